From an optimization exercise on the open Yosys and OpenROAD flow, aimed at small area, a short achievable clock period and few clock cycles per item; shortcuts taken in it are not production practice.
RTL that was checked went through simulation tests only; none was proved equivalent to the original.
The runs stand in the order in which they began. Some may have run side by side, so a run need not build on the results above it, and the first need not be the original design.
The series may have gaps, and a smaller design here may also do less where the tests do not look.
Function not checked in runs 3 to 7: the RTL went through the layout flow alone.

<file path="design/flow/design.v">
module mul_invert_2(
input i_clk,i_rst,i_start,
input [31:0] i_operand_a,
input [31:0] i_operand_b,
output reg [31:0] o_operand_o,
output o_exception,o_overflow,o_underflow,
output reg o_done
);
wire overflow,underflow;
reg [8:0] exponent;
wire [8:0] sum_exponent;
reg [22:0] product_mantissa;
wire [23:0] op_a,op_b;
reg [47:0] product;
wire [47:0] product_normalised;
reg [31:0] temp_o;
wire sign,normalised,zero;
wire exception,round;
reg [1:0] cnt;					 
assign o_exception = exception;
assign o_overflow  = overflow;
assign o_underflow = underflow;
assign sign = i_operand_a[31] ^ i_operand_b[31];				 
assign exception = (&i_operand_a[30:23]) | (&i_operand_b[30:23]);  
assign op_a = (|i_operand_a[30:23]) ? {1'b1,i_operand_a[22:0]} : {1'b0,i_operand_a[22:0]};
assign op_b = (|i_operand_b[30:23]) ? {1'b1,i_operand_b[22:0]} : {1'b0,i_operand_b[22:0]};
assign normalised = product[47] ? 1'b1 : 1'b0;
assign product_normalised = normalised ? product : product << 1;
assign round = |product_normalised[22:0];
assign zero = exception ? 1'b0 : (product_mantissa == 23'd0) ? 1'b1 : 1'b0;
assign sum_exponent = i_operand_a[30:23] + i_operand_b[30:23];
assign overflow = ((exponent[8] & !exponent[7]) & !zero); 									 
assign underflow = ((exponent[8] & exponent[7]) & !zero) ? 1'b1 : 1'b0; 							 
always@(posedge i_clk,posedge i_rst) begin
if(i_rst) begin
o_operand_o <= 32'b0;
exponent <= 8'b0;
product_mantissa <= 23'b0;
product <= 48'b0;
end
else begin
 product <= op_a * op_b;
 product_mantissa <= product_normalised[46:24] + (product_normalised[23] & round);
 exponent <= sum_exponent - 8'd127 + normalised;
 o_operand_o <= exception ? 32'd0 : zero ? {sign,31'd0} : overflow ? {sign,8'hFF,23'd0} : underflow ? {sign,31'd0} : {sign,exponent[7:0],product_mantissa};
end
end
always@(posedge i_clk,posedge i_rst) begin
if(i_rst) begin
cnt <= 2'd0;
o_done <= 1'b0;
end
else if(i_start) begin
cnt <= 2'd1;
o_done <= 1'b0;
end
else if(cnt == 2'd2) begin
cnt <= 2'd0;
o_done <= 1'b1;
end
else if(cnt != 2'd0) begin
cnt <= cnt + 2'd1;
end
end
endmodule
</file>
<file path="design/flow/config.mk">
export PLATFORM = sky130hd
export DESIGN_NAME = mul_invert_2
export DESIGN_NICKNAME = mul_invert_2
export VERILOG_FILES = /design/flow/design.v
export SDC_FILE = /design/flow/constraint.sdc
export NUM_CORES = 4
export LEC_CHECK = 0
export CAP_MARGIN = 20
export CORE_MARGIN = 2
export CORE_UTILIZATION = 40
export SLEW_MARGIN = 20
</file>
<file path="design/flow/constraint.sdc">
create_clock -name core_clock -period 8.5 [get_ports {i_clk}]
set_input_delay 1.7000 -clock core_clock [delete_from_list [all_inputs] [get_ports {i_clk}]]
set_output_delay 1.7000 -clock core_clock [all_outputs]
set_load 0.01 [all_outputs]
</file>
<file path="design/flow/run.sh">
#!/bin/bash
# synth_recipe.tcl (not shown) runs the flow's synth.tcl, then flattens the netlist and writes it again
# the make line also repeats each setting of config.mk as NAME=value (left out here)
make -C /OpenROAD-flow-scripts/flow DESIGN_CONFIG=/design/flow/config.mk WORK_HOME=/design/flow/orfs CLKGATE_MAP_FILE= SYNTH_SCRIPT=/design/flow/synth_recipe.tcl finish
</file>
==> results of run 1 <==
[layout make-up]
type	count	area, um2
multi-input cells	1733	17900
fillers	5401	30900
repair buffers	212	2160
well taps	765	957
clock buffers	20	457
clock inverters	12	201
flip-flops and latches	115	2880
inverters	531	2000
[Yosys cell counts, drive strengths merged, types with 13 or more instances]
| cell type | n |
|---|---|
| dfrtp | 115 |
| xor2 | 29 |
| inv | 531 |
| o21ai | 28 |
| a21o | 31 |
| a21oi | 81 |
| nor4 | 16 |
| nand4 | 13 |
| nand3 | 23 |
| fa | 483 |
| nor2 | 33 |
| ha | 192 |
| and2 | 274 |
| clkbuf | 112 |
| nand2 | 390 |
| xnor2 | 52 |
[per-stage QoR]
step	setup WS, ps	TNS (ps)
floorplan	565	0
global placement	-104	-615
detailed placement	-196	-1600
CTS	214	0
global route	-13.1	-27.4
finish	323	0
[routing by layer]
metal	wire (um)	vias to the layer above	GRT usage, %
met5	0	-	0
met4	1020	0	5.18
met3	3250	79	2.79
met2	27600	457	34.3
met1	24500	8497	26.3
li1	-	7641	-
[final timing paths]
kind,start,to,slack (ps),cells past startpoint
max in group asynchronous,i_rst,product_mantissa[0]$_DFF_PP0_,5560,3
min in group asynchronous,i_rst,cnt[0]$_DFFE_PP0P_,1770,2
worst min register to register,cnt[1]$_DFFE_PP0P_,cnt[1]$_DFFE_PP0P_,440,1
worst min-delay path,cnt[1]$_DFFE_PP0P_,cnt[1]$_DFFE_PP0P_,440,1
worst max register to register,product[47]$_DFF_PP0_,exponent[8]$_DFF_PP0_,5100,15
worst max-delay path,i_operand_b[11],product[42]$_DFF_PP0_,320,24
[kinds of logic (layout without fill, tap and decap cells)]
logic type / Yosys count / count (layout)
buffers and inverters: 648 / 775
and+or+nand+nor: 783 / 783
muxes: 7 / 7
adders and majority gates: 675 / 675
AOI/OAI and AO/OA: 187 / 187
xor gates and xnor gates: 81 / 81
DFF: 115 / 115
[what timing repair did]
item                                    4_1_cts  5_1_grt
endpoints found under the setup margin        0       11
hold endpoints to repair                      0        0
gates resized for setup                       0        7
hold buffers                                  0        0
[state kept, by name (all words and copies together), names as in the netlist]
name,cells
product,48
o_operand_o,32
product_mantissa,23
exponent,9
cnt,2
o_done,1
==> summary.txt, run 1 <==
Outcome:
- The flow ran to the end and the layout has no timing, DRC or antenna violations.

Synthesis:
- The number of different library cells in the post-synthesis netlist is 59.
- Counting every net in the synthesized netlist gives 3,238.
- The synthesized design contains 0 enable-type register cells.
- The complex-gate fraction of the synthesized area is 5.09%.
- The xor and xnor fraction of the mapped netlist area is 3.06%.
- After synthesis, the largest area contributor takes up 41.7% of total cell area.
- The number of instances in the synthesized netlist is 2,496.
- The average size of a mapped cell is 9.29 um2.
- By area, the combinational part of the netlist is dominated by adder cells.
- The share of flip-flops with an asynchronous set or reset after synthesis is 100%.
- After Yosys synthesis, and, or, nand and nor cells account for 16.5% of the synthesized area.
- The cell type contributing the most total cell area after synthesis is sky130_fd_sc_hd__fa_1.
- Multiplexer cells account for 0.308% of the synthesized area.
- The most used flip-flop cell after synthesis is sky130_fd_sc_hd__dfrtp_1.
- Sorting the synthesized cells by area gives the leading types as sky130_fd_sc_hd__fa_1, sky130_fd_sc_hd__dfrtp_1, sky130_fd_sc_hd__ha_1.
- The synthesized design contains 115 register bits.
- Sequential elements use 12.4% of the synthesized area.
- The number of synthesis warnings is 1.
- The arithmetic-cell share of the synthesized area counting full adders, half adders and majority gates is 52.1%.
- After synthesis the cells add up to 23,200 um2.

Placement:
- The congestion estimate from routability-driven global placement came to 0.902.
- Counting tap cells, the placed design contains a total of 3,356 instances.
- Input and output buffers added on the ports amount to 102.
- The detailed-placement wirelength estimate is 47.5 mm.
- The placed instance area is between 20,000 and 30,000 um2.

Job:
- The number of violations of the max-capacitance limit is 0.

Global route:
- The first global-routing pass estimated 95.6 mm of wire.
- For this run the aggregate overflow at the end of global routing stands at 0.
- The initial antenna violation count is 0.
- In the global route stage, overall resource usage came out at 19.9%.
- The maximum number of pins on one net before global-route repair is 62.
- The via count of the first global-routing pass came to between 15,000 and 20,000.

Route:
- For this block, the via count after detailed routing is 16,674.
- Dividing the detail-routed via count by the number of cells gives between 4 and 5.
- The detailed router finished its first iteration with between 800 and 900 violations.
- Dividing the detail-routed wire length by the instance count gives 16.6 um.
- The count of nets left with antenna violations once routing finished came out at 0.
- For this run, design rule violations remaining after detail routing come to 0.
- The iteration count of the initial detailed-routing pass is 7.
- The final layout contains routed wiring with a total length of 56.3 mm.

Cells and area:
- The final cell count without fillers is 3,388.
- The most common library cell in the layout ignoring fill and taps is sky130_fd_sc_hd__inv_1.
- The layout overhead on the synthesized area is 14.6%.
- The repair_antennas step left the layout with diodes totalling 0.
- The final cell area excluding filler cells is 26,600 um2.
- The top cell types in the final layout, fill and taps aside, are sky130_fd_sc_hd__inv_1, sky130_fd_sc_hd__fa_1, sky130_fd_sc_hd__nand2_1.
- At the end of the flow the core is filled with cells to 46.2%.
- The number of nets in the finished design is 3,352.
- The fraction of final layout cells with drive strength greater than 1 is 6.63%.

Critical path:
- For the worst setup path, the data required time is roughly 8800 ps.
- The largest single stage delay on the critical path is around 770 ps.
- STA classifies the critical path endpoint as a flop.
- The worst setup path is launched from an input pin.
- The slowest stage of the critical path is the sky130_fd_sc_hd__clkdlybuf4s50_1 cell.
- The most frequent cell on the critical path is sky130_fd_sc_hd__fa_1.
- Traced cell by cell, the critical path runs through clkdlybuf4s50_1, nand2_1, fa_1, inv_1, fa_1, inv_1, fa_1, inv_1, fa_1, inv_1, fa_1, fa_1, inv_1, fa_1, ha_1, nand4_1, nor4_1, a21oi_1, a31oi_2, o221ai_2, a21oi_2, a41oi_2, o21ai_1, xor2_1.
- The kind of cell with the highest combined delay on the critical path is adder cells.
- The buffering stage count on the worst path with inverters included is 6.
- The critical path is of the input pin to flop type.
- Along the worst path, the maximum fanout reaches 8.
- Data on the critical path arrives at its endpoint at roughly 8500 ps.

Die:
- The initial utilization of the core area, before any placement, comes to 40.3%.
- The number of standard-cell rows in the floorplan is 88.
- After floorplanning, the core was sized to cover 57,500 um2.
- From left edge to right edge, the die measures 245 um.
- The die extent in y is 245 um.
- The floorplan step defined a die boundary enclosing between 50,000 and 60,000 um2.
- The total I/O pin count is 103.

Timing:
- For the pin with the worst max-slew slack, the measured transition is 742 ps.
- The highest clock frequency the design can meet is around 120 MHz.
- For the final database, setup skew stands at 9.91 ps.
- The portion of the clock cycle consumed by the worst path in the final layout is 96.2%.
- The worst slew slack as a fraction of its limit is 50.5%.
- The final critical-path required period is just over 8000 ps.
- Setup violations remaining at the end of the flow were counted as 0.
- The final number of max-transition violations is 0.
- The final count of hold timing violations was 0.
- The final-layout worst hold slack is 444 ps.

CTS:
- No sink is reached through more buffers than the 2 on the longest clock path.
- The number of sinks on the clock net is around 120.
- The number of clock buffers added by TritonCTS is 17.
- At the later pin of the worst-skew pair, clock insertion delay measures 410 ps.
- The post-CTS setup-driven buffer insertion count is 0.
- The clock transition at the registers of the reported paths is 60 ps.
- The cell sitting at the root of the clock tree is a sky130_fd_sc_hd__clkbuf_16.
- The H-tree depth is 4.
- TritonCTS built the clock tree.

Hold path:
- The class of the worst hold path is flop to flop.
Testbench counts, summed over its fixed seeds: cycles 96,000, items 32,000.
Power of run 1 is not shown: default switching activity piles up to over one toggle a cycle in this logic, so the estimate is an artifact.
==> run 2, diff against run 1 <==
==> design/flow/design.v (replaced) <==
module mul_invert_2(
input i_clk,i_rst,i_start,
input [31:0] i_operand_a,
input [31:0] i_operand_b,
output [31:0] o_operand_o,
output o_exception,o_overflow,o_underflow,
output reg o_done
);
wire [7:0] ea = i_operand_a[30:23];
wire [7:0] eb = i_operand_b[30:23];
wire [23:0] ma = {|ea, i_operand_a[22:0]};
wire [23:0] mb = {|eb, i_operand_b[22:0]};
wire [47:0] p = ma * mb;
reg [47:22] prod;		 
reg sticky;			 
reg [8:0] exp_sum;		 
reg exc, sgn;
always @(posedge i_clk) begin
  prod <= p[47:22];
  sticky <= |p[21:0];
  exp_sum <= {1'b0,ea} + {1'b0,eb} - 9'd127;
  exc <= (&ea) | (&eb);
  sgn <= i_operand_a[31] ^ i_operand_b[31];
end
always @(posedge i_clk or posedge i_rst) begin
  if (i_rst) o_done <= 1'b0;
  else if (i_start) o_done <= 1'b1;
end
wire n = prod[47];
wire [22:0] mant = n ? prod[46:24] + (prod[23] & (prod[22] | sticky))
                     : prod[45:23] + (prod[22] & sticky);
wire [8:0] e = exp_sum + n;
wire zero = !exc & (mant == 23'd0);
assign o_overflow  = e[8] & !e[7] & !zero;
assign o_underflow = e[8] & e[7] & !zero;
assign o_exception = exc;
assign o_operand_o = exc ? 32'd0 : zero ? {sgn,31'd0} : o_overflow ? {sgn,8'hFF,23'd0} :
                     o_underflow ? {sgn,31'd0} : {sgn,e[7:0],mant};
endmodule
==> summary.txt, run 2 <==
Cells and area:
- Cells fill between 40 and 50% of the core in the end.
- The post-route netlist has between 8 and 9% of its cells at a drive strength greater than 1.
- For this run, the post-layout net count is 3,435.
- The largest registers in the layout are prod (26), exp_sum (9).
- The library cells used most frequently in the layout, excluding fill and tap cells, are sky130_fd_sc_hd__inv_1, sky130_fd_sc_hd__fa_1, sky130_fd_sc_hd__nand2_1.
- The library cell used most frequently in the layout, excluding fill and tap cells, is sky130_fd_sc_hd__inv_1.
- The number of antenna cells inserted is 0.
- Relative to the synthesized area, the layout overhead comes to 15.3%.
- The number of flip-flops in the largest register is 26.
- The register name with the most flops is prod.

Synthesis:
- The number of different library cells in the post-synthesis netlist is 74.
- Sorting the synthesized cells by area gives the leading types as sky130_fd_sc_hd__fa_1, sky130_fd_sc_hd__ha_1, sky130_fd_sc_hd__inv_1.
- By instance count, the leading cell after synthesis is sky130_fd_sc_hd__inv_1.
- The commonest cells after synthesis are sky130_fd_sc_hd__inv_1, sky130_fd_sc_hd__fa_1, sky130_fd_sc_hd__nand2_1.
- The share of flip-flops with an asynchronous set or reset after synthesis is around 2.6%.
- The area share of the largest cell type after synthesis is between 40 and 50%.
- The number of nets in the synthesized netlist is 3,282.
- Sequential elements use between 3 and 4% of the synthesized area.
- The cell type contributing the most total cell area after synthesis is sky130_fd_sc_hd__fa_1.
- Among all flip-flop cells after synthesis, the most frequent one is sky130_fd_sc_hd__dfxtp_1.
- The number of instances in the synthesized netlist is roughly 2,500.
- After synthesis the cells add up to 21,900 um2.
- For this run, the number of Yosys warnings is 1.
- The average size of a mapped cell is 8.64 um2.
- The number of register bits inferred by synthesis is 39.
- Counting flops with a built-in enable in the synthesized netlist gives 0.

Die:
- The die extent in y is 238 um.
- The die area is approximately 57,000 um2.
- The floorplan step set the die width to 238 um.
- The initial utilization of the core area, before any placement, comes to about two fifths.
- In this run the count of I/O pins placed on the die edge is ~100.
- The floorplan step defined a core boundary enclosing between 50,000 and 60,000 um2.
- In this run the core area contains 85 standard-cell rows.

Global route:
- The global-route total usage across every layer is 21.0%.
- Global routing finished with a remaining overflow of 0.
- The initial antenna violation count is 0.
- The via count of the first global-routing pass came to 18,987.
- Entering global routing, the biggest net connects 49 pins.
- The wire length of the first global-routing pass is 96.6 mm.

Critical path:
- The largest driver fanout on the critical path is 23.
- STA classifies the critical path endpoint as a flop.
- Together, buffers and inverters on the worst path number 5.
- The end of the worst register-to-register path is o_done$_DFFE_PP0P_.
- The depth of the critical timing path with buffers and inverters included is 24.
- In this run the critical register-to-register path is launched from o_done$_DFFE_PP0P_.
- The signal on the critical path passes through clkdlybuf4s50_1, nor4_2, nand2_2, buf_4, and2_1, ha_1, fa_1, fa_1, inv_1, fa_1, fa_1, inv_1, fa_1, fa_1, ha_1, inv_1, o21bai_1, a2111oi_2, o21ai_1, nand4b_1, nand2_1, or2_2, a211oi_1, nor2_1.
- The nature of the critical path startpoint is an input pin.
- The most frequent cell on the critical path is sky130_fd_sc_hd__fa_1.
- Following the worst setup path forward leads to its endpoint at prod[40]$_DFF_P_.
- For flop-to-flop paths, the worst setup slack is 7730 ps.
- By startpoint and endpoint, the worst setup path is classified as input pin to flop.
- The number of cells on the worst reg-to-reg path is 1.
- The launch point of the worst path is i_operand_a[29].
- For the worst setup path, the data required time is 8670 ps.
- The critical path arrival is 8410 ps.
- The worst stage delay on the critical path is 560 ps.
- The slowest stage cell on the critical path is sky130_fd_sc_hd__fa_1.
- The kind of cell with the highest combined delay on the critical path is adder cells.

Route:
- The total via count after detailed routing is about 17,000.
- Using the TritonRoute via totals, the vias-per-cell ratio works out to ~5.
- In the routed design, unresolved DRC markers number 0.
- For this run, the detailed router's first-pass iteration total came to 5.
- Once detail routing completed, the nets flagged for antenna violations numbered 0.
- The wire length reported by the detailed router is 57.2 mm.
- The DRC violation total after the first TritonRoute iteration is 973.
- The mean routed wirelength per cell is approximately 17 um.

Job:
- Max-cap violations in this run came to 0.

CTS:
- CTS placed an instance of sky130_fd_sc_hd__clkbuf_16 at the clock tree root.
- TritonCTS built the clock tree.
- The H-tree depth is 2.
- The insertion delay to the later sink of the worst-skew pair is 280 ps.
- The clock transition at the registers of the reported paths is around 60 ps.
- No sink is reached through more buffers than the 2 on the longest clock path.
- The quantity of hold-fixing buffers added after cts is 0.
- The number of sinks on the clock net is 39.
- The number of CTS-inserted buffers is 5.

Timing:
- The final number of max-transition violations is 0.
- Adding up every negative setup slack in the final design gives 0 ps.
- The clock skew is 0 ps.
- The portion of the clock cycle consumed by the worst path in the final layout is 97.0%.
- The final critical-path required period is 8240 ps.
- The transition time at the pin with the least slew margin is 882 ps.
- The final-report setup violation count is 0.
- The worst slew slack as a fraction of its limit is approximately two fifths.
- The final count of hold timing violations is 0.
- Based on the critical path, the design can be clocked at up to 121 MHz.

Outcome:
- The run finished with no timing, DRC or antenna violations.

Placement:
- At the end of routability-driven placement, the weighted congestion stood at 0.936.
- The count of input and output buffers is a little over 100.
- The detailed-placement wirelength estimate is 49.6 mm.

Hold path:
- The min-delay analysis places its worst path in the category flop to flop.
- The startpoint of the lowest-slack hold path is o_done$_DFFE_PP0P_.
-- run 2: changes by cell type after synthesis, sizes merged, moves of 11 or more --
| cell | before | now |
|---|---|---|
| a21oi | 81 | 68 |
| nor3 | 9 | 25 |
| o21bai | 7 | 19 |
| nor2 | 33 | 60 |
| dfxtp | 0 | 38 |
| a211oi | 7 | 18 |
| and2 | 274 | 230 |
| nand4 | 13 | 34 |
| dfrtp | 115 | 1 |
| nand2 | 390 | 409 |
-- run 2: area by class of cell --
class / instances / area [um2]
flip-flops and latches: 39 / 787
repair buffers: 273 / 2780
clock buffers: 5 / 125
well taps: 696 / 871
clock inverters: 3 / 20.0
inverters: 542 / 2030
multi-input cells: 1829 / 18700
fillers: 5182 / 28700
-- run 2: cell families after synthesis --
logic type      count (synthesis)  share of synthesized area [%]
mux                            12                          0.559
flops                          39                           3.58
xor+xnor                       88                           3.51
buf+inv                       669                           11.9
compound gates                212                           6.34
simple gates                  839                           18.9
fa+ha+maj                     678                           55.2
-- run 2: what timing repair did --
action | CTS | global route
pin swaps | 3 | 19
cloned | 0 | 0
buffers inserted | 0 | 4
endpoints found under the setup margin | 6 | 16
resized for setup | 5 | 35
-- run 2: how the worst min path moves through the flow --
| stage | end | cells past startpoint |
|---|---|---|
| after floorplan | o_done$_DFFE_PP0P_ | 1 |
| after global placement | o_done$_DFFE_PP0P_ | 1 |
| after detailed placement | o_done$_DFFE_PP0P_ | 1 |
| after CTS | o_done$_DFFE_PP0P_ | 1 |
| after global routing | o_done$_DFFE_PP0P_ | 1 |
| final | o_done$_DFFE_PP0P_ | 1 |
-- run 2: through the flow --
step,hold WS (ps),area (um2),setup slack (ps),instances
2_1_floorplan,512,21900,389,2537
3_3_place_gp,452,25000,-344,3375
6_report,470,25300,257,3387
4_1_cts,471,25100,4.44,3383
5_1_grt,498,25300,-19.4,3387
3_5_place_dp,457,25000,-478,3375
-- run 2: routing by layer --
metal | global-route usage [%] | wire length, um
met3 | 2.08 | 3160
met1 | 29.5 | 26200
met2 | 35.1 | 26700
met4 | 4.70 | 1130
met5 | 0 | 0
Testbench counts for the RTL of run 2, summed over its fixed seeds: cycles 32,000, items 32,000.
Power of run 2 is left out for the same reason.
==> run 3, diff against run 2 <==
==> design/flow/design.v (replaced) <==
module mul_invert_2(
input i_clk,i_rst,i_start,
input [31:0] i_operand_a,
input [31:0] i_operand_b,
output [31:0] o_operand_o,
output o_exception,o_overflow,o_underflow,
output reg o_done
);
wire [7:0] ea = i_operand_a[30:23];
wire [7:0] eb = i_operand_b[30:23];
wire [22:0] fa = i_operand_a[22:0];
wire [22:0] fb = i_operand_b[22:0];
wire ha = |ea;
wire hb = |eb;
wire [23:0] ma = {ha, fa};
wire [23:0] mb = {hb, fb};
wire s1, c2;
wire s3, c4;
wire s5, c6;
wire s7, c8;
wire s9, c10;
wire s11, c12;
wire s13, c14;
wire s15, c16;
wire s17, c18;
wire s19, c20;
wire s21, c22;
wire s23, c24;
wire s25, c26;
wire s27, c28;
wire s29, c30;
wire s31, c32;
wire s33, c34;
wire s35, c36;
wire s37, c38;
wire s39, c40;
wire s41, c42;
wire s43, c44;
wire s45, c46;
wire s47, c48;
wire s49, c50;
wire s51, c52;
wire s53, c54;
wire s55, c56;
wire s57, c58;
wire s59, c60;
wire s61, c62;
wire s63, c64;
wire s65, c66;
wire s67, c68;
wire s69, c70;
wire s71, c72;
wire s73, c74;
wire s75, c76;
wire s77, c78;
wire s79, c80;
wire s81, c82;
wire s83, c84;
wire s85, c86;
wire s87, c88;
wire s89, c90;
wire s91, c92;
wire s93, c94;
wire s95, c96;
wire s97, c98;
wire s99, c100;
wire s101, c102;
wire s103, c104;
wire s105, c106;
wire s107, c108;
wire s109, c110;
wire s111, c112;
wire s113, c114;
wire s115, c116;
wire s117, c118;
wire s119, c120;
wire s121, c122;
wire s123, c124;
wire s125, c126;
wire s127, c128;
wire s129, c130;
wire s131, c132;
wire s133, c134;
wire s135, c136;
wire s137, c138;
wire s139, c140;
wire s141, c142;
wire s143, c144;
wire s145, c146;
wire s147, c148;
wire s149, c150;
wire s151, c152;
wire s153, c154;
wire s155, c156;
wire s157, c158;
wire s159, c160;
wire s161, c162;
wire s163, c164;
wire s165, c166;
wire s167, c168;
wire s169, c170;
wire s171, c172;
wire s173, c174;
wire s175, c176;
wire s177, c178;
wire s179, c180;
wire s181, c182;
wire s183, c184;
wire s185, c186;
wire s187, c188;
wire s189, c190;
wire s191, c192;
wire s193, c194;
wire s195, c196;
wire s197, c198;
wire s199, c200;
wire s201, c202;
wire s203, c204;
wire s205, c206;
wire s207, c208;
wire s209, c210;
wire s211, c212;
wire s213, c214;
wire s215, c216;
wire s217, c218;
wire s219, c220;
wire s221, c222;
wire s223, c224;
wire s225, c226;
wire s227, c228;
wire s229, c230;
wire s231, c232;
wire s233, c234;
wire s235, c236;
wire s237, c238;
wire s239, c240;
wire s241, c242;
wire s243, c244;
wire s245, c246;
wire s247, c248;
wire s249, c250;
wire s251, c252;
wire s253, c254;
wire s255, c256;
wire s257, c258;
wire s259, c260;
wire s261, c262;
wire s263, c264;
wire s265, c266;
wire s267, c268;
wire s269, c270;
wire s271, c272;
wire s273, c274;
wire s275, c276;
wire s277, c278;
wire s279, c280;
wire s281, c282;
wire s283, c284;
wire s285, c286;
wire s287, c288;
wire s289, c290;
wire s291, c292;
wire s293, c294;
wire s295, c296;
wire s297, c298;
wire s299, c300;
wire s301, c302;
wire s303, c304;
wire s305, c306;
wire s307, c308;
wire s309, c310;
wire s311, c312;
wire s313, c314;
wire s315, c316;
wire s317, c318;
wire s319, c320;
wire s321, c322;
wire s323, c324;
wire s325, c326;
wire s327, c328;
wire s329, c330;
wire s331, c332;
wire s333, c334;
wire s335, c336;
wire s337, c338;
wire s339, c340;
wire s341, c342;
wire s343, c344;
wire s345, c346;
wire s347, c348;
wire s349, c350;
wire s351, c352;
wire s353, c354;
wire s355, c356;
wire s357, c358;
wire s359, c360;
wire s361, c362;
wire s363, c364;
wire s365, c366;
wire s367, c368;
wire s369, c370;
wire s371, c372;
wire s373, c374;
wire s375, c376;
wire s377, c378;
wire s379, c380;
wire s381, c382;
wire s383, c384;
wire s385, c386;
wire s387, c388;
wire s389, c390;
wire s391, c392;
wire s393, c394;
wire s395, c396;
wire s397, c398;
wire s399, c400;
wire s401, c402;
wire s403, c404;
wire s405, c406;
wire s407, c408;
wire s409, c410;
wire s411, c412;
wire s413, c414;
wire s415, c416;
wire s417, c418;
wire s419, c420;
wire s421, c422;
wire s423, c424;
wire s425, c426;
wire s427, c428;
wire s429, c430;
wire s431, c432;
wire s433, c434;
wire s435, c436;
wire s437, c438;
wire s439, c440;
wire s441, c442;
wire s443, c444;
wire s445, c446;
wire s447, c448;
wire s449, c450;
wire s451, c452;
wire s453, c454;
wire s455, c456;
wire s457, c458;
wire s459, c460;
wire s461, c462;
wire s463, c464;
wire s465, c466;
wire s467, c468;
wire s469, c470;
wire s471, c472;
wire s473, c474;
wire s475, c476;
wire s477, c478;
wire s479, c480;
wire s481, c482;
wire s483, c484;
wire s485, c486;
wire s487, c488;
wire s489, c490;
wire s491, c492;
wire s493, c494;
wire s495, c496;
wire s497, c498;
wire s499, c500;
wire s501, c502;
wire s503, c504;
wire s505, c506;
wire s507, c508;
wire s509, c510;
wire s511, c512;
wire s513, c514;
wire s515, c516;
wire s517, c518;
wire s519, c520;
wire s521, c522;
wire s523, c524;
wire s525, c526;
wire s527, c528;
wire s529, c530;
wire s531, c532;
wire s533, c534;
wire s535, c536;
wire s537, c538;
wire s539, c540;
wire s541, c542;
wire s543, c544;
wire s545, c546;
wire s547, c548;
wire s549, c550;
wire s551, c552;
wire s553, c554;
wire s555, c556;
wire s557, c558;
wire s559, c560;
wire s561, c562;
wire s563, c564;
wire s565, c566;
wire s567, c568;
wire s569, c570;
wire s571, c572;
wire s573, c574;
wire s575, c576;
wire s577, c578;
wire s579, c580;
wire s581, c582;
wire s583, c584;
wire s585, c586;
wire s587, c588;
wire s589, c590;
wire s591, c592;
wire s593, c594;
wire s595, c596;
wire s597, c598;
wire s599, c600;
wire s601, c602;
wire s603, c604;
wire s605, c606;
wire s607, c608;
wire s609, c610;
wire s611, c612;
wire s613, c614;
wire s615, c616;
wire s617, c618;
wire s619, c620;
wire s621, c622;
wire s623, c624;
wire s625, c626;
wire s627, c628;
wire s629, c630;
wire s631, c632;
wire s633, c634;
wire s635, c636;
wire s637, c638;
wire s639, c640;
wire s641, c642;
wire s643, c644;
wire s645, c646;
wire s647, c648;
wire b0_h = fb[1];
wire b0_m = fb[0];
wire b0_l = 1'b0;
wire one0 = b0_m ^ b0_l;
wire two0 = (b0_h & ~b0_m & ~b0_l) | (~b0_h & b0_m & b0_l);
wire neg0 = b0_h;
wire [24:0] pp0;
assign pp0[0] = ((one0 & ma[0])) ^ neg0;
assign pp0[1] = ((one0 & ma[1]) | (two0 & ma[0])) ^ neg0;
assign pp0[2] = ((one0 & ma[2]) | (two0 & ma[1])) ^ neg0;
assign pp0[3] = ((one0 & ma[3]) | (two0 & ma[2])) ^ neg0;
assign pp0[4] = ((one0 & ma[4]) | (two0 & ma[3])) ^ neg0;
assign pp0[5] = ((one0 & ma[5]) | (two0 & ma[4])) ^ neg0;
assign pp0[6] = ((one0 & ma[6]) | (two0 & ma[5])) ^ neg0;
assign pp0[7] = ((one0 & ma[7]) | (two0 & ma[6])) ^ neg0;
assign pp0[8] = ((one0 & ma[8]) | (two0 & ma[7])) ^ neg0;
assign pp0[9] = ((one0 & ma[9]) | (two0 & ma[8])) ^ neg0;
assign pp0[10] = ((one0 & ma[10]) | (two0 & ma[9])) ^ neg0;
assign pp0[11] = ((one0 & ma[11]) | (two0 & ma[10])) ^ neg0;
assign pp0[12] = ((one0 & ma[12]) | (two0 & ma[11])) ^ neg0;
assign pp0[13] = ((one0 & ma[13]) | (two0 & ma[12])) ^ neg0;
assign pp0[14] = ((one0 & ma[14]) | (two0 & ma[13])) ^ neg0;
assign pp0[15] = ((one0 & ma[15]) | (two0 & ma[14])) ^ neg0;
assign pp0[16] = ((one0 & ma[16]) | (two0 & ma[15])) ^ neg0;
assign pp0[17] = ((one0 & ma[17]) | (two0 & ma[16])) ^ neg0;
assign pp0[18] = ((one0 & ma[18]) | (two0 & ma[17])) ^ neg0;
assign pp0[19] = ((one0 & ma[19]) | (two0 & ma[18])) ^ neg0;
assign pp0[20] = ((one0 & ma[20]) | (two0 & ma[19])) ^ neg0;
assign pp0[21] = ((one0 & ma[21]) | (two0 & ma[20])) ^ neg0;
assign pp0[22] = ((one0 & ma[22]) | (two0 & ma[21])) ^ neg0;
assign pp0[23] = ((one0 & ma[23]) | (two0 & ma[22])) ^ neg0;
assign pp0[24] = ((two0 & ma[23])) ^ neg0;
wire b1_h = fb[3];
wire b1_m = fb[2];
wire b1_l = fb[1];
wire one1 = b1_m ^ b1_l;
wire two1 = (b1_h & ~b1_m & ~b1_l) | (~b1_h & b1_m & b1_l);
wire neg1 = b1_h;
wire [24:0] pp1;
assign pp1[0] = ((one1 & ma[0])) ^ neg1;
assign pp1[1] = ((one1 & ma[1]) | (two1 & ma[0])) ^ neg1;
assign pp1[2] = ((one1 & ma[2]) | (two1 & ma[1])) ^ neg1;
assign pp1[3] = ((one1 & ma[3]) | (two1 & ma[2])) ^ neg1;
assign pp1[4] = ((one1 & ma[4]) | (two1 & ma[3])) ^ neg1;
assign pp1[5] = ((one1 & ma[5]) | (two1 & ma[4])) ^ neg1;
assign pp1[6] = ((one1 & ma[6]) | (two1 & ma[5])) ^ neg1;
assign pp1[7] = ((one1 & ma[7]) | (two1 & ma[6])) ^ neg1;
assign pp1[8] = ((one1 & ma[8]) | (two1 & ma[7])) ^ neg1;
assign pp1[9] = ((one1 & ma[9]) | (two1 & ma[8])) ^ neg1;
assign pp1[10] = ((one1 & ma[10]) | (two1 & ma[9])) ^ neg1;
assign pp1[11] = ((one1 & ma[11]) | (two1 & ma[10])) ^ neg1;
assign pp1[12] = ((one1 & ma[12]) | (two1 & ma[11])) ^ neg1;
assign pp1[13] = ((one1 & ma[13]) | (two1 & ma[12])) ^ neg1;
assign pp1[14] = ((one1 & ma[14]) | (two1 & ma[13])) ^ neg1;
assign pp1[15] = ((one1 & ma[15]) | (two1 & ma[14])) ^ neg1;
assign pp1[16] = ((one1 & ma[16]) | (two1 & ma[15])) ^ neg1;
assign pp1[17] = ((one1 & ma[17]) | (two1 & ma[16])) ^ neg1;
assign pp1[18] = ((one1 & ma[18]) | (two1 & ma[17])) ^ neg1;
assign pp1[19] = ((one1 & ma[19]) | (two1 & ma[18])) ^ neg1;
assign pp1[20] = ((one1 & ma[20]) | (two1 & ma[19])) ^ neg1;
assign pp1[21] = ((one1 & ma[21]) | (two1 & ma[20])) ^ neg1;
assign pp1[22] = ((one1 & ma[22]) | (two1 & ma[21])) ^ neg1;
assign pp1[23] = ((one1 & ma[23]) | (two1 & ma[22])) ^ neg1;
assign pp1[24] = ((two1 & ma[23])) ^ neg1;
wire b2_h = fb[5];
wire b2_m = fb[4];
wire b2_l = fb[3];
wire one2 = b2_m ^ b2_l;
wire two2 = (b2_h & ~b2_m & ~b2_l) | (~b2_h & b2_m & b2_l);
wire neg2 = b2_h;
wire [24:0] pp2;
assign pp2[0] = ((one2 & ma[0])) ^ neg2;
assign pp2[1] = ((one2 & ma[1]) | (two2 & ma[0])) ^ neg2;
assign pp2[2] = ((one2 & ma[2]) | (two2 & ma[1])) ^ neg2;
assign pp2[3] = ((one2 & ma[3]) | (two2 & ma[2])) ^ neg2;
assign pp2[4] = ((one2 & ma[4]) | (two2 & ma[3])) ^ neg2;
assign pp2[5] = ((one2 & ma[5]) | (two2 & ma[4])) ^ neg2;
assign pp2[6] = ((one2 & ma[6]) | (two2 & ma[5])) ^ neg2;
assign pp2[7] = ((one2 & ma[7]) | (two2 & ma[6])) ^ neg2;
assign pp2[8] = ((one2 & ma[8]) | (two2 & ma[7])) ^ neg2;
assign pp2[9] = ((one2 & ma[9]) | (two2 & ma[8])) ^ neg2;
assign pp2[10] = ((one2 & ma[10]) | (two2 & ma[9])) ^ neg2;
assign pp2[11] = ((one2 & ma[11]) | (two2 & ma[10])) ^ neg2;
assign pp2[12] = ((one2 & ma[12]) | (two2 & ma[11])) ^ neg2;
assign pp2[13] = ((one2 & ma[13]) | (two2 & ma[12])) ^ neg2;
assign pp2[14] = ((one2 & ma[14]) | (two2 & ma[13])) ^ neg2;
assign pp2[15] = ((one2 & ma[15]) | (two2 & ma[14])) ^ neg2;
assign pp2[16] = ((one2 & ma[16]) | (two2 & ma[15])) ^ neg2;
assign pp2[17] = ((one2 & ma[17]) | (two2 & ma[16])) ^ neg2;
assign pp2[18] = ((one2 & ma[18]) | (two2 & ma[17])) ^ neg2;
assign pp2[19] = ((one2 & ma[19]) | (two2 & ma[18])) ^ neg2;
assign pp2[20] = ((one2 & ma[20]) | (two2 & ma[19])) ^ neg2;
assign pp2[21] = ((one2 & ma[21]) | (two2 & ma[20])) ^ neg2;
assign pp2[22] = ((one2 & ma[22]) | (two2 & ma[21])) ^ neg2;
assign pp2[23] = ((one2 & ma[23]) | (two2 & ma[22])) ^ neg2;
assign pp2[24] = ((two2 & ma[23])) ^ neg2;
wire b3_h = fb[7];
wire b3_m = fb[6];
wire b3_l = fb[5];
wire one3 = b3_m ^ b3_l;
wire two3 = (b3_h & ~b3_m & ~b3_l) | (~b3_h & b3_m & b3_l);
wire neg3 = b3_h;
wire [24:0] pp3;
assign pp3[0] = ((one3 & ma[0])) ^ neg3;
assign pp3[1] = ((one3 & ma[1]) | (two3 & ma[0])) ^ neg3;
assign pp3[2] = ((one3 & ma[2]) | (two3 & ma[1])) ^ neg3;
assign pp3[3] = ((one3 & ma[3]) | (two3 & ma[2])) ^ neg3;
assign pp3[4] = ((one3 & ma[4]) | (two3 & ma[3])) ^ neg3;
assign pp3[5] = ((one3 & ma[5]) | (two3 & ma[4])) ^ neg3;
assign pp3[6] = ((one3 & ma[6]) | (two3 & ma[5])) ^ neg3;
assign pp3[7] = ((one3 & ma[7]) | (two3 & ma[6])) ^ neg3;
assign pp3[8] = ((one3 & ma[8]) | (two3 & ma[7])) ^ neg3;
assign pp3[9] = ((one3 & ma[9]) | (two3 & ma[8])) ^ neg3;
assign pp3[10] = ((one3 & ma[10]) | (two3 & ma[9])) ^ neg3;
assign pp3[11] = ((one3 & ma[11]) | (two3 & ma[10])) ^ neg3;
assign pp3[12] = ((one3 & ma[12]) | (two3 & ma[11])) ^ neg3;
assign pp3[13] = ((one3 & ma[13]) | (two3 & ma[12])) ^ neg3;
assign pp3[14] = ((one3 & ma[14]) | (two3 & ma[13])) ^ neg3;
assign pp3[15] = ((one3 & ma[15]) | (two3 & ma[14])) ^ neg3;
assign pp3[16] = ((one3 & ma[16]) | (two3 & ma[15])) ^ neg3;
assign pp3[17] = ((one3 & ma[17]) | (two3 & ma[16])) ^ neg3;
assign pp3[18] = ((one3 & ma[18]) | (two3 & ma[17])) ^ neg3;
assign pp3[19] = ((one3 & ma[19]) | (two3 & ma[18])) ^ neg3;
assign pp3[20] = ((one3 & ma[20]) | (two3 & ma[19])) ^ neg3;
assign pp3[21] = ((one3 & ma[21]) | (two3 & ma[20])) ^ neg3;
assign pp3[22] = ((one3 & ma[22]) | (two3 & ma[21])) ^ neg3;
assign pp3[23] = ((one3 & ma[23]) | (two3 & ma[22])) ^ neg3;
assign pp3[24] = ((two3 & ma[23])) ^ neg3;
wire b4_h = fb[9];
wire b4_m = fb[8];
wire b4_l = fb[7];
wire one4 = b4_m ^ b4_l;
wire two4 = (b4_h & ~b4_m & ~b4_l) | (~b4_h & b4_m & b4_l);
wire neg4 = b4_h;
wire [24:0] pp4;
assign pp4[0] = ((one4 & ma[0])) ^ neg4;
assign pp4[1] = ((one4 & ma[1]) | (two4 & ma[0])) ^ neg4;
assign pp4[2] = ((one4 & ma[2]) | (two4 & ma[1])) ^ neg4;
assign pp4[3] = ((one4 & ma[3]) | (two4 & ma[2])) ^ neg4;
assign pp4[4] = ((one4 & ma[4]) | (two4 & ma[3])) ^ neg4;
assign pp4[5] = ((one4 & ma[5]) | (two4 & ma[4])) ^ neg4;
assign pp4[6] = ((one4 & ma[6]) | (two4 & ma[5])) ^ neg4;
assign pp4[7] = ((one4 & ma[7]) | (two4 & ma[6])) ^ neg4;
assign pp4[8] = ((one4 & ma[8]) | (two4 & ma[7])) ^ neg4;
assign pp4[9] = ((one4 & ma[9]) | (two4 & ma[8])) ^ neg4;
assign pp4[10] = ((one4 & ma[10]) | (two4 & ma[9])) ^ neg4;
assign pp4[11] = ((one4 & ma[11]) | (two4 & ma[10])) ^ neg4;
assign pp4[12] = ((one4 & ma[12]) | (two4 & ma[11])) ^ neg4;
assign pp4[13] = ((one4 & ma[13]) | (two4 & ma[12])) ^ neg4;
assign pp4[14] = ((one4 & ma[14]) | (two4 & ma[13])) ^ neg4;
assign pp4[15] = ((one4 & ma[15]) | (two4 & ma[14])) ^ neg4;
assign pp4[16] = ((one4 & ma[16]) | (two4 & ma[15])) ^ neg4;
assign pp4[17] = ((one4 & ma[17]) | (two4 & ma[16])) ^ neg4;
assign pp4[18] = ((one4 & ma[18]) | (two4 & ma[17])) ^ neg4;
assign pp4[19] = ((one4 & ma[19]) | (two4 & ma[18])) ^ neg4;
assign pp4[20] = ((one4 & ma[20]) | (two4 & ma[19])) ^ neg4;
assign pp4[21] = ((one4 & ma[21]) | (two4 & ma[20])) ^ neg4;
assign pp4[22] = ((one4 & ma[22]) | (two4 & ma[21])) ^ neg4;
assign pp4[23] = ((one4 & ma[23]) | (two4 & ma[22])) ^ neg4;
assign pp4[24] = ((two4 & ma[23])) ^ neg4;
wire b5_h = fb[11];
wire b5_m = fb[10];
wire b5_l = fb[9];
wire one5 = b5_m ^ b5_l;
wire two5 = (b5_h & ~b5_m & ~b5_l) | (~b5_h & b5_m & b5_l);
wire neg5 = b5_h;
wire [24:0] pp5;
assign pp5[0] = ((one5 & ma[0])) ^ neg5;
assign pp5[1] = ((one5 & ma[1]) | (two5 & ma[0])) ^ neg5;
assign pp5[2] = ((one5 & ma[2]) | (two5 & ma[1])) ^ neg5;
assign pp5[3] = ((one5 & ma[3]) | (two5 & ma[2])) ^ neg5;
assign pp5[4] = ((one5 & ma[4]) | (two5 & ma[3])) ^ neg5;
assign pp5[5] = ((one5 & ma[5]) | (two5 & ma[4])) ^ neg5;
assign pp5[6] = ((one5 & ma[6]) | (two5 & ma[5])) ^ neg5;
assign pp5[7] = ((one5 & ma[7]) | (two5 & ma[6])) ^ neg5;
assign pp5[8] = ((one5 & ma[8]) | (two5 & ma[7])) ^ neg5;
assign pp5[9] = ((one5 & ma[9]) | (two5 & ma[8])) ^ neg5;
assign pp5[10] = ((one5 & ma[10]) | (two5 & ma[9])) ^ neg5;
assign pp5[11] = ((one5 & ma[11]) | (two5 & ma[10])) ^ neg5;
assign pp5[12] = ((one5 & ma[12]) | (two5 & ma[11])) ^ neg5;
assign pp5[13] = ((one5 & ma[13]) | (two5 & ma[12])) ^ neg5;
assign pp5[14] = ((one5 & ma[14]) | (two5 & ma[13])) ^ neg5;
assign pp5[15] = ((one5 & ma[15]) | (two5 & ma[14])) ^ neg5;
assign pp5[16] = ((one5 & ma[16]) | (two5 & ma[15])) ^ neg5;
assign pp5[17] = ((one5 & ma[17]) | (two5 & ma[16])) ^ neg5;
assign pp5[18] = ((one5 & ma[18]) | (two5 & ma[17])) ^ neg5;
assign pp5[19] = ((one5 & ma[19]) | (two5 & ma[18])) ^ neg5;
assign pp5[20] = ((one5 & ma[20]) | (two5 & ma[19])) ^ neg5;
assign pp5[21] = ((one5 & ma[21]) | (two5 & ma[20])) ^ neg5;
assign pp5[22] = ((one5 & ma[22]) | (two5 & ma[21])) ^ neg5;
assign pp5[23] = ((one5 & ma[23]) | (two5 & ma[22])) ^ neg5;
assign pp5[24] = ((two5 & ma[23])) ^ neg5;
wire b6_h = fb[13];
wire b6_m = fb[12];
wire b6_l = fb[11];
wire one6 = b6_m ^ b6_l;
wire two6 = (b6_h & ~b6_m & ~b6_l) | (~b6_h & b6_m & b6_l);
wire neg6 = b6_h;
wire [24:0] pp6;
assign pp6[0] = ((one6 & ma[0])) ^ neg6;
assign pp6[1] = ((one6 & ma[1]) | (two6 & ma[0])) ^ neg6;
assign pp6[2] = ((one6 & ma[2]) | (two6 & ma[1])) ^ neg6;
assign pp6[3] = ((one6 & ma[3]) | (two6 & ma[2])) ^ neg6;
assign pp6[4] = ((one6 & ma[4]) | (two6 & ma[3])) ^ neg6;
assign pp6[5] = ((one6 & ma[5]) | (two6 & ma[4])) ^ neg6;
assign pp6[6] = ((one6 & ma[6]) | (two6 & ma[5])) ^ neg6;
assign pp6[7] = ((one6 & ma[7]) | (two6 & ma[6])) ^ neg6;
assign pp6[8] = ((one6 & ma[8]) | (two6 & ma[7])) ^ neg6;
assign pp6[9] = ((one6 & ma[9]) | (two6 & ma[8])) ^ neg6;
assign pp6[10] = ((one6 & ma[10]) | (two6 & ma[9])) ^ neg6;
assign pp6[11] = ((one6 & ma[11]) | (two6 & ma[10])) ^ neg6;
assign pp6[12] = ((one6 & ma[12]) | (two6 & ma[11])) ^ neg6;
assign pp6[13] = ((one6 & ma[13]) | (two6 & ma[12])) ^ neg6;
assign pp6[14] = ((one6 & ma[14]) | (two6 & ma[13])) ^ neg6;
assign pp6[15] = ((one6 & ma[15]) | (two6 & ma[14])) ^ neg6;
assign pp6[16] = ((one6 & ma[16]) | (two6 & ma[15])) ^ neg6;
assign pp6[17] = ((one6 & ma[17]) | (two6 & ma[16])) ^ neg6;
assign pp6[18] = ((one6 & ma[18]) | (two6 & ma[17])) ^ neg6;
assign pp6[19] = ((one6 & ma[19]) | (two6 & ma[18])) ^ neg6;
assign pp6[20] = ((one6 & ma[20]) | (two6 & ma[19])) ^ neg6;
assign pp6[21] = ((one6 & ma[21]) | (two6 & ma[20])) ^ neg6;
assign pp6[22] = ((one6 & ma[22]) | (two6 & ma[21])) ^ neg6;
assign pp6[23] = ((one6 & ma[23]) | (two6 & ma[22])) ^ neg6;
assign pp6[24] = ((two6 & ma[23])) ^ neg6;
wire b7_h = fb[15];
wire b7_m = fb[14];
wire b7_l = fb[13];
wire one7 = b7_m ^ b7_l;
wire two7 = (b7_h & ~b7_m & ~b7_l) | (~b7_h & b7_m & b7_l);
wire neg7 = b7_h;
wire [24:0] pp7;
assign pp7[0] = ((one7 & ma[0])) ^ neg7;
assign pp7[1] = ((one7 & ma[1]) | (two7 & ma[0])) ^ neg7;
assign pp7[2] = ((one7 & ma[2]) | (two7 & ma[1])) ^ neg7;
assign pp7[3] = ((one7 & ma[3]) | (two7 & ma[2])) ^ neg7;
assign pp7[4] = ((one7 & ma[4]) | (two7 & ma[3])) ^ neg7;
assign pp7[5] = ((one7 & ma[5]) | (two7 & ma[4])) ^ neg7;
assign pp7[6] = ((one7 & ma[6]) | (two7 & ma[5])) ^ neg7;
assign pp7[7] = ((one7 & ma[7]) | (two7 & ma[6])) ^ neg7;
assign pp7[8] = ((one7 & ma[8]) | (two7 & ma[7])) ^ neg7;
assign pp7[9] = ((one7 & ma[9]) | (two7 & ma[8])) ^ neg7;
assign pp7[10] = ((one7 & ma[10]) | (two7 & ma[9])) ^ neg7;
assign pp7[11] = ((one7 & ma[11]) | (two7 & ma[10])) ^ neg7;
assign pp7[12] = ((one7 & ma[12]) | (two7 & ma[11])) ^ neg7;
assign pp7[13] = ((one7 & ma[13]) | (two7 & ma[12])) ^ neg7;
assign pp7[14] = ((one7 & ma[14]) | (two7 & ma[13])) ^ neg7;
assign pp7[15] = ((one7 & ma[15]) | (two7 & ma[14])) ^ neg7;
assign pp7[16] = ((one7 & ma[16]) | (two7 & ma[15])) ^ neg7;
assign pp7[17] = ((one7 & ma[17]) | (two7 & ma[16])) ^ neg7;
assign pp7[18] = ((one7 & ma[18]) | (two7 & ma[17])) ^ neg7;
assign pp7[19] = ((one7 & ma[19]) | (two7 & ma[18])) ^ neg7;
assign pp7[20] = ((one7 & ma[20]) | (two7 & ma[19])) ^ neg7;
assign pp7[21] = ((one7 & ma[21]) | (two7 & ma[20])) ^ neg7;
assign pp7[22] = ((one7 & ma[22]) | (two7 & ma[21])) ^ neg7;
assign pp7[23] = ((one7 & ma[23]) | (two7 & ma[22])) ^ neg7;
assign pp7[24] = ((two7 & ma[23])) ^ neg7;
wire b8_h = fb[17];
wire b8_m = fb[16];
wire b8_l = fb[15];
wire one8 = b8_m ^ b8_l;
wire two8 = (b8_h & ~b8_m & ~b8_l) | (~b8_h & b8_m & b8_l);
wire neg8 = b8_h;
wire [24:0] pp8;
assign pp8[0] = ((one8 & ma[0])) ^ neg8;
assign pp8[1] = ((one8 & ma[1]) | (two8 & ma[0])) ^ neg8;
assign pp8[2] = ((one8 & ma[2]) | (two8 & ma[1])) ^ neg8;
assign pp8[3] = ((one8 & ma[3]) | (two8 & ma[2])) ^ neg8;
assign pp8[4] = ((one8 & ma[4]) | (two8 & ma[3])) ^ neg8;
assign pp8[5] = ((one8 & ma[5]) | (two8 & ma[4])) ^ neg8;
assign pp8[6] = ((one8 & ma[6]) | (two8 & ma[5])) ^ neg8;
assign pp8[7] = ((one8 & ma[7]) | (two8 & ma[6])) ^ neg8;
assign pp8[8] = ((one8 & ma[8]) | (two8 & ma[7])) ^ neg8;
assign pp8[9] = ((one8 & ma[9]) | (two8 & ma[8])) ^ neg8;
assign pp8[10] = ((one8 & ma[10]) | (two8 & ma[9])) ^ neg8;
assign pp8[11] = ((one8 & ma[11]) | (two8 & ma[10])) ^ neg8;
assign pp8[12] = ((one8 & ma[12]) | (two8 & ma[11])) ^ neg8;
assign pp8[13] = ((one8 & ma[13]) | (two8 & ma[12])) ^ neg8;
assign pp8[14] = ((one8 & ma[14]) | (two8 & ma[13])) ^ neg8;
assign pp8[15] = ((one8 & ma[15]) | (two8 & ma[14])) ^ neg8;
assign pp8[16] = ((one8 & ma[16]) | (two8 & ma[15])) ^ neg8;
assign pp8[17] = ((one8 & ma[17]) | (two8 & ma[16])) ^ neg8;
assign pp8[18] = ((one8 & ma[18]) | (two8 & ma[17])) ^ neg8;
assign pp8[19] = ((one8 & ma[19]) | (two8 & ma[18])) ^ neg8;
assign pp8[20] = ((one8 & ma[20]) | (two8 & ma[19])) ^ neg8;
assign pp8[21] = ((one8 & ma[21]) | (two8 & ma[20])) ^ neg8;
assign pp8[22] = ((one8 & ma[22]) | (two8 & ma[21])) ^ neg8;
assign pp8[23] = ((one8 & ma[23]) | (two8 & ma[22])) ^ neg8;
assign pp8[24] = ((two8 & ma[23])) ^ neg8;
wire b9_h = fb[19];
wire b9_m = fb[18];
wire b9_l = fb[17];
wire one9 = b9_m ^ b9_l;
wire two9 = (b9_h & ~b9_m & ~b9_l) | (~b9_h & b9_m & b9_l);
wire neg9 = b9_h;
wire [24:0] pp9;
assign pp9[0] = ((one9 & ma[0])) ^ neg9;
assign pp9[1] = ((one9 & ma[1]) | (two9 & ma[0])) ^ neg9;
assign pp9[2] = ((one9 & ma[2]) | (two9 & ma[1])) ^ neg9;
assign pp9[3] = ((one9 & ma[3]) | (two9 & ma[2])) ^ neg9;
assign pp9[4] = ((one9 & ma[4]) | (two9 & ma[3])) ^ neg9;
assign pp9[5] = ((one9 & ma[5]) | (two9 & ma[4])) ^ neg9;
assign pp9[6] = ((one9 & ma[6]) | (two9 & ma[5])) ^ neg9;
assign pp9[7] = ((one9 & ma[7]) | (two9 & ma[6])) ^ neg9;
assign pp9[8] = ((one9 & ma[8]) | (two9 & ma[7])) ^ neg9;
assign pp9[9] = ((one9 & ma[9]) | (two9 & ma[8])) ^ neg9;
assign pp9[10] = ((one9 & ma[10]) | (two9 & ma[9])) ^ neg9;
assign pp9[11] = ((one9 & ma[11]) | (two9 & ma[10])) ^ neg9;
assign pp9[12] = ((one9 & ma[12]) | (two9 & ma[11])) ^ neg9;
assign pp9[13] = ((one9 & ma[13]) | (two9 & ma[12])) ^ neg9;
assign pp9[14] = ((one9 & ma[14]) | (two9 & ma[13])) ^ neg9;
assign pp9[15] = ((one9 & ma[15]) | (two9 & ma[14])) ^ neg9;
assign pp9[16] = ((one9 & ma[16]) | (two9 & ma[15])) ^ neg9;
assign pp9[17] = ((one9 & ma[17]) | (two9 & ma[16])) ^ neg9;
assign pp9[18] = ((one9 & ma[18]) | (two9 & ma[17])) ^ neg9;
assign pp9[19] = ((one9 & ma[19]) | (two9 & ma[18])) ^ neg9;
assign pp9[20] = ((one9 & ma[20]) | (two9 & ma[19])) ^ neg9;
assign pp9[21] = ((one9 & ma[21]) | (two9 & ma[20])) ^ neg9;
assign pp9[22] = ((one9 & ma[22]) | (two9 & ma[21])) ^ neg9;
assign pp9[23] = ((one9 & ma[23]) | (two9 & ma[22])) ^ neg9;
assign pp9[24] = ((two9 & ma[23])) ^ neg9;
wire b10_h = fb[21];
wire b10_m = fb[20];
wire b10_l = fb[19];
wire one10 = b10_m ^ b10_l;
wire two10 = (b10_h & ~b10_m & ~b10_l) | (~b10_h & b10_m & b10_l);
wire neg10 = b10_h;
wire [24:0] pp10;
assign pp10[0] = ((one10 & ma[0])) ^ neg10;
assign pp10[1] = ((one10 & ma[1]) | (two10 & ma[0])) ^ neg10;
assign pp10[2] = ((one10 & ma[2]) | (two10 & ma[1])) ^ neg10;
assign pp10[3] = ((one10 & ma[3]) | (two10 & ma[2])) ^ neg10;
assign pp10[4] = ((one10 & ma[4]) | (two10 & ma[3])) ^ neg10;
assign pp10[5] = ((one10 & ma[5]) | (two10 & ma[4])) ^ neg10;
assign pp10[6] = ((one10 & ma[6]) | (two10 & ma[5])) ^ neg10;
assign pp10[7] = ((one10 & ma[7]) | (two10 & ma[6])) ^ neg10;
assign pp10[8] = ((one10 & ma[8]) | (two10 & ma[7])) ^ neg10;
assign pp10[9] = ((one10 & ma[9]) | (two10 & ma[8])) ^ neg10;
assign pp10[10] = ((one10 & ma[10]) | (two10 & ma[9])) ^ neg10;
assign pp10[11] = ((one10 & ma[11]) | (two10 & ma[10])) ^ neg10;
assign pp10[12] = ((one10 & ma[12]) | (two10 & ma[11])) ^ neg10;
assign pp10[13] = ((one10 & ma[13]) | (two10 & ma[12])) ^ neg10;
assign pp10[14] = ((one10 & ma[14]) | (two10 & ma[13])) ^ neg10;
assign pp10[15] = ((one10 & ma[15]) | (two10 & ma[14])) ^ neg10;
assign pp10[16] = ((one10 & ma[16]) | (two10 & ma[15])) ^ neg10;
assign pp10[17] = ((one10 & ma[17]) | (two10 & ma[16])) ^ neg10;
assign pp10[18] = ((one10 & ma[18]) | (two10 & ma[17])) ^ neg10;
assign pp10[19] = ((one10 & ma[19]) | (two10 & ma[18])) ^ neg10;
assign pp10[20] = ((one10 & ma[20]) | (two10 & ma[19])) ^ neg10;
assign pp10[21] = ((one10 & ma[21]) | (two10 & ma[20])) ^ neg10;
assign pp10[22] = ((one10 & ma[22]) | (two10 & ma[21])) ^ neg10;
assign pp10[23] = ((one10 & ma[23]) | (two10 & ma[22])) ^ neg10;
assign pp10[24] = ((two10 & ma[23])) ^ neg10;
wire b11_h = 1'b0;
wire b11_m = fb[22];
wire b11_l = fb[21];
wire one11 = b11_m ^ b11_l;
wire two11 = (b11_h & ~b11_m & ~b11_l) | (~b11_h & b11_m & b11_l);
wire neg11 = b11_h;
wire [24:0] pp11;
assign pp11[0] = ((one11 & ma[0])) ^ neg11;
assign pp11[1] = ((one11 & ma[1]) | (two11 & ma[0])) ^ neg11;
assign pp11[2] = ((one11 & ma[2]) | (two11 & ma[1])) ^ neg11;
assign pp11[3] = ((one11 & ma[3]) | (two11 & ma[2])) ^ neg11;
assign pp11[4] = ((one11 & ma[4]) | (two11 & ma[3])) ^ neg11;
assign pp11[5] = ((one11 & ma[5]) | (two11 & ma[4])) ^ neg11;
assign pp11[6] = ((one11 & ma[6]) | (two11 & ma[5])) ^ neg11;
assign pp11[7] = ((one11 & ma[7]) | (two11 & ma[6])) ^ neg11;
assign pp11[8] = ((one11 & ma[8]) | (two11 & ma[7])) ^ neg11;
assign pp11[9] = ((one11 & ma[9]) | (two11 & ma[8])) ^ neg11;
assign pp11[10] = ((one11 & ma[10]) | (two11 & ma[9])) ^ neg11;
assign pp11[11] = ((one11 & ma[11]) | (two11 & ma[10])) ^ neg11;
assign pp11[12] = ((one11 & ma[12]) | (two11 & ma[11])) ^ neg11;
assign pp11[13] = ((one11 & ma[13]) | (two11 & ma[12])) ^ neg11;
assign pp11[14] = ((one11 & ma[14]) | (two11 & ma[13])) ^ neg11;
assign pp11[15] = ((one11 & ma[15]) | (two11 & ma[14])) ^ neg11;
assign pp11[16] = ((one11 & ma[16]) | (two11 & ma[15])) ^ neg11;
assign pp11[17] = ((one11 & ma[17]) | (two11 & ma[16])) ^ neg11;
assign pp11[18] = ((one11 & ma[18]) | (two11 & ma[17])) ^ neg11;
assign pp11[19] = ((one11 & ma[19]) | (two11 & ma[18])) ^ neg11;
assign pp11[20] = ((one11 & ma[20]) | (two11 & ma[19])) ^ neg11;
assign pp11[21] = ((one11 & ma[21]) | (two11 & ma[20])) ^ neg11;
assign pp11[22] = ((one11 & ma[22]) | (two11 & ma[21])) ^ neg11;
assign pp11[23] = ((one11 & ma[23]) | (two11 & ma[22])) ^ neg11;
assign pp11[24] = ((two11 & ma[23])) ^ neg11;
assign s1 = 1'b1 ^ neg7;
assign c2 = 1'b1 & neg7;
assign s3 = 1'b1 ^ pp0[15];
assign c4 = 1'b1 & pp0[15];
assign s5 = 1'b1 ^ neg8 ^ pp0[16];
assign c6 = (1'b1 & neg8) | (1'b1 & pp0[16]) | (neg8 & pp0[16]);
assign s7 = pp1[14] ^ pp2[12];
assign c8 = pp1[14] & pp2[12];
assign s9 = 1'b1 ^ pp0[17] ^ pp1[15];
assign c10 = (1'b1 & pp0[17]) | (1'b1 & pp1[15]) | (pp0[17] & pp1[15]);
assign s11 = pp2[13] ^ pp3[11];
assign c12 = pp2[13] & pp3[11];
assign s13 = 1'b1 ^ neg9 ^ pp0[18];
assign c14 = (1'b1 & neg9) | (1'b1 & pp0[18]) | (neg9 & pp0[18]);
assign s15 = pp1[16] ^ pp2[14] ^ pp3[12];
assign c16 = (pp1[16] & pp2[14]) | (pp1[16] & pp3[12]) | (pp2[14] & pp3[12]);
assign s17 = pp4[10] ^ pp5[8];
assign c18 = pp4[10] & pp5[8];
assign s19 = 1'b1 ^ pp0[19] ^ pp1[17];
assign c20 = (1'b1 & pp0[19]) | (1'b1 & pp1[17]) | (pp0[19] & pp1[17]);
assign s21 = pp2[15] ^ pp3[13] ^ pp4[11];
assign c22 = (pp2[15] & pp3[13]) | (pp2[15] & pp4[11]) | (pp3[13] & pp4[11]);
assign s23 = pp5[9] ^ pp6[7];
assign c24 = pp5[9] & pp6[7];
assign s25 = 1'b1 ^ neg10 ^ pp0[20];
assign c26 = (1'b1 & neg10) | (1'b1 & pp0[20]) | (neg10 & pp0[20]);
assign s27 = pp1[18] ^ pp2[16] ^ pp3[14];
assign c28 = (pp1[18] & pp2[16]) | (pp1[18] & pp3[14]) | (pp2[16] & pp3[14]);
assign s29 = pp4[12] ^ pp5[10] ^ pp6[8];
assign c30 = (pp4[12] & pp5[10]) | (pp4[12] & pp6[8]) | (pp5[10] & pp6[8]);
assign s31 = pp7[6] ^ pp8[4];
assign c32 = pp7[6] & pp8[4];
assign s33 = 1'b1 ^ pp0[21] ^ pp1[19];
assign c34 = (1'b1 & pp0[21]) | (1'b1 & pp1[19]) | (pp0[21] & pp1[19]);
assign s35 = pp2[17] ^ pp3[15] ^ pp4[13];
assign c36 = (pp2[17] & pp3[15]) | (pp2[17] & pp4[13]) | (pp3[15] & pp4[13]);
assign s37 = pp5[11] ^ pp6[9] ^ pp7[7];
assign c38 = (pp5[11] & pp6[9]) | (pp5[11] & pp7[7]) | (pp6[9] & pp7[7]);
assign s39 = pp8[5] ^ pp9[3];
assign c40 = pp8[5] & pp9[3];
assign s41 = neg11 ^ pp0[22] ^ pp1[20];
assign c42 = (neg11 & pp0[22]) | (neg11 & pp1[20]) | (pp0[22] & pp1[20]);
assign s43 = pp2[18] ^ pp3[16] ^ pp4[14];
assign c44 = (pp2[18] & pp3[16]) | (pp2[18] & pp4[14]) | (pp3[16] & pp4[14]);
assign s45 = (hb & ma[0]) ^ pp1[21] ^ pp2[19];
assign c46 = ((hb & ma[0]) & pp1[21]) | ((hb & ma[0]) & pp2[19]) | (pp1[21] & pp2[19]);
assign s47 = (hb & ma[1]) ^ pp1[22];
assign c48 = (hb & ma[1]) & pp1[22];
assign s49 = 1'b1 ^ ~neg0 ^ (hb & ma[2]);
assign c50 = (1'b1 & ~neg0) | (1'b1 & (hb & ma[2])) | (~neg0 & (hb & ma[2]));
assign s51 = 1'b1 ^ (hb & ma[3]);
assign c52 = 1'b1 & (hb & ma[3]);
assign s53 = 1'b1 ^ neg4;
assign c54 = 1'b1 & neg4;
assign s55 = 1'b1 ^ pp0[9];
assign c56 = 1'b1 & pp0[9];
assign s57 = 1'b1 ^ neg5 ^ pp0[10];
assign c58 = (1'b1 & neg5) | (1'b1 & pp0[10]) | (neg5 & pp0[10]);
assign s59 = pp1[8] ^ pp2[6];
assign c60 = pp1[8] & pp2[6];
assign s61 = 1'b1 ^ pp0[11] ^ pp1[9];
assign c62 = (1'b1 & pp0[11]) | (1'b1 & pp1[9]) | (pp0[11] & pp1[9]);
assign s63 = pp2[7] ^ pp3[5];
assign c64 = pp2[7] & pp3[5];
assign s65 = 1'b1 ^ neg6 ^ pp0[12];
assign c66 = (1'b1 & neg6) | (1'b1 & pp0[12]) | (neg6 & pp0[12]);
assign s67 = pp1[10] ^ pp2[8] ^ pp3[6];
assign c68 = (pp1[10] & pp2[8]) | (pp1[10] & pp3[6]) | (pp2[8] & pp3[6]);
assign s69 = pp4[4] ^ pp5[2];
assign c70 = pp4[4] & pp5[2];
assign s71 = 1'b1 ^ pp0[13] ^ pp1[11];
assign c72 = (1'b1 & pp0[13]) | (1'b1 & pp1[11]) | (pp0[13] & pp1[11]);
assign s73 = pp2[9] ^ pp3[7] ^ pp4[5];
assign c74 = (pp2[9] & pp3[7]) | (pp2[9] & pp4[5]) | (pp3[7] & pp4[5]);
assign s75 = pp5[3] ^ pp6[1];
assign c76 = pp5[3] & pp6[1];
assign s77 = s1 ^ pp0[14] ^ pp1[12];
assign c78 = (s1 & pp0[14]) | (s1 & pp1[12]) | (pp0[14] & pp1[12]);
assign s79 = pp2[10] ^ pp3[8] ^ pp4[6];
assign c80 = (pp2[10] & pp3[8]) | (pp2[10] & pp4[6]) | (pp3[8] & pp4[6]);
assign s81 = pp5[4] ^ pp6[2] ^ pp7[0];
assign c82 = (pp5[4] & pp6[2]) | (pp5[4] & pp7[0]) | (pp6[2] & pp7[0]);
assign s83 = c2 ^ pp1[13] ^ pp2[11];
assign c84 = (c2 & pp1[13]) | (c2 & pp2[11]) | (pp1[13] & pp2[11]);
assign s85 = pp3[9] ^ pp4[7] ^ pp5[5];
assign c86 = (pp3[9] & pp4[7]) | (pp3[9] & pp5[5]) | (pp4[7] & pp5[5]);
assign s87 = pp6[3] ^ pp7[1] ^ s3;
assign c88 = (pp6[3] & pp7[1]) | (pp6[3] & s3) | (pp7[1] & s3);
assign s89 = pp3[10] ^ pp4[8] ^ pp5[6];
assign c90 = (pp3[10] & pp4[8]) | (pp3[10] & pp5[6]) | (pp4[8] & pp5[6]);
assign s91 = pp6[4] ^ pp7[2] ^ pp8[0];
assign c92 = (pp6[4] & pp7[2]) | (pp6[4] & pp8[0]) | (pp7[2] & pp8[0]);
assign s93 = c4 ^ s7 ^ s5;
assign c94 = (c4 & s7) | (c4 & s5) | (s7 & s5);
assign s95 = pp4[9] ^ pp5[7] ^ pp6[5];
assign c96 = (pp4[9] & pp5[7]) | (pp4[9] & pp6[5]) | (pp5[7] & pp6[5]);
assign s97 = pp7[3] ^ pp8[1] ^ c8;
assign c98 = (pp7[3] & pp8[1]) | (pp7[3] & c8) | (pp8[1] & c8);
assign s99 = s11 ^ c6 ^ s9;
assign c100 = (s11 & c6) | (s11 & s9) | (c6 & s9);
assign s101 = pp6[6] ^ pp7[4] ^ pp8[2];
assign c102 = (pp6[6] & pp7[4]) | (pp6[6] & pp8[2]) | (pp7[4] & pp8[2]);
assign s103 = pp9[0] ^ c12 ^ s17;
assign c104 = (pp9[0] & c12) | (pp9[0] & s17) | (c12 & s17);
assign s105 = c10 ^ s13 ^ s15;
assign c106 = (c10 & s13) | (c10 & s15) | (s13 & s15);
assign s107 = pp7[5] ^ pp8[3] ^ pp9[1];
assign c108 = (pp7[5] & pp8[3]) | (pp7[5] & pp9[1]) | (pp8[3] & pp9[1]);
assign s109 = c18 ^ s23 ^ c14;
assign c110 = (c18 & s23) | (c18 & c14) | (s23 & c14);
assign s111 = c16 ^ s19 ^ s21;
assign c112 = (c16 & s19) | (c16 & s21) | (s19 & s21);
assign s113 = pp9[2] ^ pp10[0] ^ c24;
assign c114 = (pp9[2] & pp10[0]) | (pp9[2] & c24) | (pp10[0] & c24);
assign s115 = s31 ^ c20 ^ c22;
assign c116 = (s31 & c20) | (s31 & c22) | (c20 & c22);
assign s117 = s25 ^ s27 ^ s29;
assign c118 = (s25 & s27) | (s25 & s29) | (s27 & s29);
assign s119 = pp10[1] ^ c32 ^ s39;
assign c120 = (pp10[1] & c32) | (pp10[1] & s39) | (c32 & s39);
assign s121 = c26 ^ c28 ^ c30;
assign c122 = (c26 & c28) | (c26 & c30) | (c28 & c30);
assign s123 = s33 ^ s35 ^ s37;
assign c124 = (s33 & s35) | (s33 & s37) | (s35 & s37);
assign s125 = pp5[12] ^ pp6[10] ^ pp7[8];
assign c126 = (pp5[12] & pp6[10]) | (pp5[12] & pp7[8]) | (pp6[10] & pp7[8]);
assign s127 = pp8[6] ^ pp9[4] ^ pp10[2];
assign c128 = (pp8[6] & pp9[4]) | (pp8[6] & pp10[2]) | (pp9[4] & pp10[2]);
assign s129 = pp11[0] ^ c40 ^ c34;
assign c130 = (pp11[0] & c40) | (pp11[0] & c34) | (c40 & c34);
assign s131 = c36 ^ c38;
assign c132 = c36 & c38;
assign s133 = pp3[17] ^ pp4[15] ^ pp5[13];
assign c134 = (pp3[17] & pp4[15]) | (pp3[17] & pp5[13]) | (pp4[15] & pp5[13]);
assign s135 = pp6[11] ^ pp7[9] ^ pp8[7];
assign c136 = (pp6[11] & pp7[9]) | (pp6[11] & pp8[7]) | (pp7[9] & pp8[7]);
assign s137 = pp9[5] ^ pp10[3] ^ pp11[1];
assign c138 = (pp9[5] & pp10[3]) | (pp9[5] & pp11[1]) | (pp10[3] & pp11[1]);
assign s139 = pp0[23] ^ c42 ^ c44;
assign c140 = (pp0[23] & c42) | (pp0[23] & c44) | (c42 & c44);
assign s141 = pp2[20] ^ pp3[18] ^ pp4[16];
assign c142 = (pp2[20] & pp3[18]) | (pp2[20] & pp4[16]) | (pp3[18] & pp4[16]);
assign s143 = pp5[14] ^ pp6[12] ^ pp7[10];
assign c144 = (pp5[14] & pp6[12]) | (pp5[14] & pp7[10]) | (pp6[12] & pp7[10]);
assign s145 = pp8[8] ^ pp9[6] ^ pp10[4];
assign c146 = (pp8[8] & pp9[6]) | (pp8[8] & pp10[4]) | (pp9[6] & pp10[4]);
assign s147 = pp11[2] ^ s47 ^ pp0[24];
assign c148 = (pp11[2] & s47) | (pp11[2] & pp0[24]) | (s47 & pp0[24]);
assign s149 = pp2[21] ^ pp3[19] ^ pp4[17];
assign c150 = (pp2[21] & pp3[19]) | (pp2[21] & pp4[17]) | (pp3[19] & pp4[17]);
assign s151 = pp5[15] ^ pp6[13] ^ pp7[11];
assign c152 = (pp5[15] & pp6[13]) | (pp5[15] & pp7[11]) | (pp6[13] & pp7[11]);
assign s153 = pp8[9] ^ pp9[7] ^ pp10[5];
assign c154 = (pp8[9] & pp9[7]) | (pp8[9] & pp10[5]) | (pp9[7] & pp10[5]);
assign s155 = pp11[3] ^ c48 ^ pp1[23];
assign c156 = (pp11[3] & c48) | (pp11[3] & pp1[23]) | (c48 & pp1[23]);
assign s157 = pp2[22] ^ pp3[20] ^ pp4[18];
assign c158 = (pp2[22] & pp3[20]) | (pp2[22] & pp4[18]) | (pp3[20] & pp4[18]);
assign s159 = pp5[16] ^ pp6[14] ^ pp7[12];
assign c160 = (pp5[16] & pp6[14]) | (pp5[16] & pp7[12]) | (pp6[14] & pp7[12]);
assign s161 = pp8[10] ^ pp9[8] ^ pp10[6];
assign c162 = (pp8[10] & pp9[8]) | (pp8[10] & pp10[6]) | (pp9[8] & pp10[6]);
assign s163 = pp11[4] ^ s51 ^ c50;
assign c164 = (pp11[4] & s51) | (pp11[4] & c50) | (s51 & c50);
assign s165 = ~neg1 ^ (hb & ma[4]) ^ pp3[21];
assign c166 = (~neg1 & (hb & ma[4])) | (~neg1 & pp3[21]) | ((hb & ma[4]) & pp3[21]);
assign s167 = pp4[19] ^ pp5[17] ^ pp6[15];
assign c168 = (pp4[19] & pp5[17]) | (pp4[19] & pp6[15]) | (pp5[17] & pp6[15]);
assign s169 = pp7[13] ^ pp8[11] ^ pp9[9];
assign c170 = (pp7[13] & pp8[11]) | (pp7[13] & pp9[9]) | (pp8[11] & pp9[9]);
assign s171 = pp10[7] ^ pp11[5] ^ c52;
assign c172 = (pp10[7] & pp11[5]) | (pp10[7] & c52) | (pp11[5] & c52);
assign s173 = 1'b1 ^ (hb & ma[5]) ^ pp3[22];
assign c174 = (1'b1 & (hb & ma[5])) | (1'b1 & pp3[22]) | ((hb & ma[5]) & pp3[22]);
assign s175 = pp4[20] ^ pp5[18] ^ pp6[16];
assign c176 = (pp4[20] & pp5[18]) | (pp4[20] & pp6[16]) | (pp5[18] & pp6[16]);
assign s177 = pp7[14] ^ pp8[12] ^ pp9[10];
assign c178 = (pp7[14] & pp8[12]) | (pp7[14] & pp9[10]) | (pp8[12] & pp9[10]);
assign s179 = pp10[8] ^ pp11[6];
assign c180 = pp10[8] & pp11[6];
assign s181 = ~neg2 ^ (hb & ma[6]) ^ pp4[21];
assign c182 = (~neg2 & (hb & ma[6])) | (~neg2 & pp4[21]) | ((hb & ma[6]) & pp4[21]);
assign s183 = pp5[19] ^ pp6[17] ^ pp7[15];
assign c184 = (pp5[19] & pp6[17]) | (pp5[19] & pp7[15]) | (pp6[17] & pp7[15]);
assign s185 = pp8[13] ^ pp9[11] ^ pp10[9];
assign c186 = (pp8[13] & pp9[11]) | (pp8[13] & pp10[9]) | (pp9[11] & pp10[9]);
assign s187 = 1'b1 ^ (hb & ma[7]) ^ pp4[22];
assign c188 = (1'b1 & (hb & ma[7])) | (1'b1 & pp4[22]) | ((hb & ma[7]) & pp4[22]);
assign s189 = pp5[20] ^ pp6[18] ^ pp7[16];
assign c190 = (pp5[20] & pp6[18]) | (pp5[20] & pp7[16]) | (pp6[18] & pp7[16]);
assign s191 = pp8[14] ^ pp9[12];
assign c192 = pp8[14] & pp9[12];
assign s193 = ~neg3 ^ (hb & ma[8]) ^ pp5[21];
assign c194 = (~neg3 & (hb & ma[8])) | (~neg3 & pp5[21]) | ((hb & ma[8]) & pp5[21]);
assign s195 = pp6[19] ^ pp7[17] ^ pp8[15];
assign c196 = (pp6[19] & pp7[17]) | (pp6[19] & pp8[15]) | (pp7[17] & pp8[15]);
assign s197 = 1'b1 ^ (hb & ma[9]) ^ pp5[22];
assign c198 = (1'b1 & (hb & ma[9])) | (1'b1 & pp5[22]) | ((hb & ma[9]) & pp5[22]);
assign s199 = pp6[20] ^ pp7[18];
assign c200 = pp6[20] & pp7[18];
assign s201 = ~neg4 ^ (hb & ma[10]) ^ pp6[21];
assign c202 = (~neg4 & (hb & ma[10])) | (~neg4 & pp6[21]) | ((hb & ma[10]) & pp6[21]);
assign s203 = 1'b1 ^ (hb & ma[11]);
assign c204 = 1'b1 & (hb & ma[11]);
assign s205 = 1'b1 ^ neg2;
assign c206 = 1'b1 & neg2;
assign s207 = 1'b1 ^ pp0[5];
assign c208 = 1'b1 & pp0[5];
assign s209 = 1'b1 ^ neg3 ^ pp0[6];
assign c210 = (1'b1 & neg3) | (1'b1 & pp0[6]) | (neg3 & pp0[6]);
assign s211 = pp1[4] ^ pp2[2];
assign c212 = pp1[4] & pp2[2];
assign s213 = 1'b1 ^ pp0[7] ^ pp1[5];
assign c214 = (1'b1 & pp0[7]) | (1'b1 & pp1[5]) | (pp0[7] & pp1[5]);
assign s215 = pp2[3] ^ pp3[1];
assign c216 = pp2[3] & pp3[1];
assign s217 = s53 ^ pp0[8] ^ pp1[6];
assign c218 = (s53 & pp0[8]) | (s53 & pp1[6]) | (pp0[8] & pp1[6]);
assign s219 = pp2[4] ^ pp3[2] ^ pp4[0];
assign c220 = (pp2[4] & pp3[2]) | (pp2[4] & pp4[0]) | (pp3[2] & pp4[0]);
assign s221 = c54 ^ pp1[7] ^ pp2[5];
assign c222 = (c54 & pp1[7]) | (c54 & pp2[5]) | (pp1[7] & pp2[5]);
assign s223 = pp3[3] ^ pp4[1] ^ s55;
assign c224 = (pp3[3] & pp4[1]) | (pp3[3] & s55) | (pp4[1] & s55);
assign s225 = pp3[4] ^ pp4[2] ^ pp5[0];
assign c226 = (pp3[4] & pp4[2]) | (pp3[4] & pp5[0]) | (pp4[2] & pp5[0]);
assign s227 = c56 ^ s59 ^ s57;
assign c228 = (c56 & s59) | (c56 & s57) | (s59 & s57);
assign s229 = pp4[3] ^ pp5[1] ^ c60;
assign c230 = (pp4[3] & pp5[1]) | (pp4[3] & c60) | (pp5[1] & c60);
assign s231 = s63 ^ c58 ^ s61;
assign c232 = (s63 & c58) | (s63 & s61) | (c58 & s61);
assign s233 = pp6[0] ^ c64 ^ s69;
assign c234 = (pp6[0] & c64) | (pp6[0] & s69) | (c64 & s69);
assign s235 = c62 ^ s65 ^ s67;
assign c236 = (c62 & s65) | (c62 & s67) | (s65 & s67);
assign s237 = c70 ^ s75 ^ c66;
assign c238 = (c70 & s75) | (c70 & c66) | (s75 & c66);
assign s239 = c68 ^ s71 ^ s73;
assign c240 = (c68 & s71) | (c68 & s73) | (s71 & s73);
assign s241 = c76 ^ c72 ^ c74;
assign c242 = (c76 & c72) | (c76 & c74) | (c72 & c74);
assign s243 = s77 ^ s79 ^ s81;
assign c244 = (s77 & s79) | (s77 & s81) | (s79 & s81);
assign s245 = c78 ^ c80 ^ c82;
assign c246 = (c78 & c80) | (c78 & c82) | (c80 & c82);
assign s247 = s83 ^ s85 ^ s87;
assign c248 = (s83 & s85) | (s83 & s87) | (s85 & s87);
assign s249 = c84 ^ c86 ^ s89;
assign c250 = (c84 & c86) | (c84 & s89) | (c86 & s89);
assign s251 = s91 ^ c88 ^ s93;
assign c252 = (s91 & c88) | (s91 & s93) | (c88 & s93);
assign s253 = c90 ^ c92 ^ s95;
assign c254 = (c90 & c92) | (c90 & s95) | (c92 & s95);
assign s255 = s97 ^ c94 ^ s99;
assign c256 = (s97 & c94) | (s97 & s99) | (c94 & s99);
assign s257 = c96 ^ s101 ^ c98;
assign c258 = (c96 & s101) | (c96 & c98) | (s101 & c98);
assign s259 = s103 ^ c100 ^ s105;
assign c260 = (s103 & c100) | (s103 & s105) | (c100 & s105);
assign s261 = c102 ^ s107 ^ c104;
assign c262 = (c102 & s107) | (c102 & c104) | (s107 & c104);
assign s263 = c106 ^ s109 ^ s111;
assign c264 = (c106 & s109) | (c106 & s111) | (s109 & s111);
assign s265 = c108 ^ s113 ^ c110;
assign c266 = (c108 & s113) | (c108 & c110) | (s113 & c110);
assign s267 = c112 ^ s115 ^ s117;
assign c268 = (c112 & s115) | (c112 & s117) | (s115 & s117);
assign s269 = c114 ^ s119 ^ c116;
assign c270 = (c114 & s119) | (c114 & c116) | (s119 & c116);
assign s271 = c118 ^ s121 ^ s123;
assign c272 = (c118 & s121) | (c118 & s123) | (s121 & s123);
assign s273 = s125 ^ s127 ^ s41;
assign c274 = (s125 & s127) | (s125 & s41) | (s127 & s41);
assign s275 = s43 ^ c120 ^ s131;
assign c276 = (s43 & c120) | (s43 & s131) | (c120 & s131);
assign s277 = c122 ^ c124;
assign c278 = c122 & c124;
assign s279 = c126 ^ c128 ^ s133;
assign c280 = (c126 & c128) | (c126 & s133) | (c128 & s133);
assign s281 = s135 ^ s137 ^ s45;
assign c282 = (s135 & s137) | (s135 & s45) | (s137 & s45);
assign s283 = c132 ^ c130 ^ s139;
assign c284 = (c132 & c130) | (c132 & s139) | (c130 & s139);
assign s285 = c134 ^ c136 ^ c138;
assign c286 = (c134 & c136) | (c134 & c138) | (c136 & c138);
assign s287 = c46 ^ s141 ^ s143;
assign c288 = (c46 & s141) | (c46 & s143) | (s141 & s143);
assign s289 = s145 ^ c140 ^ s147;
assign c290 = (s145 & c140) | (s145 & s147) | (c140 & s147);
assign s291 = s49 ^ c142 ^ c144;
assign c292 = (s49 & c142) | (s49 & c144) | (c142 & c144);
assign s293 = c146 ^ s149 ^ s151;
assign c294 = (c146 & s149) | (c146 & s151) | (s149 & s151);
assign s295 = s153 ^ c148 ^ s155;
assign c296 = (s153 & c148) | (s153 & s155) | (c148 & s155);
assign s297 = pp1[24] ^ c150 ^ c152;
assign c298 = (pp1[24] & c150) | (pp1[24] & c152) | (c150 & c152);
assign s299 = c154 ^ s157 ^ s159;
assign c300 = (c154 & s157) | (c154 & s159) | (s157 & s159);
assign s301 = s161 ^ c156 ^ s163;
assign c302 = (s161 & c156) | (s161 & s163) | (c156 & s163);
assign s303 = pp2[23] ^ c158 ^ c160;
assign c304 = (pp2[23] & c158) | (pp2[23] & c160) | (c158 & c160);
assign s305 = c162 ^ s165 ^ s167;
assign c306 = (c162 & s165) | (c162 & s167) | (s165 & s167);
assign s307 = s169 ^ s171 ^ c164;
assign c308 = (s169 & s171) | (s169 & c164) | (s171 & c164);
assign s309 = s179 ^ pp2[24] ^ c166;
assign c310 = (s179 & pp2[24]) | (s179 & c166) | (pp2[24] & c166);
assign s311 = c168 ^ c170 ^ s173;
assign c312 = (c168 & c170) | (c168 & s173) | (c170 & s173);
assign s313 = s175 ^ s177 ^ c172;
assign c314 = (s175 & s177) | (s175 & c172) | (s177 & c172);
assign s315 = pp11[7] ^ c180 ^ pp3[23];
assign c316 = (pp11[7] & c180) | (pp11[7] & pp3[23]) | (c180 & pp3[23]);
assign s317 = c174 ^ c176 ^ c178;
assign c318 = (c174 & c176) | (c174 & c178) | (c176 & c178);
assign s319 = s181 ^ s183 ^ s185;
assign c320 = (s181 & s183) | (s181 & s185) | (s183 & s185);
assign s321 = pp10[10] ^ pp11[8] ^ s191;
assign c322 = (pp10[10] & pp11[8]) | (pp10[10] & s191) | (pp11[8] & s191);
assign s323 = pp3[24] ^ c182 ^ c184;
assign c324 = (pp3[24] & c182) | (pp3[24] & c184) | (c182 & c184);
assign s325 = c186 ^ s187 ^ s189;
assign c326 = (c186 & s187) | (c186 & s189) | (s187 & s189);
assign s327 = pp9[13] ^ pp10[11] ^ pp11[9];
assign c328 = (pp9[13] & pp10[11]) | (pp9[13] & pp11[9]) | (pp10[11] & pp11[9]);
assign s329 = c192 ^ pp4[23] ^ c188;
assign c330 = (c192 & pp4[23]) | (c192 & c188) | (pp4[23] & c188);
assign s331 = c190 ^ s193 ^ s195;
assign c332 = (c190 & s193) | (c190 & s195) | (s193 & s195);
assign s333 = pp8[16] ^ pp9[14] ^ pp10[12];
assign c334 = (pp8[16] & pp9[14]) | (pp8[16] & pp10[12]) | (pp9[14] & pp10[12]);
assign s335 = pp11[10] ^ s199 ^ pp4[24];
assign c336 = (pp11[10] & s199) | (pp11[10] & pp4[24]) | (s199 & pp4[24]);
assign s337 = c194 ^ c196 ^ s197;
assign c338 = (c194 & c196) | (c194 & s197) | (c196 & s197);
assign s339 = pp7[19] ^ pp8[17] ^ pp9[15];
assign c340 = (pp7[19] & pp8[17]) | (pp7[19] & pp9[15]) | (pp8[17] & pp9[15]);
assign s341 = pp10[13] ^ pp11[11] ^ c200;
assign c342 = (pp10[13] & pp11[11]) | (pp10[13] & c200) | (pp11[11] & c200);
assign s343 = pp5[23] ^ c198 ^ s201;
assign c344 = (pp5[23] & c198) | (pp5[23] & s201) | (c198 & s201);
assign s345 = pp6[22] ^ pp7[20] ^ pp8[18];
assign c346 = (pp6[22] & pp7[20]) | (pp6[22] & pp8[18]) | (pp7[20] & pp8[18]);
assign s347 = pp9[16] ^ pp10[14] ^ pp11[12];
assign c348 = (pp9[16] & pp10[14]) | (pp9[16] & pp11[12]) | (pp10[14] & pp11[12]);
assign s349 = s203 ^ pp5[24] ^ c202;
assign c350 = (s203 & pp5[24]) | (s203 & c202) | (pp5[24] & c202);
assign s351 = ~neg5 ^ (hb & ma[12]) ^ pp7[21];
assign c352 = (~neg5 & (hb & ma[12])) | (~neg5 & pp7[21]) | ((hb & ma[12]) & pp7[21]);
assign s353 = pp8[19] ^ pp9[17] ^ pp10[15];
assign c354 = (pp8[19] & pp9[17]) | (pp8[19] & pp10[15]) | (pp9[17] & pp10[15]);
assign s355 = pp11[13] ^ c204 ^ pp6[23];
assign c356 = (pp11[13] & c204) | (pp11[13] & pp6[23]) | (c204 & pp6[23]);
assign s357 = 1'b1 ^ (hb & ma[13]) ^ pp7[22];
assign c358 = (1'b1 & (hb & ma[13])) | (1'b1 & pp7[22]) | ((hb & ma[13]) & pp7[22]);
assign s359 = pp8[20] ^ pp9[18] ^ pp10[16];
assign c360 = (pp8[20] & pp9[18]) | (pp8[20] & pp10[16]) | (pp9[18] & pp10[16]);
assign s361 = pp11[14] ^ pp6[24];
assign c362 = pp11[14] & pp6[24];
assign s363 = ~neg6 ^ (hb & ma[14]) ^ pp8[21];
assign c364 = (~neg6 & (hb & ma[14])) | (~neg6 & pp8[21]) | ((hb & ma[14]) & pp8[21]);
assign s365 = pp9[19] ^ pp10[17] ^ pp11[15];
assign c366 = (pp9[19] & pp10[17]) | (pp9[19] & pp11[15]) | (pp10[17] & pp11[15]);
assign s367 = 1'b1 ^ (hb & ma[15]) ^ pp8[22];
assign c368 = (1'b1 & (hb & ma[15])) | (1'b1 & pp8[22]) | ((hb & ma[15]) & pp8[22]);
assign s369 = pp9[20] ^ pp10[18];
assign c370 = pp9[20] & pp10[18];
assign s371 = ~neg7 ^ (hb & ma[16]) ^ pp9[21];
assign c372 = (~neg7 & (hb & ma[16])) | (~neg7 & pp9[21]) | ((hb & ma[16]) & pp9[21]);
assign s373 = 1'b1 ^ (hb & ma[17]);
assign c374 = 1'b1 & (hb & ma[17]);
assign s375 = 1'b1 ^ neg1;
assign c376 = 1'b1 & neg1;
assign s377 = 1'b1 ^ pp0[3];
assign c378 = 1'b1 & pp0[3];
assign s379 = s205 ^ pp0[4] ^ pp1[2];
assign c380 = (s205 & pp0[4]) | (s205 & pp1[2]) | (pp0[4] & pp1[2]);
assign s381 = c206 ^ pp1[3] ^ pp2[1];
assign c382 = (c206 & pp1[3]) | (c206 & pp2[1]) | (pp1[3] & pp2[1]);
assign s383 = pp3[0] ^ c208 ^ s211;
assign c384 = (pp3[0] & c208) | (pp3[0] & s211) | (c208 & s211);
assign s385 = c212 ^ s215 ^ c210;
assign c386 = (c212 & s215) | (c212 & c210) | (s215 & c210);
assign s387 = c216 ^ c214 ^ s217;
assign c388 = (c216 & c214) | (c216 & s217) | (c214 & s217);
assign s389 = c218 ^ c220 ^ s221;
assign c390 = (c218 & c220) | (c218 & s221) | (c220 & s221);
assign s391 = c222 ^ s225 ^ c224;
assign c392 = (c222 & s225) | (c222 & c224) | (s225 & c224);
assign s393 = c226 ^ s229 ^ c228;
assign c394 = (c226 & s229) | (c226 & c228) | (s229 & c228);
assign s395 = c230 ^ s233 ^ c232;
assign c396 = (c230 & s233) | (c230 & c232) | (s233 & c232);
assign s397 = c234 ^ c236 ^ s237;
assign c398 = (c234 & c236) | (c234 & s237) | (c236 & s237);
assign s399 = c238 ^ c240 ^ s241;
assign c400 = (c238 & c240) | (c238 & s241) | (c240 & s241);
assign s401 = c242 ^ c244 ^ s245;
assign c402 = (c242 & c244) | (c242 & s245) | (c244 & s245);
assign s403 = c246 ^ s249 ^ c248;
assign c404 = (c246 & s249) | (c246 & c248) | (s249 & c248);
assign s405 = c250 ^ s253 ^ c252;
assign c406 = (c250 & s253) | (c250 & c252) | (s253 & c252);
assign s407 = c254 ^ s257 ^ c256;
assign c408 = (c254 & s257) | (c254 & c256) | (s257 & c256);
assign s409 = c258 ^ s261 ^ c260;
assign c410 = (c258 & s261) | (c258 & c260) | (s261 & c260);
assign s411 = c262 ^ s265 ^ c264;
assign c412 = (c262 & s265) | (c262 & c264) | (s265 & c264);
assign s413 = c266 ^ s269 ^ c268;
assign c414 = (c266 & s269) | (c266 & c268) | (s269 & c268);
assign s415 = s129 ^ s273 ^ s275;
assign c416 = (s129 & s273) | (s129 & s275) | (s273 & s275);
assign s417 = s277 ^ c270;
assign c418 = s277 & c270;
assign s419 = c274 ^ s279 ^ s281;
assign c420 = (c274 & s279) | (c274 & s281) | (s279 & s281);
assign s421 = c276 ^ c278 ^ s283;
assign c422 = (c276 & c278) | (c276 & s283) | (c278 & s283);
assign s423 = c280 ^ c282 ^ s285;
assign c424 = (c280 & c282) | (c280 & s285) | (c282 & s285);
assign s425 = s287 ^ s289 ^ c284;
assign c426 = (s287 & s289) | (s287 & c284) | (s289 & c284);
assign s427 = c286 ^ c288 ^ s291;
assign c428 = (c286 & c288) | (c286 & s291) | (c288 & s291);
assign s429 = s293 ^ c290 ^ s295;
assign c430 = (s293 & c290) | (s293 & s295) | (c290 & s295);
assign s431 = c292 ^ c294 ^ s297;
assign c432 = (c292 & c294) | (c292 & s297) | (c294 & s297);
assign s433 = s299 ^ c296 ^ s301;
assign c434 = (s299 & c296) | (s299 & s301) | (c296 & s301);
assign s435 = c298 ^ c300 ^ s303;
assign c436 = (c298 & c300) | (c298 & s303) | (c300 & s303);
assign s437 = s305 ^ c302 ^ s307;
assign c438 = (s305 & c302) | (s305 & s307) | (c302 & s307);
assign s439 = c304 ^ c306 ^ s309;
assign c440 = (c304 & c306) | (c304 & s309) | (c306 & s309);
assign s441 = s311 ^ s313 ^ c308;
assign c442 = (s311 & s313) | (s311 & c308) | (s313 & c308);
assign s443 = c310 ^ s315 ^ c312;
assign c444 = (c310 & s315) | (c310 & c312) | (s315 & c312);
assign s445 = s317 ^ s319 ^ c314;
assign c446 = (s317 & s319) | (s317 & c314) | (s319 & c314);
assign s447 = c316 ^ s321 ^ c318;
assign c448 = (c316 & s321) | (c316 & c318) | (s321 & c318);
assign s449 = c320 ^ s323 ^ s325;
assign c450 = (c320 & s323) | (c320 & s325) | (s323 & s325);
assign s451 = s327 ^ c322 ^ c324;
assign c452 = (s327 & c322) | (s327 & c324) | (c322 & c324);
assign s453 = c326 ^ s329 ^ s331;
assign c454 = (c326 & s329) | (c326 & s331) | (s329 & s331);
assign s455 = c328 ^ s333 ^ c330;
assign c456 = (c328 & s333) | (c328 & c330) | (s333 & c330);
assign s457 = s335 ^ c332 ^ s337;
assign c458 = (s335 & c332) | (s335 & s337) | (c332 & s337);
assign s459 = c334 ^ s339 ^ s341;
assign c460 = (c334 & s339) | (c334 & s341) | (s339 & s341);
assign s461 = c336 ^ c338 ^ s343;
assign c462 = (c336 & c338) | (c336 & s343) | (c338 & s343);
assign s463 = c340 ^ s345 ^ s347;
assign c464 = (c340 & s345) | (c340 & s347) | (s345 & s347);
assign s465 = c342 ^ c344 ^ s349;
assign c466 = (c342 & c344) | (c342 & s349) | (c344 & s349);
assign s467 = c346 ^ c348 ^ s351;
assign c468 = (c346 & c348) | (c346 & s351) | (c348 & s351);
assign s469 = s353 ^ c350 ^ s355;
assign c470 = (s353 & c350) | (s353 & s355) | (c350 & s355);
assign s471 = c352 ^ c354 ^ s357;
assign c472 = (c352 & c354) | (c352 & s357) | (c354 & s357);
assign s473 = s359 ^ s361 ^ c356;
assign c474 = (s359 & s361) | (s359 & c356) | (s361 & c356);
assign s475 = pp7[23] ^ c358 ^ c360;
assign c476 = (pp7[23] & c358) | (pp7[23] & c360) | (c358 & c360);
assign s477 = s363 ^ s365 ^ c362;
assign c478 = (s363 & s365) | (s363 & c362) | (s365 & c362);
assign s479 = pp11[16] ^ s369 ^ pp7[24];
assign c480 = (pp11[16] & s369) | (pp11[16] & pp7[24]) | (s369 & pp7[24]);
assign s481 = c364 ^ c366 ^ s367;
assign c482 = (c364 & c366) | (c364 & s367) | (c366 & s367);
assign s483 = pp10[19] ^ pp11[17] ^ c370;
assign c484 = (pp10[19] & pp11[17]) | (pp10[19] & c370) | (pp11[17] & c370);
assign s485 = pp8[23] ^ c368 ^ s371;
assign c486 = (pp8[23] & c368) | (pp8[23] & s371) | (c368 & s371);
assign s487 = pp9[22] ^ pp10[20] ^ pp11[18];
assign c488 = (pp9[22] & pp10[20]) | (pp9[22] & pp11[18]) | (pp10[20] & pp11[18]);
assign s489 = s373 ^ pp8[24] ^ c372;
assign c490 = (s373 & pp8[24]) | (s373 & c372) | (pp8[24] & c372);
assign s491 = ~neg8 ^ (hb & ma[18]) ^ pp10[21];
assign c492 = (~neg8 & (hb & ma[18])) | (~neg8 & pp10[21]) | ((hb & ma[18]) & pp10[21]);
assign s493 = pp11[19] ^ c374 ^ pp9[23];
assign c494 = (pp11[19] & c374) | (pp11[19] & pp9[23]) | (c374 & pp9[23]);
assign s495 = 1'b1 ^ (hb & ma[19]) ^ pp10[22];
assign c496 = (1'b1 & (hb & ma[19])) | (1'b1 & pp10[22]) | ((hb & ma[19]) & pp10[22]);
assign s497 = pp11[20] ^ pp9[24];
assign c498 = pp11[20] & pp9[24];
assign s499 = ~neg9 ^ (hb & ma[20]) ^ pp11[21];
assign c500 = (~neg9 & (hb & ma[20])) | (~neg9 & pp11[21]) | ((hb & ma[20]) & pp11[21]);
assign s501 = 1'b1 ^ (hb & ma[21]);
assign c502 = 1'b1 & (hb & ma[21]);
assign s503 = 1'b1 ^ neg0;
assign c504 = 1'b1 & neg0;
assign s505 = 1'b1 ^ pp0[1];
assign c506 = 1'b1 & pp0[1];
assign s507 = s375 ^ pp0[2] ^ pp1[0];
assign c508 = (s375 & pp0[2]) | (s375 & pp1[0]) | (pp0[2] & pp1[0]);
assign s509 = c376 ^ pp1[1] ^ s377;
assign c510 = (c376 & pp1[1]) | (c376 & s377) | (pp1[1] & s377);
assign s511 = pp2[0] ^ c378 ^ s379;
assign c512 = (pp2[0] & c378) | (pp2[0] & s379) | (c378 & s379);
assign s513 = s207 ^ c380 ^ s381;
assign c514 = (s207 & c380) | (s207 & s381) | (c380 & s381);
assign s515 = c382 ^ s209 ^ s383;
assign c516 = (c382 & s209) | (c382 & s383) | (s209 & s383);
assign s517 = s213 ^ c384 ^ s385;
assign c518 = (s213 & c384) | (s213 & s385) | (c384 & s385);
assign s519 = s219 ^ c386 ^ s387;
assign c520 = (s219 & c386) | (s219 & s387) | (c386 & s387);
assign s521 = s223 ^ c388 ^ s389;
assign c522 = (s223 & c388) | (s223 & s389) | (c388 & s389);
assign s523 = c390 ^ s227 ^ s391;
assign c524 = (c390 & s227) | (c390 & s391) | (s227 & s391);
assign s525 = s231 ^ c392 ^ s393;
assign c526 = (s231 & c392) | (s231 & s393) | (c392 & s393);
assign s527 = s235 ^ c394 ^ s395;
assign c528 = (s235 & c394) | (s235 & s395) | (c394 & s395);
assign s529 = s239 ^ c396 ^ s397;
assign c530 = (s239 & c396) | (s239 & s397) | (c396 & s397);
assign s531 = s243 ^ c398 ^ s399;
assign c532 = (s243 & c398) | (s243 & s399) | (c398 & s399);
assign s533 = s247 ^ c400 ^ s401;
assign c534 = (s247 & c400) | (s247 & s401) | (c400 & s401);
assign s535 = c402 ^ s251 ^ s403;
assign c536 = (c402 & s251) | (c402 & s403) | (s251 & s403);
assign s537 = s255 ^ c404 ^ s405;
assign c538 = (s255 & c404) | (s255 & s405) | (c404 & s405);
assign s539 = s259 ^ c406 ^ s407;
assign c540 = (s259 & c406) | (s259 & s407) | (c406 & s407);
assign s541 = s263 ^ c408 ^ s409;
assign c542 = (s263 & c408) | (s263 & s409) | (c408 & s409);
assign s543 = s267 ^ c410 ^ s411;
assign c544 = (s267 & c410) | (s267 & s411) | (c410 & s411);
assign s545 = s271 ^ c412 ^ s413;
assign c546 = (s271 & c412) | (s271 & s413) | (c412 & s413);
assign s547 = c272 ^ s417 ^ s415;
assign c548 = (c272 & s417) | (c272 & s415) | (s417 & s415);
assign s549 = s419 ^ c418 ^ c416;
assign c550 = (s419 & c418) | (s419 & c416) | (c418 & c416);
assign s551 = c420 ^ s423 ^ c422;
assign c552 = (c420 & s423) | (c420 & c422) | (s423 & c422);
assign s553 = c424 ^ s427 ^ c426;
assign c554 = (c424 & s427) | (c424 & c426) | (s427 & c426);
assign s555 = c428 ^ s431 ^ c430;
assign c556 = (c428 & s431) | (c428 & c430) | (s431 & c430);
assign s557 = c432 ^ s435 ^ c434;
assign c558 = (c432 & s435) | (c432 & c434) | (s435 & c434);
assign s559 = c436 ^ s439 ^ c438;
assign c560 = (c436 & s439) | (c436 & c438) | (s439 & c438);
assign s561 = c440 ^ s443 ^ s445;
assign c562 = (c440 & s443) | (c440 & s445) | (s443 & s445);
assign s563 = c444 ^ s447 ^ s449;
assign c564 = (c444 & s447) | (c444 & s449) | (s447 & s449);
assign s565 = c448 ^ s451 ^ c450;
assign c566 = (c448 & s451) | (c448 & c450) | (s451 & c450);
assign s567 = c452 ^ s455 ^ c454;
assign c568 = (c452 & s455) | (c452 & c454) | (s455 & c454);
assign s569 = s459 ^ c456 ^ c458;
assign c570 = (s459 & c456) | (s459 & c458) | (c456 & c458);
assign s571 = s463 ^ c460 ^ c462;
assign c572 = (s463 & c460) | (s463 & c462) | (c460 & c462);
assign s573 = c464 ^ s467 ^ s469;
assign c574 = (c464 & s467) | (c464 & s469) | (s467 & s469);
assign s575 = c468 ^ s471 ^ c470;
assign c576 = (c468 & s471) | (c468 & c470) | (s471 & c470);
assign s577 = c472 ^ s475 ^ s477;
assign c578 = (c472 & s475) | (c472 & s477) | (s475 & s477);
assign s579 = c476 ^ s479 ^ s481;
assign c580 = (c476 & s479) | (c476 & s481) | (s479 & s481);
assign s581 = s483 ^ c480 ^ c482;
assign c582 = (s483 & c480) | (s483 & c482) | (c480 & c482);
assign s583 = s487 ^ c484 ^ c486;
assign c584 = (s487 & c484) | (s487 & c486) | (c484 & c486);
assign s585 = c488 ^ s491 ^ c490;
assign c586 = (c488 & s491) | (c488 & c490) | (s491 & c490);
assign s587 = c492 ^ s495 ^ s497;
assign c588 = (c492 & s495) | (c492 & s497) | (s495 & s497);
assign s589 = pp10[23] ^ c496 ^ s499;
assign c590 = (pp10[23] & c496) | (pp10[23] & s499) | (c496 & s499);
assign s591 = pp11[22] ^ s501 ^ pp10[24];
assign c592 = (pp11[22] & s501) | (pp11[22] & pp10[24]) | (s501 & pp10[24]);
assign s593 = ~neg10 ^ (hb & ma[22]) ^ c502;
assign c594 = (~neg10 & (hb & ma[22])) | (~neg10 & c502) | ((hb & ma[22]) & c502);
assign s595 = 1'b1 ^ (hb & ma[23]);
assign c596 = 1'b1 & (hb & ma[23]);
assign s597 = c414 ^ s547 ^ c546;
assign c598 = (c414 & s547) | (c414 & c546) | (s547 & c546);
assign s599 = s421 ^ c548 ^ s549;
assign c600 = (s421 & c548) | (s421 & s549) | (c548 & s549);
assign s601 = s425 ^ c550 ^ s551;
assign c602 = (s425 & c550) | (s425 & s551) | (c550 & s551);
assign s603 = s429 ^ c552 ^ s553;
assign c604 = (s429 & c552) | (s429 & s553) | (c552 & s553);
assign s605 = s433 ^ c554 ^ s555;
assign c606 = (s433 & c554) | (s433 & s555) | (c554 & s555);
assign s607 = s437 ^ c556 ^ s557;
assign c608 = (s437 & c556) | (s437 & s557) | (c556 & s557);
assign s609 = s441 ^ c558 ^ s559;
assign c610 = (s441 & c558) | (s441 & s559) | (c558 & s559);
assign s611 = c442 ^ s561 ^ c560;
assign c612 = (c442 & s561) | (c442 & c560) | (s561 & c560);
assign s613 = c446 ^ s563 ^ c562;
assign c614 = (c446 & s563) | (c446 & c562) | (s563 & c562);
assign s615 = s453 ^ c564 ^ s565;
assign c616 = (s453 & c564) | (s453 & s565) | (c564 & s565);
assign s617 = s457 ^ c566 ^ s567;
assign c618 = (s457 & c566) | (s457 & s567) | (c566 & s567);
assign s619 = s461 ^ c568 ^ s569;
assign c620 = (s461 & c568) | (s461 & s569) | (c568 & s569);
assign s621 = s465 ^ c570 ^ s571;
assign c622 = (s465 & c570) | (s465 & s571) | (c570 & s571);
assign s623 = c466 ^ c572 ^ s573;
assign c624 = (c466 & c572) | (c466 & s573) | (c572 & s573);
assign s625 = s473 ^ c574 ^ s575;
assign c626 = (s473 & c574) | (s473 & s575) | (c574 & s575);
assign s627 = c474 ^ s577 ^ c576;
assign c628 = (c474 & s577) | (c474 & c576) | (s577 & c576);
assign s629 = c478 ^ s579 ^ c578;
assign c630 = (c478 & s579) | (c478 & c578) | (s579 & c578);
assign s631 = s485 ^ s581 ^ c580;
assign c632 = (s485 & s581) | (s485 & c580) | (s581 & c580);
assign s633 = s489 ^ c582 ^ s583;
assign c634 = (s489 & c582) | (s489 & s583) | (c582 & s583);
assign s635 = s493 ^ c584 ^ s585;
assign c636 = (s493 & c584) | (s493 & s585) | (c584 & s585);
assign s637 = c494 ^ s587 ^ c586;
assign c638 = (c494 & s587) | (c494 & c586) | (s587 & c586);
assign s639 = c498 ^ s589 ^ c588;
assign c640 = (c498 & s589) | (c498 & c588) | (s589 & c588);
assign s641 = c500 ^ s591 ^ c590;
assign c642 = (c500 & s591) | (c500 & c590) | (s591 & c590);
assign s643 = pp11[23] ^ s593 ^ c592;
assign c644 = (pp11[23] & s593) | (pp11[23] & c592) | (s593 & c592);
assign s645 = s595 ^ pp11[24] ^ c594;
assign c646 = (s595 & pp11[24]) | (s595 & c594) | (pp11[24] & c594);
assign s647 = ~neg11 ^ c596;
assign c648 = ~neg11 & c596;
wire [21:0] lx, ly;
assign lx[0] = s503;
assign ly[0] = pp0[0];
assign lx[1] = c504;
assign ly[1] = s505;
assign lx[2] = c506;
assign ly[2] = s507;
assign lx[3] = c508;
assign ly[3] = s509;
assign lx[4] = c510;
assign ly[4] = s511;
assign lx[5] = c512;
assign ly[5] = s513;
assign lx[6] = c514;
assign ly[6] = s515;
assign lx[7] = c516;
assign ly[7] = s517;
assign lx[8] = c518;
assign ly[8] = s519;
assign lx[9] = c520;
assign ly[9] = s521;
assign lx[10] = c522;
assign ly[10] = s523;
assign lx[11] = c524;
assign ly[11] = s525;
assign lx[12] = c526;
assign ly[12] = s527;
assign lx[13] = c528;
assign ly[13] = s529;
assign lx[14] = c530;
assign ly[14] = s531;
assign lx[15] = c532;
assign ly[15] = s533;
assign lx[16] = c534;
assign ly[16] = s535;
assign lx[17] = c536;
assign ly[17] = s537;
assign lx[18] = c538;
assign ly[18] = s539;
assign lx[19] = c540;
assign ly[19] = s541;
assign lx[20] = c542;
assign ly[20] = s543;
assign lx[21] = c544;
assign ly[21] = s545;
wire [22:0] lsum = {1'b0, lx} + {1'b0, ly};
reg [24:0] rx, ry;
reg r22, rlc;
reg [8:0] rexp;
reg rexc, rsgn;
always @(posedge i_clk) begin
  rx[0] <= c598;
  ry[0] <= s599;
  rx[1] <= c600;
  ry[1] <= s601;
  rx[2] <= c602;
  ry[2] <= s603;
  rx[3] <= c604;
  ry[3] <= s605;
  rx[4] <= c606;
  ry[4] <= s607;
  rx[5] <= c608;
  ry[5] <= s609;
  rx[6] <= c610;
  ry[6] <= s611;
  rx[7] <= c612;
  ry[7] <= s613;
  rx[8] <= c614;
  ry[8] <= s615;
  rx[9] <= c616;
  ry[9] <= s617;
  rx[10] <= c618;
  ry[10] <= s619;
  rx[11] <= c620;
  ry[11] <= s621;
  rx[12] <= c622;
  ry[12] <= s623;
  rx[13] <= c624;
  ry[13] <= s625;
  rx[14] <= c626;
  ry[14] <= s627;
  rx[15] <= c628;
  ry[15] <= s629;
  rx[16] <= c630;
  ry[16] <= s631;
  rx[17] <= c632;
  ry[17] <= s633;
  rx[18] <= c634;
  ry[18] <= s635;
  rx[19] <= c636;
  ry[19] <= s637;
  rx[20] <= c638;
  ry[20] <= s639;
  rx[21] <= c640;
  ry[21] <= s641;
  rx[22] <= c642;
  ry[22] <= s643;
  rx[23] <= c644;
  ry[23] <= s645;
  rx[24] <= c646;
  ry[24] <= s647;
  r22 <= s597;
  rlc <= lsum[22];
  rexp <= {1'b0, ea} + {1'b0, eb} - 9'd127;
  rexc <= (&ea) | (&eb);
  rsgn <= i_operand_a[31] ^ i_operand_b[31];
end
always @(posedge i_clk or posedge i_rst) begin
  if (i_rst) o_done <= 1'b0;
  else if (i_start) o_done <= 1'b1;
end
wire k0 = r22 & rlc;		 
wire k1 = r22 | rlc;		 
wire [24:0] u0 = rx + ry;
wire [24:0] u1 = rx + ry + 25'd1;
wire n = k0 ? u1[24] : u0[24];
wire [22:0] m1 = k1 ? u1[23:1] : u0[23:1];
wire [22:0] m0 = k0 ? u1[22:0] : u0[22:0];
wire [22:0] mant = n ? m1 : m0;
wire z1 = k1 ? (u1[23:1] == 23'd0) : (u0[23:1] == 23'd0);
wire z0 = k0 ? (u1[22:0] == 23'd0) : (u0[22:0] == 23'd0);
wire zero = !rexc & (n ? z1 : z0);
wire [8:0] e = n ? rexp + 9'd1 : rexp;
assign o_overflow  = e[8] & !e[7] & !zero;
assign o_underflow = e[8] & e[7] & !zero;
assign o_exception = rexc;
assign o_operand_o[31] = rsgn & !rexc;
assign o_operand_o[30:23] = (rexc | zero) ? 8'd0 : e[8] ? {8{!e[7]}} : e[7:0];
assign o_operand_o[22:0] = (rexc | e[8]) ? 23'd0 : mant;
endmodule
--- a/design/flow/config.mk
+++ b/design/flow/config.mk
@@ -5,6 +5,7 @@
 export SDC_FILE = /design/flow/constraint.sdc
 export NUM_CORES = 4
 export LEC_CHECK = 0
+export ABC_AREA = 1
 export CAP_MARGIN = 20
 export CORE_MARGIN = 2
 export CORE_UTILIZATION = 40
==> summary.txt, run 3 <==
Die:
- For this configuration, the core starts out at a cell density of 40.6%.
- In this run the core area contains 78 standard-cell rows.
- The die extent in x is 219 um.
- In this run the vertical extent of the chip is 219 um.
- In this run the standard cell core region covers 45,500 um2.
- The total I/O pin count is roughly 100.
- The floorplan step defined a die boundary enclosing 47,900 um2.

Synthesis:
- In this run the biggest area consumer among cell types represents between 20% and 30% of the synthesized area.
- The average size of a mapped cell is 7.52 um2.
- The net count after synthesis is 2,892.
- Counting distinct cell types in the post-synthesis netlist gives 44.
- The share of flip-flops with an asynchronous set or reset after synthesis is 1.56%.
- The synthesized design spends more area on one cell type than any other, namely sky130_fd_sc_hd__fa_1.
- For this run, the number of Yosys warnings is 1.
- The summed instance area of the synthesized netlist is 18,500 um2.
- The count of flip-flops with a built-in enable after synthesis is 0.
- For this run, the leading register cell type out of synthesis is sky130_fd_sc_hd__dfxtp_1.
- Of the synthesized area, sequential elements account for 6.97%.
- After synthesis, the cell types taking the most area are sky130_fd_sc_hd__fa_1, sky130_fd_sc_hd__xor2_1, sky130_fd_sc_hd__inv_1.
- By count the netlist is led by sky130_fd_sc_hd__inv_1, sky130_fd_sc_hd__nand2_1, sky130_fd_sc_hd__xor2_1.
- The number of instances in the synthesized netlist is ~2,500.
- After synthesis the netlist holds a flip-flop and latch count of 64.
- Among all cell types in the netlist, the one instantiated most often is sky130_fd_sc_hd__inv_1.

Route:
- After detailed routing, the number of remaining DRC violations is 0.
- After detailed routing, the average wire length per cell comes to just under 20 um.
- The number of nets with antenna violations after routing is 0.
- The DRC violation total after the first TritonRoute iteration is ~1,600.
- Summed over all layers, the routed wires come to 59.9 mm.
- The total via count after detailed routing is 16,716.
- Using the TritonRoute via totals, the vias-per-cell ratio works out to 5.42.
- The iteration count of the initial detailed-routing pass is 7.

Critical path:
- The type of the worst setup path is input pin to flop.
- In this run the worst path has a maximum fanout of 18.
- The signal on the critical path passes through clkdlybuf4s50_1, nor2_1, a21oi_1, buf_4, o22ai_1, xor2_1, fa_1, fa_1, fa_1, inv_1, fa_1, inv_1, ha_1, nand4_1, o221ai_1, a41oi_1, o41ai_1.
- The data required time at the worst endpoint is 8750 ps.
- The capturing element type of the critical path is a flop.
- The slowest stage cell on the critical path is sky130_fd_sc_hd__clkdlybuf4s50_1.
- The nature of the critical path startpoint is an input pin.
- The most frequent cell on the critical path is sky130_fd_sc_hd__fa_1.
- The reg-to-reg setup timing slack is 7720 ps.
- The critical path arrival is 7190 ps.
- For this run, the slowest stage of the critical path takes roughly 840 ps.

Cells and area:
- In the final layout, the registers with the most flip-flops are rx (25), ry (25), rexp (9).
- The number of nets in the finished design is 2,916.
- The final-layout fill cell count is 4,673.
- The most common library cell in the layout ignoring fill and taps is sky130_fd_sc_hd__inv_1.
- The final core area utilization is 44.7%.
- The number of antenna cells inserted is 0.
- The library cells used most frequently in the layout, excluding fill and tap cells, are sky130_fd_sc_hd__inv_1, sky130_fd_sc_hd__nand2_1, sky130_fd_sc_hd__xor2_1.
- Of the cells placed in the final design, the portion with a size suffix greater than 1 is 6.24%.
- The layout overhead on the synthesized area is 10.2%.

Timing:
- Hold timing on the final database bottoms out at a slack of 474 ps.
- The final count of hold timing violations is 0.
- The portion of the clock cycle consumed by the worst path in the final layout is roughly four fifths.
- The total negative slack for setup checks is 0 ps.
- The final number of max-transition violations is 0.
- The final-report setup violation count is 0.
- The worst slew slack as a fraction of its limit is 36.6%.
- For the pin with the worst max-slew slack, the measured transition is 950 ps.
- After layout, the minimum clock period comes to 6940 ps.
- Based on the critical path, the design can be clocked at up to 144 MHz.
- Between clock sinks in the finished design, the worst skew comes to 0 ps.
- Setup repair after global routing left no endpoint under its margin.

Global route:
- Entering global routing, the biggest net connects 42 pins.
- The via count of the first global-routing pass was 17,022.
- The leftover overflow at the end of global routing is 0.
- The initial antenna violation count came to 1.
- The first global-routing pass estimated 94.2 mm of wire.
- Global routing used 25.4% of the available tracks.

CTS:
- The number of sinks on the clock net is 64.
- The number of CTS-inserted buffers is 9.
- The TritonCTS clock tree is built.
- In this run the deepest clock path goes through 2 buffers.
- In this run, post-CTS repair resized a total of 0 instances.
- The insertion delay to the later sink of the worst-skew pair is around 340 ps.
- The clock root buffer is sky130_fd_sc_hd__clkbuf_16.
- The clock tree synthesis step divided the H-tree into 3 levels.
- The quantity of hold-fixing buffers added after cts is 0.
- In this run the post-CTS setup repair buffer count came out at 0.
- Clock-pin slew was measured on the worst setup and hold paths at 70 ps.

Job:
- Across the run, the number of max-cap violations was 0.

Placement:
- The count of input and output buffers is slightly above 100.
- The HPWL after detailed placement is 46.9 mm.
- The global placement routability congestion is 1.01.

Outcome:
- The flow ran to the end and the layout has no timing, DRC or antenna violations.

Hold path:
- The tightest min-delay check is of the flop to flop type.
-- run 3: cell types whose count changed after synthesis, sizes merged, moves of 34 or more --
cell   before  now
o22ai       2  277
xor2       34  291
and2      230    0
fa        483  265
ha        195  107
nor2       60  138
xnor2      54    6
nand3      24   68
inv       540  506
-- run 3: area by class of cell --
cell class                      instances  area (um2)  area share [%]
Tap cell                              600         751            3.69
Inverter                              509        1910            9.41
Multi-Input combinational cell       1738       14700            72.2
Timing Repair Buffer                  155        1420            6.98
Clock buffer                           12         246            1.21
Sequential cell                        64        1290            6.32
Clock inverter                          4        30.0           0.148
-- run 3: path summary, 6_finish.rpt --
path                               startpoint  cells after the start                 end
setup / recovery               i_operand_b[1]                     17         rlc$_DFF_P_
min in group asynchronous               i_rst                      2  o_done$_DFFE_PP0P_
setup reg to reg           o_done$_DFFE_PP0P_                      1  o_done$_DFFE_PP0P_
max in group asynchronous               i_rst                      2  o_done$_DFFE_PP0P_
hold reg to reg            o_done$_DFFE_PP0P_                      1  o_done$_DFFE_PP0P_
hold / removal             o_done$_DFFE_PP0P_                      1  o_done$_DFFE_PP0P_
-- run 3: through the flow --
stage / std cells / worst slack (ps) / area [um2]
6_report: 3082 / 1560 / 20300
5_1_grt: 3082 / 1270 / 20300
4_1_cts: 3082 / 1700 / 20300
3_5_place_dp: 3066 / 1360 / 20100
3_3_place_gp: 3066 / 1420 / 20100
2_1_floorplan: 2453 / 2160 / 18500
-- run 3: worst max-delay path: cells and delay by family --
kind	cells	cell delay, ps
AOI/OAI and AO/OA	5	1360
xor gates and xnor gates	1	220
adders and majority gates	5	2300
and+or+nand+nor	2	270
buffers and inverters	4	1330
-- run 3: kinds of logic (layout without fill, tap and decap cells) --
kind of cell,after synthesis,in the layout,synth area share [%]
AOI/OAI and AO/OA,417,417,13.8
buffers and inverters,651,680,13.5
DFF,64,64,6.97
muxes,1,1,0.0543
adders and majority gates,372,372,36.0
xor gates and xnor gates,297,297,14.1
and+or+nand+nor,651,651,15.5
-- run 3: per-layer routing --
metal | track usage [%] | wire length, um | up-vias
met5 | 0 | 12 | -
met4 | 11.2 | 2910 | 2
met1 | 33.9 | 25700 | 7978
li1 | - | - | 7808
met3 | 4.42 | 4900 | 159
met2 | 40.3 | 26300 | 769
Power of run 3 is not shown: the default activity estimate is doubtful for this run.
==> run 4, diff against run 3 <==
--- a/design/flow/config.mk
+++ b/design/flow/config.mk
@@ -9,4 +9,5 @@
 export CAP_MARGIN = 20
 export CORE_MARGIN = 2
 export CORE_UTILIZATION = 40
+export SETUP_SLACK_MARGIN = 2.0
 export SLEW_MARGIN = 20
==> summary.txt, run 4 <==
Synthesis:
- Counting flops with an async set or reset pin after synthesis yields a share of 1.56%.
- Yosys mapped the design onto 44 distinct sky130hd cell types.
- The complex-gate fraction of the synthesized area is roughly 14%.
- By count the netlist is led by sky130_fd_sc_hd__inv_1, sky130_fd_sc_hd__nand2_1, sky130_fd_sc_hd__xor2_1.
- The count of flip-flops with a built-in enable after synthesis is 0.
- The number of synthesis warnings is 1.
- Summed over its instances, the top area cell type makes up 28.8% of the synthesized netlist area.
- By area the synthesized netlist is led by sky130_fd_sc_hd__fa_1, sky130_fd_sc_hd__xor2_1, sky130_fd_sc_hd__inv_1.
- The dominant synthesized flop cell is sky130_fd_sc_hd__dfxtp_1.
- The fraction of the mapped netlist area in simple logic gates is 15.5%.
- After synthesis, the largest family of logic cells by area is adder cells.
- Sequential cells were found to cover under 10% of the synthesized design area.
- The average size of a mapped cell is 7.52 um2.
- The mux contribution to synthesized area is 0.0543%.
- The cell type contributing the most total cell area after synthesis is sky130_fd_sc_hd__fa_1.
- Counting flops and latches in the post-synthesis netlist gives 64.
- Synthesis handed over a netlist of 2,453 instances.
- The summed instance area of the synthesized netlist is 18,500 um2.
- After Yosys synthesis, full adders, half adders and majority gates account for between 30% and 40% of the synthesized area.
- The synthesized netlist devotes ~14% of its cell area to XOR and XNOR gates.
- The net count after synthesis is 2,892.
- The most frequent cell after synthesis is sky130_fd_sc_hd__inv_1.

Timing:
- The worst slew slack as a fraction of its limit is 43.2%.
- The worst path uses approximately three quarters of the clock period.
- Static timing analysis puts the maximum clock frequency at 157 MHz.
- Setup repair after global routing could not meet its margin everywhere.
- The final-layout worst hold slack is between 400 and 500 ps.
- The final count of hold timing violations was 0.
- The transition time at the pin with the least slew margin is 851 ps.
- The final number of max-transition violations came to 0.
- The final-report setup violation count is 0.
- Summed over all failing endpoints, the final setup total negative slack is 0 ps.
- The clock period could shrink to 6370 ps.
- On the final layout, the worst clock skew is 0 ps.

CTS:
- The longest clock path from root to sink contains 2 buffers.
- For this design, the CTS-stage hold fixing added 0 buffers.
- The clock root buffer is sky130_fd_sc_hd__clkbuf_16.
- After clock tree synthesis, the clock-pin slew on the worst setup and hold paths is ~70 ps.
- Counting every sink on the clock net gives 64.
- The insertion delay to the later sink of the worst-skew pair is 340 ps.
- The TritonCTS clock tree is built.
- The H-tree depth is 3.
- The number of clock buffers added by TritonCTS is 9.

Placement:
- Routability-driven placement finished with a final weighted congestion of 1.01.
- Including well taps, the total number of placed cells is 3,066.
- The placed instance area is 20,100 um2.
- The detailed-placement wirelength estimate is 46.9 mm.
- In this run the tool buffered the top-level ports with 102 buffer cells.

Cells and area:
- The final-layout fill cell count is 4,658.
- The library cell used most frequently in the layout, excluding fill and tap cells, is sky130_fd_sc_hd__inv_1.
- In the layout the commonest cells are sky130_fd_sc_hd__inv_1, sky130_fd_sc_hd__nand2_1, sky130_fd_sc_hd__xor2_1.
- In the final layout, the registers with the most flip-flops are rx (25), ry (25), rexp (9).
- Summing all flip-flop and latch instances after layout gives 1290 um2.
- The fraction of final layout cells with drive strength greater than 1 is roughly 8.1%.
- The layout overhead on the synthesized area is 12.4%.
- The final cell count without fillers is 3,108.
- The final cell area excluding filler cells is 20,700 um2.
- The number of nets in the finished design is 2,942.
- In the final layout, the multi-input gates occupy 14,800 um2.
- The number of antenna cells inserted is 0.

Critical path:
- The data required time at the worst endpoint is 8750 ps.
- In this design, the critical path's most frequently occurring cell is sky130_fd_sc_hd__inv_1.
- The nature of the critical path startpoint is an input pin.
- The critical path goes through clkdlybuf4s50_1, inv_1, buf_4, o22ai_1, xor2_1, fa_1, inv_1, fa_1, inv_1, fa_1, inv_1, fa_1, inv_1, fa_1, inv_1, ha_1, nand4_1, o41ai_1.
- In this run the worst path has a maximum fanout of 14.
- The slowest stage cell on the critical path is sky130_fd_sc_hd__fa_1.
- The critical path arrival is between 6000 and 7000 ps.
- For flop-to-flop paths, the worst setup slack is 7720 ps.
- The worst setup path is of the input pin to flop kind.
- For this run, the slowest stage of the critical path takes 550 ps.
- The capturing element type of the critical path is a flop.

Route:
- The wire length reported by the detailed router is 61.5 mm.
- The total via count after detailed routing is 16,965.
- The first TritonRoute pass finished after 6 iterations.
- The DRC violation total after the first TritonRoute iteration is around 1,700.
- Dividing the detail-routed via count by the number of cells gives about 5.5.
- The mean routed wirelength per cell is between 15 and 20 um.
- The number of nets with antenna violations after routing is 0.
- In the routed design, unresolved DRC markers number 0.

Global route:
- Entering global routing, the biggest net connects 42 pins.
- The initial antenna violation count was 2.
- In the global route stage, overall resource usage came out at 25.6%.
- The via count of the first global-routing pass came to 17,085.
- Summed over all layers, the global routing overflow is 0.
- The wire length of the first global-routing pass is 94.6 mm.

Die:
- The die covers 47,900 um2.
- From bottom edge to top edge, the die measures ~220 um.
- The initial cell density of the core is 40.6%.
- The initialized floorplan defines 78 standard-cell rows.
- The total I/O pin count is 103.
- The die is between 200 and 250 um wide.
- The region available for standard cell placement spans 45,500 um2.

Job:
- The number of violations of the max-capacitance limit is 0.

Hold path:
- The class of the worst hold path is flop to flop.

Outcome:
- The run finished with no timing, DRC or antenna violations.
[run 4: cell count changes in the layout (fill, tap and decap cells not counted), sizes merged]
cell           delta
clkinvlp          +7
nand2             +2
dlymetal6s2s      +8
buf              +20
inv               -4
clkbuf            +3
clkdlybuf4s50    -10
[run 4: routing by layer]
layer | share of wire, % | GRT usage (%) | vias to the layer above
li1 | - | - | 7861
met1 | 42 | 33.8 | 8107
met2 | 44 | 40.4 | 847
met3 | 9.0 | 5.17 | 146
met4 | 4.5 | 11.6 | 4
met5 | 0.037 | 0 | -
[run 4: final cells by class]
type / instances / share of cell area (%)
Timing Repair inverter: 3 / 0.0724
Clock inverter: 4 / 0.145
Clock buffer: 12 / 1.19
Tap cell: 600 / 3.62
Inverter: 509 / 9.31
Timing Repair Buffer: 176 / 7.94
Multi-Input combinational cell: 1740 / 71.5
Sequential cell: 64 / 6.20
[run 4: kinds of logic after synthesis]
| logic type | Yosys count |
|---|---|
| flip-flops | 64 |
| multiplexers | 1 |
| buffers and inverters | 651 |
| XOR/XNOR | 297 |
| AO/OA/AOI/OAI | 417 |
| AND/OR/NAND/NOR | 651 |
| adder cells (fa/ha/maj) | 372 |
[run 4: path summary, 6_finish.rpt]
check                                    from                  to  cells after the start
max                            i_operand_a[9]         rlc$_DFF_P_                     18
min                        o_done$_DFFE_PP0P_  o_done$_DFFE_PP0P_                      1
max reg2reg                o_done$_DFFE_PP0P_  o_done$_DFFE_PP0P_                      1
min reg2reg                o_done$_DFFE_PP0P_  o_done$_DFFE_PP0P_                      1
max in group asynchronous               i_rst  o_done$_DFFE_PP0P_                      2
min in group asynchronous               i_rst  o_done$_DFFE_PP0P_                      2
[run 4: critical path, delay by kind of cell]
family / cells / cell delay, ps
adder cells (fa/ha/maj): 6 / 2590
buffers and inverters: 8 / 1530
AO/OA/AOI/OAI: 2 / 480
XOR/XNOR: 1 / 190
AND/OR/NAND/NOR: 1 / 120
[run 4: through the flow]
stage          setup WS [ps]  util [%]
4_1_cts                 1930      44.9
6_report                2130      45.6
3_5_place_dp            1360      44.1
5_1_grt                 1950      45.6
3_3_place_gp            1420      44.1
2_1_floorplan           2160         -
[run 4: timing repair]
action,4_1_cts,5_1_grt
cloned,3,5
gates resized for setup,10,49
endpoints found under the setup margin,10,46
setup buffers,5,13
pin swaps,0,3
Power of run 4 is not shown: the default activity estimate is doubtful for this run.
==> run 5, diff against run 4 <==
--- a/design/flow/config.mk
+++ b/design/flow/config.mk
@@ -8,6 +8,7 @@
 export ABC_AREA = 1
 export CAP_MARGIN = 20
 export CORE_MARGIN = 2
-export CORE_UTILIZATION = 40
-export SETUP_SLACK_MARGIN = 2.0
+export CORE_UTILIZATION = 60
+export PLACE_DENSITY = 0.75
+export SETUP_SLACK_MARGIN = 3.0
 export SLEW_MARGIN = 20
==> summary.txt, run 5 <==
Global route:
- The fraction of met2 tracks used by global routing is 65.9%.
- The met3 usage in global routing is 12.4%.
- The via count of the first global-routing pass is 18,713.
- Entering global routing, the biggest net connects 29 pins.
- The most used routing layer in global routing is met2.
- The initial antenna violation count was 4.
- Across every metal layer, demand over resource in global routing totals 42.6%.
- The first global-routing pass estimated ~100 mm of wire.
- For this run the aggregate overflow at the end of global routing stands at 0.
- In the global route stage, met1 resource usage came out at 52.9%.

Die:
- The die covers roughly 32,000 um2.
- The floorplan has 64 rows.
- In this run the vertical extent of the chip is approximately 180 um.
- The die extent in x is 179 um.
- The total I/O pin count is 103.
- Once the floorplan was initialized, standard cells occupied 60.6% of the core.
- The region available for standard cell placement spans a little over 30,000 um2.

Critical path:
- In this run the worst setup path begins at i_operand_a[7].
- The critical path arrival is 6240 ps.
- The type of the worst setup path is input pin to flop.
- STA classifies the critical path endpoint as a flop.
- The largest driver fanout on the critical path is 7.
- The data required time at the worst endpoint is 8750 ps.
- The worst setup path is launched from an input pin.
- The launching point of the worst reg2reg path is o_done$_DFFE_PP0P_.

Placement:
- The global placement routability congestion is 1.05.
- The detailed-placement wirelength estimate is 44.6 mm.
- The placed instances occupy a cell area of approximately 20,000 um2.
- During placement, the flow inserted port buffers numbering 102.

Timing:
- Hold timing on the final database bottoms out at a slack of 479 ps.
- Setup violations remaining at the end of the flow were counted as 0.
- The final number of max-transition violations is 0.
- The final count of hold timing violations was 0.
- The portion of the clock cycle consumed by the worst path in the final layout is 70.4%.
- The final critical-path required period is 5990 ps.
- Setup repair after global routing could not meet its margin everywhere.
- Between clock sinks in the finished design, the worst skew comes to 0 ps.
- In this run the tightest slew margin relative to its limit is 37.5%.
- At the pin with the least slew margin, the transition time is 937 ps.
- Derived from the worst setup path, the maximum achievable clock frequency is 167 MHz.
- Adding up every negative setup slack in the final design gives 0 ps.

Synthesis:
- Synthesis produced a netlist with a net count of 2,892.
- By area the synthesized netlist is led by sky130_fd_sc_hd__fa_1, sky130_fd_sc_hd__xor2_1, sky130_fd_sc_hd__inv_1.
- Summed over all instances, the cell type with the most area after synthesis is sky130_fd_sc_hd__fa_1.
- The share of the yosys chip area belonging to registers is 6.97%.
- After synthesis, the netlist uses 44 different library cells.
- The number of synthesis warnings is 1.
- The number of instances in the synthesized netlist is 2,453.
- The dominant synthesized flop cell is sky130_fd_sc_hd__dfxtp_1.
- The count of flip-flops with a built-in enable after synthesis is 0.
- By count the netlist is led by sky130_fd_sc_hd__inv_1, sky130_fd_sc_hd__nand2_1, sky130_fd_sc_hd__xor2_1.
- Synthesis inferred 64 register bits.
- The most frequent cell after synthesis is sky130_fd_sc_hd__inv_1.
- The share of synthesized area in the top cell type comes to between 20 and 30%.
- The summed instance area of the synthesized netlist is between 15,000 and 20,000 um2.
- The share of flip-flops with an asynchronous set or reset after synthesis is about 1.6%.
- Averaged over all synthesized cells, the footprint is about 7.5 um2.

Hold path:
- The worst hold path belongs to the class flop to flop.
- The startpoint of the lowest-slack hold path is o_done$_DFFE_PP0P_.

Cells and area:
- In the final design database the tool counted between 3,000 and 4,000 nets.
- In the final layout, flip-flops and latches occupy 1290 um2.
- The top cell types in the final layout, fill and taps aside, are sky130_fd_sc_hd__inv_1, sky130_fd_sc_hd__nand2_1, sky130_fd_sc_hd__xor2_1.
- From synthesis to final layout, the design area changed by 28.8%.
- The final cell area excluding filler cells is 23,800 um2.
- The most common library cell in the layout ignoring fill and taps is sky130_fd_sc_hd__inv_1.
- The largest registers in the layout are rx (25), ry (25), rexp (9).
- In the final layout, the multi-input gates occupy 16,300 um2.
- Fill cells in the final layout number 1,998.
- The post-route netlist has a little over a quarter of its cells at a drive strength greater than 1.

Job:
- The number of violations of the max-capacitance limit is 0.

Route:
- The DRC violation total after the first TritonRoute iteration is between 2,000 and 3,000.
- In the routed layout, each cell is associated on average with a via count of 6.42.
- The number of nets with antenna violations after routing is 0.
- In the final routed layout, each cell accounts on average for approximately 24 um.
- The iteration count of the initial detailed-routing pass is 11.
- The total via count after detailed routing is between 15,000 and 20,000.
- For this run, design rule violations remaining after detail routing come to 0.
- The wire length reported by the detailed router is 74.9 mm.

CTS:
- The number of CTS-inserted buffers is 9.
- For this design, the CTS-stage hold fixing added 0 buffers.
- The clock tree synthesis step divided the H-tree into 3 levels.
- The tree built by TritonCTS fans out to 64 sinks.
- Clock-pin slew was measured on the worst setup and hold paths at 70 ps.
- The clock reaches the later pin of the worst-skew pair after between 300 and 400 ps.
- The clock root buffer is sky130_fd_sc_hd__clkbuf_16.
- The TritonCTS clock tree is built.
- The maximum buffer depth of the clock tree is 2.

Outcome:
- The flow ran to the end and the layout has no timing, DRC or antenna violations.
-- run 5: cell counts after synthesis --
Identical to the previous run, type by type.
-- run 5: layer usage --
layer  up-vias  wire length [um]
met4         4              7100
met5         -                28
met2      1739             31700
met3       601             11200
li1       8189                 -
met1      9099             25000
-- run 5: cells by family after synthesis --
family / share of synthesized area (%)
XOR/XNOR: 14.1
flip-flops: 6.97
adder cells (fa/ha/maj): 36.0
AND/OR/NAND/NOR: 15.5
buffers and inverters: 13.5
AO/OA/AOI/OAI: 13.8
multiplexers: 0.0543
-- run 5: repair_timing --
| action | in CTS | in global routing |
|---|---|---|
| pin swaps | 94 | 112 |
| gates resized for setup | 509 | 264 |
| cloned | 22 | 4 |
| hold endpoints to repair | 0 | 0 |
| setup endpoints to repair | 71 | 62 |
| setup buffers | 124 | 36 |
-- run 5: path summary, 6_finish.rpt --
check	slack (ps)	end	depth (start not counted)
max	2510	rlc$_DFF_P_	19
min	480	o_done$_DFFE_PP0P_	1
max reg2reg	7710	o_done$_DFFE_PP0P_	1
min reg2reg	480	o_done$_DFFE_PP0P_	1
max in group asynchronous	6930	o_done$_DFFE_PP0P_	2
min in group asynchronous	1480	o_done$_DFFE_PP0P_	2
-- run 5: critical path: stages --
cell                              delay, ps
sky130_fd_sc_hd__clkdlybuf4s15_1        430
sky130_fd_sc_hd__clkinvlp_4             300
sky130_fd_sc_hd__buf_12                 200
sky130_fd_sc_hd__buf_4                  150
sky130_fd_sc_hd__o22ai_1                150
sky130_fd_sc_hd__xor2_1                 180
sky130_fd_sc_hd__ha_1                   170
sky130_fd_sc_hd__inv_1                   60
sky130_fd_sc_hd__fa_1                   530
sky130_fd_sc_hd__inv_1                   50
sky130_fd_sc_hd__fa_1                   500
sky130_fd_sc_hd__inv_1                   50
sky130_fd_sc_hd__fa_1                   530
sky130_fd_sc_hd__inv_1                   40
sky130_fd_sc_hd__ha_1                   300
sky130_fd_sc_hd__nand4_1                160
sky130_fd_sc_hd__nor2_2                 140
sky130_fd_sc_hd__a41oi_2                180
sky130_fd_sc_hd__o41ai_2                400
-- run 5: cell type report --
type / count / share of cell area [%]
multi-input combinational: 1746 / 68.7
timing repair buffer: 315 / 12.6
inverter: 509 / 9.34
sequential: 64 / 5.42
tap: 396 / 2.08
clock buffer: 9 / 0.948
clock inverter: 7 / 0.432
timing repair inverter: 13 / 0.432
antenna: 1 / 0.0105
-- run 5: stage by stage --
step / worst slack [ps] / instances / util, %
after detailed placement: 1180 / 2857 / 65.2
after CTS: 2820 / 3019 / 73.8
after floorplan: 2740 / 2453 / -
after global routing: 2400 / 3059 / 78.1
final: 2510 / 3060 / 78.1
after global placement: 1350 / 2857 / 65.2
Power of run 5 is not shown: the default activity estimate is doubtful for this run.
==> run 6, diff against run 5 <==
--- a/design/flow/config.mk
+++ b/design/flow/config.mk
@@ -8,7 +8,6 @@
 export ABC_AREA = 1
 export CAP_MARGIN = 20
 export CORE_MARGIN = 2
-export CORE_UTILIZATION = 60
-export PLACE_DENSITY = 0.75
+export CORE_UTILIZATION = 40
 export SETUP_SLACK_MARGIN = 3.0
 export SLEW_MARGIN = 20
==> summary.txt, run 6 <==
Cells and area:
- In the layout the commonest cells are sky130_fd_sc_hd__inv_1, sky130_fd_sc_hd__nand2_1, sky130_fd_sc_hd__xor2_1.
- The final-layout fill cell count is 4,205.
- The layout overhead on the synthesized area is 30.8%.
- The most common library cell in the layout ignoring fill and taps is sky130_fd_sc_hd__inv_1.
- The fraction of final layout cells with drive strength greater than 1 is 25.5%.
- After the last flow step, the layout net total stands at around 3,100.
- In the final layout, the registers with the most flip-flops are rx (25), ry (25), rexp (9).

Synthesis:
- When the netlist entered floorplanning its net count stood at 2,892.
- The cell type contributing the most total cell area after synthesis is sky130_fd_sc_hd__fa_1.
- The number of synthesis warnings is 1.
- The share of the yosys chip area belonging to registers is 6.97%.
- The summed instance area of the synthesized netlist is 18,500 um2.
- Yosys mapped the design onto 44 distinct sky130hd cell types.
- A synthesized cell averages 7.52 um2.
- The share of flip-flops with an asynchronous set or reset after synthesis is 1.56%.
- In this run, synthesis produced a sequential element count of 64.
- The most common cell in the synthesized netlist is sky130_fd_sc_hd__inv_1.
- The commonest cells after synthesis are sky130_fd_sc_hd__inv_1, sky130_fd_sc_hd__nand2_1, sky130_fd_sc_hd__xor2_1.
- In the synthesized netlist the dominant register cell turns out to be sky130_fd_sc_hd__dfxtp_1.
- In this run the biggest area consumer among cell types represents approximately 29% of the synthesized area.
- Yosys attributes the largest share of cell area to sky130_fd_sc_hd__fa_1, sky130_fd_sc_hd__xor2_1, sky130_fd_sc_hd__inv_1.
- The number of instances in the synthesized netlist is 2,453.
- Yosys mapped a number of flops with a built-in enable equal to 0.

Global route:
- The wire length of the first global-routing pass is approximately 100 mm.
- The leftover overflow at the end of global routing is 0.
- The most used routing layer in global routing is met2.
- Global routing used 5.50% of the available met3 tracks.
- The initial antenna violation count is 3.
- For this run, global-route usage on met1 was measured as 36.6%.
- The fraction of met2 tracks used by global routing is 44.6%.
- The via count of the first global-routing pass is around 18,000.
- Entering global routing, the biggest net connects 29 pins.
- Global routing used between 20% and 30% of the available tracks.

CTS:
- After clock tree synthesis, the flow added hold-fix buffers numbering 0.
- Counting every sink on the clock net gives 64.
- The maximum buffer depth of the clock tree is 2.
- The clock root buffer is sky130_fd_sc_hd__clkbuf_16.
- The insertion delay to the later sink of the worst-skew pair is 330 ps.
- The H-tree depth is 3.
- The TritonCTS clock tree is built.
- Counting the buffers created by CTS gives 9.
- Clock-pin slew was measured on the worst setup and hold paths at 70 ps.

Hold path:
- The startpoint of the lowest-slack hold path is o_done$_DFFE_PP0P_.
- In this run the worst hold path is classified as flop to flop.
- The instance count along the most critical hold path is 1.
- The endpoint of the worst hold path is o_done$_DFFE_PP0P_.

Placement:
- The detailed-placement wirelength estimate is 47.0 mm.
- The count of input and output buffers is 102.
- The congestion estimate from routability-driven global placement came to 0.929.

Timing:
- The final critical-path required period is 5740 ps.
- The worst slew slack as a fraction of its limit is 41.0%.
- Setup violations remaining at the end of the flow were counted as 0.
- The final count of hold timing violations is 0.
- The portion of the clock cycle consumed by the worst path in the final layout is 67.6%.
- The final number of max-transition violations is 0.
- The transition time at the pin with the least slew margin is 885 ps.
- Clock skew on the completed layout was measured at 0 ps.
- In the final timing run, aggregate negative setup slack is 0 ps.
- The highest clock frequency the design can meet is 174 MHz.
- Setup repair after global routing could not meet its margin everywhere.

Route:
- The detailed router placed 18,499 vias in this run.
- Once detail routing completed, the nets flagged for antenna violations numbered 0.
- Wires add up to approximately 70 mm.
- The DRC violation total after the first TritonRoute iteration is approximately 1,900.
- The vias per cell is between 5 and 6.
- After detailed routing, the average wire length per cell comes to around 21 um.
- After detailed routing, the number of remaining DRC violations is 0.
- The iteration count of the initial detailed-routing pass is 6.

Outcome:
- The run finished with no timing, DRC or antenna violations.

Critical path:
- The critical path arrival is 5980 ps.
- The launching point of the worst reg2reg path is o_done$_DFFE_PP0P_.
- The end of the worst register-to-register path is o_done$_DFFE_PP0P_.
- On the critical path, the stage with the largest delay is an instance of sky130_fd_sc_hd__fa_1.
- For flop-to-flop paths, the worst setup slack is around 7700 ps.
- The nature of the critical path startpoint is an input pin.
- The data required time at the worst endpoint is 8730 ps.
- The critical path runs through a total of 19 cells.
- The kind of cell with the highest combined delay on the critical path is adder cells.
- By instance count, the cell type seen most on the critical path is sky130_fd_sc_hd__fa_1.
- The number of cells on the worst reg-to-reg path is 1.
- The type of the worst setup path is input pin to flop.
- The buffering stage count on the worst path with inverters included is 5.
- The capturing element type of the critical path is a flop.
- The signal on the critical path passes through buf_4, nand2_2, inv_2, nor2_4, clkinvlp_4, buf_8, buf_4, o22ai_1, xor2_1, fa_1, fa_2, fa_1, fa_1, ha_1, nand2_2, nor2_1, a211oi_2, o221a_2, o41ai_2.
- For this run, the slowest stage of the critical path takes 610 ps.
- The largest driver fanout on the critical path is 7.

Die:
- For this design the top-level I/O count stands at 103.
- For this configuration, the core starts out at a cell density of around two fifths.
- The die area is 47,900 um2.
- The floorplan step defined a core boundary enclosing 45,500 um2.
- The die extent in y is 219 um.
- Row generation in the floorplan step produced 78 rows.
- The die is between 200 and 250 um wide.

Job:
- The number of violations of the max-capacitance limit is 0.
==> run 6: final cells by class <==
class                           instances  area, um2  area share [%]
Clock inverter                          7        103           0.425
Sequential cell                        64       1290            5.34
Timing Repair inverter                 11       87.6           0.363
Multi-Input combinational cell       1745      16200            67.2
Antenna cell                            1       2.50          0.0104
Tap cell                              600        751            3.11
Clock buffer                            9        225           0.933
Timing Repair Buffer                  326       3230            13.4
Inverter                              509       2220            9.21
==> run 6: cells by family after synthesis <==
logic type | Yosys count | synth area share, %
AOI/OAI and AO/OA | 417 | 13.8
xor gates and xnor gates | 297 | 14.1
DFF | 64 | 6.97
buffers and inverters | 651 | 13.5
muxes | 1 | 0.0543
and+or+nand+nor | 651 | 15.5
adders and majority gates | 372 | 36.0
==> run 6: repair_timing <==
action / 4_1_cts / 5_1_grt
setup buffers: 122 / 43
gates resized for setup: 522 / 233
gates cloned: 22 / 5
pin swaps: 111 / 114
setup endpoints to repair: 67 / 57
==> run 6: worst max-delay path by stage <==
stage | startpoint | to | slack [ps]
after floorplan | i_operand_b[1] | rlc$_DFF_P_ | 2740
after global placement | i_operand_b[1] | rlc$_DFF_P_ | 1260
after detailed placement | i_operand_b[1] | rlc$_DFF_P_ | 1140
after CTS | i_operand_b[3] | rlc$_DFF_P_ | 2800
after global routing | i_operand_b[7] | rlc$_DFF_P_ | 2590
final | i_operand_b[5] | rlc$_DFF_P_ | 2760
==> run 6: stage by stage <==
stage | hold WS [ps] | instance area [um2] | util [%] | instances | setup slack [ps]
4_1_cts | 473 | 22900 | 50.3 | 3223 | 2800
3_3_place_gp | 450 | 20100 | 44.3 | 3063 | 1260
3_5_place_dp | 459 | 20100 | 44.3 | 3063 | 1140
6_report | 465 | 24100 | 53.1 | 3272 | 2760
5_1_grt | 492 | 24100 | 53.1 | 3271 | 2590
2_1_floorplan | 512 | 18800 | - | 2453 | 2740
==> run 6: metal layers <==
metal / share of wire (%) / vias to the layer above
li1: - / 8192
met5: 0.034 / -
met2: 44 / 1165
met3: 10 / 306
met1: 39 / 8832
met4: 6.1 / 4
Power of run 6 is not shown: the default activity estimate is doubtful for this run.
==> run 7, diff against run 6 <==
==> design/flow/design.v (replaced) <==
module mul_invert_2(
input i_clk,i_rst,i_start,
input [31:0] i_operand_a,
input [31:0] i_operand_b,
output [31:0] o_operand_o,
output o_exception,o_overflow,o_underflow,
output reg o_done
);
wire [7:0] ea = i_operand_a[30:23];
wire [7:0] eb = i_operand_b[30:23];
wire [22:0] fb = i_operand_b[22:0];
wire ha = |ea;
wire hb = |eb;
wire [23:0] ma = {ha, i_operand_a[22:0]};
wire s1, c2;
wire s3, c4;
wire s5, c6;
wire s7, c8;
wire s9, c10;
wire s11, c12;
wire s13, c14;
wire s15, c16;
wire s17, c18;
wire s19, c20;
wire s21, c22;
wire s23, c24;
wire s25, c26;
wire s27, c28;
wire s29, c30;
wire s31, c32;
wire s33, c34;
wire s35, c36;
wire s37, c38;
wire s39, c40;
wire s41, c42;
wire s43, c44;
wire s45, c46;
wire s47, c48;
wire s49, c50;
wire s51, c52;
wire s53, c54;
wire s55, c56;
wire s57, c58;
wire s59, c60;
wire s61, c62;
wire s63, c64;
wire s65, c66;
wire s67, c68;
wire s69, c70;
wire s71, c72;
wire s73, c74;
wire s75, c76;
wire s77, c78;
wire s79, c80;
wire s81, c82;
wire s83, c84;
wire s85, c86;
wire s87, c88;
wire s89, c90;
wire s91, c92;
wire s93, c94;
wire s95, c96;
wire s97, c98;
wire s99, c100;
wire s101, c102;
wire s103, c104;
wire s105, c106;
wire s107, c108;
wire s109, c110;
wire s111, c112;
wire s113, c114;
wire s115, c116;
wire s117, c118;
wire s119, c120;
wire s121, c122;
wire s123, c124;
wire s125, c126;
wire s127, c128;
wire s129, c130;
wire s131, c132;
wire s133, c134;
wire s135, c136;
wire s137, c138;
wire s139, c140;
wire s141, c142;
wire s143, c144;
wire s145, c146;
wire s147, c148;
wire s149, c150;
wire s151, c152;
wire s153, c154;
wire s155, c156;
wire s157, c158;
wire s159, c160;
wire s161, c162;
wire s163, c164;
wire s165, c166;
wire s167, c168;
wire s169, c170;
wire s171, c172;
wire s173, c174;
wire s175, c176;
wire s177, c178;
wire s179, c180;
wire s181, c182;
wire s183, c184;
wire s185, c186;
wire s187, c188;
wire s189, c190;
wire s191, c192;
wire s193, c194;
wire s195, c196;
wire s197, c198;
wire s199, c200;
wire s201, c202;
wire s203, c204;
wire s205, c206;
wire s207, c208;
wire s209, c210;
wire s211, c212;
wire s213, c214;
wire s215, c216;
wire s217, c218;
wire s219, c220;
wire s221, c222;
wire s223, c224;
wire s225, c226;
wire s227, c228;
wire s229, c230;
wire s231, c232;
wire s233, c234;
wire s235, c236;
wire s237, c238;
wire s239, c240;
wire s241, c242;
wire s243, c244;
wire s245, c246;
wire s247, c248;
wire s249, c250;
wire s251, c252;
wire s253, c254;
wire s255, c256;
wire s257, c258;
wire s259, c260;
wire s261, c262;
wire s263, c264;
wire s265, c266;
wire s267, c268;
wire s269, c270;
wire s271, c272;
wire s273, c274;
wire s275, c276;
wire s277, c278;
wire s279, c280;
wire s281, c282;
wire s283, c284;
wire s285, c286;
wire s287, c288;
wire s289, c290;
wire s291, c292;
wire s293, c294;
wire s295, c296;
wire s297, c298;
wire s299, c300;
wire s301, c302;
wire s303, c304;
wire s305, c306;
wire s307, c308;
wire s309, c310;
wire s311, c312;
wire s313, c314;
wire s315, c316;
wire s317, c318;
wire s319, c320;
wire s321, c322;
wire s323, c324;
wire s325, c326;
wire s327, c328;
wire s329, c330;
wire s331, c332;
wire s333, c334;
wire s335, c336;
wire s337, c338;
wire s339, c340;
wire s341, c342;
wire s343, c344;
wire s345, c346;
wire s347, c348;
wire s349, c350;
wire s351, c352;
wire s353, c354;
wire s355, c356;
wire s357, c358;
wire s359, c360;
wire s361, c362;
wire s363, c364;
wire s365, c366;
wire s367, c368;
wire s369, c370;
wire s371, c372;
wire s373, c374;
wire s375, c376;
wire s377, c378;
wire s379, c380;
wire s381, c382;
wire s383, c384;
wire s385, c386;
wire s387, c388;
wire s389, c390;
wire s391, c392;
wire s393, c394;
wire s395, c396;
wire s397, c398;
wire s399, c400;
wire s401, c402;
wire s403, c404;
wire s405, c406;
wire s407, c408;
wire s409, c410;
wire s411, c412;
wire s413, c414;
wire s415, c416;
wire s417, c418;
wire s419, c420;
wire s421, c422;
wire s423, c424;
wire s425, c426;
wire s427, c428;
wire s429, c430;
wire s431, c432;
wire s433, c434;
wire s435, c436;
wire s437, c438;
wire s439, c440;
wire s441, c442;
wire s443, c444;
wire s445, c446;
wire s447, c448;
wire s449, c450;
wire s451, c452;
wire s453, c454;
wire s455, c456;
wire s457, c458;
wire s459, c460;
wire s461, c462;
wire s463, c464;
wire s465, c466;
wire s467, c468;
wire s469, c470;
wire s471, c472;
wire s473, c474;
wire s475, c476;
wire s477, c478;
wire s479, c480;
wire s481, c482;
wire s483, c484;
wire s485, c486;
wire s487, c488;
wire s489, c490;
wire s491, c492;
wire s493, c494;
wire s495, c496;
wire s497, c498;
wire s499, c500;
wire s501, c502;
wire s503, c504;
wire s505, c506;
wire s507, c508;
wire s509, c510;
wire s511, c512;
wire s513, c514;
wire s515, c516;
wire s517, c518;
wire s519, c520;
wire s521, c522;
wire s523, c524;
wire s525, c526;
wire s527, c528;
wire s529, c530;
wire s531, c532;
wire s533, c534;
wire s535, c536;
wire s537, c538;
wire s539, c540;
wire s541, c542;
wire s543, c544;
wire s545, c546;
wire s547, c548;
wire s549, c550;
wire s551, c552;
wire s553, c554;
wire s555, c556;
wire s557, c558;
wire s559, c560;
wire s561, c562;
wire s563, c564;
wire s565, c566;
wire s567, c568;
wire s569, c570;
wire s571, c572;
wire s573, c574;
wire s575, c576;
wire s577, c578;
wire s579, c580;
wire s581, c582;
wire s583, c584;
wire s585, c586;
wire s587, c588;
wire s589, c590;
wire s591, c592;
wire s593, c594;
wire s595, c596;
wire s597, c598;
wire s599, c600;
wire s601, c602;
wire s603, c604;
wire s605, c606;
wire s607, c608;
wire s609, c610;
wire s611, c612;
wire s613, c614;
wire s615, c616;
wire s617, c618;
wire s619, c620;
wire s621, c622;
wire s623, c624;
wire s625, c626;
wire s627, c628;
wire s629, c630;
wire s631, c632;
wire s633, c634;
wire s635, c636;
wire s637, c638;
wire s639, c640;
wire s641, c642;
wire s643, c644;
wire s645, c646;
wire s647, c648;
wire s649, c650;
wire s651, c652;
wire s653, c654;
wire s655, c656;
wire s657, c658;
wire s659, c660;
wire s661, c662;
wire s663, c664;
wire s665, c666;
wire s667, c668;
wire s669, c670;
wire s671, c672;
wire s673, c674;
wire s675, c676;
wire s677, c678;
wire s679, c680;
wire s681, c682;
wire s683, c684;
wire s685, c686;
wire s687, c688;
wire s689, c690;
wire s691, c692;
wire s693, c694;
wire s695, c696;
wire s697, c698;
wire s699, c700;
wire s701, c702;
wire s703, c704;
wire s705, c706;
wire s707, c708;
wire one0 = fb[0] ^ 1'b0;
wire two0 = (fb[1] & ~fb[0] & ~1'b0) | (~fb[1] & fb[0] & 1'b0);
wire neg0 = fb[1];
wire [24:0] pp0;
assign pp0[0] = ((one0 & ma[0])) ^ neg0;
assign pp0[1] = ((one0 & ma[1]) | (two0 & ma[0])) ^ neg0;
assign pp0[2] = ((one0 & ma[2]) | (two0 & ma[1])) ^ neg0;
assign pp0[3] = ((one0 & ma[3]) | (two0 & ma[2])) ^ neg0;
assign pp0[4] = ((one0 & ma[4]) | (two0 & ma[3])) ^ neg0;
assign pp0[5] = ((one0 & ma[5]) | (two0 & ma[4])) ^ neg0;
assign pp0[6] = ((one0 & ma[6]) | (two0 & ma[5])) ^ neg0;
assign pp0[7] = ((one0 & ma[7]) | (two0 & ma[6])) ^ neg0;
assign pp0[8] = ((one0 & ma[8]) | (two0 & ma[7])) ^ neg0;
assign pp0[9] = ((one0 & ma[9]) | (two0 & ma[8])) ^ neg0;
assign pp0[10] = ((one0 & ma[10]) | (two0 & ma[9])) ^ neg0;
assign pp0[11] = ((one0 & ma[11]) | (two0 & ma[10])) ^ neg0;
assign pp0[12] = ((one0 & ma[12]) | (two0 & ma[11])) ^ neg0;
assign pp0[13] = ((one0 & ma[13]) | (two0 & ma[12])) ^ neg0;
assign pp0[14] = ((one0 & ma[14]) | (two0 & ma[13])) ^ neg0;
assign pp0[15] = ((one0 & ma[15]) | (two0 & ma[14])) ^ neg0;
assign pp0[16] = ((one0 & ma[16]) | (two0 & ma[15])) ^ neg0;
assign pp0[17] = ((one0 & ma[17]) | (two0 & ma[16])) ^ neg0;
assign pp0[18] = ((one0 & ma[18]) | (two0 & ma[17])) ^ neg0;
assign pp0[19] = ((one0 & ma[19]) | (two0 & ma[18])) ^ neg0;
assign pp0[20] = ((one0 & ma[20]) | (two0 & ma[19])) ^ neg0;
assign pp0[21] = ((one0 & ma[21]) | (two0 & ma[20])) ^ neg0;
assign pp0[22] = ((one0 & ma[22]) | (two0 & ma[21])) ^ neg0;
assign pp0[23] = ((one0 & ma[23]) | (two0 & ma[22])) ^ neg0;
assign pp0[24] = ((two0 & ma[23])) ^ neg0;
wire one1 = fb[2] ^ fb[1];
wire two1 = (fb[3] & ~fb[2] & ~fb[1]) | (~fb[3] & fb[2] & fb[1]);
wire neg1 = fb[3];
wire [24:0] pp1;
assign pp1[0] = ((one1 & ma[0])) ^ neg1;
assign pp1[1] = ((one1 & ma[1]) | (two1 & ma[0])) ^ neg1;
assign pp1[2] = ((one1 & ma[2]) | (two1 & ma[1])) ^ neg1;
assign pp1[3] = ((one1 & ma[3]) | (two1 & ma[2])) ^ neg1;
assign pp1[4] = ((one1 & ma[4]) | (two1 & ma[3])) ^ neg1;
assign pp1[5] = ((one1 & ma[5]) | (two1 & ma[4])) ^ neg1;
assign pp1[6] = ((one1 & ma[6]) | (two1 & ma[5])) ^ neg1;
assign pp1[7] = ((one1 & ma[7]) | (two1 & ma[6])) ^ neg1;
assign pp1[8] = ((one1 & ma[8]) | (two1 & ma[7])) ^ neg1;
assign pp1[9] = ((one1 & ma[9]) | (two1 & ma[8])) ^ neg1;
assign pp1[10] = ((one1 & ma[10]) | (two1 & ma[9])) ^ neg1;
assign pp1[11] = ((one1 & ma[11]) | (two1 & ma[10])) ^ neg1;
assign pp1[12] = ((one1 & ma[12]) | (two1 & ma[11])) ^ neg1;
assign pp1[13] = ((one1 & ma[13]) | (two1 & ma[12])) ^ neg1;
assign pp1[14] = ((one1 & ma[14]) | (two1 & ma[13])) ^ neg1;
assign pp1[15] = ((one1 & ma[15]) | (two1 & ma[14])) ^ neg1;
assign pp1[16] = ((one1 & ma[16]) | (two1 & ma[15])) ^ neg1;
assign pp1[17] = ((one1 & ma[17]) | (two1 & ma[16])) ^ neg1;
assign pp1[18] = ((one1 & ma[18]) | (two1 & ma[17])) ^ neg1;
assign pp1[19] = ((one1 & ma[19]) | (two1 & ma[18])) ^ neg1;
assign pp1[20] = ((one1 & ma[20]) | (two1 & ma[19])) ^ neg1;
assign pp1[21] = ((one1 & ma[21]) | (two1 & ma[20])) ^ neg1;
assign pp1[22] = ((one1 & ma[22]) | (two1 & ma[21])) ^ neg1;
assign pp1[23] = ((one1 & ma[23]) | (two1 & ma[22])) ^ neg1;
assign pp1[24] = ((two1 & ma[23])) ^ neg1;
wire one2 = fb[4] ^ fb[3];
wire two2 = (fb[5] & ~fb[4] & ~fb[3]) | (~fb[5] & fb[4] & fb[3]);
wire neg2 = fb[5];
wire [24:0] pp2;
assign pp2[0] = ((one2 & ma[0])) ^ neg2;
assign pp2[1] = ((one2 & ma[1]) | (two2 & ma[0])) ^ neg2;
assign pp2[2] = ((one2 & ma[2]) | (two2 & ma[1])) ^ neg2;
assign pp2[3] = ((one2 & ma[3]) | (two2 & ma[2])) ^ neg2;
assign pp2[4] = ((one2 & ma[4]) | (two2 & ma[3])) ^ neg2;
assign pp2[5] = ((one2 & ma[5]) | (two2 & ma[4])) ^ neg2;
assign pp2[6] = ((one2 & ma[6]) | (two2 & ma[5])) ^ neg2;
assign pp2[7] = ((one2 & ma[7]) | (two2 & ma[6])) ^ neg2;
assign pp2[8] = ((one2 & ma[8]) | (two2 & ma[7])) ^ neg2;
assign pp2[9] = ((one2 & ma[9]) | (two2 & ma[8])) ^ neg2;
assign pp2[10] = ((one2 & ma[10]) | (two2 & ma[9])) ^ neg2;
assign pp2[11] = ((one2 & ma[11]) | (two2 & ma[10])) ^ neg2;
assign pp2[12] = ((one2 & ma[12]) | (two2 & ma[11])) ^ neg2;
assign pp2[13] = ((one2 & ma[13]) | (two2 & ma[12])) ^ neg2;
assign pp2[14] = ((one2 & ma[14]) | (two2 & ma[13])) ^ neg2;
assign pp2[15] = ((one2 & ma[15]) | (two2 & ma[14])) ^ neg2;
assign pp2[16] = ((one2 & ma[16]) | (two2 & ma[15])) ^ neg2;
assign pp2[17] = ((one2 & ma[17]) | (two2 & ma[16])) ^ neg2;
assign pp2[18] = ((one2 & ma[18]) | (two2 & ma[17])) ^ neg2;
assign pp2[19] = ((one2 & ma[19]) | (two2 & ma[18])) ^ neg2;
assign pp2[20] = ((one2 & ma[20]) | (two2 & ma[19])) ^ neg2;
assign pp2[21] = ((one2 & ma[21]) | (two2 & ma[20])) ^ neg2;
assign pp2[22] = ((one2 & ma[22]) | (two2 & ma[21])) ^ neg2;
assign pp2[23] = ((one2 & ma[23]) | (two2 & ma[22])) ^ neg2;
assign pp2[24] = ((two2 & ma[23])) ^ neg2;
wire one3 = fb[6] ^ fb[5];
wire two3 = (fb[7] & ~fb[6] & ~fb[5]) | (~fb[7] & fb[6] & fb[5]);
wire neg3 = fb[7];
wire [24:0] pp3;
assign pp3[0] = ((one3 & ma[0])) ^ neg3;
assign pp3[1] = ((one3 & ma[1]) | (two3 & ma[0])) ^ neg3;
assign pp3[2] = ((one3 & ma[2]) | (two3 & ma[1])) ^ neg3;
assign pp3[3] = ((one3 & ma[3]) | (two3 & ma[2])) ^ neg3;
assign pp3[4] = ((one3 & ma[4]) | (two3 & ma[3])) ^ neg3;
assign pp3[5] = ((one3 & ma[5]) | (two3 & ma[4])) ^ neg3;
assign pp3[6] = ((one3 & ma[6]) | (two3 & ma[5])) ^ neg3;
assign pp3[7] = ((one3 & ma[7]) | (two3 & ma[6])) ^ neg3;
assign pp3[8] = ((one3 & ma[8]) | (two3 & ma[7])) ^ neg3;
assign pp3[9] = ((one3 & ma[9]) | (two3 & ma[8])) ^ neg3;
assign pp3[10] = ((one3 & ma[10]) | (two3 & ma[9])) ^ neg3;
assign pp3[11] = ((one3 & ma[11]) | (two3 & ma[10])) ^ neg3;
assign pp3[12] = ((one3 & ma[12]) | (two3 & ma[11])) ^ neg3;
assign pp3[13] = ((one3 & ma[13]) | (two3 & ma[12])) ^ neg3;
assign pp3[14] = ((one3 & ma[14]) | (two3 & ma[13])) ^ neg3;
assign pp3[15] = ((one3 & ma[15]) | (two3 & ma[14])) ^ neg3;
assign pp3[16] = ((one3 & ma[16]) | (two3 & ma[15])) ^ neg3;
assign pp3[17] = ((one3 & ma[17]) | (two3 & ma[16])) ^ neg3;
assign pp3[18] = ((one3 & ma[18]) | (two3 & ma[17])) ^ neg3;
assign pp3[19] = ((one3 & ma[19]) | (two3 & ma[18])) ^ neg3;
assign pp3[20] = ((one3 & ma[20]) | (two3 & ma[19])) ^ neg3;
assign pp3[21] = ((one3 & ma[21]) | (two3 & ma[20])) ^ neg3;
assign pp3[22] = ((one3 & ma[22]) | (two3 & ma[21])) ^ neg3;
assign pp3[23] = ((one3 & ma[23]) | (two3 & ma[22])) ^ neg3;
assign pp3[24] = ((two3 & ma[23])) ^ neg3;
wire one4 = fb[8] ^ fb[7];
wire two4 = (fb[9] & ~fb[8] & ~fb[7]) | (~fb[9] & fb[8] & fb[7]);
wire neg4 = fb[9];
wire [24:0] pp4;
assign pp4[0] = ((one4 & ma[0])) ^ neg4;
assign pp4[1] = ((one4 & ma[1]) | (two4 & ma[0])) ^ neg4;
assign pp4[2] = ((one4 & ma[2]) | (two4 & ma[1])) ^ neg4;
assign pp4[3] = ((one4 & ma[3]) | (two4 & ma[2])) ^ neg4;
assign pp4[4] = ((one4 & ma[4]) | (two4 & ma[3])) ^ neg4;
assign pp4[5] = ((one4 & ma[5]) | (two4 & ma[4])) ^ neg4;
assign pp4[6] = ((one4 & ma[6]) | (two4 & ma[5])) ^ neg4;
assign pp4[7] = ((one4 & ma[7]) | (two4 & ma[6])) ^ neg4;
assign pp4[8] = ((one4 & ma[8]) | (two4 & ma[7])) ^ neg4;
assign pp4[9] = ((one4 & ma[9]) | (two4 & ma[8])) ^ neg4;
assign pp4[10] = ((one4 & ma[10]) | (two4 & ma[9])) ^ neg4;
assign pp4[11] = ((one4 & ma[11]) | (two4 & ma[10])) ^ neg4;
assign pp4[12] = ((one4 & ma[12]) | (two4 & ma[11])) ^ neg4;
assign pp4[13] = ((one4 & ma[13]) | (two4 & ma[12])) ^ neg4;
assign pp4[14] = ((one4 & ma[14]) | (two4 & ma[13])) ^ neg4;
assign pp4[15] = ((one4 & ma[15]) | (two4 & ma[14])) ^ neg4;
assign pp4[16] = ((one4 & ma[16]) | (two4 & ma[15])) ^ neg4;
assign pp4[17] = ((one4 & ma[17]) | (two4 & ma[16])) ^ neg4;
assign pp4[18] = ((one4 & ma[18]) | (two4 & ma[17])) ^ neg4;
assign pp4[19] = ((one4 & ma[19]) | (two4 & ma[18])) ^ neg4;
assign pp4[20] = ((one4 & ma[20]) | (two4 & ma[19])) ^ neg4;
assign pp4[21] = ((one4 & ma[21]) | (two4 & ma[20])) ^ neg4;
assign pp4[22] = ((one4 & ma[22]) | (two4 & ma[21])) ^ neg4;
assign pp4[23] = ((one4 & ma[23]) | (two4 & ma[22])) ^ neg4;
assign pp4[24] = ((two4 & ma[23])) ^ neg4;
wire one5 = fb[10] ^ fb[9];
wire two5 = (fb[11] & ~fb[10] & ~fb[9]) | (~fb[11] & fb[10] & fb[9]);
wire neg5 = fb[11];
wire [24:0] pp5;
assign pp5[0] = ((one5 & ma[0])) ^ neg5;
assign pp5[1] = ((one5 & ma[1]) | (two5 & ma[0])) ^ neg5;
assign pp5[2] = ((one5 & ma[2]) | (two5 & ma[1])) ^ neg5;
assign pp5[3] = ((one5 & ma[3]) | (two5 & ma[2])) ^ neg5;
assign pp5[4] = ((one5 & ma[4]) | (two5 & ma[3])) ^ neg5;
assign pp5[5] = ((one5 & ma[5]) | (two5 & ma[4])) ^ neg5;
assign pp5[6] = ((one5 & ma[6]) | (two5 & ma[5])) ^ neg5;
assign pp5[7] = ((one5 & ma[7]) | (two5 & ma[6])) ^ neg5;
assign pp5[8] = ((one5 & ma[8]) | (two5 & ma[7])) ^ neg5;
assign pp5[9] = ((one5 & ma[9]) | (two5 & ma[8])) ^ neg5;
assign pp5[10] = ((one5 & ma[10]) | (two5 & ma[9])) ^ neg5;
assign pp5[11] = ((one5 & ma[11]) | (two5 & ma[10])) ^ neg5;
assign pp5[12] = ((one5 & ma[12]) | (two5 & ma[11])) ^ neg5;
assign pp5[13] = ((one5 & ma[13]) | (two5 & ma[12])) ^ neg5;
assign pp5[14] = ((one5 & ma[14]) | (two5 & ma[13])) ^ neg5;
assign pp5[15] = ((one5 & ma[15]) | (two5 & ma[14])) ^ neg5;
assign pp5[16] = ((one5 & ma[16]) | (two5 & ma[15])) ^ neg5;
assign pp5[17] = ((one5 & ma[17]) | (two5 & ma[16])) ^ neg5;
assign pp5[18] = ((one5 & ma[18]) | (two5 & ma[17])) ^ neg5;
assign pp5[19] = ((one5 & ma[19]) | (two5 & ma[18])) ^ neg5;
assign pp5[20] = ((one5 & ma[20]) | (two5 & ma[19])) ^ neg5;
assign pp5[21] = ((one5 & ma[21]) | (two5 & ma[20])) ^ neg5;
assign pp5[22] = ((one5 & ma[22]) | (two5 & ma[21])) ^ neg5;
assign pp5[23] = ((one5 & ma[23]) | (two5 & ma[22])) ^ neg5;
assign pp5[24] = ((two5 & ma[23])) ^ neg5;
wire one6 = fb[12] ^ fb[11];
wire two6 = (fb[13] & ~fb[12] & ~fb[11]) | (~fb[13] & fb[12] & fb[11]);
wire neg6 = fb[13];
wire [24:0] pp6;
assign pp6[0] = ((one6 & ma[0])) ^ neg6;
assign pp6[1] = ((one6 & ma[1]) | (two6 & ma[0])) ^ neg6;
assign pp6[2] = ((one6 & ma[2]) | (two6 & ma[1])) ^ neg6;
assign pp6[3] = ((one6 & ma[3]) | (two6 & ma[2])) ^ neg6;
assign pp6[4] = ((one6 & ma[4]) | (two6 & ma[3])) ^ neg6;
assign pp6[5] = ((one6 & ma[5]) | (two6 & ma[4])) ^ neg6;
assign pp6[6] = ((one6 & ma[6]) | (two6 & ma[5])) ^ neg6;
assign pp6[7] = ((one6 & ma[7]) | (two6 & ma[6])) ^ neg6;
assign pp6[8] = ((one6 & ma[8]) | (two6 & ma[7])) ^ neg6;
assign pp6[9] = ((one6 & ma[9]) | (two6 & ma[8])) ^ neg6;
assign pp6[10] = ((one6 & ma[10]) | (two6 & ma[9])) ^ neg6;
assign pp6[11] = ((one6 & ma[11]) | (two6 & ma[10])) ^ neg6;
assign pp6[12] = ((one6 & ma[12]) | (two6 & ma[11])) ^ neg6;
assign pp6[13] = ((one6 & ma[13]) | (two6 & ma[12])) ^ neg6;
assign pp6[14] = ((one6 & ma[14]) | (two6 & ma[13])) ^ neg6;
assign pp6[15] = ((one6 & ma[15]) | (two6 & ma[14])) ^ neg6;
assign pp6[16] = ((one6 & ma[16]) | (two6 & ma[15])) ^ neg6;
assign pp6[17] = ((one6 & ma[17]) | (two6 & ma[16])) ^ neg6;
assign pp6[18] = ((one6 & ma[18]) | (two6 & ma[17])) ^ neg6;
assign pp6[19] = ((one6 & ma[19]) | (two6 & ma[18])) ^ neg6;
assign pp6[20] = ((one6 & ma[20]) | (two6 & ma[19])) ^ neg6;
assign pp6[21] = ((one6 & ma[21]) | (two6 & ma[20])) ^ neg6;
assign pp6[22] = ((one6 & ma[22]) | (two6 & ma[21])) ^ neg6;
assign pp6[23] = ((one6 & ma[23]) | (two6 & ma[22])) ^ neg6;
assign pp6[24] = ((two6 & ma[23])) ^ neg6;
wire one7 = fb[14] ^ fb[13];
wire two7 = (fb[15] & ~fb[14] & ~fb[13]) | (~fb[15] & fb[14] & fb[13]);
wire neg7 = fb[15];
wire [24:0] pp7;
assign pp7[0] = ((one7 & ma[0])) ^ neg7;
assign pp7[1] = ((one7 & ma[1]) | (two7 & ma[0])) ^ neg7;
assign pp7[2] = ((one7 & ma[2]) | (two7 & ma[1])) ^ neg7;
assign pp7[3] = ((one7 & ma[3]) | (two7 & ma[2])) ^ neg7;
assign pp7[4] = ((one7 & ma[4]) | (two7 & ma[3])) ^ neg7;
assign pp7[5] = ((one7 & ma[5]) | (two7 & ma[4])) ^ neg7;
assign pp7[6] = ((one7 & ma[6]) | (two7 & ma[5])) ^ neg7;
assign pp7[7] = ((one7 & ma[7]) | (two7 & ma[6])) ^ neg7;
assign pp7[8] = ((one7 & ma[8]) | (two7 & ma[7])) ^ neg7;
assign pp7[9] = ((one7 & ma[9]) | (two7 & ma[8])) ^ neg7;
assign pp7[10] = ((one7 & ma[10]) | (two7 & ma[9])) ^ neg7;
assign pp7[11] = ((one7 & ma[11]) | (two7 & ma[10])) ^ neg7;
assign pp7[12] = ((one7 & ma[12]) | (two7 & ma[11])) ^ neg7;
assign pp7[13] = ((one7 & ma[13]) | (two7 & ma[12])) ^ neg7;
assign pp7[14] = ((one7 & ma[14]) | (two7 & ma[13])) ^ neg7;
assign pp7[15] = ((one7 & ma[15]) | (two7 & ma[14])) ^ neg7;
assign pp7[16] = ((one7 & ma[16]) | (two7 & ma[15])) ^ neg7;
assign pp7[17] = ((one7 & ma[17]) | (two7 & ma[16])) ^ neg7;
assign pp7[18] = ((one7 & ma[18]) | (two7 & ma[17])) ^ neg7;
assign pp7[19] = ((one7 & ma[19]) | (two7 & ma[18])) ^ neg7;
assign pp7[20] = ((one7 & ma[20]) | (two7 & ma[19])) ^ neg7;
assign pp7[21] = ((one7 & ma[21]) | (two7 & ma[20])) ^ neg7;
assign pp7[22] = ((one7 & ma[22]) | (two7 & ma[21])) ^ neg7;
assign pp7[23] = ((one7 & ma[23]) | (two7 & ma[22])) ^ neg7;
assign pp7[24] = ((two7 & ma[23])) ^ neg7;
wire one8 = fb[16] ^ fb[15];
wire two8 = (fb[17] & ~fb[16] & ~fb[15]) | (~fb[17] & fb[16] & fb[15]);
wire neg8 = fb[17];
wire [24:0] pp8;
assign pp8[0] = ((one8 & ma[0])) ^ neg8;
assign pp8[1] = ((one8 & ma[1]) | (two8 & ma[0])) ^ neg8;
assign pp8[2] = ((one8 & ma[2]) | (two8 & ma[1])) ^ neg8;
assign pp8[3] = ((one8 & ma[3]) | (two8 & ma[2])) ^ neg8;
assign pp8[4] = ((one8 & ma[4]) | (two8 & ma[3])) ^ neg8;
assign pp8[5] = ((one8 & ma[5]) | (two8 & ma[4])) ^ neg8;
assign pp8[6] = ((one8 & ma[6]) | (two8 & ma[5])) ^ neg8;
assign pp8[7] = ((one8 & ma[7]) | (two8 & ma[6])) ^ neg8;
assign pp8[8] = ((one8 & ma[8]) | (two8 & ma[7])) ^ neg8;
assign pp8[9] = ((one8 & ma[9]) | (two8 & ma[8])) ^ neg8;
assign pp8[10] = ((one8 & ma[10]) | (two8 & ma[9])) ^ neg8;
assign pp8[11] = ((one8 & ma[11]) | (two8 & ma[10])) ^ neg8;
assign pp8[12] = ((one8 & ma[12]) | (two8 & ma[11])) ^ neg8;
assign pp8[13] = ((one8 & ma[13]) | (two8 & ma[12])) ^ neg8;
assign pp8[14] = ((one8 & ma[14]) | (two8 & ma[13])) ^ neg8;
assign pp8[15] = ((one8 & ma[15]) | (two8 & ma[14])) ^ neg8;
assign pp8[16] = ((one8 & ma[16]) | (two8 & ma[15])) ^ neg8;
assign pp8[17] = ((one8 & ma[17]) | (two8 & ma[16])) ^ neg8;
assign pp8[18] = ((one8 & ma[18]) | (two8 & ma[17])) ^ neg8;
assign pp8[19] = ((one8 & ma[19]) | (two8 & ma[18])) ^ neg8;
assign pp8[20] = ((one8 & ma[20]) | (two8 & ma[19])) ^ neg8;
assign pp8[21] = ((one8 & ma[21]) | (two8 & ma[20])) ^ neg8;
assign pp8[22] = ((one8 & ma[22]) | (two8 & ma[21])) ^ neg8;
assign pp8[23] = ((one8 & ma[23]) | (two8 & ma[22])) ^ neg8;
assign pp8[24] = ((two8 & ma[23])) ^ neg8;
wire one9 = fb[18] ^ fb[17];
wire two9 = (fb[19] & ~fb[18] & ~fb[17]) | (~fb[19] & fb[18] & fb[17]);
wire neg9 = fb[19];
wire [24:0] pp9;
assign pp9[0] = ((one9 & ma[0])) ^ neg9;
assign pp9[1] = ((one9 & ma[1]) | (two9 & ma[0])) ^ neg9;
assign pp9[2] = ((one9 & ma[2]) | (two9 & ma[1])) ^ neg9;
assign pp9[3] = ((one9 & ma[3]) | (two9 & ma[2])) ^ neg9;
assign pp9[4] = ((one9 & ma[4]) | (two9 & ma[3])) ^ neg9;
assign pp9[5] = ((one9 & ma[5]) | (two9 & ma[4])) ^ neg9;
assign pp9[6] = ((one9 & ma[6]) | (two9 & ma[5])) ^ neg9;
assign pp9[7] = ((one9 & ma[7]) | (two9 & ma[6])) ^ neg9;
assign pp9[8] = ((one9 & ma[8]) | (two9 & ma[7])) ^ neg9;
assign pp9[9] = ((one9 & ma[9]) | (two9 & ma[8])) ^ neg9;
assign pp9[10] = ((one9 & ma[10]) | (two9 & ma[9])) ^ neg9;
assign pp9[11] = ((one9 & ma[11]) | (two9 & ma[10])) ^ neg9;
assign pp9[12] = ((one9 & ma[12]) | (two9 & ma[11])) ^ neg9;
assign pp9[13] = ((one9 & ma[13]) | (two9 & ma[12])) ^ neg9;
assign pp9[14] = ((one9 & ma[14]) | (two9 & ma[13])) ^ neg9;
assign pp9[15] = ((one9 & ma[15]) | (two9 & ma[14])) ^ neg9;
assign pp9[16] = ((one9 & ma[16]) | (two9 & ma[15])) ^ neg9;
assign pp9[17] = ((one9 & ma[17]) | (two9 & ma[16])) ^ neg9;
assign pp9[18] = ((one9 & ma[18]) | (two9 & ma[17])) ^ neg9;
assign pp9[19] = ((one9 & ma[19]) | (two9 & ma[18])) ^ neg9;
assign pp9[20] = ((one9 & ma[20]) | (two9 & ma[19])) ^ neg9;
assign pp9[21] = ((one9 & ma[21]) | (two9 & ma[20])) ^ neg9;
assign pp9[22] = ((one9 & ma[22]) | (two9 & ma[21])) ^ neg9;
assign pp9[23] = ((one9 & ma[23]) | (two9 & ma[22])) ^ neg9;
assign pp9[24] = ((two9 & ma[23])) ^ neg9;
wire one10 = fb[20] ^ fb[19];
wire two10 = (fb[21] & ~fb[20] & ~fb[19]) | (~fb[21] & fb[20] & fb[19]);
wire neg10 = fb[21];
wire [24:0] pp10;
assign pp10[0] = ((one10 & ma[0])) ^ neg10;
assign pp10[1] = ((one10 & ma[1]) | (two10 & ma[0])) ^ neg10;
assign pp10[2] = ((one10 & ma[2]) | (two10 & ma[1])) ^ neg10;
assign pp10[3] = ((one10 & ma[3]) | (two10 & ma[2])) ^ neg10;
assign pp10[4] = ((one10 & ma[4]) | (two10 & ma[3])) ^ neg10;
assign pp10[5] = ((one10 & ma[5]) | (two10 & ma[4])) ^ neg10;
assign pp10[6] = ((one10 & ma[6]) | (two10 & ma[5])) ^ neg10;
assign pp10[7] = ((one10 & ma[7]) | (two10 & ma[6])) ^ neg10;
assign pp10[8] = ((one10 & ma[8]) | (two10 & ma[7])) ^ neg10;
assign pp10[9] = ((one10 & ma[9]) | (two10 & ma[8])) ^ neg10;
assign pp10[10] = ((one10 & ma[10]) | (two10 & ma[9])) ^ neg10;
assign pp10[11] = ((one10 & ma[11]) | (two10 & ma[10])) ^ neg10;
assign pp10[12] = ((one10 & ma[12]) | (two10 & ma[11])) ^ neg10;
assign pp10[13] = ((one10 & ma[13]) | (two10 & ma[12])) ^ neg10;
assign pp10[14] = ((one10 & ma[14]) | (two10 & ma[13])) ^ neg10;
assign pp10[15] = ((one10 & ma[15]) | (two10 & ma[14])) ^ neg10;
assign pp10[16] = ((one10 & ma[16]) | (two10 & ma[15])) ^ neg10;
assign pp10[17] = ((one10 & ma[17]) | (two10 & ma[16])) ^ neg10;
assign pp10[18] = ((one10 & ma[18]) | (two10 & ma[17])) ^ neg10;
assign pp10[19] = ((one10 & ma[19]) | (two10 & ma[18])) ^ neg10;
assign pp10[20] = ((one10 & ma[20]) | (two10 & ma[19])) ^ neg10;
assign pp10[21] = ((one10 & ma[21]) | (two10 & ma[20])) ^ neg10;
assign pp10[22] = ((one10 & ma[22]) | (two10 & ma[21])) ^ neg10;
assign pp10[23] = ((one10 & ma[23]) | (two10 & ma[22])) ^ neg10;
assign pp10[24] = ((two10 & ma[23])) ^ neg10;
wire one11 = fb[22] ^ fb[21];
wire two11 = (1'b0 & ~fb[22] & ~fb[21]) | (~1'b0 & fb[22] & fb[21]);
wire neg11 = 1'b0;
wire [24:0] pp11;
assign pp11[0] = ((one11 & ma[0])) ^ neg11;
assign pp11[1] = ((one11 & ma[1]) | (two11 & ma[0])) ^ neg11;
assign pp11[2] = ((one11 & ma[2]) | (two11 & ma[1])) ^ neg11;
assign pp11[3] = ((one11 & ma[3]) | (two11 & ma[2])) ^ neg11;
assign pp11[4] = ((one11 & ma[4]) | (two11 & ma[3])) ^ neg11;
assign pp11[5] = ((one11 & ma[5]) | (two11 & ma[4])) ^ neg11;
assign pp11[6] = ((one11 & ma[6]) | (two11 & ma[5])) ^ neg11;
assign pp11[7] = ((one11 & ma[7]) | (two11 & ma[6])) ^ neg11;
assign pp11[8] = ((one11 & ma[8]) | (two11 & ma[7])) ^ neg11;
assign pp11[9] = ((one11 & ma[9]) | (two11 & ma[8])) ^ neg11;
assign pp11[10] = ((one11 & ma[10]) | (two11 & ma[9])) ^ neg11;
assign pp11[11] = ((one11 & ma[11]) | (two11 & ma[10])) ^ neg11;
assign pp11[12] = ((one11 & ma[12]) | (two11 & ma[11])) ^ neg11;
assign pp11[13] = ((one11 & ma[13]) | (two11 & ma[12])) ^ neg11;
assign pp11[14] = ((one11 & ma[14]) | (two11 & ma[13])) ^ neg11;
assign pp11[15] = ((one11 & ma[15]) | (two11 & ma[14])) ^ neg11;
assign pp11[16] = ((one11 & ma[16]) | (two11 & ma[15])) ^ neg11;
assign pp11[17] = ((one11 & ma[17]) | (two11 & ma[16])) ^ neg11;
assign pp11[18] = ((one11 & ma[18]) | (two11 & ma[17])) ^ neg11;
assign pp11[19] = ((one11 & ma[19]) | (two11 & ma[18])) ^ neg11;
assign pp11[20] = ((one11 & ma[20]) | (two11 & ma[19])) ^ neg11;
assign pp11[21] = ((one11 & ma[21]) | (two11 & ma[20])) ^ neg11;
assign pp11[22] = ((one11 & ma[22]) | (two11 & ma[21])) ^ neg11;
assign pp11[23] = ((one11 & ma[23]) | (two11 & ma[22])) ^ neg11;
assign pp11[24] = ((two11 & ma[23])) ^ neg11;
assign s1 = 1'b1 ^ neg0 ^ pp0[0];
assign c2 = (1'b1 & neg0) | (1'b1 & pp0[0]) | (neg0 & pp0[0]);
assign s3 = 1'b1 ^ pp0[1];
assign c4 = 1'b1 & pp0[1];
assign s5 = 1'b1 ^ neg1 ^ pp0[2];
assign c6 = (1'b1 & neg1) | (1'b1 & pp0[2]) | (neg1 & pp0[2]);
assign s7 = 1'b1 ^ pp0[3] ^ pp1[1];
assign c8 = (1'b1 & pp0[3]) | (1'b1 & pp1[1]) | (pp0[3] & pp1[1]);
assign s9 = 1'b1 ^ neg2 ^ pp0[4];
assign c10 = (1'b1 & neg2) | (1'b1 & pp0[4]) | (neg2 & pp0[4]);
assign s11 = pp1[2] ^ pp2[0];
assign c12 = pp1[2] & pp2[0];
assign s13 = 1'b1 ^ pp0[5] ^ pp1[3];
assign c14 = (1'b1 & pp0[5]) | (1'b1 & pp1[3]) | (pp0[5] & pp1[3]);
assign s15 = 1'b1 ^ neg3 ^ pp0[6];
assign c16 = (1'b1 & neg3) | (1'b1 & pp0[6]) | (neg3 & pp0[6]);
assign s17 = pp1[4] ^ pp2[2] ^ pp3[0];
assign c18 = (pp1[4] & pp2[2]) | (pp1[4] & pp3[0]) | (pp2[2] & pp3[0]);
assign s19 = 1'b1 ^ pp0[7] ^ pp1[5];
assign c20 = (1'b1 & pp0[7]) | (1'b1 & pp1[5]) | (pp0[7] & pp1[5]);
assign s21 = pp2[3] ^ pp3[1];
assign c22 = pp2[3] & pp3[1];
assign s23 = 1'b1 ^ neg4 ^ pp0[8];
assign c24 = (1'b1 & neg4) | (1'b1 & pp0[8]) | (neg4 & pp0[8]);
assign s25 = pp1[6] ^ pp2[4] ^ pp3[2];
assign c26 = (pp1[6] & pp2[4]) | (pp1[6] & pp3[2]) | (pp2[4] & pp3[2]);
assign s27 = 1'b1 ^ pp0[9] ^ pp1[7];
assign c28 = (1'b1 & pp0[9]) | (1'b1 & pp1[7]) | (pp0[9] & pp1[7]);
assign s29 = pp2[5] ^ pp3[3] ^ pp4[1];
assign c30 = (pp2[5] & pp3[3]) | (pp2[5] & pp4[1]) | (pp3[3] & pp4[1]);
assign s31 = 1'b1 ^ neg5 ^ pp0[10];
assign c32 = (1'b1 & neg5) | (1'b1 & pp0[10]) | (neg5 & pp0[10]);
assign s33 = pp1[8] ^ pp2[6] ^ pp3[4];
assign c34 = (pp1[8] & pp2[6]) | (pp1[8] & pp3[4]) | (pp2[6] & pp3[4]);
assign s35 = pp4[2] ^ pp5[0];
assign c36 = pp4[2] & pp5[0];
assign s37 = 1'b1 ^ pp0[11] ^ pp1[9];
assign c38 = (1'b1 & pp0[11]) | (1'b1 & pp1[9]) | (pp0[11] & pp1[9]);
assign s39 = pp2[7] ^ pp3[5] ^ pp4[3];
assign c40 = (pp2[7] & pp3[5]) | (pp2[7] & pp4[3]) | (pp3[5] & pp4[3]);
assign s41 = 1'b1 ^ neg6 ^ pp0[12];
assign c42 = (1'b1 & neg6) | (1'b1 & pp0[12]) | (neg6 & pp0[12]);
assign s43 = pp1[10] ^ pp2[8] ^ pp3[6];
assign c44 = (pp1[10] & pp2[8]) | (pp1[10] & pp3[6]) | (pp2[8] & pp3[6]);
assign s45 = pp4[4] ^ pp5[2] ^ pp6[0];
assign c46 = (pp4[4] & pp5[2]) | (pp4[4] & pp6[0]) | (pp5[2] & pp6[0]);
assign s47 = 1'b1 ^ pp0[13] ^ pp1[11];
assign c48 = (1'b1 & pp0[13]) | (1'b1 & pp1[11]) | (pp0[13] & pp1[11]);
assign s49 = pp2[9] ^ pp3[7] ^ pp4[5];
assign c50 = (pp2[9] & pp3[7]) | (pp2[9] & pp4[5]) | (pp3[7] & pp4[5]);
assign s51 = pp5[3] ^ pp6[1];
assign c52 = pp5[3] & pp6[1];
assign s53 = 1'b1 ^ neg7 ^ pp0[14];
assign c54 = (1'b1 & neg7) | (1'b1 & pp0[14]) | (neg7 & pp0[14]);
assign s55 = pp1[12] ^ pp2[10] ^ pp3[8];
assign c56 = (pp1[12] & pp2[10]) | (pp1[12] & pp3[8]) | (pp2[10] & pp3[8]);
assign s57 = pp4[6] ^ pp5[4] ^ pp6[2];
assign c58 = (pp4[6] & pp5[4]) | (pp4[6] & pp6[2]) | (pp5[4] & pp6[2]);
assign s59 = 1'b1 ^ pp0[15] ^ pp1[13];
assign c60 = (1'b1 & pp0[15]) | (1'b1 & pp1[13]) | (pp0[15] & pp1[13]);
assign s61 = pp2[11] ^ pp3[9] ^ pp4[7];
assign c62 = (pp2[11] & pp3[9]) | (pp2[11] & pp4[7]) | (pp3[9] & pp4[7]);
assign s63 = pp5[5] ^ pp6[3] ^ pp7[1];
assign c64 = (pp5[5] & pp6[3]) | (pp5[5] & pp7[1]) | (pp6[3] & pp7[1]);
assign s65 = 1'b1 ^ neg8 ^ pp0[16];
assign c66 = (1'b1 & neg8) | (1'b1 & pp0[16]) | (neg8 & pp0[16]);
assign s67 = pp1[14] ^ pp2[12] ^ pp3[10];
assign c68 = (pp1[14] & pp2[12]) | (pp1[14] & pp3[10]) | (pp2[12] & pp3[10]);
assign s69 = pp4[8] ^ pp5[6] ^ pp6[4];
assign c70 = (pp4[8] & pp5[6]) | (pp4[8] & pp6[4]) | (pp5[6] & pp6[4]);
assign s71 = pp7[2] ^ pp8[0];
assign c72 = pp7[2] & pp8[0];
assign s73 = 1'b1 ^ pp0[17] ^ pp1[15];
assign c74 = (1'b1 & pp0[17]) | (1'b1 & pp1[15]) | (pp0[17] & pp1[15]);
assign s75 = pp2[13] ^ pp3[11] ^ pp4[9];
assign c76 = (pp2[13] & pp3[11]) | (pp2[13] & pp4[9]) | (pp3[11] & pp4[9]);
assign s77 = pp5[7] ^ pp6[5] ^ pp7[3];
assign c78 = (pp5[7] & pp6[5]) | (pp5[7] & pp7[3]) | (pp6[5] & pp7[3]);
assign s79 = 1'b1 ^ neg9 ^ pp0[18];
assign c80 = (1'b1 & neg9) | (1'b1 & pp0[18]) | (neg9 & pp0[18]);
assign s81 = pp1[16] ^ pp2[14] ^ pp3[12];
assign c82 = (pp1[16] & pp2[14]) | (pp1[16] & pp3[12]) | (pp2[14] & pp3[12]);
assign s83 = pp4[10] ^ pp5[8] ^ pp6[6];
assign c84 = (pp4[10] & pp5[8]) | (pp4[10] & pp6[6]) | (pp5[8] & pp6[6]);
assign s85 = pp7[4] ^ pp8[2] ^ pp9[0];
assign c86 = (pp7[4] & pp8[2]) | (pp7[4] & pp9[0]) | (pp8[2] & pp9[0]);
assign s87 = 1'b1 ^ pp0[19] ^ pp1[17];
assign c88 = (1'b1 & pp0[19]) | (1'b1 & pp1[17]) | (pp0[19] & pp1[17]);
assign s89 = pp2[15] ^ pp3[13] ^ pp4[11];
assign c90 = (pp2[15] & pp3[13]) | (pp2[15] & pp4[11]) | (pp3[13] & pp4[11]);
assign s91 = pp5[9] ^ pp6[7] ^ pp7[5];
assign c92 = (pp5[9] & pp6[7]) | (pp5[9] & pp7[5]) | (pp6[7] & pp7[5]);
assign s93 = pp8[3] ^ pp9[1];
assign c94 = pp8[3] & pp9[1];
assign s95 = 1'b1 ^ neg10 ^ pp0[20];
assign c96 = (1'b1 & neg10) | (1'b1 & pp0[20]) | (neg10 & pp0[20]);
assign s97 = pp1[18] ^ pp2[16] ^ pp3[14];
assign c98 = (pp1[18] & pp2[16]) | (pp1[18] & pp3[14]) | (pp2[16] & pp3[14]);
assign s99 = pp4[12] ^ pp5[10] ^ pp6[8];
assign c100 = (pp4[12] & pp5[10]) | (pp4[12] & pp6[8]) | (pp5[10] & pp6[8]);
assign s101 = pp7[6] ^ pp8[4] ^ pp9[2];
assign c102 = (pp7[6] & pp8[4]) | (pp7[6] & pp9[2]) | (pp8[4] & pp9[2]);
assign s103 = 1'b1 ^ pp0[21] ^ pp1[19];
assign c104 = (1'b1 & pp0[21]) | (1'b1 & pp1[19]) | (pp0[21] & pp1[19]);
assign s105 = pp2[17] ^ pp3[15] ^ pp4[13];
assign c106 = (pp2[17] & pp3[15]) | (pp2[17] & pp4[13]) | (pp3[15] & pp4[13]);
assign s107 = pp5[11] ^ pp6[9] ^ pp7[7];
assign c108 = (pp5[11] & pp6[9]) | (pp5[11] & pp7[7]) | (pp6[9] & pp7[7]);
assign s109 = pp8[5] ^ pp9[3] ^ pp10[1];
assign c110 = (pp8[5] & pp9[3]) | (pp8[5] & pp10[1]) | (pp9[3] & pp10[1]);
assign s111 = neg11 ^ pp0[22] ^ pp1[20];
assign c112 = (neg11 & pp0[22]) | (neg11 & pp1[20]) | (pp0[22] & pp1[20]);
assign s113 = pp2[18] ^ pp3[16] ^ pp4[14];
assign c114 = (pp2[18] & pp3[16]) | (pp2[18] & pp4[14]) | (pp3[16] & pp4[14]);
assign s115 = (hb & ma[0]) ^ pp1[21] ^ pp2[19];
assign c116 = ((hb & ma[0]) & pp1[21]) | ((hb & ma[0]) & pp2[19]) | (pp1[21] & pp2[19]);
assign s117 = (hb & ma[1]) ^ pp1[22];
assign c118 = (hb & ma[1]) & pp1[22];
assign s119 = 1'b1 ^ ~neg0 ^ (hb & ma[2]);
assign c120 = (1'b1 & ~neg0) | (1'b1 & (hb & ma[2])) | (~neg0 & (hb & ma[2]));
assign s121 = 1'b1 ^ (hb & ma[3]);
assign c122 = 1'b1 & (hb & ma[3]);
assign s123 = pp1[0] ^ c4 ^ s5;
assign c124 = (pp1[0] & c4) | (pp1[0] & s5) | (c4 & s5);
assign s125 = c6 ^ s7;
assign c126 = c6 & s7;
assign s127 = s11 ^ c8 ^ s9;
assign c128 = (s11 & c8) | (s11 & s9) | (c8 & s9);
assign s129 = pp2[1] ^ c12 ^ c10;
assign c130 = (pp2[1] & c12) | (pp2[1] & c10) | (c12 & c10);
assign s131 = c14 ^ s15 ^ s17;
assign c132 = (c14 & s15) | (c14 & s17) | (s15 & s17);
assign s133 = s21 ^ c16 ^ c18;
assign c134 = (s21 & c16) | (s21 & c18) | (c16 & c18);
assign s135 = pp4[0] ^ c22 ^ c20;
assign c136 = (pp4[0] & c22) | (pp4[0] & c20) | (c22 & c20);
assign s137 = s23 ^ s25;
assign c138 = s23 & s25;
assign s139 = c24 ^ c26 ^ s27;
assign c140 = (c24 & c26) | (c24 & s27) | (c26 & s27);
assign s141 = s35 ^ c28 ^ c30;
assign c142 = (s35 & c28) | (s35 & c30) | (c28 & c30);
assign s143 = s31 ^ s33;
assign c144 = s31 & s33;
assign s145 = pp5[1] ^ c36 ^ c32;
assign c146 = (pp5[1] & c36) | (pp5[1] & c32) | (c36 & c32);
assign s147 = c34 ^ s37 ^ s39;
assign c148 = (c34 & s37) | (c34 & s39) | (s37 & s39);
assign s149 = c38 ^ c40 ^ s41;
assign c150 = (c38 & c40) | (c38 & s41) | (c40 & s41);
assign s151 = s43 ^ s45;
assign c152 = s43 & s45;
assign s153 = s51 ^ c42 ^ c44;
assign c154 = (s51 & c42) | (s51 & c44) | (c42 & c44);
assign s155 = c46 ^ s47 ^ s49;
assign c156 = (c46 & s47) | (c46 & s49) | (s47 & s49);
assign s157 = pp7[0] ^ c52 ^ c48;
assign c158 = (pp7[0] & c52) | (pp7[0] & c48) | (c52 & c48);
assign s159 = c50 ^ s53 ^ s55;
assign c160 = (c50 & s53) | (c50 & s55) | (s53 & s55);
assign s161 = c54 ^ c56 ^ c58;
assign c162 = (c54 & c56) | (c54 & c58) | (c56 & c58);
assign s163 = s59 ^ s61 ^ s63;
assign c164 = (s59 & s61) | (s59 & s63) | (s61 & s63);
assign s165 = s71 ^ c60 ^ c62;
assign c166 = (s71 & c60) | (s71 & c62) | (c60 & c62);
assign s167 = c64 ^ s65 ^ s67;
assign c168 = (c64 & s65) | (c64 & s67) | (s65 & s67);
assign s169 = pp8[1] ^ c72 ^ c66;
assign c170 = (pp8[1] & c72) | (pp8[1] & c66) | (c72 & c66);
assign s171 = c68 ^ c70 ^ s73;
assign c172 = (c68 & c70) | (c68 & s73) | (c70 & s73);
assign s173 = s75 ^ s77;
assign c174 = s75 & s77;
assign s175 = c74 ^ c76 ^ c78;
assign c176 = (c74 & c76) | (c74 & c78) | (c76 & c78);
assign s177 = s79 ^ s81 ^ s83;
assign c178 = (s79 & s81) | (s79 & s83) | (s81 & s83);
assign s179 = s93 ^ c80 ^ c82;
assign c180 = (s93 & c80) | (s93 & c82) | (c80 & c82);
assign s181 = c84 ^ c86 ^ s87;
assign c182 = (c84 & c86) | (c84 & s87) | (c86 & s87);
assign s183 = s89 ^ s91;
assign c184 = s89 & s91;
assign s185 = pp10[0] ^ c94 ^ c88;
assign c186 = (pp10[0] & c94) | (pp10[0] & c88) | (c94 & c88);
assign s187 = c90 ^ c92 ^ s95;
assign c188 = (c90 & c92) | (c90 & s95) | (c92 & s95);
assign s189 = s97 ^ s99 ^ s101;
assign c190 = (s97 & s99) | (s97 & s101) | (s99 & s101);
assign s191 = c96 ^ c98 ^ c100;
assign c192 = (c96 & c98) | (c96 & c100) | (c98 & c100);
assign s193 = c102 ^ s103 ^ s105;
assign c194 = (c102 & s103) | (c102 & s105) | (s103 & s105);
assign s195 = s107 ^ s109;
assign c196 = s107 & s109;
assign s197 = pp5[12] ^ pp6[10] ^ pp7[8];
assign c198 = (pp5[12] & pp6[10]) | (pp5[12] & pp7[8]) | (pp6[10] & pp7[8]);
assign s199 = pp8[6] ^ pp9[4] ^ pp10[2];
assign c200 = (pp8[6] & pp9[4]) | (pp8[6] & pp10[2]) | (pp9[4] & pp10[2]);
assign s201 = pp11[0] ^ c104 ^ c106;
assign c202 = (pp11[0] & c104) | (pp11[0] & c106) | (c104 & c106);
assign s203 = c108 ^ c110;
assign c204 = c108 & c110;
assign s205 = pp3[17] ^ pp4[15] ^ pp5[13];
assign c206 = (pp3[17] & pp4[15]) | (pp3[17] & pp5[13]) | (pp4[15] & pp5[13]);
assign s207 = pp6[11] ^ pp7[9] ^ pp8[7];
assign c208 = (pp6[11] & pp7[9]) | (pp6[11] & pp8[7]) | (pp7[9] & pp8[7]);
assign s209 = pp9[5] ^ pp10[3] ^ pp11[1];
assign c210 = (pp9[5] & pp10[3]) | (pp9[5] & pp11[1]) | (pp10[3] & pp11[1]);
assign s211 = pp0[23] ^ c112 ^ c114;
assign c212 = (pp0[23] & c112) | (pp0[23] & c114) | (c112 & c114);
assign s213 = pp2[20] ^ pp3[18] ^ pp4[16];
assign c214 = (pp2[20] & pp3[18]) | (pp2[20] & pp4[16]) | (pp3[18] & pp4[16]);
assign s215 = pp5[14] ^ pp6[12] ^ pp7[10];
assign c216 = (pp5[14] & pp6[12]) | (pp5[14] & pp7[10]) | (pp6[12] & pp7[10]);
assign s217 = pp8[8] ^ pp9[6] ^ pp10[4];
assign c218 = (pp8[8] & pp9[6]) | (pp8[8] & pp10[4]) | (pp9[6] & pp10[4]);
assign s219 = pp11[2] ^ s117 ^ pp0[24];
assign c220 = (pp11[2] & s117) | (pp11[2] & pp0[24]) | (s117 & pp0[24]);
assign s221 = pp2[21] ^ pp3[19] ^ pp4[17];
assign c222 = (pp2[21] & pp3[19]) | (pp2[21] & pp4[17]) | (pp3[19] & pp4[17]);
assign s223 = pp5[15] ^ pp6[13] ^ pp7[11];
assign c224 = (pp5[15] & pp6[13]) | (pp5[15] & pp7[11]) | (pp6[13] & pp7[11]);
assign s225 = pp8[9] ^ pp9[7] ^ pp10[5];
assign c226 = (pp8[9] & pp9[7]) | (pp8[9] & pp10[5]) | (pp9[7] & pp10[5]);
assign s227 = pp11[3] ^ c118 ^ pp1[23];
assign c228 = (pp11[3] & c118) | (pp11[3] & pp1[23]) | (c118 & pp1[23]);
assign s229 = pp2[22] ^ pp3[20] ^ pp4[18];
assign c230 = (pp2[22] & pp3[20]) | (pp2[22] & pp4[18]) | (pp3[20] & pp4[18]);
assign s231 = pp5[16] ^ pp6[14] ^ pp7[12];
assign c232 = (pp5[16] & pp6[14]) | (pp5[16] & pp7[12]) | (pp6[14] & pp7[12]);
assign s233 = pp8[10] ^ pp9[8] ^ pp10[6];
assign c234 = (pp8[10] & pp9[8]) | (pp8[10] & pp10[6]) | (pp9[8] & pp10[6]);
assign s235 = pp11[4] ^ s121 ^ c120;
assign c236 = (pp11[4] & s121) | (pp11[4] & c120) | (s121 & c120);
assign s237 = ~neg1 ^ (hb & ma[4]) ^ pp3[21];
assign c238 = (~neg1 & (hb & ma[4])) | (~neg1 & pp3[21]) | ((hb & ma[4]) & pp3[21]);
assign s239 = pp4[19] ^ pp5[17] ^ pp6[15];
assign c240 = (pp4[19] & pp5[17]) | (pp4[19] & pp6[15]) | (pp5[17] & pp6[15]);
assign s241 = pp7[13] ^ pp8[11] ^ pp9[9];
assign c242 = (pp7[13] & pp8[11]) | (pp7[13] & pp9[9]) | (pp8[11] & pp9[9]);
assign s243 = pp10[7] ^ pp11[5] ^ c122;
assign c244 = (pp10[7] & pp11[5]) | (pp10[7] & c122) | (pp11[5] & c122);
assign s245 = 1'b1 ^ (hb & ma[5]) ^ pp3[22];
assign c246 = (1'b1 & (hb & ma[5])) | (1'b1 & pp3[22]) | ((hb & ma[5]) & pp3[22]);
assign s247 = pp4[20] ^ pp5[18] ^ pp6[16];
assign c248 = (pp4[20] & pp5[18]) | (pp4[20] & pp6[16]) | (pp5[18] & pp6[16]);
assign s249 = pp7[14] ^ pp8[12] ^ pp9[10];
assign c250 = (pp7[14] & pp8[12]) | (pp7[14] & pp9[10]) | (pp8[12] & pp9[10]);
assign s251 = pp10[8] ^ pp11[6];
assign c252 = pp10[8] & pp11[6];
assign s253 = ~neg2 ^ (hb & ma[6]) ^ pp4[21];
assign c254 = (~neg2 & (hb & ma[6])) | (~neg2 & pp4[21]) | ((hb & ma[6]) & pp4[21]);
assign s255 = pp5[19] ^ pp6[17] ^ pp7[15];
assign c256 = (pp5[19] & pp6[17]) | (pp5[19] & pp7[15]) | (pp6[17] & pp7[15]);
assign s257 = pp8[13] ^ pp9[11] ^ pp10[9];
assign c258 = (pp8[13] & pp9[11]) | (pp8[13] & pp10[9]) | (pp9[11] & pp10[9]);
assign s259 = 1'b1 ^ (hb & ma[7]) ^ pp4[22];
assign c260 = (1'b1 & (hb & ma[7])) | (1'b1 & pp4[22]) | ((hb & ma[7]) & pp4[22]);
assign s261 = pp5[20] ^ pp6[18] ^ pp7[16];
assign c262 = (pp5[20] & pp6[18]) | (pp5[20] & pp7[16]) | (pp6[18] & pp7[16]);
assign s263 = pp8[14] ^ pp9[12];
assign c264 = pp8[14] & pp9[12];
assign s265 = ~neg3 ^ (hb & ma[8]) ^ pp5[21];
assign c266 = (~neg3 & (hb & ma[8])) | (~neg3 & pp5[21]) | ((hb & ma[8]) & pp5[21]);
assign s267 = pp6[19] ^ pp7[17] ^ pp8[15];
assign c268 = (pp6[19] & pp7[17]) | (pp6[19] & pp8[15]) | (pp7[17] & pp8[15]);
assign s269 = 1'b1 ^ (hb & ma[9]) ^ pp5[22];
assign c270 = (1'b1 & (hb & ma[9])) | (1'b1 & pp5[22]) | ((hb & ma[9]) & pp5[22]);
assign s271 = pp6[20] ^ pp7[18];
assign c272 = pp6[20] & pp7[18];
assign s273 = ~neg4 ^ (hb & ma[10]) ^ pp6[21];
assign c274 = (~neg4 & (hb & ma[10])) | (~neg4 & pp6[21]) | ((hb & ma[10]) & pp6[21]);
assign s275 = 1'b1 ^ (hb & ma[11]);
assign c276 = 1'b1 & (hb & ma[11]);
assign s277 = s13 ^ c128 ^ s129;
assign c278 = (s13 & c128) | (s13 & s129) | (c128 & s129);
assign s279 = c130 ^ s131;
assign c280 = c130 & s131;
assign s281 = s19 ^ c132 ^ s133;
assign c282 = (s19 & c132) | (s19 & s133) | (c132 & s133);
assign s283 = s137 ^ c134 ^ s135;
assign c284 = (s137 & c134) | (s137 & s135) | (c134 & s135);
assign s285 = s29 ^ c138 ^ c136;
assign c286 = (s29 & c138) | (s29 & c136) | (c138 & c136);
assign s287 = s143 ^ c140 ^ s141;
assign c288 = (s143 & c140) | (s143 & s141) | (c140 & s141);
assign s289 = c144 ^ c142 ^ s145;
assign c290 = (c144 & c142) | (c144 & s145) | (c142 & s145);
assign s291 = s151 ^ c146 ^ c148;
assign c292 = (s151 & c146) | (s151 & c148) | (c146 & c148);
assign s293 = c152 ^ c150 ^ s153;
assign c294 = (c152 & c150) | (c152 & s153) | (c150 & s153);
assign s295 = s57 ^ c154 ^ c156;
assign c296 = (s57 & c154) | (s57 & c156) | (c154 & c156);
assign s297 = s157 ^ s159;
assign c298 = s157 & s159;
assign s299 = c158 ^ c160 ^ s161;
assign c300 = (c158 & c160) | (c158 & s161) | (c160 & s161);
assign s301 = s69 ^ c162 ^ c164;
assign c302 = (s69 & c162) | (s69 & c164) | (c162 & c164);
assign s303 = s165 ^ s167;
assign c304 = s165 & s167;
assign s305 = s173 ^ c166 ^ c168;
assign c306 = (s173 & c166) | (s173 & c168) | (c166 & c168);
assign s307 = s169 ^ s171;
assign c308 = s169 & s171;
assign s309 = s85 ^ c174 ^ c170;
assign c310 = (s85 & c174) | (s85 & c170) | (c174 & c170);
assign s311 = c172 ^ s175 ^ s177;
assign c312 = (c172 & s175) | (c172 & s177) | (s175 & s177);
assign s313 = s183 ^ c176 ^ c178;
assign c314 = (s183 & c176) | (s183 & c178) | (c176 & c178);
assign s315 = s179 ^ s181;
assign c316 = s179 & s181;
assign s317 = c184 ^ c180 ^ c182;
assign c318 = (c184 & c180) | (c184 & c182) | (c180 & c182);
assign s319 = s185 ^ s187 ^ s189;
assign c320 = (s185 & s187) | (s185 & s189) | (s187 & s189);
assign s321 = s195 ^ c186 ^ c188;
assign c322 = (s195 & c186) | (s195 & c188) | (c186 & c188);
assign s323 = c190 ^ s191 ^ s193;
assign c324 = (c190 & s191) | (c190 & s193) | (s191 & s193);
assign s325 = s197 ^ s199 ^ s111;
assign c326 = (s197 & s199) | (s197 & s111) | (s199 & s111);
assign s327 = s113 ^ c196 ^ s203;
assign c328 = (s113 & c196) | (s113 & s203) | (c196 & s203);
assign s329 = c192 ^ c194;
assign c330 = c192 & c194;
assign s331 = c198 ^ c200 ^ s205;
assign c332 = (c198 & c200) | (c198 & s205) | (c200 & s205);
assign s333 = s207 ^ s209 ^ s115;
assign c334 = (s207 & s209) | (s207 & s115) | (s209 & s115);
assign s335 = c204 ^ c202 ^ s211;
assign c336 = (c204 & c202) | (c204 & s211) | (c202 & s211);
assign s337 = c206 ^ c208 ^ c210;
assign c338 = (c206 & c208) | (c206 & c210) | (c208 & c210);
assign s339 = c116 ^ s213 ^ s215;
assign c340 = (c116 & s213) | (c116 & s215) | (s213 & s215);
assign s341 = s217 ^ c212 ^ s219;
assign c342 = (s217 & c212) | (s217 & s219) | (c212 & s219);
assign s343 = s119 ^ c214 ^ c216;
assign c344 = (s119 & c214) | (s119 & c216) | (c214 & c216);
assign s345 = c218 ^ s221 ^ s223;
assign c346 = (c218 & s221) | (c218 & s223) | (s221 & s223);
assign s347 = s225 ^ c220 ^ s227;
assign c348 = (s225 & c220) | (s225 & s227) | (c220 & s227);
assign s349 = pp1[24] ^ c222 ^ c224;
assign c350 = (pp1[24] & c222) | (pp1[24] & c224) | (c222 & c224);
assign s351 = c226 ^ s229 ^ s231;
assign c352 = (c226 & s229) | (c226 & s231) | (s229 & s231);
assign s353 = s233 ^ c228 ^ s235;
assign c354 = (s233 & c228) | (s233 & s235) | (c228 & s235);
assign s355 = pp2[23] ^ c230 ^ c232;
assign c356 = (pp2[23] & c230) | (pp2[23] & c232) | (c230 & c232);
assign s357 = c234 ^ s237 ^ s239;
assign c358 = (c234 & s237) | (c234 & s239) | (s237 & s239);
assign s359 = s241 ^ s243 ^ c236;
assign c360 = (s241 & s243) | (s241 & c236) | (s243 & c236);
assign s361 = s251 ^ pp2[24] ^ c238;
assign c362 = (s251 & pp2[24]) | (s251 & c238) | (pp2[24] & c238);
assign s363 = c240 ^ c242 ^ s245;
assign c364 = (c240 & c242) | (c240 & s245) | (c242 & s245);
assign s365 = s247 ^ s249 ^ c244;
assign c366 = (s247 & s249) | (s247 & c244) | (s249 & c244);
assign s367 = pp11[7] ^ c252 ^ pp3[23];
assign c368 = (pp11[7] & c252) | (pp11[7] & pp3[23]) | (c252 & pp3[23]);
assign s369 = c246 ^ c248 ^ c250;
assign c370 = (c246 & c248) | (c246 & c250) | (c248 & c250);
assign s371 = s253 ^ s255 ^ s257;
assign c372 = (s253 & s255) | (s253 & s257) | (s255 & s257);
assign s373 = pp10[10] ^ pp11[8] ^ s263;
assign c374 = (pp10[10] & pp11[8]) | (pp10[10] & s263) | (pp11[8] & s263);
assign s375 = pp3[24] ^ c254 ^ c256;
assign c376 = (pp3[24] & c254) | (pp3[24] & c256) | (c254 & c256);
assign s377 = c258 ^ s259 ^ s261;
assign c378 = (c258 & s259) | (c258 & s261) | (s259 & s261);
assign s379 = pp9[13] ^ pp10[11] ^ pp11[9];
assign c380 = (pp9[13] & pp10[11]) | (pp9[13] & pp11[9]) | (pp10[11] & pp11[9]);
assign s381 = c264 ^ pp4[23] ^ c260;
assign c382 = (c264 & pp4[23]) | (c264 & c260) | (pp4[23] & c260);
assign s383 = c262 ^ s265 ^ s267;
assign c384 = (c262 & s265) | (c262 & s267) | (s265 & s267);
assign s385 = pp8[16] ^ pp9[14] ^ pp10[12];
assign c386 = (pp8[16] & pp9[14]) | (pp8[16] & pp10[12]) | (pp9[14] & pp10[12]);
assign s387 = pp11[10] ^ s271 ^ pp4[24];
assign c388 = (pp11[10] & s271) | (pp11[10] & pp4[24]) | (s271 & pp4[24]);
assign s389 = c266 ^ c268 ^ s269;
assign c390 = (c266 & c268) | (c266 & s269) | (c268 & s269);
assign s391 = pp7[19] ^ pp8[17] ^ pp9[15];
assign c392 = (pp7[19] & pp8[17]) | (pp7[19] & pp9[15]) | (pp8[17] & pp9[15]);
assign s393 = pp10[13] ^ pp11[11] ^ c272;
assign c394 = (pp10[13] & pp11[11]) | (pp10[13] & c272) | (pp11[11] & c272);
assign s395 = pp5[23] ^ c270 ^ s273;
assign c396 = (pp5[23] & c270) | (pp5[23] & s273) | (c270 & s273);
assign s397 = pp6[22] ^ pp7[20] ^ pp8[18];
assign c398 = (pp6[22] & pp7[20]) | (pp6[22] & pp8[18]) | (pp7[20] & pp8[18]);
assign s399 = pp9[16] ^ pp10[14] ^ pp11[12];
assign c400 = (pp9[16] & pp10[14]) | (pp9[16] & pp11[12]) | (pp10[14] & pp11[12]);
assign s401 = s275 ^ pp5[24] ^ c274;
assign c402 = (s275 & pp5[24]) | (s275 & c274) | (pp5[24] & c274);
assign s403 = ~neg5 ^ (hb & ma[12]) ^ pp7[21];
assign c404 = (~neg5 & (hb & ma[12])) | (~neg5 & pp7[21]) | ((hb & ma[12]) & pp7[21]);
assign s405 = pp8[19] ^ pp9[17] ^ pp10[15];
assign c406 = (pp8[19] & pp9[17]) | (pp8[19] & pp10[15]) | (pp9[17] & pp10[15]);
assign s407 = pp11[13] ^ c276 ^ pp6[23];
assign c408 = (pp11[13] & c276) | (pp11[13] & pp6[23]) | (c276 & pp6[23]);
assign s409 = 1'b1 ^ (hb & ma[13]) ^ pp7[22];
assign c410 = (1'b1 & (hb & ma[13])) | (1'b1 & pp7[22]) | ((hb & ma[13]) & pp7[22]);
assign s411 = pp8[20] ^ pp9[18] ^ pp10[16];
assign c412 = (pp8[20] & pp9[18]) | (pp8[20] & pp10[16]) | (pp9[18] & pp10[16]);
assign s413 = pp11[14] ^ pp6[24];
assign c414 = pp11[14] & pp6[24];
assign s415 = ~neg6 ^ (hb & ma[14]) ^ pp8[21];
assign c416 = (~neg6 & (hb & ma[14])) | (~neg6 & pp8[21]) | ((hb & ma[14]) & pp8[21]);
assign s417 = pp9[19] ^ pp10[17] ^ pp11[15];
assign c418 = (pp9[19] & pp10[17]) | (pp9[19] & pp11[15]) | (pp10[17] & pp11[15]);
assign s419 = 1'b1 ^ (hb & ma[15]) ^ pp8[22];
assign c420 = (1'b1 & (hb & ma[15])) | (1'b1 & pp8[22]) | ((hb & ma[15]) & pp8[22]);
assign s421 = pp9[20] ^ pp10[18];
assign c422 = pp9[20] & pp10[18];
assign s423 = ~neg7 ^ (hb & ma[16]) ^ pp9[21];
assign c424 = (~neg7 & (hb & ma[16])) | (~neg7 & pp9[21]) | ((hb & ma[16]) & pp9[21]);
assign s425 = 1'b1 ^ (hb & ma[17]);
assign c426 = 1'b1 & (hb & ma[17]);
assign s427 = s139 ^ s285 ^ c284;
assign c428 = (s139 & s285) | (s139 & c284) | (s285 & c284);
assign s429 = c286 ^ s287;
assign c430 = c286 & s287;
assign s431 = s147 ^ c288 ^ s289;
assign c432 = (s147 & c288) | (s147 & s289) | (c288 & s289);
assign s433 = s149 ^ c290 ^ s291;
assign c434 = (s149 & c290) | (s149 & s291) | (c290 & s291);
assign s435 = s155 ^ c292 ^ s293;
assign c436 = (s155 & c292) | (s155 & s293) | (c292 & s293);
assign s437 = s297 ^ c294 ^ s295;
assign c438 = (s297 & c294) | (s297 & s295) | (c294 & s295);
assign s439 = s163 ^ c298 ^ c296;
assign c440 = (s163 & c298) | (s163 & c296) | (c298 & c296);
assign s441 = s303 ^ c300 ^ s301;
assign c442 = (s303 & c300) | (s303 & s301) | (c300 & s301);
assign s443 = c304 ^ s307 ^ c302;
assign c444 = (c304 & s307) | (c304 & c302) | (s307 & c302);
assign s445 = c308 ^ c306 ^ s309;
assign c446 = (c308 & c306) | (c308 & s309) | (c306 & s309);
assign s447 = c310 ^ s315 ^ s313;
assign c448 = (c310 & s315) | (c310 & s313) | (s315 & s313);
assign s449 = c316 ^ c314 ^ s317;
assign c450 = (c316 & c314) | (c316 & s317) | (c314 & s317);
assign s451 = c318 ^ s321 ^ c320;
assign c452 = (c318 & s321) | (c318 & c320) | (s321 & c320);
assign s453 = s201 ^ s325 ^ s327;
assign c454 = (s201 & s325) | (s201 & s327) | (s325 & s327);
assign s455 = s329 ^ c322;
assign c456 = s329 & c322;
assign s457 = c326 ^ s331 ^ s333;
assign c458 = (c326 & s331) | (c326 & s333) | (s331 & s333);
assign s459 = c328 ^ c330 ^ s335;
assign c460 = (c328 & c330) | (c328 & s335) | (c330 & s335);
assign s461 = c332 ^ c334 ^ s337;
assign c462 = (c332 & c334) | (c332 & s337) | (c334 & s337);
assign s463 = s339 ^ s341 ^ c336;
assign c464 = (s339 & s341) | (s339 & c336) | (s341 & c336);
assign s465 = c338 ^ c340 ^ s343;
assign c466 = (c338 & c340) | (c338 & s343) | (c340 & s343);
assign s467 = s345 ^ c342 ^ s347;
assign c468 = (s345 & c342) | (s345 & s347) | (c342 & s347);
assign s469 = c344 ^ c346 ^ s349;
assign c470 = (c344 & c346) | (c344 & s349) | (c346 & s349);
assign s471 = s351 ^ c348 ^ s353;
assign c472 = (s351 & c348) | (s351 & s353) | (c348 & s353);
assign s473 = c350 ^ c352 ^ s355;
assign c474 = (c350 & c352) | (c350 & s355) | (c352 & s355);
assign s475 = s357 ^ c354 ^ s359;
assign c476 = (s357 & c354) | (s357 & s359) | (c354 & s359);
assign s477 = c356 ^ c358 ^ s361;
assign c478 = (c356 & c358) | (c356 & s361) | (c358 & s361);
assign s479 = s363 ^ s365 ^ c360;
assign c480 = (s363 & s365) | (s363 & c360) | (s365 & c360);
assign s481 = c362 ^ s367 ^ c364;
assign c482 = (c362 & s367) | (c362 & c364) | (s367 & c364);
assign s483 = s369 ^ s371 ^ c366;
assign c484 = (s369 & s371) | (s369 & c366) | (s371 & c366);
assign s485 = c368 ^ s373 ^ c370;
assign c486 = (c368 & s373) | (c368 & c370) | (s373 & c370);
assign s487 = c372 ^ s375 ^ s377;
assign c488 = (c372 & s375) | (c372 & s377) | (s375 & s377);
assign s489 = s379 ^ c374 ^ c376;
assign c490 = (s379 & c374) | (s379 & c376) | (c374 & c376);
assign s491 = c378 ^ s381 ^ s383;
assign c492 = (c378 & s381) | (c378 & s383) | (s381 & s383);
assign s493 = c380 ^ s385 ^ c382;
assign c494 = (c380 & s385) | (c380 & c382) | (s385 & c382);
assign s495 = s387 ^ c384 ^ s389;
assign c496 = (s387 & c384) | (s387 & s389) | (c384 & s389);
assign s497 = c386 ^ s391 ^ s393;
assign c498 = (c386 & s391) | (c386 & s393) | (s391 & s393);
assign s499 = c388 ^ c390 ^ s395;
assign c500 = (c388 & c390) | (c388 & s395) | (c390 & s395);
assign s501 = c392 ^ s397 ^ s399;
assign c502 = (c392 & s397) | (c392 & s399) | (s397 & s399);
assign s503 = c394 ^ c396 ^ s401;
assign c504 = (c394 & c396) | (c394 & s401) | (c396 & s401);
assign s505 = c398 ^ c400 ^ s403;
assign c506 = (c398 & c400) | (c398 & s403) | (c400 & s403);
assign s507 = s405 ^ c402 ^ s407;
assign c508 = (s405 & c402) | (s405 & s407) | (c402 & s407);
assign s509 = c404 ^ c406 ^ s409;
assign c510 = (c404 & c406) | (c404 & s409) | (c406 & s409);
assign s511 = s411 ^ s413 ^ c408;
assign c512 = (s411 & s413) | (s411 & c408) | (s413 & c408);
assign s513 = pp7[23] ^ c410 ^ c412;
assign c514 = (pp7[23] & c410) | (pp7[23] & c412) | (c410 & c412);
assign s515 = s415 ^ s417 ^ c414;
assign c516 = (s415 & s417) | (s415 & c414) | (s417 & c414);
assign s517 = pp11[16] ^ s421 ^ pp7[24];
assign c518 = (pp11[16] & s421) | (pp11[16] & pp7[24]) | (s421 & pp7[24]);
assign s519 = c416 ^ c418 ^ s419;
assign c520 = (c416 & c418) | (c416 & s419) | (c418 & s419);
assign s521 = pp10[19] ^ pp11[17] ^ c422;
assign c522 = (pp10[19] & pp11[17]) | (pp10[19] & c422) | (pp11[17] & c422);
assign s523 = pp8[23] ^ c420 ^ s423;
assign c524 = (pp8[23] & c420) | (pp8[23] & s423) | (c420 & s423);
assign s525 = pp9[22] ^ pp10[20] ^ pp11[18];
assign c526 = (pp9[22] & pp10[20]) | (pp9[22] & pp11[18]) | (pp10[20] & pp11[18]);
assign s527 = s425 ^ pp8[24] ^ c424;
assign c528 = (s425 & pp8[24]) | (s425 & c424) | (pp8[24] & c424);
assign s529 = ~neg8 ^ (hb & ma[18]) ^ pp10[21];
assign c530 = (~neg8 & (hb & ma[18])) | (~neg8 & pp10[21]) | ((hb & ma[18]) & pp10[21]);
assign s531 = pp11[19] ^ c426 ^ pp9[23];
assign c532 = (pp11[19] & c426) | (pp11[19] & pp9[23]) | (c426 & pp9[23]);
assign s533 = 1'b1 ^ (hb & ma[19]) ^ pp10[22];
assign c534 = (1'b1 & (hb & ma[19])) | (1'b1 & pp10[22]) | ((hb & ma[19]) & pp10[22]);
assign s535 = pp11[20] ^ pp9[24];
assign c536 = pp11[20] & pp9[24];
assign s537 = ~neg9 ^ (hb & ma[20]) ^ pp11[21];
assign c538 = (~neg9 & (hb & ma[20])) | (~neg9 & pp11[21]) | ((hb & ma[20]) & pp11[21]);
assign s539 = 1'b1 ^ (hb & ma[21]);
assign c540 = 1'b1 & (hb & ma[21]);
assign s541 = s299 ^ c438 ^ s439;
assign c542 = (s299 & c438) | (s299 & s439) | (c438 & s439);
assign s543 = c440 ^ s441;
assign c544 = c440 & s441;
assign s545 = s305 ^ c442 ^ s443;
assign c546 = (s305 & c442) | (s305 & s443) | (c442 & s443);
assign s547 = s311 ^ c444 ^ s445;
assign c548 = (s311 & c444) | (s311 & s445) | (c444 & s445);
assign s549 = c312 ^ c446 ^ s447;
assign c550 = (c312 & c446) | (c312 & s447) | (c446 & s447);
assign s551 = s319 ^ c448 ^ s449;
assign c552 = (s319 & c448) | (s319 & s449) | (c448 & s449);
assign s553 = s323 ^ c450 ^ s451;
assign c554 = (s323 & c450) | (s323 & s451) | (c450 & s451);
assign s555 = c324 ^ s455 ^ s453;
assign c556 = (c324 & s455) | (c324 & s453) | (s455 & s453);
assign s557 = s457 ^ c456 ^ c454;
assign c558 = (s457 & c456) | (s457 & c454) | (c456 & c454);
assign s559 = c458 ^ s461 ^ c460;
assign c560 = (c458 & s461) | (c458 & c460) | (s461 & c460);
assign s561 = c462 ^ s465 ^ c464;
assign c562 = (c462 & s465) | (c462 & c464) | (s465 & c464);
assign s563 = c466 ^ s469 ^ c468;
assign c564 = (c466 & s469) | (c466 & c468) | (s469 & c468);
assign s565 = c470 ^ s473 ^ c472;
assign c566 = (c470 & s473) | (c470 & c472) | (s473 & c472);
assign s567 = c474 ^ s477 ^ c476;
assign c568 = (c474 & s477) | (c474 & c476) | (s477 & c476);
assign s569 = c478 ^ s481 ^ s483;
assign c570 = (c478 & s481) | (c478 & s483) | (s481 & s483);
assign s571 = c482 ^ s485 ^ s487;
assign c572 = (c482 & s485) | (c482 & s487) | (s485 & s487);
assign s573 = c486 ^ s489 ^ c488;
assign c574 = (c486 & s489) | (c486 & c488) | (s489 & c488);
assign s575 = c490 ^ s493 ^ c492;
assign c576 = (c490 & s493) | (c490 & c492) | (s493 & c492);
assign s577 = s497 ^ c494 ^ c496;
assign c578 = (s497 & c494) | (s497 & c496) | (c494 & c496);
assign s579 = s501 ^ c498 ^ c500;
assign c580 = (s501 & c498) | (s501 & c500) | (c498 & c500);
assign s581 = c502 ^ s505 ^ s507;
assign c582 = (c502 & s505) | (c502 & s507) | (s505 & s507);
assign s583 = c506 ^ s509 ^ c508;
assign c584 = (c506 & s509) | (c506 & c508) | (s509 & c508);
assign s585 = c510 ^ s513 ^ s515;
assign c586 = (c510 & s513) | (c510 & s515) | (s513 & s515);
assign s587 = c514 ^ s517 ^ s519;
assign c588 = (c514 & s517) | (c514 & s519) | (s517 & s519);
assign s589 = s521 ^ c518 ^ c520;
assign c590 = (s521 & c518) | (s521 & c520) | (c518 & c520);
assign s591 = s525 ^ c522 ^ c524;
assign c592 = (s525 & c522) | (s525 & c524) | (c522 & c524);
assign s593 = c526 ^ s529 ^ c528;
assign c594 = (c526 & s529) | (c526 & c528) | (s529 & c528);
assign s595 = c530 ^ s533 ^ s535;
assign c596 = (c530 & s533) | (c530 & s535) | (s533 & s535);
assign s597 = pp10[23] ^ c534 ^ s537;
assign c598 = (pp10[23] & c534) | (pp10[23] & s537) | (c534 & s537);
assign s599 = pp11[22] ^ s539 ^ pp10[24];
assign c600 = (pp11[22] & s539) | (pp11[22] & pp10[24]) | (s539 & pp10[24]);
assign s601 = ~neg10 ^ (hb & ma[22]) ^ c540;
assign c602 = (~neg10 & (hb & ma[22])) | (~neg10 & c540) | ((hb & ma[22]) & c540);
assign s603 = 1'b1 ^ (hb & ma[23]);
assign c604 = 1'b1 & (hb & ma[23]);
assign s605 = c452 ^ s555;
assign c606 = c452 & s555;
assign s607 = s459 ^ c556 ^ s557;
assign c608 = (s459 & c556) | (s459 & s557) | (c556 & s557);
assign s609 = s463 ^ c558 ^ s559;
assign c610 = (s463 & c558) | (s463 & s559) | (c558 & s559);
assign s611 = s467 ^ c560 ^ s561;
assign c612 = (s467 & c560) | (s467 & s561) | (c560 & s561);
assign s613 = s471 ^ c562 ^ s563;
assign c614 = (s471 & c562) | (s471 & s563) | (c562 & s563);
assign s615 = s475 ^ c564 ^ s565;
assign c616 = (s475 & c564) | (s475 & s565) | (c564 & s565);
assign s617 = s479 ^ c566 ^ s567;
assign c618 = (s479 & c566) | (s479 & s567) | (c566 & s567);
assign s619 = c480 ^ s569 ^ c568;
assign c620 = (c480 & s569) | (c480 & c568) | (s569 & c568);
assign s621 = c484 ^ s571 ^ c570;
assign c622 = (c484 & s571) | (c484 & c570) | (s571 & c570);
assign s623 = s491 ^ c572 ^ s573;
assign c624 = (s491 & c572) | (s491 & s573) | (c572 & s573);
assign s625 = s495 ^ c574 ^ s575;
assign c626 = (s495 & c574) | (s495 & s575) | (c574 & s575);
assign s627 = s499 ^ c576 ^ s577;
assign c628 = (s499 & c576) | (s499 & s577) | (c576 & s577);
assign s629 = s503 ^ c578 ^ s579;
assign c630 = (s503 & c578) | (s503 & s579) | (c578 & s579);
assign s631 = c504 ^ c580 ^ s581;
assign c632 = (c504 & c580) | (c504 & s581) | (c580 & s581);
assign s633 = s511 ^ c582 ^ s583;
assign c634 = (s511 & c582) | (s511 & s583) | (c582 & s583);
assign s635 = c512 ^ s585 ^ c584;
assign c636 = (c512 & s585) | (c512 & c584) | (s585 & c584);
assign s637 = c516 ^ s587 ^ c586;
assign c638 = (c516 & s587) | (c516 & c586) | (s587 & c586);
assign s639 = s523 ^ s589 ^ c588;
assign c640 = (s523 & s589) | (s523 & c588) | (s589 & c588);
assign s641 = s527 ^ c590 ^ s591;
assign c642 = (s527 & c590) | (s527 & s591) | (c590 & s591);
assign s643 = s531 ^ c592 ^ s593;
assign c644 = (s531 & c592) | (s531 & s593) | (c592 & s593);
assign s645 = c532 ^ s595 ^ c594;
assign c646 = (c532 & s595) | (c532 & c594) | (s595 & c594);
assign s647 = c536 ^ s597 ^ c596;
assign c648 = (c536 & s597) | (c536 & c596) | (s597 & c596);
assign s649 = c538 ^ s599 ^ c598;
assign c650 = (c538 & s599) | (c538 & c598) | (s599 & c598);
assign s651 = pp11[23] ^ s601 ^ c600;
assign c652 = (pp11[23] & s601) | (pp11[23] & c600) | (s601 & c600);
assign s653 = s603 ^ pp11[24] ^ c602;
assign c654 = (s603 & pp11[24]) | (s603 & c602) | (pp11[24] & c602);
assign s655 = ~neg11 ^ c604;
assign c656 = ~neg11 & c604;
wire [13:0] lx, ly;
assign lx[0] = s1;
assign ly[0] = 1'b0;
assign lx[1] = s3;
assign ly[1] = c2;
assign lx[2] = s123;
assign ly[2] = 1'b0;
assign lx[3] = s125;
assign ly[3] = c124;
assign lx[4] = c126;
assign ly[4] = s127;
assign lx[5] = s277;
assign ly[5] = 1'b0;
assign lx[6] = s279;
assign ly[6] = c278;
assign lx[7] = c280;
assign ly[7] = s281;
assign lx[8] = c282;
assign ly[8] = s283;
assign lx[9] = s427;
assign ly[9] = 1'b0;
assign lx[10] = s429;
assign ly[10] = c428;
assign lx[11] = c430;
assign ly[11] = s431;
assign lx[12] = c432;
assign ly[12] = s433;
assign lx[13] = c434;
assign ly[13] = s435;
wire [14:0] bs0 = {1'b0, lx[13:0]} + {1'b0, ly[13:0]};
reg [1:0] q22;
reg [1:0] q23;
reg [1:0] q24;
reg [1:0] q25;
reg [1:0] q26;
reg [1:0] q27;
reg [1:0] q28;
reg [1:0] q29;
reg [1:0] q30;
reg [1:0] q31;
reg [1:0] q32;
reg [1:0] q33;
reg [1:0] q34;
reg [1:0] q35;
reg [1:0] q36;
reg [1:0] q37;
reg [1:0] q38;
reg [1:0] q39;
reg [1:0] q40;
reg [1:0] q41;
reg [1:0] q42;
reg [1:0] q43;
reg [1:0] q44;
reg [1:0] q45;
reg [1:0] q46;
reg [1:0] q47;
reg [7:0] mx, my;
reg [0:0] rg;
reg [8:0] rexp;
reg rexc, rsgn;
always @(posedge i_clk) begin
  q22[0] <= s605;
  q22[1] <= c554;
  q23[0] <= c606;
  q23[1] <= s607;
  q24[0] <= c608;
  q24[1] <= s609;
  q25[0] <= c610;
  q25[1] <= s611;
  q26[0] <= c612;
  q26[1] <= s613;
  q27[0] <= c614;
  q27[1] <= s615;
  q28[0] <= c616;
  q28[1] <= s617;
  q29[0] <= c618;
  q29[1] <= s619;
  q30[0] <= c620;
  q30[1] <= s621;
  q31[0] <= c622;
  q31[1] <= s623;
  q32[0] <= c624;
  q32[1] <= s625;
  q33[0] <= c626;
  q33[1] <= s627;
  q34[0] <= c628;
  q34[1] <= s629;
  q35[0] <= c630;
  q35[1] <= s631;
  q36[0] <= c632;
  q36[1] <= s633;
  q37[0] <= c634;
  q37[1] <= s635;
  q38[0] <= c636;
  q38[1] <= s637;
  q39[0] <= c638;
  q39[1] <= s639;
  q40[0] <= c640;
  q40[1] <= s641;
  q41[0] <= c642;
  q41[1] <= s643;
  q42[0] <= c644;
  q42[1] <= s645;
  q43[0] <= c646;
  q43[1] <= s647;
  q44[0] <= c648;
  q44[1] <= s649;
  q45[0] <= c650;
  q45[1] <= s651;
  q46[0] <= c652;
  q46[1] <= s653;
  q47[0] <= c654;
  q47[1] <= s655;
  mx[0] <= c436;
  my[0] <= s437;
  mx[1] <= s541;
  my[1] <= 1'b0;
  mx[2] <= s543;
  my[2] <= c542;
  mx[3] <= c544;
  my[3] <= s545;
  mx[4] <= c546;
  my[4] <= s547;
  mx[5] <= c548;
  my[5] <= s549;
  mx[6] <= c550;
  my[6] <= s551;
  mx[7] <= c552;
  my[7] <= s553;
  rg[0] <= bs0[14];
  rexp <= {1'b0, ea} + {1'b0, eb} - 9'd127;
  rexc <= (&ea) | (&eb);
  rsgn <= i_operand_a[31] ^ i_operand_b[31];
end
always @(posedge i_clk or posedge i_rst) begin
  if (i_rst) o_done <= 1'b0;
  else if (i_start) o_done <= 1'b1;
end
assign s657 = q22[0] ^ q22[1];
assign c658 = q22[0] & q22[1];
assign s659 = q23[0] ^ q23[1];
assign c660 = q23[0] & q23[1];
assign s661 = q24[0] ^ q24[1];
assign c662 = q24[0] & q24[1];
assign s663 = q25[0] ^ q25[1];
assign c664 = q25[0] & q25[1];
assign s665 = q26[0] ^ q26[1];
assign c666 = q26[0] & q26[1];
assign s667 = q27[0] ^ q27[1];
assign c668 = q27[0] & q27[1];
assign s669 = q28[0] ^ q28[1];
assign c670 = q28[0] & q28[1];
assign s671 = q29[0] ^ q29[1];
assign c672 = q29[0] & q29[1];
assign s673 = q30[0] ^ q30[1];
assign c674 = q30[0] & q30[1];
assign s675 = q31[0] ^ q31[1];
assign c676 = q31[0] & q31[1];
assign s677 = q32[0] ^ q32[1];
assign c678 = q32[0] & q32[1];
assign s679 = q33[0] ^ q33[1];
assign c680 = q33[0] & q33[1];
assign s681 = q34[0] ^ q34[1];
assign c682 = q34[0] & q34[1];
assign s683 = q35[0] ^ q35[1];
assign c684 = q35[0] & q35[1];
assign s685 = q36[0] ^ q36[1];
assign c686 = q36[0] & q36[1];
assign s687 = q37[0] ^ q37[1];
assign c688 = q37[0] & q37[1];
assign s689 = q38[0] ^ q38[1];
assign c690 = q38[0] & q38[1];
assign s691 = q39[0] ^ q39[1];
assign c692 = q39[0] & q39[1];
assign s693 = q40[0] ^ q40[1];
assign c694 = q40[0] & q40[1];
assign s695 = q41[0] ^ q41[1];
assign c696 = q41[0] & q41[1];
assign s697 = q42[0] ^ q42[1];
assign c698 = q42[0] & q42[1];
assign s699 = q43[0] ^ q43[1];
assign c700 = q43[0] & q43[1];
assign s701 = q44[0] ^ q44[1];
assign c702 = q44[0] & q44[1];
assign s703 = q45[0] ^ q45[1];
assign c704 = q45[0] & q45[1];
assign s705 = q46[0] ^ q46[1];
assign c706 = q46[0] & q46[1];
assign s707 = q47[0] ^ q47[1];
assign c708 = q47[0] & q47[1];
wire [8:0] msum = {1'b0, mx} + {1'b0, my} + {8'd0, (rg[0])};
wire lc = msum[8];
wire [24:0] rx, ry;
assign rx[0] = c658;
assign ry[0] = s659;
assign rx[1] = c660;
assign ry[1] = s661;
assign rx[2] = c662;
assign ry[2] = s663;
assign rx[3] = c664;
assign ry[3] = s665;
assign rx[4] = c666;
assign ry[4] = s667;
assign rx[5] = c668;
assign ry[5] = s669;
assign rx[6] = c670;
assign ry[6] = s671;
assign rx[7] = c672;
assign ry[7] = s673;
assign rx[8] = c674;
assign ry[8] = s675;
assign rx[9] = c676;
assign ry[9] = s677;
assign rx[10] = c678;
assign ry[10] = s679;
assign rx[11] = c680;
assign ry[11] = s681;
assign rx[12] = c682;
assign ry[12] = s683;
assign rx[13] = c684;
assign ry[13] = s685;
assign rx[14] = c686;
assign ry[14] = s687;
assign rx[15] = c688;
assign ry[15] = s689;
assign rx[16] = c690;
assign ry[16] = s691;
assign rx[17] = c692;
assign ry[17] = s693;
assign rx[18] = c694;
assign ry[18] = s695;
assign rx[19] = c696;
assign ry[19] = s697;
assign rx[20] = c698;
assign ry[20] = s699;
assign rx[21] = c700;
assign ry[21] = s701;
assign rx[22] = c702;
assign ry[22] = s703;
assign rx[23] = c704;
assign ry[23] = s705;
assign rx[24] = c706;
assign ry[24] = s707;
wire x22 = s657;
wire k0 = x22 & lc;		 
wire k1 = x22 | lc;		 
wire [24:0] gg = rx & ry;
wire [24:0] pp = rx ^ ry;
wire G709 = gg[1] | (pp[1] & gg[0]);
wire P710 = pp[1] & pp[0];
wire G711 = gg[3] | (pp[3] & gg[2]);
wire P712 = pp[3] & pp[2];
wire G713 = gg[5] | (pp[5] & gg[4]);
wire P714 = pp[5] & pp[4];
wire G715 = gg[7] | (pp[7] & gg[6]);
wire P716 = pp[7] & pp[6];
wire G717 = gg[9] | (pp[9] & gg[8]);
wire P718 = pp[9] & pp[8];
wire G719 = gg[11] | (pp[11] & gg[10]);
wire P720 = pp[11] & pp[10];
wire G721 = gg[13] | (pp[13] & gg[12]);
wire P722 = pp[13] & pp[12];
wire G723 = gg[15] | (pp[15] & gg[14]);
wire P724 = pp[15] & pp[14];
wire G725 = gg[17] | (pp[17] & gg[16]);
wire P726 = pp[17] & pp[16];
wire G727 = gg[19] | (pp[19] & gg[18]);
wire P728 = pp[19] & pp[18];
wire G729 = gg[21] | (pp[21] & gg[20]);
wire P730 = pp[21] & pp[20];
wire G731 = gg[23] | (pp[23] & gg[22]);
wire P732 = pp[23] & pp[22];
wire G733 = gg[2] | (pp[2] & G709);
wire P734 = pp[2] & P710;
wire G735 = G711 | (P712 & G709);
wire P736 = P712 & P710;
wire G737 = gg[6] | (pp[6] & G713);
wire P738 = pp[6] & P714;
wire G739 = G715 | (P716 & G713);
wire P740 = P716 & P714;
wire G741 = gg[10] | (pp[10] & G717);
wire P742 = pp[10] & P718;
wire G743 = G719 | (P720 & G717);
wire P744 = P720 & P718;
wire G745 = gg[14] | (pp[14] & G721);
wire P746 = pp[14] & P722;
wire G747 = G723 | (P724 & G721);
wire P748 = P724 & P722;
wire G749 = gg[18] | (pp[18] & G725);
wire P750 = pp[18] & P726;
wire G751 = G727 | (P728 & G725);
wire P752 = P728 & P726;
wire G753 = gg[22] | (pp[22] & G729);
wire P754 = pp[22] & P730;
wire G755 = G731 | (P732 & G729);
wire P756 = P732 & P730;
wire G757 = gg[4] | (pp[4] & G735);
wire P758 = pp[4] & P736;
wire G759 = G713 | (P714 & G735);
wire P760 = P714 & P736;
wire G761 = G737 | (P738 & G735);
wire P762 = P738 & P736;
wire G763 = G739 | (P740 & G735);
wire P764 = P740 & P736;
wire G765 = gg[12] | (pp[12] & G743);
wire P766 = pp[12] & P744;
wire G767 = G721 | (P722 & G743);
wire P768 = P722 & P744;
wire G769 = G745 | (P746 & G743);
wire P770 = P746 & P744;
wire G771 = G747 | (P748 & G743);
wire P772 = P748 & P744;
wire G773 = gg[20] | (pp[20] & G751);
wire P774 = pp[20] & P752;
wire G775 = G729 | (P730 & G751);
wire P776 = P730 & P752;
wire G777 = G753 | (P754 & G751);
wire P778 = P754 & P752;
wire G779 = G755 | (P756 & G751);
wire P780 = P756 & P752;
wire G781 = gg[8] | (pp[8] & G763);
wire P782 = pp[8] & P764;
wire G783 = G717 | (P718 & G763);
wire P784 = P718 & P764;
wire G785 = G741 | (P742 & G763);
wire P786 = P742 & P764;
wire G787 = G743 | (P744 & G763);
wire P788 = P744 & P764;
wire G789 = G765 | (P766 & G763);
wire P790 = P766 & P764;
wire G791 = G767 | (P768 & G763);
wire P792 = P768 & P764;
wire G793 = G769 | (P770 & G763);
wire P794 = P770 & P764;
wire G795 = G771 | (P772 & G763);
wire P796 = P772 & P764;
wire G797 = gg[24] | (pp[24] & G779);
wire P798 = pp[24] & P780;
wire G799 = gg[16] | (pp[16] & G795);
wire P800 = pp[16] & P796;
wire G801 = G725 | (P726 & G795);
wire P802 = P726 & P796;
wire G803 = G749 | (P750 & G795);
wire P804 = P750 & P796;
wire G805 = G751 | (P752 & G795);
wire P806 = P752 & P796;
wire G807 = G773 | (P774 & G795);
wire P808 = P774 & P796;
wire G809 = G775 | (P776 & G795);
wire P810 = P776 & P796;
wire G811 = G777 | (P778 & G795);
wire P812 = P778 & P796;
wire G813 = G779 | (P780 & G795);
wire P814 = P780 & P796;
wire G815 = G797 | (P798 & G795);
wire P816 = P798 & P796;
wire [24:0] u0, u1;
assign u0[0] = pp[0];
assign u1[0] = ~pp[0];
assign u0[1] = pp[1] ^ gg[0];
assign u1[1] = pp[1] ^ (gg[0] | pp[0]);
assign u0[2] = pp[2] ^ G709;
assign u1[2] = pp[2] ^ (G709 | P710);
assign u0[3] = pp[3] ^ G733;
assign u1[3] = pp[3] ^ (G733 | P734);
assign u0[4] = pp[4] ^ G735;
assign u1[4] = pp[4] ^ (G735 | P736);
assign u0[5] = pp[5] ^ G757;
assign u1[5] = pp[5] ^ (G757 | P758);
assign u0[6] = pp[6] ^ G759;
assign u1[6] = pp[6] ^ (G759 | P760);
assign u0[7] = pp[7] ^ G761;
assign u1[7] = pp[7] ^ (G761 | P762);
assign u0[8] = pp[8] ^ G763;
assign u1[8] = pp[8] ^ (G763 | P764);
assign u0[9] = pp[9] ^ G781;
assign u1[9] = pp[9] ^ (G781 | P782);
assign u0[10] = pp[10] ^ G783;
assign u1[10] = pp[10] ^ (G783 | P784);
assign u0[11] = pp[11] ^ G785;
assign u1[11] = pp[11] ^ (G785 | P786);
assign u0[12] = pp[12] ^ G787;
assign u1[12] = pp[12] ^ (G787 | P788);
assign u0[13] = pp[13] ^ G789;
assign u1[13] = pp[13] ^ (G789 | P790);
assign u0[14] = pp[14] ^ G791;
assign u1[14] = pp[14] ^ (G791 | P792);
assign u0[15] = pp[15] ^ G793;
assign u1[15] = pp[15] ^ (G793 | P794);
assign u0[16] = pp[16] ^ G795;
assign u1[16] = pp[16] ^ (G795 | P796);
assign u0[17] = pp[17] ^ G799;
assign u1[17] = pp[17] ^ (G799 | P800);
assign u0[18] = pp[18] ^ G801;
assign u1[18] = pp[18] ^ (G801 | P802);
assign u0[19] = pp[19] ^ G803;
assign u1[19] = pp[19] ^ (G803 | P804);
assign u0[20] = pp[20] ^ G805;
assign u1[20] = pp[20] ^ (G805 | P806);
assign u0[21] = pp[21] ^ G807;
assign u1[21] = pp[21] ^ (G807 | P808);
assign u0[22] = pp[22] ^ G809;
assign u1[22] = pp[22] ^ (G809 | P810);
assign u0[23] = pp[23] ^ G811;
assign u1[23] = pp[23] ^ (G811 | P812);
assign u0[24] = pp[24] ^ G813;
assign u1[24] = pp[24] ^ (G813 | P814);
wire n = k0 ? u1[24] : u0[24];
wire [22:0] m1 = k1 ? u1[23:1] : u0[23:1];
wire [22:0] m0 = k0 ? u1[22:0] : u0[22:0];
wire [22:0] mant = n ? m1 : m0;
wire z1 = k1 ? (u1[23:1] == 23'd0) : (u0[23:1] == 23'd0);
wire z0 = k0 ? (u1[22:0] == 23'd0) : (u0[22:0] == 23'd0);
wire zero = !rexc & (n ? z1 : z0);
wire [8:0] e = n ? rexp + 9'd1 : rexp;
assign o_overflow  = e[8] & !e[7] & !zero;
assign o_underflow = e[8] & e[7] & !zero;
assign o_exception = rexc;
assign o_operand_o[31] = rsgn & !rexc;
assign o_operand_o[30:23] = (rexc | zero) ? 8'd0 : e[8] ? {8{!e[7]}} : e[7:0];
assign o_operand_o[22:0] = (rexc | e[8]) ? 23'd0 : mant;
endmodule
--- a/design/flow/config.mk
+++ b/design/flow/config.mk
@@ -9,5 +9,5 @@
 export CAP_MARGIN = 20
 export CORE_MARGIN = 2
 export CORE_UTILIZATION = 40
-export SETUP_SLACK_MARGIN = 3.0
+export SETUP_SLACK_MARGIN = 2.0
 export SLEW_MARGIN = 20
==> summary.txt, run 7 <==
CTS:
- The H-tree depth is 3.
- The insertion delay to the later sink of the worst-skew pair is 360 ps.
- The number of CTS-inserted buffers is 9.
- The tree is rooted in a sky130_fd_sc_hd__clkbuf_16.
- TritonCTS built the clock tree.
- The longest clock path from root to sink contains 2 buffers.
- After clock tree synthesis, the clock-pin slew on the worst setup and hold paths is 60 ps.
- The quantity of hold-fixing buffers added after cts is 0.
- The number of sinks on the clock net is 80.

Global route:
- The first global-routing pass estimated 88.4 mm of wire.
- Global routing used between 20% and 30% of the available tracks across all layers.
- The via count of the first global-routing pass was 15,912.
- The initial antenna violation count is 2.
- Entering global routing, the biggest net connects 35 pins.
- For this run the aggregate overflow at the end of global routing stands at 0.

Cells and area:
- Compared with the post-synthesis result, the final layout area differs by 10.9%.
- Of the cells placed in the final design, the portion with a size suffix greater than 1 is 6.24%.
- The most common library cell in the layout ignoring fill and taps is sky130_fd_sc_hd__inv_1.
- The register with the most flip-flops in the layout has 9 of them.
- The largest registers in the layout are rexp (9), mx (8), my (7).
- After filler insertion, the fill cell instance count of the layout stands at 4,524.
- The register name with the most flops is rexp.
- After the last flow step, the layout net total stands at 2,828.
- Leaving out fill and tap cells, the most frequent cells in the layout are sky130_fd_sc_hd__inv_1, sky130_fd_sc_hd__xor2_1, sky130_fd_sc_hd__o22ai_1.
- The number of antenna cells inserted is 0.

Route:
- In this run the remaining antenna-violating nets after routing total 0.
- Dividing the detail-routed wire length by the instance count gives approximately 19 um.
- The DRC violation total after the first TritonRoute iteration is 1,408.
- The vias per cell is around 5.3.
- The iteration count of the initial detailed-routing pass is 5.
- The wire length reported by the detailed router is around 56 mm.
- The routed layout has about 16,000 vias.
- The number of DRC violations after detailed routing is 0.

Die:
- For this configuration, the core starts out at a cell density of between 40 and 50%.
- The die extent in y is 218 um.
- The core area is 45,400 um2.
- Row generation in the floorplan step produced 78 rows.
- The die extent in x is 218 um.
- The die covers 47,700 um2.
- The total I/O pin count is 103.

Synthesis:
- The number of instances in the synthesized netlist is approximately 2,300.
- The number of register bits inferred by synthesis is 80.
- The count of flip-flops with a built-in enable after synthesis is 0.
- The number of synthesis warnings is 1.
- By area the synthesized netlist is led by sky130_fd_sc_hd__fa_1, sky130_fd_sc_hd__xor2_1, sky130_fd_sc_hd__ha_1.
- The share of the yosys chip area belonging to registers is 8.74%.
- The net count after synthesis is 2,808.
- The summed instance area of the synthesized netlist is between 15,000 and 20,000 um2.
- The share of flip-flops with an asynchronous set or reset after synthesis is between 1 and 1.5%.
- The number of different library cells in the post-synthesis netlist is 43.
- The most frequent cell after synthesis is sky130_fd_sc_hd__inv_1.
- Summed over its instances, the top area cell type makes up between 20 and 30% of the synthesized netlist area.
- The most used flip-flop cell after synthesis is sky130_fd_sc_hd__dfxtp_1.
- The cell type contributing the most total cell area after synthesis is sky130_fd_sc_hd__fa_1.
- The commonest cells after synthesis are sky130_fd_sc_hd__inv_1, sky130_fd_sc_hd__xor2_1, sky130_fd_sc_hd__o22ai_1.
- A synthesized cell averages roughly 7.9 um2.

Critical path:
- The data required time at the worst endpoint is 8730 ps.
- The number of buffers and inverters on the critical path is 7.
- The slowest stage of the critical path is the sky130_fd_sc_hd__inv_1 cell.
- Of all nets on the critical path, the largest fanout is 23.
- The capturing element type of the critical path is a flop.
- The critical path arrival is 6520 ps.
- In this design, the largest share of critical-path delay is due to adder cells.
- STA classifies the critical path startpoint as an input pin.
- The worst stage delay on the critical path is 670 ps.
- Traced cell by cell, the critical path runs through clkdlybuf4s50_1, buf_4, nand2_1, inv_1, nor2_1, inv_1, o22ai_1, xor2_1, fa_1, inv_1, ha_1, inv_1, fa_1, fa_1, fa_1, inv_1, fa_1.
- The type of the worst setup path is input pin to flop.

Hold path:
- The class of the worst hold path is flop to flop.

Placement:
- Summed over all nets, the half-perimeter wirelength after detailed placement is 43.8 mm.
- At the end of routability-driven placement, the weighted congestion stood at 0.919.
- During placement, the flow inserted port buffers numbering 102.

Timing:
- Setup repair after global routing left no endpoint under its margin.
- Dividing the final minimum period by the clock period gives 73.9%.
- The final count of hold timing violations came to 0.
- On the final layout, the worst clock skew is 0 ps.
- After layout, the minimum clock period comes to around 6300 ps.
- The transition time at the pin with the least slew margin is between 900 and 1000 ps.
- Headroom to the max-slew limit came out at 37.1%.
- Summed over all failing endpoints, the final setup total negative slack is 0 ps.
- Setup violations remaining at the end of the flow were counted as 0.
- For this run, the top clock speed supported by timing is roughly 160 MHz.
- The final number of max-transition violations is 0.

Job:
- The number of violations of the max-capacitance limit is 0.

Outcome:
- The run finished with no timing, DRC or antenna violations.
## run 7: final cells by class
class                   instances  area [um2]  share of cell area [%]
multi-input cells            1625       14500                    71.0
inverters                     484        1840                    9.04
flip-flops and latches         80        1610                    7.88
repair buffers                150        1390                    6.84
well taps                     600         751                    3.68
clock buffers                  10         239                    1.17
clock inverters                 6        75.1                   0.368
## run 7: metrics by stage
stage	hold slack (ps)	instances	setup slack, ps	util, %	instance area [um2]
floorplan	512	2330	2490	-	18400
global placement	449	2934	1500	43.9	19900
detailed placement	464	2934	1520	43.9	19900
CTS	481	2950	2000	44.7	20300
global route	492	2955	2030	44.9	20400
finish	470	2955	2220	44.9	20400
## run 7: logic make-up after synthesis
logic type | count (synthesis) | share of synthesized area [%]
fa+ha+maj | 411 | 38.9
simple gates | 517 | 12.2
compound gates | 410 | 13.7
buf+inv | 625 | 12.9
flops | 80 | 8.74
xor+xnor | 287 | 13.7
## run 7: final timing paths
kind | from | end | slack [ps] | cells past startpoint
worst max-delay path | i_operand_b[15] | q23[1]$_DFF_P_ | 2220 | 17
worst max register to register | o_done$_DFFE_PP0P_ | o_done$_DFFE_PP0P_ | 7730 | 1
min in group asynchronous | i_rst | o_done$_DFFE_PP0P_ | 1480 | 2
worst min-delay path | o_done$_DFFE_PP0P_ | o_done$_DFFE_PP0P_ | 470 | 1
worst min register to register | o_done$_DFFE_PP0P_ | o_done$_DFFE_PP0P_ | 470 | 1
max in group asynchronous | i_rst | o_done$_DFFE_PP0P_ | 6930 | 2
## run 7: what timing repair did
| action | 4_1_cts | 5_1_grt |
|---|---|---|
| resized for setup | 6 | 25 |
| pin swaps | 1 | 4 |
| setup endpoints to repair | 13 | 62 |
| setup buffers | 0 | 5 |
## run 7: per-layer routing
| metal | global-route usage (%) | vias up | wire length (um) |
|---|---|---|---|
| li1 | - | 7414 | - |
| met1 | 34.0 | 7577 | 25400 |
| met2 | 36.7 | 712 | 24500 |
| met3 | 3.15 | 86 | 4040 |
| met4 | 8.16 | 0 | 1610 |
| met5 | 0 | - | 0 |
Power of run 7 is not shown: the default activity estimate is doubtful for this run.

## port drivers added, routing unchanged
Ports are ideal in the flow. The routed layouts listed here were re-timed in OpenROAD. Step 1 (the two cells are an assumption about what drives the block):
set clk [get_ports {i_clk}]
set_driving_cell -lib_cell sky130_fd_sc_hd__clkbuf_16 $clk
set_driving_cell -lib_cell sky130_fd_sc_hd__buf_2 [delete_from_list [all_inputs] $clk]
Step 2 moves the port delays by t, midway between the first and last clock arrival at a register: inputs arrive t later, outputs are due t later. That takes back most of the time a late clock gives input paths. Slacks: ideal / step 1 / step 2; pairs: ideal / step 1.
run	shift t [ns]	slack for setup (ns)	hold WS [ns]
run 1	0.443	0.323 / 0.337 / -0.105	0.444 / 0.444 / 0.444
run 2	0.316	0.257 / 0.271 / -0.045	0.470 / 0.470 / 0.470
run 3	0.391	1.561 / 1.530 / 1.139	0.474 / 0.474 / 0.474
run 4	0.389	2.134 / 2.152 / 1.763	0.474 / 0.474 / 0.474
run 5	0.379	2.513 / 2.502 / 2.123	0.479 / 0.479 / 0.479
run 6	0.389	2.757 / 2.773 / 2.385	0.465 / 0.465 / 0.465
run 7	0.403	2.215 / 2.238 / 1.834	0.470 / 0.470 / 0.470
With both steps, setup timing fails in run 1 and run 2, where it was met with ideal ports. For run 1, which loses most, drivers alone change the setup slack by +0.014 ns; drivers and shift together by -0.428 ns.
